This is an optimization exercise on Yosys and OpenROAD, whose aim is small area, a short achievable clock period and few clock cycles per item, not a production implementation.
At most, simulation tests tie the RTL to the original design; equivalence was not proved.
The runs stand in the order in which they began. Some may have run side by side, so a run need not build on the results above it, and the first need not be the original design.
Not every run is shown, and edits may drop behaviour that the tests do not exercise.
The RTL of runs 3, 4 and 9 was laid out without a check of its function.

==> design/flow/design.v <==
module decoder7seg(Binary, LED);
   input [3:0] Binary;
   output [6:0] LED;
	reg [6:0] LED_L;
	always @(Binary) begin
		case (Binary)
			 8'b0000 : LED_L <= 7'b1000000;    
			 8'b0001 : LED_L <= 7'b1111001;    
			 8'b0010 : LED_L <= 7'b0100100;    
			 8'b0011 : LED_L <= 7'b0110000;    
			 8'b0100 : LED_L <= 7'b0011001;    
			 8'b0101 : LED_L <= 7'b0010010;    
			 8'b0110 : LED_L <= 7'b0000010;    
			 8'b0111 : LED_L <= 7'b1111000;    
			 8'b1000 : LED_L <= 7'b0000000;    
			 8'b1001 : LED_L <= 7'b0010000;    
			 8'b1010 : LED_L <= 7'b0001000;    
			 8'b1011 : LED_L <= 7'b0000011;    
			 8'b1100 : LED_L <= 7'b1000110;    
			 8'b1101 : LED_L <= 7'b0100001;    
			 8'b1110 : LED_L <= 7'b0000110;    
			 8'b1111 : LED_L <= 7'b0001110;    
			 default : 		LED_L <= 7'b1000000;    
		 endcase
	end
	assign LED = ~LED_L;
endmodule
`timescale 1ns / 1ps
module signext(
    input [1:0] in,
    output reg [7:0] out,
    input Clear
    );
	always @(*) begin
		if (Clear) out <= 0;
		else out <= {{6{in[1]}}, in};
	end
endmodule
`timescale 1ns / 1ps
module mux(
    input Control,
    input [7:0] in0,
    input [7:0] in1,
    output reg [7:0] out,
    input Clear
    );
	always @(*) begin
		if (Clear) out <= 0;
		else begin
			if (Control) out <= in1;
			else out <= in0;
		end
	end
endmodule
`timescale 1ns / 1ps
module jump(
    input [7:0] PC_Added,
    input [7:0] Sign_Extended_Instruction,
    output reg [7:0] Jump_Address,
    input Clear
    );
	always @(*) begin
		if (Clear) Jump_Address <= 0;
		else Jump_Address <= PC_Added + Sign_Extended_Instruction;
	end
endmodule
`timescale 1ns / 1ps
module dest(
    input RegDst,
    input [3:0] Instruction30,
    output reg [1:0] Write_Register,
    input Clear
    );
	always @(*) begin
		if (Clear) Write_Register <= 0;
		else begin
			if (RegDst) Write_Register <= Instruction30[1:0];
			else Write_Register <= Instruction30[3:2];
		end
	end
endmodule
`timescale 1ns / 1ps
module control(
    input [1:0] in,
    output reg RegDst,
    output reg RegWrite,
    output reg ALUSrc,
    output reg Branch,
    output reg MemRead,
    output reg MemWrite,
    output reg MemtoReg,
    output reg ALUOp,
    input Clear
    );
	always @(*) begin
		if (Clear) begin RegDst <= 0; RegWrite <= 0; ALUSrc <= 0; Branch <= 0; MemRead <= 0; MemWrite <= 0; MemtoReg <= 0; ALUOp <= 0; end
		else begin
			case (in)
				2'b00: begin RegDst <= 1; RegWrite <= 1; ALUSrc <= 0; Branch <= 0; MemRead <= 0; MemWrite <= 0; MemtoReg <= 0; ALUOp <= 1; end
				2'b01: begin RegDst <= 0; RegWrite <= 1; ALUSrc <= 1; Branch <= 0; MemRead <= 1; MemWrite <= 0; MemtoReg <= 1; ALUOp <= 1 ; end
				2'b10: begin RegDst <= 0; RegWrite <= 0; ALUSrc <= 1; Branch <= 0; MemRead <= 0; MemWrite <= 1; MemtoReg <= 0; ALUOp <= 1 ; end
				2'b11: begin RegDst <= 0; RegWrite <= 0; ALUSrc <= 0; Branch <= 1; MemRead <= 0; MemWrite <= 0; MemtoReg <= 0; ALUOp <= 0; end
				default: begin RegDst <= 0; RegWrite <= 0; ALUSrc <= 0; Branch <= 0; MemRead <= 0; MemWrite <= 0; MemtoReg <= 0; ALUOp <= 0; end
			endcase
		end
	end
endmodule
`timescale 1ns / 1ps
module alu(
    input Clk,
    input [2:0] state,
    input ALUOp,
    input [7:0] Data1,
    input [7:0] Data2,
    output reg [7:0] ALU_Result,
    input Clear
    );
	always @(posedge Clk or posedge Clear) begin
		if (Clear) ALU_Result <= 0;
		else if (state == 3'd2) begin
			if (!ALUOp) ALU_Result <= 0;
			else ALU_Result <= Data1 + Data2;
		end
	end
endmodule
`timescale 1ns / 1ps
module register(
    input [2:0] state,
    input RegWrite,
    input [3:0] Instruction52,
    output reg [7:0] Read_Data1,
    output reg [7:0] Read_Data2,
    input [7:0] Reg_Write_Data,
    input [1:0] Write_Register,
    input Clear,
    input Clk
    );
	reg[7:0] s0;
	reg[7:0] s1;
	reg[7:0] s2;
	reg[7:0] s3;
	always @(posedge Clk or posedge Clear) begin
		if (Clear) begin
			s0 <= 0;
			s1 <= 0;
			s2 <= 0;
			s3 <= 0;
			Read_Data1 <= 0;
			Read_Data2 <= 0;
		end
		else begin
			if (state == 3'd1) begin
				case (Instruction52[3:2])
					2'b00: Read_Data1 <= s0;
					2'b01: Read_Data1 <= s1;
					2'b10: Read_Data1 <= s2;
					2'b11: Read_Data1 <= s3;
					default: Read_Data1 <= 0;
				endcase
				case (Instruction52[1:0])
					2'b00: Read_Data2 <= s0;
					2'b01: Read_Data2 <= s1;
					2'b10: Read_Data2 <= s2;
					2'b11: Read_Data2 <= s3;
					default: Read_Data2 <= 0;
				endcase
			end
			else if (state == 3'd4) begin
				if (RegWrite) begin
					case (Write_Register)
						2'b00: s0 <= Reg_Write_Data;
						2'b01: s1 <= Reg_Write_Data;
						2'b10: s2 <= Reg_Write_Data;
						2'b11: s3 <= Reg_Write_Data;
					endcase
				end
			end
		end
	end
endmodule
`timescale 1ns / 1ps
module programcounter(
    output reg [7:0] PC,
    input [7:0] Next_PC,
    input Clear,
    input Clk,
    input En
    );
	always @(posedge Clk or posedge Clear) begin
		if (Clear) PC <= 0;
		else if (En) PC <= Next_PC;
	end
endmodule
`timescale 1ns / 1ps
module DMEM ( state, Read_Data, Write_Data, Address, MemRead, MemWrite, Clear, Clk );
	input[2:0] state;
	output[7:0]	Read_Data;
	input[7:0]	Write_Data;
	input[7:0]	Address;
	input			MemRead, MemWrite, Clear, Clk;
	reg[7:0] 	MemByte[31:0];
	always @ ( posedge Clk or posedge Clear )
	begin
		if ( Clear )
		begin
			MemByte[0] <= 8'h00;
			MemByte[1] <= 8'h01;
			MemByte[2] <= 8'h02;
			MemByte[3] <= 8'h03;
			MemByte[4] <= 8'h04;
			MemByte[5] <= 8'h05;
			MemByte[6] <= 8'h06;
			MemByte[7] <= 8'h07;
			MemByte[8] <= 8'h08;
			MemByte[9] <= 8'h09;
			MemByte[10] <= 8'h0a;
			MemByte[11] <= 8'h0b;
			MemByte[12] <= 8'h0c;
			MemByte[13] <= 8'h0d;
			MemByte[14] <= 8'h0e;
			MemByte[15] <= 8'h0f;
			MemByte[16] <= 8'h00;
			MemByte[17] <= 8'hff;
			MemByte[18] <= 8'hfe;
			MemByte[19] <= 8'hfd;
			MemByte[20] <= 8'hfc;
			MemByte[21] <= 8'hfb;
			MemByte[22] <= 8'hfa;
			MemByte[23] <= 8'hf9;
			MemByte[24] <= 8'hf8;
			MemByte[25] <= 8'hf7;
			MemByte[26] <= 8'hf6;
			MemByte[27] <= 8'hf5;
			MemByte[28] <= 8'hf4;
			MemByte[29] <= 8'hf3;
			MemByte[30] <= 8'hf2;
			MemByte[31] <= 8'hf1;
		end
		else if ( state == 3'd3 && MemWrite )
		begin
			MemByte[Address[4:0]] <= Write_Data;
		end
	end
	assign Read_Data = ( MemRead ) ? MemByte[Address[4:0]] : 0;
endmodule
`timescale 1ns / 1ps
module MIPS ( Clk_O, Reset, Instruction, PC, Retire, LED, LEDten, LEDPC, LEDPCten, LEDSC, LEDwrr, LEDs);
	input 		Clk_O, Reset;
	output		Retire;
	input [7:0]	Instruction;
	output[7:0] PC;
	output[6:0]	LED, LEDten, LEDPC, LEDPCten, LEDSC, LEDwrr;
	output[3:0] LEDs;
	wire[7:0] 	PC, Next_PC;
	wire[7:0] 	Instruction;
	wire[7:0]	Sign_Extended_Instruction;
	wire[7:0]	Read_Data1, Read_Data2, Reg_Write_Data;
	wire[1:0]	Write_Register;
	wire 			RegWrite, MemtoReg, Branch, MemRead, MemWrite, RegDst, ALUSrc;
	wire			ALUOp;
	wire[7:0]	ALU_SrcB, ALU_Result;
	wire[7:0]	Jump_Address;
	wire[7:0]	Read_Data;
	reg[2:0] current_state;
	reg[2:0] next_state;
	parameter State_None = 3'd0;
	parameter State_Register_Read = 3'd1;
	parameter State_ALU = 3'd2;
	parameter State_Memory = 3'd3;
	parameter State_Register_Write = 3'd4;
	parameter State_Error = 3'd5;
	always @(*) begin
		case (current_state)
			State_None: next_state = State_Register_Read;
			State_Register_Read: next_state = State_ALU;
			State_ALU: next_state = State_Memory;
			State_Memory: next_state = State_Register_Write;
			State_Register_Write: next_state = State_None;
			default: next_state = State_Error;
		endcase
	end
	always @(posedge Clk_O or posedge Reset) begin
		if (Reset) current_state <= State_None;
		else current_state <= next_state;
	end
	assign Retire = (current_state == State_Register_Write);
	mux MUX1(.Control(Branch), .in0(PC + 1'b1), .in1(Jump_Address), .out(Next_PC), .Clear(Reset));
	programcounter Program_Counter(.PC(PC), .Next_PC(Next_PC), .Clear(Reset), .Clk(Clk_O), .En(Retire));
	signext Sign_Extension(.in(Instruction[1:0]), .out(Sign_Extended_Instruction), .Clear(Reset));
	dest Destination(.RegDst(RegDst), .Instruction30(Instruction[3:0]), .Write_Register(Write_Register), .Clear(Reset));
	mux MUX2(.Control(MemtoReg), .in0(ALU_Result), .in1(Read_Data), .out(Reg_Write_Data), .Clear(Reset));
	register Register(.state(current_state), .RegWrite(RegWrite), .Instruction52(Instruction[5:2]), .Read_Data1(Read_Data1), .Read_Data2(Read_Data2), .Reg_Write_Data(Reg_Write_Data), .Write_Register(Write_Register), .Clear(Reset), .Clk(Clk_O));
	control Control(.in(Instruction[7:6]), .RegDst(RegDst), .RegWrite(RegWrite), .ALUSrc(ALUSrc), .Branch(Branch), .MemRead(MemRead), .MemWrite(MemWrite), .MemtoReg(MemtoReg), .ALUOp(ALUOp), .Clear(Reset));
	jump Calc_Jump(.PC_Added(PC + 1'b1), .Sign_Extended_Instruction(Sign_Extended_Instruction), .Jump_Address(Jump_Address), .Clear(Reset));
	mux MUX3(.Control(ALUSrc), .in0(Read_Data2), .in1(Sign_Extended_Instruction), .out(ALU_SrcB), .Clear(Reset));
	alu ALU(.Clk(Clk_O), .state(current_state), .ALUOp(ALUOp), .Data1(Read_Data1), .Data2(ALU_SrcB), .ALU_Result(ALU_Result), .Clear(Reset));
	DMEM Data_Memory (.state(current_state), .Read_Data(Read_Data), .Write_Data(Read_Data2), .Address(ALU_Result), .MemRead(MemRead), .MemWrite(MemWrite), .Clear(Reset), .Clk(Clk_O) );
	decoder7seg LEDoneDecode ( .Binary(Reg_Write_Data[3:0]), .LED(LED) );
	decoder7seg LEDtenDecode ( .Binary(Reg_Write_Data[7:4]), .LED(LEDten) );
	decoder7seg LEDPConeDecode(.Binary(PC[3:0]), .LED(LEDPC));
	decoder7seg LEDPCtenDecode(.Binary(PC[7:4]), .LED(LEDPCten));
	assign LEDSC = 7'b1101101;
	decoder7seg LEDWriteRegister(.Binary({2'b00,Write_Register}), .LED(LEDwrr));
	assign LEDs[0] = ~Instruction[7] & ~Instruction[6];
	assign LEDs[1] = ~Instruction[7] & Instruction[6];
	assign LEDs[2] = Instruction[7] & ~Instruction[6];
	assign LEDs[3] = Instruction[7] & Instruction[6];
endmodule
==> design/flow/run.sh <==
#!/bin/bash
# synth_recipe.tcl (not shown) runs the flow's synth.tcl, then flattens the netlist and writes it again
# the make line also repeats each setting of config.mk as NAME=value (left out here)
make -C /OpenROAD-flow-scripts/flow DESIGN_CONFIG=/design/flow/config.mk WORK_HOME=/design/flow/orfs CLKGATE_MAP_FILE= SYNTH_SCRIPT=/design/flow/synth_recipe.tcl finish
==> design/flow/config.mk <==
export PLATFORM = sky130hd
export DESIGN_NAME = MIPS
export DESIGN_NICKNAME = MIPS
export VERILOG_FILES = /design/flow/design.v
export SDC_FILE = /design/flow/constraint.sdc
export NUM_CORES = 4
export LEC_CHECK = 0
export CAP_MARGIN = 20
export CORE_MARGIN = 2
export CORE_UTILIZATION = 40
export PLACE_DENSITY = 0.6
export SLEW_MARGIN = 20
==> design/flow/constraint.sdc <==
create_clock -name core_clock -period 12.0 [get_ports {Clk_O}]
set_input_delay 2.4000 -clock core_clock [delete_from_list [all_inputs] [get_ports {Clk_O}]]
set_output_delay 2.4000 -clock core_clock [all_outputs]
set_load 0.01 [all_outputs]
==> results of run 1 <==
[through the flow]
stage                     area, sq um  utilization (%)  instances  setup WS (ns)
after global routing            19090            45.62       1993          3.293
after global placement          17910            42.80       1930          3.717
after CTS                       19090            45.62       1993          3.604
after detailed placement        17910            42.80       1930          3.622
final                           19090            45.62       1993          3.602
after floorplan                 16940                -       1396         0.2730
[flip-flops by register name, indices dropped and copies added, names as in the netlist]
name,count
Register.s0,8
Data_Memory.MemByte,256
Register.s3,8
Register.s1,8
ALU.ALU_Result,8
Register.s2,8
Register.Read_Data1,8
current_state,3
Program_Counter.PC,8
Register.Read_Data2,8
[worst paths after layout]
kind                            slack (ns)  cells past startpoint                         end
worst max-delay path                  3.60                     11                      LED[0]
worst min-delay path                  0.50                      1  Data_Memory.MemByte[16][1]
worst max register to register        7.90                      9              Register.s3[6]
worst min register to register        0.50                      1  Data_Memory.MemByte[16][1]
max in group asynchronous             7.23                      5  Data_Memory.MemByte[10][2]
min in group asynchronous             2.56                      3              Register.s1[7]
[layer usage]
| layer | GRT usage [%] | share of wire [%] | vias to the layer above |
|---|---|---|---|
| met5 | 0 | 0 | - |
| met4 | 8.046 | 3.6 | 0 |
| met3 | 3.367 | 4.7 | 72 |
| met2 | 35.39 | 46 | 290 |
| met1 | 31.32 | 45 | 5967 |
| li1 | - | - | 5146 |
[Yosys cell counts (4+ instances only)]
cell type	n
nor2_2	10
mux2i_1	13
clkbuf_1	48
nor4_2	4
nand4_1	16
a2111oi_0	4
nand3b_1	4
o22ai_1	5
nor2_8	7
a221oi_1	6
buf_2	7
buf_6	7
xnor2_1	13
nand3_1	16
nand2b_1	14
a221oi_2	4
a31oi_1	4
mux4_2	17
ha_1	49
or3b_1	4
and3_1	21
nand2_1	118
a22o_1	7
buf_4	16
a21oi_1	30
xor2_1	8
a22oi_1	88
mux2_2	289
a21o_1	6
nor2b_1	10
dfstp_2	124
nor3_1	9
inv_1	30
o21bai_1	4
mux2_1	4
a2bb2oi_1	4
nor2_4	4
dfrtp_1	199
o21ai_0	56
nor2_1	47
[logic make-up (layout without fill, tap and decap cells)]
logic type	Yosys count	after routing	share of synthesized area (%)
AND/OR/NAND/NOR	307	307	9.985
multiplexers	323	323	22.54
XOR/XNOR	21	21	1.087
AO/OA/AOI/OAI	249	249	10.44
flip-flops	323	323	48.70
buffers and inverters	114	172	3.343
adder cells (fa/ha/maj)	51	51	3.861
other	2	8	0.04440
[layout make-up]
type | instances | area, sq um | area share (%)
multi-input combinational | 959 | 8143 | 42.65
tap | 539 | 674.4 | 3.532
clock inverter | 9 | 121.4 | 0.6356
clock buffer | 54 | 1060 | 5.550
inverter | 32 | 123.9 | 0.6488
sequential | 323 | 8240 | 43.16
timing repair buffer | 77 | 730.7 | 3.827
==> results_dict.tcl, run 1 <==
set metrics [dict create \
    die_h_um 209.6 \
    postCtsResizedCells 0 \
    cts_root_buffer "clkbuf_16" \
    max_stage_delay_ns 0.56 \
    crit_slowest_cell "clkdlybuf4s50_1" \
    crit_path_cell_trace "clkdlybuf4s50_1, inv_1, ha_1, nor2b_1, o211ai_1, nor3_1, a211oi_2, ha_1, or3b_1, o211ai_1, clkdlybuf4s50_1" \
    synth.yosys.warnings 12 \
    cts_hold_buf 0 \
    gr-usage-all-layers_pct 22.36 \
    design.portCount 65 \
    ys_dominant_reg_cell "dfrtp_1" \
    grt_antenna_before_repair 0 \
    cts.reportedPaths.clkPinSlew_ns 0.05 \
    h-tree-depth 2 \
    finish.net_count 1489 \
    synth_area_per_cell_sq_um 12.17 \
    post_synth_num_cell_types 80 \
    netlist_top_cells_area "dfrtp_1 (29%), dfstp_2 (19%), mux2_2 (19%)" \
    routed_wire_length_um 48450 \
    most_common_cell_after_layout_fill_and_taps_aside "mux2_2" \
    finalHoldViolations 0 \
    first_global_vias 11680 \
    max-clock-path-buffers 3 \
    worst-path-buf-inv 3 \
    drt_drc_violations_left 0 \
    die_width_um 209.6 \
    placement_rows 75 \
    final-max-slew-violation-count 0 \
    crit_family "buffers and inverters" \
    n_fill_cell 3856 \
    critPathKind "in2out" \
    cts-buffers-inserted 35 \
    final.hold.worst_slack_ns 0.4975 \
    drv.max_cap_violation_count 0 \
    worst_setup_path_end_kind "primary output" \
    arrival_time_of_the_worst_setup_path_ns 6.00 \
    required_ns 9.60 \
    cts_sinks 323 \
    ys_ff_latch 323 \
    globalRouteOverflowTotal 0 \
    postSynthCellCount 1390 \
    final_critical_path_share_of_the_clock_period_pct 69.98 \
    start_util_pct 40.42 \
    vias 11480 \
    unrepaired_setup_endpoints_after_global_routing "false" \
    timing_worst_slew_pin_value_ns 1.045 \
    fmax_mhz 119.1 \
    post_route_cells_drive_above_1_share_pct 38.31 \
    critPathLaunch "Instruction[7]" \
    largest_net_degree_at_the_start_of_global_routing 164 \
    synth-seq-area-share_pct 48.70 \
    drt.antenna.violating_nets 0 \
    hpwlAfterDp_um 33110 \
    flow.area_growth_from_synthesis_pct 12.87 \
    worstHoldStart "Data_Memory.MemByte[16][1]" \
    synth-edff-count 0 \
    detail_route.wl_per_cell_um 24.31 \
    core_sq_um 41850 \
    timing.clock.skew_ns 0.02622 \
    setup.worst_path.start_class "input pin" \
    postCtsSetupBuffers 0 \
    timing.setup.tns_ns 0 \
    synth_area_leader_cell "dfrtp_1" \
    io_buffer_count 56 \
    globalplace.congestion 0.8835 \
    tritoncts "built" \
    clk_latency_ns 0.53 \
    timing.critical_path.fanout_max 10 \
    relSlewSlack_pct 28.52 \
    synth-async-reset-ratio_pct 100.0 \
    avgViaCountPerCell 5.758 \
    post-synth-top-area-fraction_pct 29.44 \
    r2r_start "ALU.ALU_Result[2]" \
    design.die.area_sq_um 43950 \
    global_route_wire_length_before_repair_um 74200 \
    final_cell_mix "mux2_2 (289), dfrtp_1 (197), dfstp_2 (124), nand2_1 (118), a22oi_1 (88)" \
    drt-pass1-iter-count 5 \
    outcome "finished clean" \
    synthesis.area_sq_um 16920 \
    setup_violations 0 \
    drt_iter0_markers 1146 \
    hold_path_class "reg2reg" \
    finalCriticalPeriod_ns 8.398 \
    antenna-diode-count 0 \
]
Testbench counts, summed over its fixed seeds: cycles 96,096, instrs 19,200.
Power of run 1 is not shown: the default activity estimate is doubtful for this run.
==> inputs of run 2 (changes only) <==
==> design/flow/design.v (replaced) <==
module decoder7seg(Binary, LED);
   input [3:0] Binary;
   output [6:0] LED;
	reg [6:0] LED_L;
	always @(Binary) begin
		case (Binary)
			 8'b0000 : LED_L <= 7'b1000000;    
			 8'b0001 : LED_L <= 7'b1111001;    
			 8'b0010 : LED_L <= 7'b0100100;    
			 8'b0011 : LED_L <= 7'b0110000;    
			 8'b0100 : LED_L <= 7'b0011001;    
			 8'b0101 : LED_L <= 7'b0010010;    
			 8'b0110 : LED_L <= 7'b0000010;    
			 8'b0111 : LED_L <= 7'b1111000;    
			 8'b1000 : LED_L <= 7'b0000000;    
			 8'b1001 : LED_L <= 7'b0010000;    
			 8'b1010 : LED_L <= 7'b0001000;    
			 8'b1011 : LED_L <= 7'b0000011;    
			 8'b1100 : LED_L <= 7'b1000110;    
			 8'b1101 : LED_L <= 7'b0100001;    
			 8'b1110 : LED_L <= 7'b0000110;    
			 8'b1111 : LED_L <= 7'b0001110;    
			 default : 		LED_L <= 7'b1000000;    
		 endcase
	end
	assign LED = ~LED_L;
endmodule
`timescale 1ns / 1ps
module signext(
    input [1:0] in,
    output reg [7:0] out,
    input Clear
    );
	always @(*) begin
		if (Clear) out <= 0;
		else out <= {{6{in[1]}}, in};
	end
endmodule
`timescale 1ns / 1ps
module mux(
    input Control,
    input [7:0] in0,
    input [7:0] in1,
    output reg [7:0] out,
    input Clear
    );
	always @(*) begin
		if (Clear) out <= 0;
		else begin
			if (Control) out <= in1;
			else out <= in0;
		end
	end
endmodule
`timescale 1ns / 1ps
module jump(
    input [7:0] PC_Added,
    input [7:0] Sign_Extended_Instruction,
    output reg [7:0] Jump_Address,
    input Clear
    );
	always @(*) begin
		if (Clear) Jump_Address <= 0;
		else Jump_Address <= PC_Added + Sign_Extended_Instruction;
	end
endmodule
`timescale 1ns / 1ps
module dest(
    input RegDst,
    input [3:0] Instruction30,
    output reg [1:0] Write_Register,
    input Clear
    );
	always @(*) begin
		if (Clear) Write_Register <= 0;
		else begin
			if (RegDst) Write_Register <= Instruction30[1:0];
			else Write_Register <= Instruction30[3:2];
		end
	end
endmodule
`timescale 1ns / 1ps
module control(
    input [1:0] in,
    output reg RegDst,
    output reg RegWrite,
    output reg ALUSrc,
    output reg Branch,
    output reg MemRead,
    output reg MemWrite,
    output reg MemtoReg,
    output reg ALUOp,
    input Clear
    );
	always @(*) begin
		if (Clear) begin RegDst <= 0; RegWrite <= 0; ALUSrc <= 0; Branch <= 0; MemRead <= 0; MemWrite <= 0; MemtoReg <= 0; ALUOp <= 0; end
		else begin
			case (in)
				2'b00: begin RegDst <= 1; RegWrite <= 1; ALUSrc <= 0; Branch <= 0; MemRead <= 0; MemWrite <= 0; MemtoReg <= 0; ALUOp <= 1; end
				2'b01: begin RegDst <= 0; RegWrite <= 1; ALUSrc <= 1; Branch <= 0; MemRead <= 1; MemWrite <= 0; MemtoReg <= 1; ALUOp <= 1 ; end
				2'b10: begin RegDst <= 0; RegWrite <= 0; ALUSrc <= 1; Branch <= 0; MemRead <= 0; MemWrite <= 1; MemtoReg <= 0; ALUOp <= 1 ; end
				2'b11: begin RegDst <= 0; RegWrite <= 0; ALUSrc <= 0; Branch <= 1; MemRead <= 0; MemWrite <= 0; MemtoReg <= 0; ALUOp <= 0; end
				default: begin RegDst <= 0; RegWrite <= 0; ALUSrc <= 0; Branch <= 0; MemRead <= 0; MemWrite <= 0; MemtoReg <= 0; ALUOp <= 0; end
			endcase
		end
	end
endmodule
`timescale 1ns / 1ps
module alu(
    input Clk,
    input [2:0] state,
    input ALUOp,
    input [7:0] Data1,
    input [7:0] Data2,
    output reg [7:0] ALU_Result,
    input Clear
    );
	always @(posedge Clk or posedge Clear) begin
		if (Clear) ALU_Result <= 0;
		else if (state == 3'd2) begin
			if (!ALUOp) ALU_Result <= 0;
			else ALU_Result <= Data1 + Data2;
		end
	end
endmodule
`timescale 1ns / 1ps
module register(
    input Clk,
    input Clear,
    input RegWrite,
    input [1:0] Read_Register1,
    input [1:0] Read_Register2,
    output [7:0] Read_Data1,
    output [7:0] Read_Data2,
    input [1:0] Write_Register,
    input [7:0] Reg_Write_Data
    );
	reg [31:0] s;	 
	wire [7:0] wd = Reg_Write_Data & {8{~Clear}};
	genvar k;
	generate
		for (k = 0; k < 4; k = k + 1) begin : regs
			always @(posedge Clk)
				if (Clear | (RegWrite & (Write_Register == k))) s[8*k +: 8] <= wd;
		end
	endgenerate
	assign Read_Data1 = s[8*Read_Register1 +: 8];
	assign Read_Data2 = s[8*Read_Register2 +: 8];
endmodule
`timescale 1ns / 1ps
module programcounter(
    output reg [7:0] PC,
    input [7:0] Next_PC,
    input Clear,
    input Clk,
    input En
    );
	always @(posedge Clk or posedge Clear) begin
		if (Clear) PC <= 0;
		else if (En) PC <= Next_PC;
	end
endmodule
`timescale 1ns / 1ps
module DMEM ( Clk, Clear, MemWrite, Address, Write_Data, Read_Data );
	input			Clk, Clear, MemWrite;
	input[4:0]		Address;
	input[7:0]		Write_Data;
	output[7:0]		Read_Data;
	reg[255:0]	MemByte;	 
	wire[7:0]	wd0 = Write_Data & {8{~Clear}};
	wire[7:0]	wd1 = Write_Data | {8{Clear}};
	genvar i, b;
	generate
		for (i = 0; i < 32; i = i + 1) begin : rows
			localparam [7:0] INIT = (i < 16) ? i : 8'd16 - i;
			wire[7:0] wd;
			for (b = 0; b < 8; b = b + 1) begin : bits
				assign wd[b] = INIT[b] ? wd1[b] : wd0[b];
			end
			always @(posedge Clk)
				if (Clear | (MemWrite & (Address == i))) MemByte[8*i +: 8] <= wd;
		end
	endgenerate
	assign Read_Data = MemByte[8*Address +: 8];
endmodule
`timescale 1ns / 1ps
module MIPS ( Clk_O, Reset, Instruction, PC, Retire, LED, LEDten, LEDPC, LEDPCten, LEDSC, LEDwrr, LEDs);
	input 		Clk_O, Reset;
	output		Retire;
	input [7:0]	Instruction;
	output[7:0] PC;
	output[6:0]	LED, LEDten, LEDPC, LEDPCten, LEDSC, LEDwrr;
	output[3:0] LEDs;
	reg			valid;	 
	reg [7:0]	A;		 
	reg [7:0]	IR;
	wire		is_j = valid & IR[7] & IR[6];
	wire [7:0]	delta = is_j ? {{6{IR[1]}}, IR[1:0]} + 8'd1 : 8'd1;
	assign PC = A + delta;
	always @(posedge Clk_O or posedge Reset) begin
		if (Reset) begin
			valid <= 1'b0;
			A <= 8'hff;
		end else begin
			valid <= 1'b1;
			A <= PC;
		end
	end
	always @(posedge Clk_O) IR <= Instruction;
	assign Retire = valid;
	wire [7:0]	R1, R2, Mem_Data;
	wire [1:0]	Write_Register = IR[6] ? IR[3:2] : IR[1:0];
	wire [4:0]	Mem_Address = R1[4:0] + {{3{IR[1]}}, IR[1:0]};
	wire [7:0]	Reg_Write_Data = IR[6] ? Mem_Data : R1 + R2;
	register Register(.Clk(Clk_O), .Clear(Reset), .RegWrite(valid & ~IR[7]),
		.Read_Register1(IR[5:4]), .Read_Register2(IR[3:2]), .Read_Data1(R1), .Read_Data2(R2),
		.Write_Register(Write_Register), .Reg_Write_Data(Reg_Write_Data));
	DMEM Data_Memory(.Clk(Clk_O), .Clear(Reset), .MemWrite(valid & IR[7] & ~IR[6]),
		.Address(Mem_Address), .Write_Data(R2), .Read_Data(Mem_Data));
	decoder7seg LEDoneDecode ( .Binary(Reg_Write_Data[3:0]), .LED(LED) );
	decoder7seg LEDtenDecode ( .Binary(Reg_Write_Data[7:4]), .LED(LEDten) );
	decoder7seg LEDPConeDecode(.Binary(A[3:0]), .LED(LEDPC));
	decoder7seg LEDPCtenDecode(.Binary(A[7:4]), .LED(LEDPCten));
	decoder7seg LEDWriteRegister(.Binary({2'b00, Write_Register}), .LED(LEDwrr));
	assign LEDSC = 7'b1101101;
	assign LEDs[0] = ~Instruction[7] & ~Instruction[6];
	assign LEDs[1] = ~Instruction[7] & Instruction[6];
	assign LEDs[2] = Instruction[7] & ~Instruction[6];
	assign LEDs[3] = Instruction[7] & Instruction[6];
endmodule
==> run 2 against run 1 <==
Effect of this change:
- design area is 16% lower
- register-to-register slack worse by 1.0 ns
- via count decreased by 36%
- count of clock-buffer cells in the layout down 20
- first-iteration DRC count decreased by 44%
- routed wire length decreased by 38%
- non-clock buffer count decreased by 16
- worst setup slack got worse by 0.35 ns
- still clean
- largest cell class unchanged
- sequential cell count is 18 lower
- critical path type is now reg2out
- synthesized cell count is 41% lower
- critical endpoint is now LED[5]
- clock skew shrank 0.0069 ns
==> results_dict.tcl, run 2 <==
set metrics [dict create \
    global_route_wire_length_before_repair_um 45460 \
    hpwlAfterDp_um 19830 \
    finalHoldViolations 0 \
    die_width_um 191.7 \
    synthesis.area_sq_um 14090 \
    h-tree-depth 1 \
    final-max-slew-violation-count 0 \
    final_cell_mix "edfxtp_1 (288), mux4_2 (88), nand2_1 (82), clkdlybuf4s50_1 (56), ha_1 (42)" \
    r2r_start "IR[4]" \
    rr_worst_depth 7 \
    postCtsResizedCells 0 \
    flow.area_growth_from_synthesis_pct 14.19 \
    synth.yosys.warnings 4 \
    post_synth_num_cell_types 66 \
    worstHoldStart "IR[0]" \
    post_route_cells_drive_above_1_share_pct 20.20 \
    drt-pass1-iter-count 5 \
    globalRouteOverflowTotal 0 \
    clk_latency_ns 0.56 \
    biggestRegsByFlops "Data_Memory.MemByte: 256 flops, Register.s: 32 flops" \
    setup_violations 0 \
    drt.antenna.violating_nets 0 \
    antenna-diode-count 0 \
    die_h_um 191.7 \
    design.portCount 65 \
    vias 7371 \
    gr-usage-all-layers_pct 16.69 \
    routed_wire_length_um 30120 \
    avgViaCountPerCell 5.456 \
    most_common_cell_after_layout_fill_and_taps_aside "edfxtp_1" \
    hold_path_class "reg2reg" \
    timing.setup.tns_ns 0 \
    synth_area_leader_cell "edfxtp_1" \
    drv.max_cap_violation_count 0 \
    io_buffer_count 56 \
    postCtsSetupBuffers 0 \
    timing.critical_path.fanout_max 52 \
    cts-buffers-inserted 31 \
    drt_drc_violations_left 0 \
    cts_sinks 305 \
    ys_ff_latch 305 \
    core_sq_um 34630 \
    detail_route.wl_per_cell_um 22.29 \
    ys_dominant_reg_cell "edfxtp_1" \
    globalplace.congestion 0.7979 \
    post-synth-top-area-fraction_pct 61.36 \
    synth-seq-area-share_pct 64.16 \
    final_critical_path_share_of_the_clock_period_pct 72.89 \
    most_frequent_cell_after_synthesis "edfxtp_1" \
    cts_root_buffer "clkbuf_16" \
    synth_area_per_cell_sq_um 17.11 \
    setup.worst_path.start_class "register" \
    relSlewSlack_pct 24.28 \
    outcome "finished clean" \
    setup.reg_to_reg.worst_slack_ns 6.86 \
    fmax_mhz 114.3 \
    postSynthCellCount 824 \
    design.die.area_sq_um 36750 \
    max-clock-path-buffers 3 \
    drt_iter0_markers 638 \
    cts.reportedPaths.clkPinSlew_ns 0.06 \
    placement_rows 68 \
    largest_register "Data_Memory.MemByte" \
    worst_setup_path_end_kind "primary output" \
    critPathLaunch "IR[4]" \
    synth-edff-count 288 \
    cts_hold_buf 0 \
    start_util_pct 40.70 \
    timing_worst_slew_pin_value_ns 1.120 \
    unrepaired_setup_endpoints_after_global_routing "false" \
    post_synth_most_frequent_cells "edfxtp_1 (288), mux4_2 (88), nand2_1 (82)" \
    first_global_vias 7244 \
    required_ns 9.60 \
    finish.net_count 928 \
    netlist_top_cells_area "edfxtp_1 (61%), mux4_2 (14%), ha_1 (3.8%)" \
    timing.hold.worst_path_depth 2 \
    tritoncts "built" \
    critPathKind "reg2out" \
    timing.clock.skew_ns 0.01930 \
    max_reg_flops 256 \
    largest_net_degree_at_the_start_of_global_routing 70 \
    grt_antenna_before_repair 0 \
    synth-async-reset-ratio_pct 2.951 \
    min_delay_worst_endpoint "A[0]" \
    arrival_time_of_the_worst_setup_path_ns 6.35 \
    timing.rr.end "Register.s[3]" \
    finalCriticalPeriod_ns 8.747 \
]
-- run 2: per-layer routing --
metal	track usage [%]	share of wire (%)
met1	23.23	44
met3	2.997	6.4
met2	26.42	46
met5	0	0
met4	5.976	3.6
-- run 2: how the worst max path moves through the flow --
stage | endpoint | cells past startpoint
floorplan | LED[5] | 16
finish | LED[5] | 11
detailed placement | LED[5] | 11
CTS | LED[5] | 11
global placement | LED[5] | 12
global route | LED[5] | 12
-- run 2: area by class of cell --
class	count	area [sq um]
clock inverter	23	300.3
clock buffer	34	787.0
timing repair buffer	61	598.1
multi-input combinational	439	4668
sequential	305	9044
fill	2936	18530
inverter	34	127.6
tap	455	569.3
-- run 2: critical path, stage by stage (launching register included) --
cell             delay, ns
dfxtp_1               0.67
mux4_2                0.64
ha_4                  0.54
buf_4                 0.85
mux4_1                0.64
mux4_2                0.51
a221oi_4              0.49
inv_2                 0.11
ha_1                  0.26
mux2_1                0.30
a22oi_1               0.21
clkdlybuf4s50_1       0.57
-- run 2: kinds of logic (layout without fill, tap and decap cells) --
family | after synthesis | count (layout) | share of synthesized area (%)
AO/OA/AOI/OAI | 76 | 76 | 4.013
other | 2 | 9 | 0.05328
AND/OR/NAND/NOR | 178 | 178 | 6.036
adder cells (fa/ha/maj) | 46 | 46 | 4.243
XOR/XNOR | 19 | 19 | 1.287
buffers and inverters | 87 | 152 | 3.231
flip-flops | 305 | 305 | 64.16
multiplexers | 111 | 111 | 16.97
-- run 2: metrics by stage --
| stage | worst slack, ns | hold slack [ns] | instance area [sq um] | utilization [%] | std cells |
|---|---|---|---|---|---|
| finish | 3.253 | 0.7079 | 16090 | 46.48 | 1351 |
| global route | 2.798 | 0.7513 | 16090 | 46.48 | 1351 |
| CTS | 3.087 | 0.7317 | 16090 | 46.48 | 1351 |
| detailed placement | 3.675 | 0.7119 | 15010 | 43.34 | 1294 |
| floorplan | 5.175 | 0.5835 | 14120 | - | 831 |
| global placement | 3.729 | 0.7142 | 15010 | 43.34 | 1294 |
Testbench counts for the RTL of run 2, summed over its fixed seeds: cycles 19,344, instrs 19,200.
Power of run 2 is not shown: the default activity estimate is doubtful for this run.
==> inputs of run 3 (changes only) <==
--- a/design/flow/design.v
+++ b/design/flow/design.v
@@ -207,7 +207,6 @@
 		end
 	end
 	always @(posedge Clk_O) IR <= Instruction;
-	assign Retire = valid;
 	wire [7:0]	R1, R2, Mem_Data;
 	wire [1:0]	Write_Register = IR[6] ? IR[3:2] : IR[1:0];
 	wire [4:0]	Mem_Address = R1[4:0] + {{3{IR[1]}}, IR[1:0]};
@@ -217,11 +216,21 @@
 		.Write_Register(Write_Register), .Reg_Write_Data(Reg_Write_Data));
 	DMEM Data_Memory(.Clk(Clk_O), .Clear(Reset), .MemWrite(valid & IR[7] & ~IR[6]),
 		.Address(Mem_Address), .Write_Data(R2), .Read_Data(Mem_Data));
-	decoder7seg LEDoneDecode ( .Binary(Reg_Write_Data[3:0]), .LED(LED) );
-	decoder7seg LEDtenDecode ( .Binary(Reg_Write_Data[7:4]), .LED(LEDten) );
-	decoder7seg LEDPConeDecode(.Binary(A[3:0]), .LED(LEDPC));
-	decoder7seg LEDPCtenDecode(.Binary(A[7:4]), .LED(LEDPCten));
-	decoder7seg LEDWriteRegister(.Binary({2'b00, Write_Register}), .LED(LEDwrr));
+	reg			Retire_Valid;
+	reg [7:0]	Retire_Address, Retire_Data;
+	reg [1:0]	Retire_Register;
+	always @(posedge Clk_O) begin
+		Retire_Valid <= valid;
+		Retire_Address <= A;
+		Retire_Data <= Reg_Write_Data;
+		Retire_Register <= Write_Register;
+	end
+	assign Retire = Retire_Valid;
+	decoder7seg LEDoneDecode ( .Binary(Retire_Data[3:0]), .LED(LED) );
+	decoder7seg LEDtenDecode ( .Binary(Retire_Data[7:4]), .LED(LEDten) );
+	decoder7seg LEDPConeDecode(.Binary(Retire_Address[3:0]), .LED(LEDPC));
+	decoder7seg LEDPCtenDecode(.Binary(Retire_Address[7:4]), .LED(LEDPCten));
+	decoder7seg LEDWriteRegister(.Binary({2'b00, Retire_Register}), .LED(LEDwrr));
 	assign LEDSC = 7'b1101101;
 	assign LEDs[0] = ~Instruction[7] & ~Instruction[6];
 	assign LEDs[1] = ~Instruction[7] & Instruction[6];
--- a/design/flow/config.mk
+++ b/design/flow/config.mk
@@ -8,5 +8,7 @@
 export CAP_MARGIN = 20
 export CORE_MARGIN = 2
 export CORE_UTILIZATION = 40
+export CTS_BUF_LIST = sky130_fd_sc_hd__clkbuf_4 sky130_fd_sc_hd__clkbuf_8
 export PLACE_DENSITY = 0.6
+export SETUP_SLACK_MARGIN = 5
 export SLEW_MARGIN = 20
==> run 3 against run 2 <==
Effect of this change:
- still clean
- non-clock buffer count grew 12
- hold slack lost 0.28 ns
- synthesized area grew 5.6%
- sequential share of layout area grew 1.4 points
- global-route usage grew 0.58 points
- worst setup slack gained 2.4 ns
- first-iteration DRC count grew 5.2%
- critical path depth grew 2
- largest cell class unchanged
- highest routed layer unchanged
==> results_dict.tcl, run 3 <==
set metrics [dict create \
    outcome "finished clean" \
    most_common_cell_after_layout_fill_and_taps_aside "edfxtp_1" \
    synthesis.area_sq_um 14890 \
    globalplace.congestion 0.8024 \
    core_sq_um 36610 \
    flow.area_growth_from_synthesis_pct 13.49 \
    synth-seq-area-share_pct 65.32 \
    antenna-diode-count 0 \
    worst_setup_path_end_kind "primary output" \
    io_buffer_count 56 \
    ys_ff_latch 339 \
    post_route_cells_drive_above_1_share_pct 20.00 \
    largest_net_degree_at_the_start_of_global_routing 65 \
    hpwlAfterDp_um 21160 \
    postCtsResizedCells 0 \
    first_global_vias 8223 \
    fmax_mhz 156.5 \
    unrepaired_setup_endpoints_after_global_routing "false" \
    drt_iter0_markers 671 \
    routed_wire_length_um 32840 \
    critPathLaunch "IR[6]" \
    worst-path-buf-inv 3 \
    setup_violations 0 \
    arrival_time_of_the_worst_setup_path_ns 3.99 \
    gr-usage-all-layers_pct 17.27 \
    post-synth-top-area-fraction_pct 58.09 \
    synth-edff-count 288 \
    timing_worst_slew_pin_value_ns 1.089 \
    synth_area_per_cell_sq_um 15.77 \
    final_cell_mix "edfxtp_1 (288), nand2_1 (94), mux4_2 (74), inv_1 (62), clkdlybuf4s50_1 (56)" \
    finish.net_count 1075 \
    drv.max_cap_violation_count 0 \
    crit_slowest_cell "clkdlybuf4s50_1" \
    timing.setup.tns_ns 0 \
    finalCriticalPeriod_ns 6.389 \
    clk_latency_ns 0.59 \
    timing.clock.skew_ns 0.01167 \
    start_util_pct 40.67 \
    setup.worst_path.start_class "register" \
    critPathKind "reg2out" \
    final-max-slew-violation-count 0 \
    cts.reportedPaths.clkPinSlew_ns 0.06 \
    design.die.area_sq_um 38780 \
    postSynthCellCount 944 \
    drt-pass1-iter-count 6 \
    largest_register "Data_Memory.MemByte" \
    global_route_wire_length_before_repair_um 49840 \
    grt_antenna_before_repair 0 \
    ys_dominant_reg_cell "edfxtp_1" \
    netlist_top_cells_area "edfxtp_1 (58%), mux4_2 (11%), dfxtp_1 (5.6%)" \
    synth_area_leader_cell "edfxtp_1" \
    die_h_um 196.9 \
    die_width_um 196.9 \
    h-tree-depth 2 \
    synth.yosys.warnings 4 \
    r2r_start "IR[4]" \
    final_critical_path_share_of_the_clock_period_pct 53.25 \
    cts_hold_buf 0 \
    post_synth_num_cell_types 76 \
    relSlewSlack_pct 26.94 \
    required_ns 9.60 \
    synth-async-reset-ratio_pct 2.655 \
    vias 8155 \
    max_reg_flops 256 \
    placement_rows 70 \
    postLayoutCoreUtil_pct 46.15 \
    tritoncts "built" \
    finalHoldViolations 0 \
    hold_path_class "reg2reg" \
    design.portCount 65 \
    cts_root_buffer "clkbuf_8" \
    postCtsSetupBuffers 0 \
    post_synth_most_frequent_cells "edfxtp_1 (288), nand2_1 (94), mux4_2 (74)" \
    avgViaCountPerCell 5.320 \
    detail_route.wl_per_cell_um 21.42 \
    globalRouteOverflowTotal 0 \
    crit_path_cell_trace "inv_1, or3_1, inv_1, ha_1, a21o_1, a21oi_1, o21bai_1, a21oi_1, nor2b_1, o21ai_0, nand2b_1, xnor2_1, clkdlybuf4s50_1" \
    most_frequent_cell_after_synthesis "edfxtp_1" \
    crit_family "compound AO/OA/AOI/OAI gates" \
    biggestRegsByFlops "Data_Memory.MemByte: 256 flops, Register.s: 32 flops" \
    cts-buffers-inserted 54 \
    max-clock-path-buffers 3 \
    final.hold.worst_slack_ns 0.4238 \
    drt_drc_violations_left 0 \
    timing.critical_path.fanout_max 18 \
    cts_sinks 339 \
    drt.antenna.violating_nets 0 \
    worstHoldStart "valid" \
    max_stage_delay_ns 0.58 \
]
## run 3: changes by cell type after synthesis, moves of 4 or more
| cell | before | now |
|---|---|---|
| buf_4 | 10 | 17 |
| nand2_1 | 82 | 94 |
| mux2i_1 | 8 | 31 |
| or3_1 | 1 | 5 |
| clkbuf_1 | 22 | 17 |
| ha_1 | 43 | 37 |
| mux4_2 | 88 | 74 |
| a22oi_1 | 8 | 1 |
| dfxtp_1 | 8 | 42 |
| nand3_1 | 2 | 21 |
| inv_1 | 31 | 62 |
| a21oi_1 | 18 | 22 |
| o21ai_0 | 18 | 28 |
## run 3: cell type report
class,instances,area [sq um]
clock inverter,22,92.59
sequential,339,9726
multi-input combinational,494,4668
clock buffer,74,899.6
tap,468,585.6
timing repair buffer,73,688.2
inverter,63,236.5
fill,3198,19710
## run 3: logic make-up after synthesis
kind of cell / share of synthesized area [%]
other: 0.05044
muxes: 14.77
buffers and inverters: 3.841
AOI/OAI and AO/OA: 4.547
and+or+nand+nor: 6.597
xor gates and xnor gates: 1.370
DFF: 65.32
adders and majority gates: 3.513
## run 3: path summary, 6_finish.rpt
kind,to,slack [ns],cells after the start
worst max-delay path,PC[7],5.61,13
worst min-delay path,Retire_Valid,0.42,0
worst max register to register,LEDoneDecode.LED_L[5],6.42,12
worst min register to register,Retire_Valid,0.42,0
max in group asynchronous,valid,9.19,3
min in group asynchronous,valid,2.43,3
## run 3: metal layers
metal	GRT usage (%)	vias up	wire length [um]
met4	5.486	0	861
met1	24.04	4115	14570
met5	0	-	0
li1	-	3730	-
met3	2.960	64	1714
met2	27.84	246	15690
## run 3: through the flow
stage | std cells | cell area, sq um | setup WS (ns)
after floorplan | 951 | 14910 | 7.003
after global placement | 1436 | 15890 | 5.967
after detailed placement | 1436 | 15890 | 5.927
after CTS | 1532 | 16880 | 5.249
after global routing | 1533 | 16900 | 5.161
final | 1533 | 16900 | 5.611
Power of run 3 is not shown: the default activity estimate is doubtful for this run.
==> inputs of run 4 (changes only) <==
--- a/design/flow/config.mk
+++ b/design/flow/config.mk
@@ -8,7 +8,5 @@
 export CAP_MARGIN = 20
 export CORE_MARGIN = 2
 export CORE_UTILIZATION = 40
-export CTS_BUF_LIST = sky130_fd_sc_hd__clkbuf_4 sky130_fd_sc_hd__clkbuf_8
 export PLACE_DENSITY = 0.6
-export SETUP_SLACK_MARGIN = 5
 export SLEW_MARGIN = 20
==> run 4 against run 3 <==
Effect of this change:
- count of clock-buffer cells in the layout is 25 lower
- highest routed layer unchanged
- largest cell class unchanged
- critical path type unchanged
- synthesized cell count unchanged
- critical path depth unchanged
- non-clock buffer count down 1
- die area unchanged
- hold slack worse by 0.0045 ns
- worst setup slack lost 0.25 ns
- still clean
==> results_dict.tcl, run 4 <==
set metrics [dict create \
    ys_dominant_reg_cell "edfxtp_1" \
    first_global_vias 8084 \
    post_synth_num_cell_types 76 \
    synth-simple-area-share_pct 6.597 \
    clk_latency_ns 0.52 \
    design.portCount 65 \
    io_buffer_count 56 \
    max-clock-path-buffers 3 \
    largest_register "Data_Memory.MemByte" \
    arrival_time_of_the_worst_setup_path_ns 4.24 \
    drv.max_cap_violation_count 0 \
    final_critical_path_share_of_the_clock_period_pct 55.32 \
    placement_rows 70 \
    post_route_cells_drive_above_1_share_pct 17.68 \
    synth.yosys.warnings 4 \
    timing.rr.end "LEDoneDecode.LED_L[5]" \
    drt.antenna.violating_nets 0 \
    synth-async-reset-ratio_pct 2.655 \
    global_route_wire_length_before_repair_um 49670 \
    die_h_um 196.9 \
    post-synth-top-area-fraction_pct 58.09 \
    synth_xor_area_share_pct 1.370 \
    biggestRegsByFlops "Data_Memory.MemByte: 256 flops, Register.s: 32 flops" \
    worst_setup_path_end_kind "primary output" \
    ys_ff_latch 339 \
    hold_path_class "reg2reg" \
    most_common_cell_after_layout_fill_and_taps_aside "edfxtp_1" \
    timing_worst_slew_pin_value_ns 1.095 \
    flow.area_growth_from_synthesis_pct 14.78 \
    synth_area_per_cell_sq_um 15.77 \
    drt_iter0_markers 713 \
    relSlewSlack_pct 26.49 \
    timing.hold.worst_path_depth 0 \
    detailedPlace.worstSlack_ns 5.927 \
    tritoncts "built" \
    cts-buffers-inserted 37 \
    fmax_mhz 150.6 \
    largest_net_degree_at_the_start_of_global_routing 65 \
    gr-usage-all-layers_pct 17.26 \
    setup.reg_to_reg.worst_slack_ns 6.44 \
    largest_family_of_logic_cells_by_synthesized_area "multiplexers" \
    muxShareOfSynthArea_pct 14.77 \
    netlist_top_cells_area "edfxtp_1 (58%), mux4_2 (11%), dfxtp_1 (5.6%)" \
    worstHoldStart "valid" \
    synth-edff-count 288 \
    finalHoldViolations 0 \
    critPathKind "reg2out" \
    rr_worst_depth 12 \
    final_cell_mix "edfxtp_1 (288), nand2_1 (94), mux4_2 (74), inv_1 (62), clkdlybuf4s50_1 (56)" \
    start_util_pct 40.67 \
    synth-seq-area-share_pct 65.32 \
    antenna-diode-count 0 \
    routed_wire_length_um 32620 \
    detail_route.wl_per_cell_um 21.70 \
    max_reg_flops 256 \
    final-max-slew-violation-count 0 \
    die_width_um 196.9 \
    setup.worst_path.start_class "register" \
    postCtsResizedCells 0 \
    synth_area_leader_cell "edfxtp_1" \
    synth-adder-area-share_pct 3.513 \
    timing.clock.skew_ns 0.01469 \
    avgViaCountPerCell 5.405 \
    most_frequent_cell_after_synthesis "edfxtp_1" \
    grt_antenna_before_repair 0 \
    synth_compound_area_share_pct 4.547 \
    timing.setup.tns_ns 0 \
    cts_sinks 339 \
    worst_slack_ns 5.361 \
    design.die.area_sq_um 38780 \
    setup_violations 0 \
    postCtsSetupBuffers 0 \
    hpwlAfterDp_um 21160 \
    cts_hold_buf 0 \
    outcome "finished clean" \
    globalRouteOverflowTotal 0 \
    synthesis.area_sq_um 14890 \
    post_synth_most_frequent_cells "edfxtp_1 (288), nand2_1 (94), mux4_2 (74)" \
    cts_root_buffer "clkbuf_16" \
    min_delay_worst_endpoint "Retire_Valid" \
    finalNonFillerCells 1503 \
    finalCriticalPeriod_ns 6.639 \
    timing.critical_path.fanout_max 18 \
    required_ns 9.60 \
    postSynthCellCount 944 \
    n_fill_cell 3144 \
    core_sq_um 36610 \
    unrepaired_setup_endpoints_after_global_routing "false" \
    drt-pass1-iter-count 4 \
    globalplace.congestion 0.8024 \
    h-tree-depth 2 \
    place.detailed.instances 1436 \
    drt_drc_violations_left 0 \
    finish.net_count 1057 \
    vias 8124 \
    r2r_start "IR[4]" \
    cts.reportedPaths.clkPinSlew_ns 0.06 \
]
-- run 4: worst max path at each step --
stage	from	slack [ns]	depth (start not counted)	end
global placement	IR[6]	5.97	13	PC[7]
finish	IR[6]	5.36	13	PC[7]
CTS	IR[6]	5.33	13	PC[7]
global route	IR[6]	4.88	13	PC[7]
floorplan	Instruction[6]	7.00	1	LEDs[1]
detailed placement	IR[6]	5.93	13	PC[7]
-- run 4: critical path, cell delays in order (launching register included) --
cell and delay [ns]:
dfxtp_1 0.78, inv_1 0.31, or3_1 0.48, inv_1 0.08, ha_1 0.21, a21o_1 0.18, a21oi_1 0.23, o21bai_1 0.09
a21oi_1 0.23, nor2b_1 0.07, o21ai_0 0.17, nand2b_1 0.09, xnor2_1 0.23, clkdlybuf4s50_1 0.58
-- run 4: routing by layer --
layer	global-route usage (%)	share of wire, %	vias to the layer above
li1	-	-	3691
met1	24.17	44	4144
met2	27.63	48	240
met3	3.149	5.6	49
met4	5.207	2.6	0
met5	0	0	-
-- run 4: kinds of logic (layout without fill, tap and decap cells) --
group                      count (synthesis)  after routing
other                                      2              9
and+or+nand+nor                          212            212
adders and majority gates                 40             40
buffers and inverters                    118            202
AOI/OAI and AO/OA                         99             99
xor gates and xnor gates                  19             19
muxes                                    115            115
DFF                                      339            339
-- run 4: final cells by class --
class,instances,area (sq um),area share (%)
Clock buffer,49,1023,5.989
Clock inverter,18,166.4,0.9738
Inverter,63,236.5,1.384
Multi-Input combinational cell,494,4672,27.34
Sequential cell,339,9724,56.90
Tap cell,468,585.6,3.427
Timing Repair Buffer,72,680.7,3.983
-- run 4: per-stage QoR --
stage               utilization (%)  hold slack, ns  instance area, sq um
floorplan                         -          0.3605                 14910
global placement              43.41          0.3916                 15890
detailed placement            43.41          0.4103                 15890
CTS                           46.66          0.4201                 17080
global route                  46.68          0.4290                 17090
finish                        46.68          0.4193                 17090
Power of run 4 is not shown: the default activity estimate is doubtful for this run.
==> inputs of run 5 (changes only) <==
--- a/design/flow/design.v
+++ b/design/flow/design.v
@@ -1,29 +1,13 @@
 module decoder7seg(Binary, LED);
    input [3:0] Binary;
    output [6:0] LED;
-	reg [6:0] LED_L;
-	always @(Binary) begin
-		case (Binary)
-			 8'b0000 : LED_L <= 7'b1000000;    
-			 8'b0001 : LED_L <= 7'b1111001;    
-			 8'b0010 : LED_L <= 7'b0100100;    
-			 8'b0011 : LED_L <= 7'b0110000;    
-			 8'b0100 : LED_L <= 7'b0011001;    
-			 8'b0101 : LED_L <= 7'b0010010;    
-			 8'b0110 : LED_L <= 7'b0000010;    
-			 8'b0111 : LED_L <= 7'b1111000;    
-			 8'b1000 : LED_L <= 7'b0000000;    
-			 8'b1001 : LED_L <= 7'b0010000;    
-			 8'b1010 : LED_L <= 7'b0001000;    
-			 8'b1011 : LED_L <= 7'b0000011;    
-			 8'b1100 : LED_L <= 7'b1000110;    
-			 8'b1101 : LED_L <= 7'b0100001;    
-			 8'b1110 : LED_L <= 7'b0000110;    
-			 8'b1111 : LED_L <= 7'b0001110;    
-			 default : 		LED_L <= 7'b1000000;    
-		 endcase
-	end
-	assign LED = ~LED_L;
+	localparam [127:0] SEG = {
+		8'b01110001, 8'b01111001, 8'b01011110, 8'b00111001,	 
+		8'b01111100, 8'b01110111, 8'b01101111, 8'b01111111,	 
+		8'b00000111, 8'b01111101, 8'b01101101, 8'b01100110,	 
+		8'b01001111, 8'b01011011, 8'b00000110, 8'b00111111	 
+	};
+	assign LED = SEG[8*Binary +: 7];
 endmodule
 `timescale 1ns / 1ps
 module signext(
@@ -195,8 +179,20 @@
 	reg [7:0]	A;		 
 	reg [7:0]	IR;
 	wire		is_j = valid & IR[7] & IR[6];
-	wire [7:0]	delta = is_j ? {{6{IR[1]}}, IR[1:0]} + 8'd1 : 8'd1;
-	assign PC = A + delta;
+	wire [7:0]	A_plus1 = A + 8'd1;
+	wire [7:0]	A_plus2 = A + 8'd2;
+	wire [7:0]	A_minus1 = A - 8'd1;
+	reg [7:0]	Next_PC;
+	always @(*) begin
+		if (!is_j) Next_PC = A_plus1;
+		else case (IR[1:0])
+			2'b00: Next_PC = A_plus1;
+			2'b01: Next_PC = A_plus2;
+			2'b10: Next_PC = A_minus1;
+			2'b11: Next_PC = A;
+		endcase
+	end
+	assign PC = Next_PC;
 	always @(posedge Clk_O or posedge Reset) begin
 		if (Reset) begin
 			valid <= 1'b0;
==> design/flow/flow/run.sh (new file) <==
#!/bin/bash
# The standard layout with small port buffers (buf_2 instead of the slow
# clkdlybuf4s50_1) and larger clock-tree sink clusters.
set -o pipefail
bash standard.sh \
  BUFFER_PORTS_ARGS="-buffer_cell sky130_fd_sc_hd__buf_2" \
  CTS_ARGS="-sink_clustering_enable -repair_clock_nets -sink_clustering_size 25 -sink_clustering_max_diameter 120" \
  finish > standard.log 2>&1
==> design/flow/standard.sh (new file) <==
#!/bin/bash
# synth_recipe.tcl (not shown) runs the flow's synth.tcl, then flattens the netlist and writes it again
# the make line also repeats each setting of config.mk as NAME=value (left out here)
make -C /OpenROAD-flow-scripts/flow DESIGN_CONFIG=/design/flow/config.mk WORK_HOME=/design/flow/orfs CLKGATE_MAP_FILE= SYNTH_SCRIPT=/design/flow/synth_recipe.tcl "${@:-finish}"
removed: design/flow/run.sh
==> run 5 against run 4 <==
Effect of this change:
- hold slack worse by 0.0037 ns
- critical endpoint is now LEDs[3]
- via count is 2.7% lower
- register-to-register slack better by 0.65 ns
- cell count is 4.0% lower
- global-route usage is 0.68 points lower
- sequential share of layout area is 2.0 points higher
- clock skew hardly changed
- first-iteration DRC count is 4.8% higher
- die area is 1.4% lower
- non-clock buffer count is 15 higher
- synthesized area is 1.4% lower
- design area is 6.4% lower
==> results_dict.tcl, run 5 <==
set metrics [dict create \
    synth-adder-area-share_pct 4.025 \
    synth_area_per_cell_sq_um 16.02 \
    worst_setup_path_end_kind "primary output" \
    timing.clock.skew_ns 0.01428 \
    synth-simple-area-share_pct 5.082 \
    n_fill_cell 3156 \
    h-tree-depth 1 \
    drv.max_cap_violation_count 0 \
    setup_violations 0 \
    timing.setup.tns_ns 0 \
    post-synth-top-area-fraction_pct 58.94 \
    hold_path_class "reg2reg" \
    routed_wire_length_um 31560 \
    drt.antenna.violating_nets 0 \
    drt_iter0_markers 747 \
    grt_antenna_before_repair 1 \
    synth-seq-area-share_pct 64.22 \
    crit_family "buffers and inverters" \
    relSlewSlack_pct 41.17 \
    design.die.area_sq_um 38230 \
    first_global_vias 7808 \
    io_buffer_count 56 \
    hpwlAfterDp_um 20800 \
    final_critical_path_share_of_the_clock_period_pct 43.31 \
    final_cell_mix "edfxtp_1 (288), mux4_2 (76), nand2_1 (59), buf_2 (57), mux2i_1 (47)" \
    max_reg_flops 256 \
    r2r_start "IR[4]" \
    timing.rr.end "Register.s[3]" \
    synthesis.area_sq_um 14670 \
    setup.worst_path.start_class "input pin" \
    post_synth_num_cell_types 53 \
    core_sq_um 36350 \
    clk_latency_ns 0.51 \
    synth-edff-count 288 \
    unrepaired_setup_endpoints_after_global_routing "false" \
    fmax_mhz 192.4 \
    flow.area_growth_from_synthesis_pct 8.953 \
    drt_drc_violations_left 0 \
    critPathMostFrequentCell "buf_2" \
    antenna-diode-count 0 \
    max_stage_delay_ns 0.15 \
    most_common_cell_after_layout_fill_and_taps_aside "edfxtp_1" \
    rr_worst_depth 9 \
    muxShareOfSynthArea_pct 16.20 \
    largest_register "Data_Memory.MemByte" \
    die_width_um 195.5 \
    drt-pass1-iter-count 5 \
    most_frequent_cell_after_synthesis "edfxtp_1" \
    vias 7905 \
    critPathKind "in2out" \
    crit_slowest_cell "and2_1" \
    required_ns 9.60 \
    globalplace.congestion 0.8435 \
    start_util_pct 40.37 \
    multi_input_area_sq_um 4872 \
    finish.net_count 1027 \
    globalRouteOverflowTotal 0 \
    timing_worst_slew_pin_value_ns 0.8825 \
    tritoncts "built" \
    die_h_um 195.5 \
    outcome "finished clean" \
    gr-usage-all-layers_pct 16.58 \
    synth_compound_area_share_pct 5.440 \
    max-clock-path-buffers 3 \
    finalHoldViolations 0 \
    post_route_cells_drive_above_1_share_pct 21.23 \
    timing.hold.worst_path_depth 0 \
    cts_sinks 324 \
    arrival_time_of_the_worst_setup_path_ns 2.80 \
    synth-async-reset-ratio_pct 2.778 \
    detailedPlace.worstSlack_ns 6.801 \
    postSynthCellCount 916 \
    postCtsResizedCells 0 \
    final-max-slew-violation-count 0 \
    cts_hold_buf 0 \
    timing.critical_path.fanout_max 5 \
    largest_net_degree_at_the_start_of_global_routing 53 \
    min_delay_worst_endpoint "Retire_Valid" \
    post_synth_most_frequent_cells "edfxtp_1 (288), mux4_2 (76), nand2_1 (59)" \
    avgViaCountPerCell 5.478 \
    detail_route.wl_per_cell_um 21.87 \
    cts.reportedPaths.clkPinSlew_ns 0.10 \
    cts-buffers-inserted 16 \
    postCtsSetupBuffers 0 \
    worst-path-buf-inv 2 \
    synth_area_leader_cell "edfxtp_1" \
    ys_dominant_reg_cell "edfxtp_1" \
    critPathLaunch "Instruction[6]" \
    design.portCount 65 \
    ys_ff_latch 324 \
    synth.yosys.warnings 3 \
    biggestRegsByFlops "Data_Memory.MemByte: 256 flops, Register.s: 32 flops" \
    netlist_top_cells_area "edfxtp_1 (59%), mux4_2 (12%), ha_1 (3.8%)" \
    cts_root_buffer "clkbuf_16" \
    placement_rows 70 \
    worst_slack_ns 6.803 \
    largest_family_of_logic_cells_by_synthesized_area "multiplexers" \
    crit_path_cell_trace "buf_2, and2_1, buf_2" \
    global_route_wire_length_before_repair_um 48180 \
    setup.reg_to_reg.worst_slack_ns 7.09 \
    finalCriticalPeriod_ns 5.197 \
    worstHoldStart "valid" \
    synth_xor_area_share_pct 1.927 \
    seq_area_sq_um 9424 \
]
run 5: cell types whose count changed after synthesis, sizes merged, moves of 14 or more:
cell,delta
inv,-23
dfxtp,-15
nand2,-36
mux2i,+16
o21ai,+14
run 5: stage by stage:
stage               hold slack, ns  std cells  utilization, %  area, sq um
floorplan                   0.3813        923               -        14700
global placement            0.4074       1420           42.75        15540
detailed placement          0.4068       1421           42.76        15540
CTS                         0.4214       1443           43.99        15990
global route                0.4468       1443           43.99        15990
finish                      0.4156       1443           43.99        15990
run 5: layer usage:
metal	wire length (um)	GRT usage [%]
met2	15550	27.98
met1	14220	23.67
met4	411	2.827
met5	0	0
met3	1378	1.779
run 5: area by class of cell:
type,count,area share (%)
sequential,324,58.95
clock buffer,22,2.786
inverter,40,0.9391
multi-input combinational,502,30.47
tap,468,3.663
timing repair buffer,87,3.193
run 5: how the worst max path moves through the flow:
stage / endpoint / slack (ns) / cells past startpoint
2_1_floorplan: LEDs[1] / 7.00 / 1
3_3_place_gp: LEDs[3] / 6.81 / 3
3_5_place_dp: LEDs[3] / 6.80 / 3
4_1_cts: LEDs[3] / 6.80 / 3
5_1_grt: PC[5] / 6.56 / 8
6_report: LEDs[3] / 6.80 / 3
run 5: logic make-up after synthesis:
group                      after synthesis
muxes                                  131
and+or+nand+nor                        161
adders and majority gates               46
other                                    2
xor gates and xnor gates                28
buffers and inverters                   97
DFF                                    324
AOI/OAI and AO/OA                      127
Testbench counts for the RTL of run 5, summed over its fixed seeds: cycles 19,392, instrs 19,200.
Power of run 5 is not shown: the default activity estimate is doubtful for this run.
==> inputs of run 6 (changes only) <==
==> design/flow/flow/run.sh (replaced) <==
#!/bin/bash
# The standard layout, changed in how it is made:
#  - synthesis: abc maps with flow/abc.script (area-oriented, with deepsyn)
#    and Yosys does not pre-extract half/full adders; registers are mapped
#    exactly as in the standard synthesis (same dfflibmap step);
#  - port buffers are buf_2 instead of the slow clkdlybuf4s50_1;
#  - clock-tree sinks are clustered in larger groups, without dummy loads.
set -o pipefail
HERE=$(pwd)
rm -rf "$HERE/scripts"
cp -r "$FLOW_HOME/scripts" "$HERE/scripts"
cp "$HERE/flow/abc.script" "$HERE/scripts/abc_speed.script"
bash standard.sh \
  SCRIPTS_DIR="$HERE/scripts" \
  ADDER_MAP_FILE= \
  BUFFER_PORTS_ARGS="-buffer_cell sky130_fd_sc_hd__buf_2" \
  CTS_ARGS="-sink_clustering_enable -repair_clock_nets -sink_clustering_size 30 -sink_clustering_max_diameter 120 -dont_use_dummy_load" \
  finish > standard.log 2>&1
==> design/flow/flow/abc.script (new file) <==
strash
&get -n
&fraig -x
&put
scorr
dc2
strash
&get -n
&deepsyn -T 20
&put
strash
&get -n
&dch -f
&nf
&put
==> run 6 against run 5 <==
Effect of this change:
- sequential cell count did not move
- register-to-register slack better by 0.28 ns
- clock skew grew 0.025 ns
- critical path depth is 7 higher
- hold slack improved by 0.0034 ns
- routed wire length about the same
- non-clock buffer count is 1 higher
- global-route usage increased by 2.2 points
- synthesized area is 13% lower
- via count grew 2.7%
- core utilization grew 0.76 points
- cell count down 2.9%
==> results_dict.tcl, run 6 <==
set metrics [dict create \
    globalplace.congestion 0.8045 \
    post_synth_num_cell_types 54 \
    synth-seq-area-share_pct 73.67 \
    detail_route.wl_per_cell_um 22.51 \
    unrepaired_setup_endpoints_after_global_routing "false" \
    design.die.area_sq_um 33430 \
    antenna-diode-count 0 \
    avgViaCountPerCell 5.796 \
    n_fill_cell 2789 \
    timing.critical_path.fanout_max 11 \
    synth_area_per_cell_sq_um 14.21 \
    io_buffer_count 56 \
    finalCriticalPeriod_ns 5.421 \
    post-synth-top-area-fraction_pct 67.61 \
    drt.antenna.violating_nets 0 \
    drt-pass1-iter-count 5 \
    seq_area_sq_um 9424 \
    design.portCount 65 \
    cts-buffers-inserted 14 \
    h-tree-depth 1 \
    finalHoldViolations 0 \
    synth-edff-count 288 \
    critPathKind "reg2out" \
    multi_input_area_sq_um 3276 \
    synth_area_leader_cell "edfxtp_1" \
    timing_worst_slew_pin_value_ns 1.104 \
    largest_register "Data_Memory.MemByte" \
    cts.reportedPaths.clkPinSlew_ns 0.11 \
    post_synth_most_frequent_cells "edfxtp_1 (288), nor2_1 (101), o22ai_1 (90)" \
    required_ns 9.60 \
    final-max-slew-violation-count 0 \
    relSlewSlack_pct 26.23 \
    core_sq_um 31560 \
    cts_hold_buf 0 \
    timing.setup.tns_ns 0 \
    placement_rows 65 \
    cts_root_buffer "clkbuf_16" \
    ys_dominant_reg_cell "edfxtp_1" \
    fmax_mhz 184.5 \
    largest_net_degree_at_the_start_of_global_routing 62 \
    post_route_cells_drive_above_1_share_pct 11.81 \
    finish.net_count 1011 \
    max-clock-path-buffers 3 \
    grt_antenna_before_repair 0 \
    postCtsResizedCells 0 \
    drt_drc_violations_left 0 \
    globalRouteOverflowTotal 0 \
    gr-usage-all-layers_pct 18.80 \
    arrival_time_of_the_worst_setup_path_ns 3.02 \
    setup.worst_path.start_class "register" \
    die_h_um 182.8 \
    final_cell_mix "edfxtp_1 (288), nor2_1 (99), o22ai_1 (90), nand2_1 (58), buf_2 (57)" \
    cts_sinks 324 \
    ys_ff_latch 324 \
    synth-async-reset-ratio_pct 2.778 \
    drt_iter0_markers 890 \
    worst_slack_ns 6.579 \
    die_width_um 182.8 \
    postCtsSetupBuffers 0 \
    start_util_pct 40.54 \
    hpwlAfterDp_um 20890 \
    synthesis.area_sq_um 12790 \
    clk_latency_ns 0.50 \
    global_route_wire_length_before_repair_um 47730 \
    first_global_vias 7736 \
    hold_path_class "reg2reg" \
    worst_setup_path_end_kind "primary output" \
    timing.clock.skew_ns 0.03909 \
    most_frequent_cell_after_synthesis "edfxtp_1" \
    postSynthCellCount 900 \
    flow.area_growth_from_synthesis_pct 10.38 \
    setup_violations 0 \
    tritoncts "built" \
    vias 8120 \
    outcome "finished clean" \
    drv.max_cap_violation_count 0 \
    biggestRegsByFlops "Data_Memory.MemByte: 256 flops, Register.s: 32 flops" \
    most_common_cell_after_layout_fill_and_taps_aside "edfxtp_1" \
    routed_wire_length_um 31540 \
    netlist_top_cells_area "edfxtp_1 (68%), o22ai_1 (4.4%), dfxtp_1 (4.2%)" \
    synth.yosys.warnings 3 \
    detailedPlace.worstSlack_ns 6.806 \
    final_critical_path_share_of_the_clock_period_pct 45.18 \
    max_reg_flops 256 \
]
-- run 6: changes by cell type after synthesis, sizes merged, moves of 28 or more --
cell and delta:
clkbuf -28, ha -44, inv -40, mux2i -45, mux4 -77, nor2 +64, nor3 +30, o22ai +80
-- run 6: worst max-delay path, stage by stage (launching register included) --
cell and delay, ns:
dfxtp_1 0.61, and3_1 0.31, a21oi_1 0.12, a21oi_1 0.22, nand3_1 0.12, nand2_1 0.07, o21ai_0 0.12, or2_0 0.29
a211oi_1 0.27, xor2_1 0.22, buf_2 0.17
-- run 6: final cells by class --
type                       instances  area share [%]
timing repair buffer              88           3.669
inverter                          13          0.3456
tap                              402           3.562
clock buffer                      14           2.481
multi-input combinational        560           23.20
sequential                       324           66.74
-- run 6: cells by family after synthesis --
logic type               share of synthesized area (%)
buffers and inverters                           0.9683
other                                          0.05871
AO/OA/AOI/OAI                                    11.28
flip-flops                                       73.67
AND/OR/NAND/NOR                                  11.05
adder cells (fa/ha/maj)                         0.2348
multiplexers                                     1.301
XOR/XNOR                                         1.438
-- run 6: worst paths after layout --
path,start,to,slack [ns],cells past startpoint
min in group asynchronous,Reset,valid,2.17,3
worst min register to register,valid,Retire_Valid,0.42,0
worst min-delay path,valid,Retire_Valid,0.42,0
worst max-delay path,IR[6],PC[7],6.58,10
max in group asynchronous,Reset,valid,9.40,3
worst max register to register,IR[4],Register.s[8],7.37,10
-- run 6: through the flow --
step / hold WS (ns) / area [sq um] / std cells / utilization, %
after floorplan: 0.3674 / 12820 / 907 / -
after global placement: 0.3762 / 13760 / 1386 / 43.62
after detailed placement: 0.3974 / 13770 / 1387 / 43.64
after CTS: 0.4234 / 14120 / 1401 / 44.75
after global routing: 0.4370 / 14120 / 1401 / 44.75
final: 0.4190 / 14120 / 1401 / 44.75
-- run 6: routing by layer --
layer	share of wire (%)	global-route usage, %	wire (um)	vias to the layer above
li1	-	-	-	3719
met4	1.6	3.616	507	0
met1	46	28.04	14520	4056
met5	0	0	0	-
met3	6.5	2.542	2049	34
met2	46	29.84	14470	311
Power of run 6 is not shown: the default activity estimate is doubtful for this run.
==> inputs of run 7 (changes only) <==
==> design/flow/flow/run.sh (replaced) <==
#!/bin/bash
# The standard layout with small port buffers (buf_2 instead of the slow
# clkdlybuf4s50_1), larger clock-tree sink clusters without dummy loads, and
# timing repair aimed at a 5.5 ns period.
set -o pipefail
bash standard.sh \
  BUFFER_PORTS_ARGS="-buffer_cell sky130_fd_sc_hd__buf_2" \
  CTS_ARGS="-sink_clustering_enable -repair_clock_nets -sink_clustering_size 30 -sink_clustering_max_diameter 120 -dont_use_dummy_load" \
  SETUP_SLACK_MARGIN=6.5 \
  finish > standard.log 2>&1
removed: design/flow/flow/abc.script
==> run 7 against run 6 <==
Effect of this change:
- die area is 14% higher
- routed wire length is 0.25% lower
- critical path type is now in2out
- synthesized cell count is 1.8% higher
- first-iteration DRC count is 10% lower
- design area is 13% higher
- synthesized area is 15% higher
- via count is 2.7% lower
- cell count is 2.4% higher
- register-to-register slack worse by 0.29 ns
- non-clock buffer count is 1 lower
==> results_dict.tcl, run 7 <==
set metrics [dict create \
    outcome "finished clean" \
    clk_latency_ns 0.51 \
    design.die.area_sq_um 38230 \
    timing.critical_path.fanout_max 5 \
    synth.yosys.warnings 3 \
    max_reg_flops 256 \
    avgViaCountPerCell 5.505 \
    timing_worst_slew_pin_value_ns 0.9272 \
    drt-pass1-iter-count 5 \
    synth_xor_area_share_pct 1.927 \
    core_sq_um 36350 \
    placement_rows 70 \
    cts_sinks 324 \
    cts_hold_buf 0 \
    ys_ff_latch 324 \
    tritoncts "built" \
    synth-adder-area-share_pct 4.025 \
    critPathKind "in2out" \
    required_ns 9.60 \
    postCtsResizedCells 0 \
    crit_family "buffers and inverters" \
    synth-edff-count 288 \
    post_synth_num_cell_types 53 \
    finish.net_count 1025 \
    fmax_mhz 192.4 \
    vias 7900 \
    ys_dominant_reg_cell "edfxtp_1" \
    cts-buffers-inserted 14 \
    antenna-diode-count 0 \
    hpwlAfterDp_um 20800 \
    timing.setup.tns_ns 0 \
    biggestRegsByFlops "Data_Memory.MemByte: 256 flops, Register.s: 32 flops" \
    synth_area_per_cell_sq_um 16.02 \
    global_route_wire_length_before_repair_um 48130 \
    postCtsSetupBuffers 0 \
    h-tree-depth 1 \
    post-synth-top-area-fraction_pct 58.94 \
    routed_wire_length_um 31460 \
    final_critical_path_share_of_the_clock_period_pct 43.31 \
    synthesis.area_sq_um 14670 \
    finalNonFillerCells 1435 \
    largest_family_of_logic_cells_by_synthesized_area "multiplexers" \
    drt.antenna.violating_nets 0 \
    synth-simple-area-share_pct 5.082 \
    synth_area_leader_cell "edfxtp_1" \
    design.portCount 65 \
    hold_path_class "reg2reg" \
    setup_violations 0 \
    finalCriticalPeriod_ns 5.197 \
    most_frequent_cell_after_synthesis "edfxtp_1" \
    synth-seq-area-share_pct 64.22 \
    cts_root_buffer "clkbuf_16" \
    drv.max_cap_violation_count 0 \
    muxShareOfSynthArea_pct 16.20 \
    flow.area_growth_from_synthesis_pct 8.305 \
    grt_antenna_before_repair 0 \
    place.detailed.instances 1421 \
    arrival_time_of_the_worst_setup_path_ns 2.80 \
    netlist_top_cells_area "edfxtp_1 (59%), mux4_2 (12%), ha_1 (3.8%)" \
    cts.reportedPaths.clkPinSlew_ns 0.11 \
    drt_iter0_markers 797 \
    synth-async-reset-ratio_pct 2.778 \
    globalplace.congestion 0.8435 \
    worst-path-buf-inv 2 \
    timing.clock.skew_ns 0.04345 \
    drt_drc_violations_left 0 \
    crit_slowest_cell "and2_1" \
    max-clock-path-buffers 3 \
    largest_net_degree_at_the_start_of_global_routing 53 \
    post_synth_most_frequent_cells "edfxtp_1 (288), mux4_2 (76), nand2_1 (59)" \
    globalRouteOverflowTotal 0 \
    detail_route.wl_per_cell_um 21.92 \
    io_buffer_count 56 \
    post_route_cells_drive_above_1_share_pct 20.99 \
    finalHoldViolations 0 \
    relSlewSlack_pct 37.81 \
    synth_compound_area_share_pct 5.440 \
    crit_path_cell_trace "buf_2, and2_1, buf_2" \
    gr-usage-all-layers_pct 16.59 \
    die_width_um 195.5 \
    n_fill_cell 3164 \
    die_h_um 195.5 \
    final-max-slew-violation-count 0 \
    max_stage_delay_ns 0.15 \
    unrepaired_setup_endpoints_after_global_routing "false" \
    critPathMostFrequentCell "buf_2" \
    first_global_vias 7819 \
    most_common_cell_after_layout_fill_and_taps_aside "edfxtp_1" \
    setup.worst_path.start_class "input pin" \
    largest_register "Data_Memory.MemByte" \
    start_util_pct 40.37 \
    final_cell_mix "edfxtp_1 (288), mux4_2 (76), nand2_1 (59), buf_2 (57), mux2i_1 (47)" \
    postSynthCellCount 916 \
    worst_setup_path_end_kind "primary output" \
]
[run 7: cell types whose count changed after synthesis, moves of 30 or more]
cell / change
inv_1: +40
mux2i_1: +45
ha_1: +44
nor2_1: -66
nor3_1: -30
mux4_2: +70
o22ai_1: -80
[run 7: per-layer routing]
| metal | wire (um) | track usage (%) | part of all wire (%) | up-vias |
|---|---|---|---|---|
| met3 | 1254 | 1.520 | 4.0 | 28 |
| met5 | 0 | 0 | 0 | - |
| met2 | 15430 | 28.04 | 49 | 183 |
| li1 | - | - | - | 3605 |
| met1 | 14300 | 23.67 | 45 | 4084 |
| met4 | 477 | 3.223 | 1.5 | 0 |
[run 7: per-stage QoR]
stage / cell area [sq um] / worst slack, ns / hold slack, ns / util, %
3_3_place_gp: 15540 / 6.807 / 0.4074 / 42.75
2_1_floorplan: 14700 / 7.003 / 0.3813 / -
5_1_grt: 15890 / 6.571 / 0.4572 / 43.72
6_report: 15890 / 6.803 / 0.4285 / 43.72
4_1_cts: 15890 / 6.801 / 0.4262 / 43.72
3_5_place_dp: 15540 / 6.801 / 0.4068 / 42.76
[run 7: final cells by class]
type | count | area (sq um) | area share (%)
Tap cell | 468 | 585.6 | 3.684
Inverter | 40 | 150.1 | 0.9447
Multi-Input combinational cell | 502 | 4872 | 30.66
Clock buffer | 14 | 350.3 | 2.204
Timing Repair Buffer | 87 | 510.5 | 3.212
Sequential cell | 324 | 9424 | 59.30
[run 7: logic make-up (layout without fill, tap and decap cells)]
group	after synthesis	after routing
other cells	2	9
buf+inv	97	141
flops	324	324
simple gates	161	161
xor+xnor	28	28
compound gates	127	127
mux	131	131
fa+ha+maj	46	46
[run 7: worst register-to-register path, stage by stage (launching register included)]
cell	delay (ns)
dfxtp_1	0.65
mux4_1	0.70
ha_4	0.21
fa_4	0.98
buf_4	0.68
mux4_2	0.44
mux2i_1	0.26
mux2i_1	0.16
a221o_1	0.38
and2_1	0.21
[run 7: worst paths after layout]
check,from,end,slack (ns),cells after the start
worst max-delay path,Instruction[6],LEDs[3],6.80,3
worst min-delay path,valid,Retire_Valid,0.43,0
worst max register to register,IR[4],Register.s[19],7.08,9
worst min register to register,valid,Retire_Valid,0.43,0
max in group asynchronous,Reset,valid,9.32,2
min in group asynchronous,Reset,valid,2.23,2
Power of run 7 is not shown: the default activity estimate is doubtful for this run.
==> inputs of run 8 (changes only) <==
==> design/flow/flow/run.sh (replaced) <==
#!/bin/bash
# The standard layout, changed in how it is made:
#  - synthesis: abc maps with flow/abc.script (area-oriented, with deepsyn)
#    and Yosys does not pre-extract half/full adders; registers are mapped
#    exactly as in the standard synthesis (same dfflibmap step);
#  - port buffers are buf_2 instead of the slow clkdlybuf4s50_1;
#  - clock-tree sinks are clustered in larger groups, without dummy loads.
#  - timing repair aims at a 5.1 ns period (setup margin 6.9 ns at 12 ns).
set -o pipefail
HERE=$(pwd)
rm -rf "$HERE/scripts"
cp -r "$FLOW_HOME/scripts" "$HERE/scripts"
cp "$HERE/flow/abc.script" "$HERE/scripts/abc_speed.script"
bash standard.sh \
  SCRIPTS_DIR="$HERE/scripts" \
  ADDER_MAP_FILE= \
  BUFFER_PORTS_ARGS="-buffer_cell sky130_fd_sc_hd__buf_2" \
  CTS_ARGS="-sink_clustering_enable -repair_clock_nets -sink_clustering_size 30 -sink_clustering_max_diameter 120 -dont_use_dummy_load" \
  SETUP_SLACK_MARGIN=6.9 \
  finish > standard.log 2>&1
==> design/flow/flow/abc.script (new file) <==
strash
&get -n
&fraig -x
&put
scorr
dc2
strash
&get -n
&deepsyn -T 20
&put
strash
&get -n
&dch -f
&nf
&put
==> run 8 against run 7 <==
Effect of this change:
- sequential cell count stayed put
- cell count is 2.2% lower
- critical endpoint unchanged
- synthesized area is 13% lower
- still clean
- routed wire length is 0.87% higher
- synthesized cell count is 1.7% lower
- worst setup slack better by 0.032 ns
- first-iteration DRC count is 1.9% higher
- fmax is 0.61% higher
==> results_dict.tcl, run 8 <==
set metrics [dict create \
    outcome "finished clean" \
    final_critical_path_share_of_the_clock_period_pct 43.05 \
    synthesis.area_sq_um 12790 \
    final_cell_mix "edfxtp_1 (288), nor2_1 (98), o22ai_1 (90), nand2_1 (58), buf_2 (52)" \
    final-max-slew-violation-count 0 \
    max_reg_flops 256 \
    detail_route.wl_per_cell_um 22.62 \
    max-clock-path-buffers 3 \
    tritoncts "built" \
    synth-async-reset-ratio_pct 2.778 \
    avgViaCountPerCell 5.794 \
    globalRouteOverflowTotal 0 \
    worst_setup_path_end_kind "primary output" \
    placement_rows 65 \
    io_buffer_count 56 \
    cts-buffers-inserted 14 \
    globalplace.congestion 0.8045 \
    start_util_pct 40.54 \
    post_dp_cell_area_sq_um 13770 \
    hpwlAfterDp_um 20890 \
    synth-seq-area-share_pct 73.67 \
    critPathKind "in2out" \
    flow.area_growth_from_synthesis_pct 11.21 \
    routed_wire_length_um 31730 \
    largest_net_degree_at_the_start_of_global_routing 62 \
    synth.yosys.warnings 3 \
    drv.max_cap_violation_count 0 \
    drt_iter0_markers 812 \
    seq_area_sq_um 9428 \
    postSynthCellCount 900 \
    grt_antenna_before_repair 0 \
    required_ns 9.60 \
    hold_path_class "reg2reg" \
    drt_drc_violations_left 0 \
    cts_hold_buf 0 \
    cts_root_buffer "clkbuf_16" \
    design.die.area_sq_um 33430 \
    synth_area_per_cell_sq_um 14.21 \
    most_frequent_cell_after_synthesis "edfxtp_1" \
    cts_sinks 324 \
    ys_dominant_reg_cell "edfxtp_1" \
    design.portCount 65 \
    cts.reportedPaths.clkPinSlew_ns 0.11 \
    most_common_cell_after_layout_fill_and_taps_aside "edfxtp_1" \
    timing.setup.tns_ns 0 \
    post_route_cells_drive_above_1_share_pct 12.99 \
    first_global_vias 7762 \
    setup.worst_path.start_class "input pin" \
    drt-pass1-iter-count 5 \
    relSlewSlack_pct 30.17 \
    antenna-diode-count 0 \
    biggestRegsByFlops "Data_Memory.MemByte: 256 flops, Register.s: 32 flops" \
    detailedPlace.worstSlack_ns 6.806 \
    finalHoldViolations 0 \
    post_synth_num_cell_types 54 \
    fmax_mhz 193.6 \
    largest_register "Data_Memory.MemByte" \
    timing_worst_slew_pin_value_ns 1.044 \
    timing.clock.skew_ns 0.03993 \
    n_fill_cell 2777 \
    synth_area_leader_cell "edfxtp_1" \
    die_h_um 182.8 \
    arrival_time_of_the_worst_setup_path_ns 2.77 \
    final_area_sq_um 14230 \
    clk_latency_ns 0.50 \
    synth-edff-count 288 \
    finalCriticalPeriod_ns 5.166 \
    gr-usage-all-layers_pct 18.86 \
    worst_slack_ns 6.834 \
    setup_violations 0 \
    drt.antenna.violating_nets 0 \
    global_route_wire_length_before_repair_um 47870 \
    die_width_um 182.8 \
    post_synth_most_frequent_cells "edfxtp_1 (288), nor2_1 (101), o22ai_1 (90)" \
    netlist_top_cells_area "edfxtp_1 (68%), o22ai_1 (4.4%), dfxtp_1 (4.2%)" \
    ys_ff_latch 324 \
    vias 8129 \
    unrepaired_setup_endpoints_after_global_routing "true" \
    h-tree-depth 1 \
    core_sq_um 31560 \
    timing.critical_path.fanout_max 5 \
    multi_input_area_sq_um 3324 \
    finish.net_count 1013 \
    post-synth-top-area-fraction_pct 67.61 \
]
-- run 8: area by class of cell --
| cell class | count | share of cell area [%] |
|---|---|---|
| clock buffers | 14 | 2.463 |
| inverters | 13 | 0.3430 |
| well taps | 402 | 3.536 |
| flip-flops and latches | 324 | 66.27 |
| multi-input cells | 560 | 23.37 |
| repair buffers | 90 | 4.019 |
-- run 8: worst paths after layout --
kind                                 from                 to  slack [ns]  cells past startpoint
min                                  A[7]  Retire_Address[7]        0.42                      0
min reg2reg                          A[7]  Retire_Address[7]        0.42                      0
max reg2reg                         IR[4]      Register.s[8]        7.42                     10
max                        Instruction[6]            LEDs[3]        6.83                      3
min in group asynchronous           Reset              valid        2.17                      3
max in group asynchronous           Reset              valid        9.41                      3
-- run 8: cell families (layout without fill, tap and decap cells) --
| group | count (synthesis) | after routing | synth area share [%] |
|---|---|---|---|
| flops | 324 | 324 | 73.67 |
| other cells | 2 | 9 | 0.05871 |
| mux | 9 | 9 | 1.301 |
| buf+inv | 23 | 117 | 0.9683 |
| xor+xnor | 21 | 21 | 1.438 |
| compound gates | 221 | 221 | 11.28 |
| simple gates | 297 | 297 | 11.05 |
| fa+ha+maj | 3 | 3 | 0.2348 |
-- run 8: critical path, stage by stage --
cell,delay (ns)
buf_8,0.11
and2_4,0.15
buf_6,0.11
-- run 8: through the flow --
step	hold slack, ns	util (%)	cells
floorplan	0.3674	-	907
global placement	0.3762	43.62	1386
detailed placement	0.3974	43.64	1387
CTS	0.4232	44.83	1401
global route	0.4374	45.08	1403
finish	0.4243	45.08	1403
-- run 8: repair_timing --
| item | 4_1_cts | 5_1_grt |
|---|---|---|
| cloned | 0 | 0 |
| buffers inserted | 0 | 2 |
| pin swaps | 3 | 6 |
| endpoints found under the setup margin | 7 | 6 |
| resized for setup | 9 | 14 |
-- run 8: routing by layer --
metal / GRT usage [%] / vias to the layer above / share of wire (%)
met5: 0 / - / 0
met1: 28.07 / 4074 / 46
met3: 2.542 / 34 / 6.6
li1: - / 3725 / -
met2: 30.01 / 296 / 46
met4: 3.616 / 0 / 1.6
Power of run 8 is not shown: the default activity estimate is doubtful for this run.
==> inputs of run 9 (changes only) <==
--- a/design/flow/design.v
+++ b/design/flow/design.v
@@ -176,30 +176,18 @@
 	output[6:0]	LED, LEDten, LEDPC, LEDPCten, LEDSC, LEDwrr;
 	output[3:0] LEDs;
 	reg			valid;	 
-	reg [7:0]	A;		 
+	reg [7:0]	PC;
 	reg [7:0]	IR;
-	wire		is_j = valid & IR[7] & IR[6];
-	wire [7:0]	A_plus1 = A + 8'd1;
-	wire [7:0]	A_plus2 = A + 8'd2;
-	wire [7:0]	A_minus1 = A - 8'd1;
-	reg [7:0]	Next_PC;
-	always @(*) begin
-		if (!is_j) Next_PC = A_plus1;
-		else case (IR[1:0])
-			2'b00: Next_PC = A_plus1;
-			2'b01: Next_PC = A_plus2;
-			2'b10: Next_PC = A_minus1;
-			2'b11: Next_PC = A;
-		endcase
-	end
-	assign PC = Next_PC;
+	function [7:0] step(input [7:0] ins);
+		step = (ins[7] & ins[6]) ? {{6{ins[1]}}, ins[1:0]} + 8'd1 : 8'd1;
+	endfunction
 	always @(posedge Clk_O or posedge Reset) begin
 		if (Reset) begin
 			valid <= 1'b0;
-			A <= 8'hff;
+			PC <= 8'h00;
 		end else begin
 			valid <= 1'b1;
-			A <= PC;
+			PC <= PC + step(Instruction);
 		end
 	end
 	always @(posedge Clk_O) IR <= Instruction;
@@ -217,7 +205,7 @@
 	reg [1:0]	Retire_Register;
 	always @(posedge Clk_O) begin
 		Retire_Valid <= valid;
-		Retire_Address <= A;
+		Retire_Address <= PC - step(IR);	 
 		Retire_Data <= Reg_Write_Data;
 		Retire_Register <= Write_Register;
 	end
--- a/design/flow/flow/run.sh
+++ b/design/flow/flow/run.sh
@@ -5,7 +5,6 @@
 #    exactly as in the standard synthesis (same dfflibmap step);
 #  - port buffers are buf_2 instead of the slow clkdlybuf4s50_1;
 #  - clock-tree sinks are clustered in larger groups, without dummy loads.
-#  - timing repair aims at a 5.1 ns period (setup margin 6.9 ns at 12 ns).
 set -o pipefail
 HERE=$(pwd)
 rm -rf "$HERE/scripts"
@@ -16,5 +15,4 @@
   ADDER_MAP_FILE= \
   BUFFER_PORTS_ARGS="-buffer_cell sky130_fd_sc_hd__buf_2" \
   CTS_ARGS="-sink_clustering_enable -repair_clock_nets -sink_clustering_size 30 -sink_clustering_max_diameter 120 -dont_use_dummy_load" \
-  SETUP_SLACK_MARGIN=6.9 \
   finish > standard.log 2>&1
==> run 9 against run 8 <==
Effect of this change:
- first-iteration DRC count increased by 4.7%
- hold slack got worse by 0.0063 ns
- critical path type unchanged
- die area increased by 2.2%
- largest cell class unchanged
==> results_dict.tcl, run 9 <==
set metrics [dict create \
    outcome "finished clean" \
    synth.yosys.warnings 3 \
    cts_hold_buf 0 \
    globalplace.congestion 0.8932 \
    final_cell_mix "edfxtp_1 (288), o22ai_1 (128), nor2_1 (87), buf_2 (56), nand2_1 (36)" \
    synth_compound_area_share_pct 12.35 \
    design.die.area_sq_um 34170 \
    most_frequent_cell_after_synthesis "edfxtp_1" \
    synth-async-reset-ratio_pct 2.778 \
    post_synth_most_frequent_cells "edfxtp_1 (288), o22ai_1 (128), nor2_1 (88)" \
    post_route_cells_drive_above_1_share_pct 10.67 \
    drt_iter0_markers 850 \
    unrepaired_setup_endpoints_after_global_routing "false" \
    die_width_um 184.9 \
    io_buffer_count 56 \
    max_stage_delay_ns 0.21 \
    ys_dominant_reg_cell "edfxtp_1" \
    antenna-diode-count 0 \
    globalRouteOverflowTotal 0 \
    seq_area_sq_um 9414 \
    drt.antenna.violating_nets 0 \
    synth_xor_area_share_pct 2.008 \
    synth_area_per_cell_sq_um 14.01 \
    detailedPlace.worstSlack_ns 6.709 \
    ys_ff_latch 324 \
    hpwlAfterDp_um 22300 \
    most_common_cell_after_layout_fill_and_taps_aside "edfxtp_1" \
    synth-edff-count 288 \
    max-clock-path-buffers 3 \
    worst_slack_ns 6.716 \
    fmax_mhz 189.2 \
    finalCriticalPeriod_ns 5.284 \
    n_fill_cell 2932 \
    worst-path-buf-inv 2 \
    finish.net_count 1043 \
    synthesis.area_sq_um 13080 \
    gr-usage-all-layers_pct 19.33 \
    final.hold.worst_slack_ns 0.4180 \
    critPathCapture "LEDs[3]" \
    netlist_top_cells_area "edfxtp_1 (66%), o22ai_1 (6.1%), dfxtp_1 (4.1%)" \
    hold_path_class "reg2reg" \
    design.portCount 65 \
    core_sq_um 32370 \
    cts_root_buffer "clkbuf_16" \
    cts-buffers-inserted 14 \
    required_ns 9.60 \
    crit_family "buffers and inverters" \
    timing.clock.skew_ns 0.03588 \
    flow.area_growth_from_synthesis_pct 10.47 \
    muxShareOfSynthArea_pct 1.932 \
    routed_wire_length_um 33000 \
    drt_drc_violations_left 0 \
    final_critical_path_share_of_the_clock_period_pct 44.03 \
    crit_path_cell_trace "buf_2, and2_0, buf_2" \
    arrival_time_of_the_worst_setup_path_ns 2.88 \
    relSlewSlack_pct 22.75 \
    timing.rr.end "Data_Memory.MemByte[113]" \
    post_dp_cell_area_sq_um 14100 \
    synth_area_leader_cell "edfxtp_1" \
    start_util_pct 40.42 \
    grt_antenna_before_repair 0 \
    drv.max_cap_violation_count 0 \
    max_reg_flops 256 \
    synth-adder-area-share_pct 0 \
    h-tree-depth 1 \
    clk_latency_ns 0.51 \
    avgViaCountPerCell 5.737 \
    crit_slowest_cell "and2_0" \
    cts_sinks 324 \
    rr_worst_depth 8 \
    largest_register "Data_Memory.MemByte" \
    tritoncts "built" \
    synth-simple-area-share_pct 10.36 \
    r2r_start "IR[4]" \
    die_h_um 184.9 \
    biggestRegsByFlops "Data_Memory.MemByte: 256 flops, Register.s: 32 flops" \
    drt-pass1-iter-count 6 \
    critPathMostFrequentCell "buf_2" \
    setup_violations 0 \
    cts.reportedPaths.clkPinSlew_ns 0.10 \
    critPathLaunch "Instruction[6]" \
    placement_rows 66 \
    postSynthCellCount 934 \
    post_synth_num_cell_types 54 \
    synth-seq-area-share_pct 71.95 \
    post-synth-top-area-fraction_pct 66.10 \
    vias 8451 \
    worst_setup_path_end_kind "primary output" \
    setup.reg_to_reg.worst_slack_ns 6.78 \
    stages_on_the_worst_setup_path 3 \
    postCtsResizedCells 0 \
    final-max-slew-violation-count 0 \
    setup.worst_path.start_class "input pin" \
    multi_input_area_sq_um 3530 \
    postCtsSetupBuffers 0 \
    detail_route.wl_per_cell_um 22.40 \
    timing.setup.tns_ns 0 \
    timing.critical_path.fanout_max 5 \
    finalHoldViolations 0 \
    global_route_wire_length_before_repair_um 49110 \
    final_area_sq_um 14450 \
    timing_worst_slew_pin_value_ns 1.147 \
    largest_family_of_logic_cells_by_synthesized_area "compound AO/OA/AOI/OAI gates" \
    first_global_vias 7960 \
    largest_net_degree_at_the_start_of_global_routing 57 \
    critPathKind "in2out" \
]
==> run 9: changes by cell type in the layout (fill, tap and decap cells not counted), moves of 11 or more <==
cell / delta
nor2_1: -11
clkinv_1: +14
o2111ai_1: -15
o22ai_1: +38
nand3_1: +13
nand2_1: -22
==> run 9: metrics by stage <==
stage               util, %  cells
global placement      43.55   1459
global route          44.65   1473
detailed placement    43.55   1459
finish                44.65   1473
CTS                   44.63   1473
floorplan                 -    941
==> run 9: cell families (layout without fill, tap and decap cells) <==
group                     count (synthesis)  count (layout)
muxes                                    15              15
xor gates and xnor gates                 30              30
other                                     2               9
AOI/OAI and AO/OA                       253             253
and+or+nand+nor                         273             273
buffers and inverters                    37             127
DFF                                     324             324
==> run 9: worst register-to-register path, cell delays in order, from the launching register on <==
cell and delay, ns:
dfxtp_1 0.68, mux4_2 0.69, xnor2_1 0.52, mux2_1 0.45, nor2_1 0.37, a31o_1 0.23, a21o_1 0.18, nand3_1 0.56
o21ai_0 1.15
==> run 9: cell type report <==
| cell class | count | area share, % |
|---|---|---|
| Clock buffer | 14 | 2.424 |
| Multi-Input combinational cell | 580 | 24.42 |
| Timing Repair Buffer | 86 | 3.497 |
| Inverter | 27 | 0.7012 |
| Sequential cell | 324 | 65.13 |
| Tap cell | 442 | 3.826 |
==> run 9: per-layer routing <==
layer | vias to the layer above | track usage [%] | wire (um)
met1 | 4156 | 27.78 | 14460
li1 | 3881 | - | -
met4 | 0 | 4.698 | 720
met3 | 48 | 2.890 | 2494
met5 | - | 0 | 0
met2 | 366 | 31.07 | 15320
==> run 9: worst min-delay path by stage <==
stage | from | to | slack (ns) | cells past startpoint
global placement | valid | Retire_Valid | 0.40 | 0
global route | valid | Retire_Valid | 0.44 | 0
CTS | valid | Retire_Valid | 0.42 | 0
floorplan | valid | Retire_Valid | 0.35 | 0
detailed placement | valid | Retire_Valid | 0.39 | 0
finish | valid | Retire_Valid | 0.42 | 0
Power of run 9 is not shown: the default activity estimate is doubtful for this run.
==> inputs of run 10 (changes only) <==
--- a/design/flow/design.v
+++ b/design/flow/design.v
@@ -176,18 +176,30 @@
 	output[6:0]	LED, LEDten, LEDPC, LEDPCten, LEDSC, LEDwrr;
 	output[3:0] LEDs;
 	reg			valid;	 
-	reg [7:0]	PC;
+	reg [7:0]	A;		 
 	reg [7:0]	IR;
-	function [7:0] step(input [7:0] ins);
-		step = (ins[7] & ins[6]) ? {{6{ins[1]}}, ins[1:0]} + 8'd1 : 8'd1;
-	endfunction
+	wire		is_j = valid & IR[7] & IR[6];
+	wire [7:0]	A_plus1 = A + 8'd1;
+	wire [7:0]	A_plus2 = A + 8'd2;
+	wire [7:0]	A_minus1 = A - 8'd1;
+	reg [7:0]	Next_PC;
+	always @(*) begin
+		if (!is_j) Next_PC = A_plus1;
+		else case (IR[1:0])
+			2'b00: Next_PC = A_plus1;
+			2'b01: Next_PC = A_plus2;
+			2'b10: Next_PC = A_minus1;
+			2'b11: Next_PC = A;
+		endcase
+	end
+	assign PC = Next_PC;
 	always @(posedge Clk_O or posedge Reset) begin
 		if (Reset) begin
 			valid <= 1'b0;
-			PC <= 8'h00;
+			A <= 8'hff;
 		end else begin
 			valid <= 1'b1;
-			PC <= PC + step(Instruction);
+			A <= PC;
 		end
 	end
 	always @(posedge Clk_O) IR <= Instruction;
@@ -205,7 +217,7 @@
 	reg [1:0]	Retire_Register;
 	always @(posedge Clk_O) begin
 		Retire_Valid <= valid;
-		Retire_Address <= PC - step(IR);	 
+		Retire_Address <= A;
 		Retire_Data <= Reg_Write_Data;
 		Retire_Register <= Write_Register;
 	end
--- a/design/flow/flow/run.sh
+++ b/design/flow/flow/run.sh
@@ -5,6 +5,7 @@
 #    exactly as in the standard synthesis (same dfflibmap step);
 #  - port buffers are buf_2 instead of the slow clkdlybuf4s50_1;
 #  - clock-tree sinks are clustered in larger groups, without dummy loads.
+#  - timing repair aims at a 5.1 ns period (setup margin 6.9 ns at 12 ns).
 set -o pipefail
 HERE=$(pwd)
 rm -rf "$HERE/scripts"
@@ -15,4 +16,5 @@
   ADDER_MAP_FILE= \
   BUFFER_PORTS_ARGS="-buffer_cell sky130_fd_sc_hd__buf_2" \
   CTS_ARGS="-sink_clustering_enable -repair_clock_nets -sink_clustering_size 30 -sink_clustering_max_diameter 120 -dont_use_dummy_load" \
+  SETUP_SLACK_MARGIN=6.9 CORE_UTILIZATION=60 PLACE_DENSITY=0.75 CAP_MARGIN=0 SLEW_MARGIN=0 \
   finish > standard.log 2>&1
==> run 10 against run 9 <==
Effect of this change:
- cell count fell by 14%
- first-iteration DRC count rose by 24%
- sequential share of layout area rose by 2.4 points
- die area fell by 34%
- count of clock-buffer cells in the layout did not move
- design area fell by 3.4%
- hold slack got worse by 0.0016 ns
- critical endpoint unchanged
- global-route usage rose by 8.9 points
- core utilization rose by 22 points
- synthesized cell count fell by 3.6%
- fmax rose by 2.4%
==> results_dict.tcl, run 10 <==
set metrics [dict create \
    outcome "finished clean" \
    setup_violations 0 \
    timing_worst_slew_pin_value_ns 1.318 \
    max_reg_flops 256 \
    relSlewSlack_pct 11.22 \
    netlist_top_cells_area "edfxtp_1 (68%), o22ai_1 (4.4%), dfxtp_1 (4.2%)" \
    timing.critical_path.fanout_max 5 \
    drt_iter0_markers 1053 \
    die_h_um 150.0 \
    finish.net_count 1005 \
    postSynthCellCount 900 \
    critPathKind "in2out" \
    drt-pass1-iter-count 7 \
    required_ns 9.60 \
    final-max-slew-violation-count 0 \
    synth-async-reset-ratio_pct 2.778 \
    globalRouteOverflowTotal 0 \
    synth.yosys.warnings 3 \
    drv.max_cap_violation_count 0 \
    hpwlAfterDp_um 20540 \
    worst_setup_path_end_kind "primary output" \
    synth_area_per_cell_sq_um 14.21 \
    arrival_time_of_the_worst_setup_path_ns 2.76 \
    design.portCount 65 \
    biggestRegsByFlops "Data_Memory.MemByte: 256 flops, Register.s: 32 flops" \
    antenna-diode-count 0 \
    synthesis.area_sq_um 12790 \
    r2r_start "IR[4]" \
    tritoncts "built" \
    synth-seq-area-share_pct 73.67 \
    cts.reportedPaths.clkPinSlew_ns 0.11 \
    vias 8376 \
    final_critical_path_share_of_the_clock_period_pct 42.99 \
    rr_worst_depth 9 \
    die_width_um 150.0 \
    start_util_pct 61.05 \
    io_buffer_count 56 \
    ys_ff_latch 324 \
    timing.rr.end "Data_Memory.MemByte[93]" \
    unrepaired_setup_endpoints_after_global_routing "true" \
    most_frequent_cell_after_synthesis "edfxtp_1" \
    hold_path_class "reg2reg" \
    synth-edff-count 288 \
    core_sq_um 20960 \
    synth_area_leader_cell "edfxtp_1" \
    flow.area_growth_from_synthesis_pct 9.125 \
    final_cell_mix "edfxtp_1 (288), nor2_1 (98), o22ai_1 (90), nand2_1 (58), buf_2 (53)" \
    setup.reg_to_reg.worst_slack_ns 7.21 \
    max-clock-path-buffers 3 \
    grt_antenna_before_repair 0 \
    cts_root_buffer "clkbuf_16" \
    globalplace.congestion 0.9036 \
    min_delay_worst_endpoint "Retire_Valid" \
    timing.clock.skew_ns 0.01672 \
    finalCriticalPeriod_ns 5.159 \
    first_global_vias 7881 \
    h-tree-depth 1 \
    post_synth_most_frequent_cells "edfxtp_1 (288), nor2_1 (101), o22ai_1 (90)" \
    gr-usage-all-layers_pct 28.25 \
    routed_wire_length_um 31410 \
    most_common_cell_after_layout_fill_and_taps_aside "edfxtp_1" \
    post_route_cells_drive_above_1_share_pct 11.88 \
    timing.setup.tns_ns 0 \
    ys_dominant_reg_cell "edfxtp_1" \
    cts_sinks 324 \
    detail_route.wl_per_cell_um 24.77 \
    drt.antenna.violating_nets 0 \
    post_synth_num_cell_types 54 \
    largest_net_degree_at_the_start_of_global_routing 46 \
    design.die.area_sq_um 22500 \
    avgViaCountPerCell 6.606 \
    fmax_mhz 193.8 \
    timing.hold.worst_path_depth 0 \
    global_route_wire_length_before_repair_um 47000 \
    placement_rows 53 \
    clk_latency_ns 0.50 \
    finalHoldViolations 0 \
    post-synth-top-area-fraction_pct 67.61 \
    worstHoldStart "valid" \
    cts-buffers-inserted 14 \
    drt_drc_violations_left 0 \
    setup.worst_path.start_class "input pin" \
    largest_register "Data_Memory.MemByte" \
]
[run 10: layer usage]
| layer | track usage, % | vias up | share of wire [%] |
|---|---|---|---|
| met3 | 4.634 | 63 | 10 |
| met2 | 44.50 | 491 | 47 |
| met4 | 8.821 | 0 | 2.9 |
| li1 | - | 3713 | - |
| met5 | 0 | - | 0 |
| met1 | 41.09 | 4109 | 40 |
[run 10: area by class of cell]
class	instances	area, sq um
Sequential cell	324	9428
Fill cell	1485	6995
Multi-Input combinational cell	560	3293
Timing Repair Buffer	82	495.5
Clock buffer	14	350.3
Tap cell	275	344.1
Inverter	13	48.80
[run 10: cells by family after synthesis]
logic type                 share of synthesized area, %
DFF                                               73.67
and+or+nand+nor                                   11.05
AOI/OAI and AO/OA                                 11.28
buffers and inverters                            0.9683
xor gates and xnor gates                          1.438
muxes                                             1.301
adders and majority gates                        0.2348
other                                           0.05871
[run 10: worst max path at each step]
| stage | cells after the start | slack [ns] | to | startpoint |
|---|---|---|---|---|
| 2_1_floorplan | 1 | 7.00 | LEDs[1] | Instruction[6] |
| 3_3_place_gp | 3 | 6.81 | LEDs[3] | Instruction[6] |
| 3_5_place_dp | 3 | 6.81 | LEDs[3] | Instruction[6] |
| 4_1_cts | 3 | 6.84 | LEDs[3] | Instruction[7] |
| 5_1_grt | 3 | 6.83 | LEDs[3] | Instruction[7] |
| 6_report | 3 | 6.84 | LEDs[3] | Instruction[7] |
[run 10: metrics by stage]
| step | area, sq um | hold slack, ns | cells | setup slack (ns) | util [%] |
|---|---|---|---|---|---|
| after floorplan | 12820 | 0.3674 | 907 | 7.003 | - |
| after global placement | 13540 | 0.3770 | 1250 | 6.810 | 64.62 |
| after CTS | 13920 | 0.4114 | 1264 | 6.838 | 66.43 |
| after detailed placement | 13540 | 0.3855 | 1250 | 6.811 | 64.62 |
| final | 13960 | 0.4165 | 1268 | 6.841 | 66.62 |
| after global routing | 13960 | 0.4275 | 1268 | 6.832 | 66.62 |
[run 10: worst max-delay path, stage by stage]
cell and delay, ns:
buf_8 0.10, and2_4 0.15, buf_6 0.11
[run 10: what timing repair did]
item,CTS,global route
setup endpoints to repair,7,22
setup buffers,0,3
pin swaps,2,5
resized for setup,10,6
hold buffers,0,0
Testbench counts for the RTL of run 10, summed over its fixed seeds: cycles 19,392, instrs 19,200.
Power of run 10 is not shown: the default activity estimate is doubtful for this run.
==> inputs of run 11 (changes only) <==
--- a/design/flow/flow/run.sh
+++ b/design/flow/flow/run.sh
@@ -16,5 +16,5 @@
   ADDER_MAP_FILE= \
   BUFFER_PORTS_ARGS="-buffer_cell sky130_fd_sc_hd__buf_2" \
   CTS_ARGS="-sink_clustering_enable -repair_clock_nets -sink_clustering_size 30 -sink_clustering_max_diameter 120 -dont_use_dummy_load" \
-  SETUP_SLACK_MARGIN=6.9 CORE_UTILIZATION=60 PLACE_DENSITY=0.75 CAP_MARGIN=0 SLEW_MARGIN=0 \
+  SETUP_SLACK_MARGIN=6.9 CORE_UTILIZATION=60 PLACE_DENSITY=0.75 \
   finish > standard.log 2>&1
==> run 11 against run 10 <==
Effect of this change:
- first-iteration DRC count is 18% higher
- cell count stayed put
- via count is 0.26% lower
- critical path depth stayed put
- worst setup slack worse by 0.0082 ns
- clock skew is 0.0091 ns higher
- hold slack better by 0.017 ns
- critical endpoint unchanged
- largest cell class unchanged
==> results_dict.tcl, run 11 <==
set metrics [dict create \
    antenna-diode-count 0 \
    finalCriticalPeriod_ns 5.167 \
    globalRouteOverflowTotal 0 \
    synth.yosys.warnings 3 \
    global_route_wire_length_before_repair_um 46970 \
    ys_dominant_reg_cell "edfxtp_1" \
    finish.net_count 1005 \
    rr_worst_depth 10 \
    unrepaired_setup_endpoints_after_global_routing "true" \
    detail_route.wl_per_cell_um 24.47 \
    h-tree-depth 1 \
    cts_sinks 324 \
    max_stage_delay_ns 0.13 \
    crit_family "buffers and inverters" \
    tritoncts "built" \
    routed_wire_length_um 31030 \
    synth_area_per_cell_sq_um 14.21 \
    design.portCount 65 \
    final-max-slew-violation-count 0 \
    biggestRegsByFlops "Data_Memory.MemByte: 256 flops, Register.s: 32 flops" \
    max_reg_flops 256 \
    postSynthCellCount 900 \
    design.die.area_sq_um 22500 \
    avgViaCountPerCell 6.588 \
    vias 8354 \
    clk_latency_ns 0.51 \
    setup_violations 0 \
    synthesis.area_sq_um 12790 \
    required_ns 9.60 \
    grt_antenna_before_repair 0 \
    arrival_time_of_the_worst_setup_path_ns 2.77 \
    cts_root_buffer "clkbuf_16" \
    crit_path_cell_trace "buf_8, and2_0, buf_2" \
    cts.reportedPaths.clkPinSlew_ns 0.11 \
    io_buffer_count 56 \
    post_synth_most_frequent_cells "edfxtp_1 (288), nor2_1 (101), o22ai_1 (90)" \
    critPathLaunch "Instruction[6]" \
    die_h_um 150.0 \
    drt_iter0_markers 1243 \
    hold_path_class "reg2reg" \
    most_common_cell_after_layout_fill_and_taps_aside "edfxtp_1" \
    die_width_um 150.0 \
    core_sq_um 20960 \
    netlist_top_cells_area "edfxtp_1 (68%), o22ai_1 (4.4%), dfxtp_1 (4.2%)" \
    setup.reg_to_reg.worst_slack_ns 7.20 \
    first_global_vias 7934 \
    synth-async-reset-ratio_pct 2.778 \
    cts-buffers-inserted 14 \
    crit_slowest_cell "and2_0" \
    timing.clock.skew_ns 0.02582 \
    timing.rr.end "Data_Memory.MemByte[50]" \
    final_cell_mix "edfxtp_1 (288), nor2_1 (97), o22ai_1 (90), nand2_1 (58), buf_2 (55)" \
    fmax_mhz 193.5 \
    min_delay_worst_endpoint "Retire_Address[7]" \
    synth-edff-count 288 \
    post_route_cells_drive_above_1_share_pct 11.98 \
    timing.critical_path.fanout_max 5 \
    max-clock-path-buffers 3 \
    relSlewSlack_pct 27.28 \
    r2r_start "IR[4]" \
    setup.worst_path.start_class "input pin" \
    drv.max_cap_violation_count 0 \
    n_fill_cell 1481 \
    worst-path-buf-inv 2 \
    worstHoldStart "A[7]" \
    critPathKind "in2out" \
    outcome "finished clean" \
    drt.antenna.violating_nets 0 \
    finalHoldViolations 0 \
    synth-seq-area-share_pct 73.67 \
    synth_area_leader_cell "edfxtp_1" \
    hpwlAfterDp_um 20520 \
    post-synth-top-area-fraction_pct 67.61 \
    most_frequent_cell_after_synthesis "edfxtp_1" \
    drt-pass1-iter-count 7 \
    flow.area_growth_from_synthesis_pct 9.203 \
    timing_worst_slew_pin_value_ns 1.079 \
    largest_register "Data_Memory.MemByte" \
    placement_rows 53 \
    final_critical_path_share_of_the_clock_period_pct 43.06 \
    gr-usage-all-layers_pct 28.19 \
    ys_ff_latch 324 \
    largest_net_degree_at_the_start_of_global_routing 46 \
    timing.hold.worst_path_depth 0 \
    post_synth_num_cell_types 54 \
    timing.setup.tns_ns 0 \
    worst_setup_path_end_kind "primary output" \
    start_util_pct 61.05 \
    globalplace.congestion 0.9036 \
    drt_drc_violations_left 0 \
]
## run 11: logic make-up after synthesis
logic type      after synthesis  synth area share, %
simple gates                297                11.05
other cells                   2              0.05871
mux                           9                1.301
fa+ha+maj                     3               0.2348
flops                       324                73.67
compound gates              221                11.28
xor+xnor                     21                1.438
buf+inv                      23               0.9683
## run 11: repair_timing
| action | in CTS | in global routing |
|---|---|---|
| hold buffers | 0 | 0 |
| gates resized for setup | 11 | 5 |
| pin swaps | 2 | 6 |
| setup buffers | 0 | 2 |
| setup endpoints to repair | 7 | 6 |
## run 11: layer usage
layer,track usage [%],wire (um),up-vias
met5,0,0,-
met1,40.61,12440,4088
met2,45.00,14740,490
met3,4.238,2857,67
met4,8.962,993,0
li1,-,-,3709
## run 11: worst register-to-register path, cell delays in order (launching register included)
cell and delay (ns):
dfxtp_1 0.61, mux4_2 0.73, or4_1 0.59, nand2_1 0.14, a22oi_1 0.09, buf_4 0.25, mux2i_1 0.21, xnor2_1 0.13
nand2b_1 0.49, o21ai_0 1.00, buf_4 0.27
## run 11: worst max-delay path by stage
stage | endpoint | slack [ns] | cells past startpoint
after floorplan | LEDs[1] | 7.00 | 1
after global placement | LEDs[3] | 6.81 | 3
after detailed placement | LEDs[3] | 6.80 | 3
after CTS | LEDs[3] | 6.84 | 3
after global routing | LEDs[0] | 6.81 | 3
final | LEDs[3] | 6.83 | 3
## run 11: area by class of cell
type                       instances  area, sq um  share of cell area (%)
clock buffer                      14        350.3                   2.508
timing repair buffer              82        493.0                   3.529
tap                              275        344.1                   2.463
multi-input combinational        560         3306                   23.66
inverter                          13        48.80                  0.3493
sequential                       324         9428                   67.49
## run 11: per-stage QoR
step / utilization (%) / instances / hold slack (ns) / instance area, sq um / setup WS (ns)
6_report: 66.66 / 1268 / 0.4337 / 13970 / 6.833
3_3_place_gp: 64.62 / 1250 / 0.3770 / 13540 / 6.810
4_1_cts: 66.48 / 1265 / 0.4231 / 13930 / 6.838
3_5_place_dp: 64.65 / 1251 / 0.3984 / 13550 / 6.804
5_1_grt: 66.66 / 1268 / 0.4336 / 13970 / 6.814
2_1_floorplan: - / 907 / 0.3674 / 12820 / 7.003
Power of run 11 is not shown: the default activity estimate is doubtful for this run.
==> inputs of run 12 (changes only) <==
==> design/flow/flow/run.sh (replaced) <==
#!/bin/bash
# The standard layout, changed in how it is made:
#  - synthesis: abc maps with flow/abc.script (area-oriented, with deepsyn)
#    and Yosys does not pre-extract half/full adders; registers are mapped
#    exactly as in the standard synthesis (same dfflibmap step);
#  - port buffers are buf_1 instead of the slow clkdlybuf4s50_1;
#  - clock-tree sinks are clustered in larger groups, without dummy loads.
#  - timing repair aims at a 5.1 ns period (setup margin 6.9 ns at 12 ns).
set -o pipefail
HERE=$(pwd)
rm -rf "$HERE/scripts"
cp -r "$FLOW_HOME/scripts" "$HERE/scripts"
cp "$HERE/flow/abc.script" "$HERE/scripts/abc_speed.script"
bash standard.sh \
  SCRIPTS_DIR="$HERE/scripts" \
  ADDER_MAP_FILE= \
  BUFFER_PORTS_ARGS="-buffer_cell sky130_fd_sc_hd__buf_1" \
  CTS_ARGS="-sink_clustering_enable -repair_clock_nets -sink_clustering_size 30 -sink_clustering_max_diameter 120 -dont_use_dummy_load" \
  SETUP_SLACK_MARGIN=6.9 CORE_UTILIZATION=75 PLACE_DENSITY=0.85 CAP_MARGIN=0 SLEW_MARGIN=0 \
  finish > standard.log 2>&1
==> design/flow/flow/abc.script (replaced) <==
strash
&get -n
&fraig -x
&put
scorr
dc2
strash
&get -n
&deepsyn -T 20
&put
strash
&get -n
&dch -f
&nf -R 1000
&put
==> run 12 against run 11 <==
Effect of this change:
- still clean on timing, DRC and antenna
- synthesized cell count grew 2.0%
- count of clock-buffer cells in the layout is the same
- clock skew shrank 0.0070 ns
- largest cell class unchanged
==> results_dict.tcl, run 12 <==
set metrics [dict create \
    detail_route.wl_per_cell_um 24.93 \
    design.die.area_sq_um 18020 \
    synth_area_leader_cell "edfxtp_1" \
    tritoncts "built" \
    ys_dominant_reg_cell "edfxtp_1" \
    arrival_time_of_the_worst_setup_path_ns 2.78 \
    n_fill_cell 854 \
    critPathKind "in2out" \
    detailedPlace.worstSlack_ns 6.706 \
    final_area_sq_um 13840 \
    avgViaCountPerCell 7.027 \
    die_width_um 134.2 \
    setup.reg_to_reg.worst_slack_ns 6.96 \
    rr_worst_depth 12 \
    io_buffer_count 56 \
    die_h_um 134.2 \
    vias 8685 \
    routed_wire_length_um 30810 \
    relSlewSlack_pct 10.69 \
    cts_sinks 324 \
    cts_hold_buf 0 \
    seq_area_sq_um 9428 \
    netlist_top_cells_area "edfxtp_1 (68%), o22ai_1 (4.5%), dfxtp_1 (4.2%)" \
    gr-usage-all-layers_pct 34.35 \
    setup.worst_path.start_class "input pin" \
    final_cell_mix "edfxtp_1 (288), nor2_1 (110), o22ai_1 (92), nand2_1 (69), buf_1 (49)" \
    unrepaired_setup_endpoints_after_global_routing "true" \
    cts.reportedPaths.clkPinSlew_ns 0.10 \
    multi_input_area_sq_um 3256 \
    finalCriticalPeriod_ns 5.177 \
    biggestRegsByFlops "Data_Memory.MemByte: 256 flops, Register.s: 32 flops" \
    start_util_pct 76.70 \
    largest_net_degree_at_the_start_of_global_routing 42 \
    final-max-slew-violation-count 0 \
    worst_setup_path_end_kind "primary output" \
    worst_slack_ns 6.823 \
    timing.clock.skew_ns 0.01878 \
    synth.yosys.warnings 3 \
    critPathCapture "LEDs[2]" \
    synth-async-reset-ratio_pct 2.778 \
    hold_path_class "reg2reg" \
    post_route_cells_drive_above_1_share_pct 7.185 \
    core_sq_um 16580 \
    flow.area_growth_from_synthesis_pct 8.814 \
    drv.max_cap_violation_count 0 \
    largest_register "Data_Memory.MemByte" \
    max-clock-path-buffers 3 \
    clk_latency_ns 0.50 \
    cts_root_buffer "clkbuf_16" \
    timing_worst_slew_pin_value_ns 1.335 \
    drt_drc_violations_left 0 \
    grt_antenna_before_repair 0 \
    place.detailed.instances 1220 \
    final_critical_path_share_of_the_clock_period_pct 43.14 \
    post_synth_num_cell_types 47 \
    timing.critical_path.fanout_max 5 \
    synth-seq-area-share_pct 74.09 \
    global_route_wire_length_before_repair_um 46240 \
    first_global_vias 8272 \
    fmax_mhz 193.1 \
    synth_area_per_cell_sq_um 13.86 \
    cts-buffers-inserted 14 \
    post-synth-top-area-fraction_pct 67.99 \
    outcome "finished clean" \
    globalplace.congestion 0.8689 \
    design.portCount 65 \
    max_reg_flops 256 \
    globalRouteOverflowTotal 0 \
    setup_violations 0 \
    drt_iter0_markers 1181 \
    ys_ff_latch 324 \
    post_dp_cell_area_sq_um 13370 \
    drt-pass1-iter-count 6 \
    postSynthCellCount 918 \
    synth-edff-count 288 \
    critPathLaunch "Instruction[7]" \
    finish.net_count 1028 \
    timing.rr.end "Data_Memory.MemByte[231]" \
    antenna-diode-count 0 \
    synthesis.area_sq_um 12720 \
    finalNonFillerCells 1236 \
    timing.setup.tns_ns 0 \
    hpwlAfterDp_um 20210 \
    most_common_cell_after_layout_fill_and_taps_aside "edfxtp_1" \
    most_frequent_cell_after_synthesis "edfxtp_1" \
    post_synth_most_frequent_cells "edfxtp_1 (288), nor2_1 (111), o22ai_1 (92)" \
    drt.antenna.violating_nets 0 \
    finalHoldViolations 0 \
    required_ns 9.60 \
    r2r_start "IR[4]" \
    h-tree-depth 1 \
    placement_rows 47 \
]
-- run 12: changes by cell type after synthesis, sizes merged, moves of 3 or more --
cell	previous run	this run
o22a	9	13
nor4	8	11
nor3	39	33
o21ai	49	59
nand3b	3	0
o221ai	0	3
nand2	58	73
or4	7	4
a21oi	15	18
o2111ai	16	13
nor2	101	111
mux4	6	0
-- run 12: repair_timing --
action | CTS | global route
setup buffers | 0 | 2
setup endpoints to repair | 7 | 167
gates cloned | 0 | 0
resized for setup | 18 | 26
endpoints found under the hold margin | 0 | 0
pin swaps | 2 | 4
-- run 12: worst min path at each step --
stage / from / cells after the start / end
after CTS: A[7] / 0 / Retire_Address[7]
after global placement: A[7] / 0 / Retire_Address[7]
final: A[7] / 0 / Retire_Address[7]
after global routing: A[7] / 0 / Retire_Address[7]
after detailed placement: A[7] / 0 / Retire_Address[7]
after floorplan: valid / 0 / Retire_Valid
-- run 12: per-layer routing --
| layer | routed length [um] | global-route usage [%] | share of wire [%] | vias up |
|---|---|---|---|---|
| met3 | 4036 | 6.122 | 13 | 96 |
| met1 | 10830 | 47.88 | 35 | 4129 |
| met2 | 14670 | 54.62 | 48 | 704 |
| met5 | 0 | 0 | 0 | - |
| li1 | - | - | - | 3756 |
| met4 | 1275 | 14.85 | 4.1 | 0 |
-- run 12: cell families after synthesis --
logic type | Yosys count | share of synthesized area [%]
flip-flops | 324 | 74.09
AND/OR/NAND/NOR | 308 | 11.14
AO/OA/AOI/OAI | 239 | 12.11
XOR/XNOR | 21 | 1.446
buffers and inverters | 21 | 0.9148
other | 2 | 0.05904
multiplexers | 2 | 0.1574
adder cells (fa/ha/maj) | 1 | 0.07870
-- run 12: area by class of cell --
type / count / area share, %
flip-flops and latches: 324 / 68.12
multi-input cells: 580 / 23.52
repair buffers: 87 / 3.544
clock buffers: 14 / 2.531
well taps: 220 / 1.989
inverters: 11 / 0.2983
-- run 12: metrics by stage --
| step | utilization, % | hold slack, ns |
|---|---|---|
| after floorplan | - | 0.3674 |
| after global placement | 80.65 | 0.4085 |
| after detailed placement | 80.65 | 0.4057 |
| after CTS | 83.03 | 0.4254 |
| after global routing | 83.46 | 0.4308 |
| final | 83.46 | 0.4247 |
-- run 12: critical path, cell delays in order --
cell,delay [ns]
buf_8,0.10
nor2b_1,0.14
buf_2,0.14
Power of run 12 is not shown: the default activity estimate is doubtful for this run.
==> inputs of run 13 (changes only) <==
--- a/design/flow/flow/run.sh
+++ b/design/flow/flow/run.sh
@@ -16,5 +16,5 @@
   ADDER_MAP_FILE= \
   BUFFER_PORTS_ARGS="-buffer_cell sky130_fd_sc_hd__buf_1" \
   CTS_ARGS="-sink_clustering_enable -repair_clock_nets -sink_clustering_size 30 -sink_clustering_max_diameter 120 -dont_use_dummy_load" \
-  SETUP_SLACK_MARGIN=6.9 CORE_UTILIZATION=75 PLACE_DENSITY=0.85 CAP_MARGIN=0 SLEW_MARGIN=0 \
+  SETUP_SLACK_MARGIN=6.9 CORE_UTILIZATION=60 PLACE_DENSITY=0.75 CAP_MARGIN=0 SLEW_MARGIN=0 \
   finish > standard.log 2>&1
==> run 13 against run 12 <==
Effect of this change:
- design area fell by 0.23%
- non-clock buffer count down 14
- die area up 24%
- routed wire length up 1.0%
- synthesized cell count unchanged
- fmax grew 0.37%
- still clean
- core utilization fell by 17 points
- critical path depth stayed put
- first-iteration DRC count is 14% lower
- clock skew decreased by 0.0015 ns
- count of clock-buffer cells in the layout stayed put
- cell count increased by 3.3%
==> results_dict.tcl, run 13 <==
set metrics [dict create \
    timing.setup.tns_ns 0 \
    max_stage_delay_ns 0.15 \
    cts-buffers-inserted 14 \
    synth-seq-area-share_pct 74.09 \
    max_reg_flops 256 \
    timing_worst_slew_pin_value_ns 1.330 \
    crit_family "buffers and inverters" \
    routed_wire_length_um 31130 \
    antenna-diode-count 0 \
    most_common_cell_after_layout_fill_and_taps_aside "edfxtp_1" \
    post-synth-top-area-fraction_pct 67.99 \
    synthesis.area_sq_um 12720 \
    cts_sinks 324 \
    die_h_um 149.6 \
    placement_rows 53 \
    globalRouteOverflowTotal 0 \
    postSynthCellCount 918 \
    fmax_mhz 193.9 \
    synth_area_per_cell_sq_um 13.86 \
    timing.clock.skew_ns 0.01725 \
    synth_area_leader_cell "edfxtp_1" \
    post_synth_num_cell_types 47 \
    final_cell_mix "edfxtp_1 (288), nor2_1 (106), o22ai_1 (92), nand2_1 (73), buf_1 (49)" \
    start_util_pct 60.89 \
    drt.antenna.violating_nets 0 \
    avgViaCountPerCell 6.665 \
    critPathKind "in2out" \
    drv.max_cap_violation_count 0 \
    timing.hold.worst_path_depth 0 \
    hpwlAfterDp_um 20560 \
    drt_drc_violations_left 0 \
    tritoncts "built" \
    globalplace.congestion 0.9398 \
    global_route_wire_length_before_repair_um 46190 \
    max-clock-path-buffers 3 \
    detail_route.wl_per_cell_um 24.38 \
    vias 8511 \
    flow.area_growth_from_synthesis_pct 8.568 \
    setup.worst_path.start_class "input pin" \
    unrepaired_setup_endpoints_after_global_routing "true" \
    arrival_time_of_the_worst_setup_path_ns 2.76 \
    r2r_start "IR[5]" \
    synth.yosys.warnings 3 \
    largest_net_degree_at_the_start_of_global_routing 42 \
    die_width_um 149.6 \
    relSlewSlack_pct 10.39 \
    synth-edff-count 288 \
    post_synth_most_frequent_cells "edfxtp_1 (288), nor2_1 (111), o22ai_1 (92)" \
    worstHoldStart "A[7]" \
    worst-path-buf-inv 2 \
    largest_register "Data_Memory.MemByte" \
    rr_worst_depth 13 \
    most_frequent_cell_after_synthesis "edfxtp_1" \
    hold_path_class "reg2reg" \
    gr-usage-all-layers_pct 28.09 \
    finalCriticalPeriod_ns 5.159 \
    final_critical_path_share_of_the_clock_period_pct 42.99 \
    drt-pass1-iter-count 6 \
    core_sq_um 20890 \
    h-tree-depth 1 \
    first_global_vias 7913 \
    synth-async-reset-ratio_pct 2.778 \
    setup_violations 0 \
    stages_on_the_worst_setup_path 3 \
    design.portCount 65 \
    setup.reg_to_reg.worst_slack_ns 6.99 \
    post_route_cells_drive_above_1_share_pct 6.188 \
    outcome "finished clean" \
    required_ns 9.60 \
    clk_latency_ns 0.50 \
    grt_antenna_before_repair 1 \
    drt_iter0_markers 1011 \
    biggestRegsByFlops "Data_Memory.MemByte: 256 flops, Register.s: 32 flops" \
    ys_ff_latch 324 \
    ys_dominant_reg_cell "edfxtp_1" \
    cts_root_buffer "clkbuf_16" \
    worst_setup_path_end_kind "primary output" \
    cts.reportedPaths.clkPinSlew_ns 0.11 \
    final-max-slew-violation-count 0 \
    critPathLaunch "Instruction[6]" \
    design.die.area_sq_um 22380 \
    min_delay_worst_endpoint "Retire_Address[7]" \
    finish.net_count 1014 \
    netlist_top_cells_area "edfxtp_1 (68%), o22ai_1 (4.5%), dfxtp_1 (4.2%)" \
    finalHoldViolations 0 \
    crit_slowest_cell "and2_4" \
    timing.critical_path.fanout_max 5 \
    io_buffer_count 56 \
    crit_path_cell_trace "buf_8, and2_4, buf_6" \
    timing.rr.end "Data_Memory.MemByte[39]" \
]
## run 13: cell counts after synthesis
Identical to the previous run, type by type.
## run 13: logic make-up (layout without fill, tap and decap cells)
logic type	count (synthesis)	count (layout)	share of synthesized area, %
buffers and inverters	21	98	0.9148
other	2	9	0.05904
muxes	2	2	0.1574
xor gates and xnor gates	21	21	1.446
adders and majority gates	1	1	0.07870
and+or+nand+nor	308	308	11.14
DFF	324	324	74.09
AOI/OAI and AO/OA	239	239	12.11
## run 13: cell type report
cell class | instances | area (sq um)
timing repair buffer | 73 | 379.1
fill | 1487 | 7079
multi-input combinational | 580 | 3267
sequential | 324 | 9428
tap | 275 | 344.1
clock buffer | 14 | 350.3
inverter | 11 | 41.29
## run 13: worst reg2reg max path, cell delays in order, from the launching register on
cell and delay, ns:
dfxtp_1 0.47, nor2b_1 0.47, clkinv_1 0.24, o22ai_1 0.17, nor2_1 0.05, o21ai_0 0.25, clkinv_1 0.20, nor2_1 0.32
a32oi_1 0.16, buf_4 0.25, a21oi_1 0.27, xor2_1 0.22, nand2_1 0.41, o21ai_0 1.16
## run 13: what timing repair did
item	CTS	global route
pin swaps	2	4
setup buffers	3	0
endpoints found under the setup margin	7	251
hold buffers	0	0
gates resized for setup	15	25
## run 13: per-layer routing
layer  GRT usage, %  share of wire [%]  routed length (um)
met1          38.66                 37               11540
met2          45.73                 48               14950
met3          4.634                 11                3533
met4          10.57                3.5                1097
met5              0              0.035                  11
## run 13: how the worst max path moves through the flow
stage and endpoint:
3_3_place_gp LEDs[2], 4_1_cts LEDs[3], 5_1_grt Data_Memory.MemByte[62], 2_1_floorplan LEDs[1], 6_report LEDs[3], 3_5_place_dp LEDs[2]
## run 13: per-stage QoR
stage               cell area, sq um  utilization, %  hold slack (ns)  worst slack, ns  instances
CTS                            13750           65.85           0.4225            6.835       1276
global route                   13810           66.11           0.4231            6.678       1277
floorplan                      12750               -           0.3674            7.003        925
finish                         13810           66.11           0.4194            6.841       1277
detailed placement             13350           63.89           0.4099            6.720       1259
global placement               13350           63.89           0.4026            6.754       1259
Power of run 13 is not shown: the default activity estimate is doubtful for this run.
==> inputs of run 14 (changes only) <==
--- a/design/flow/flow/run.sh
+++ b/design/flow/flow/run.sh
@@ -15,6 +15,6 @@
   SCRIPTS_DIR="$HERE/scripts" \
   ADDER_MAP_FILE= \
   BUFFER_PORTS_ARGS="-buffer_cell sky130_fd_sc_hd__buf_1" \
-  CTS_ARGS="-sink_clustering_enable -repair_clock_nets -sink_clustering_size 30 -sink_clustering_max_diameter 120 -dont_use_dummy_load" \
+  CTS_ARGS="-sink_clustering_enable -repair_clock_nets -sink_clustering_size 20 -sink_clustering_max_diameter 100 -dont_use_dummy_load -buf_list sky130_fd_sc_hd__clkbuf_8 -root_buf sky130_fd_sc_hd__clkbuf_16" \
   SETUP_SLACK_MARGIN=6.9 CORE_UTILIZATION=60 PLACE_DENSITY=0.75 CAP_MARGIN=0 SLEW_MARGIN=0 \
   finish > standard.log 2>&1
==> run 14 against run 13 <==
Effect of this change:
- count of clock-buffer cells in the layout grew 6
- worst setup slack stayed put
- global-route usage about the same
- hold slack better by 0.0032 ns
- synthesized area unchanged
- synthesized cell count did not move
- non-clock buffer count down 1
- via count is 0.66% lower
- fmax stayed put
- sequential share of layout area increased by 0.23 points
- routed wire length rose by 0.18%
- first-iteration DRC count rose by 15%
- critical endpoint unchanged
- highest routed layer is now met4
==> results_dict.tcl, run 14 <==
set metrics [dict create \
    outcome "finished clean" \
    hpwlAfterDp_um 20560 \
    die_width_um 149.6 \
    avgViaCountPerCell 6.590 \
    finish.net_count 1019 \
    drt_drc_violations_left 0 \
    cts.reportedPaths.clkPinSlew_ns 0.12 \
    post_synth_most_frequent_cells "edfxtp_1 (288), nor2_1 (111), o22ai_1 (92)" \
    drt.antenna.violating_nets 0 \
    drv.max_cap_violation_count 0 \
    synth_area_per_cell_sq_um 13.86 \
    post_route_cells_drive_above_1_share_pct 6.653 \
    synth-seq-area-share_pct 74.09 \
    vias 8455 \
    placement_rows 53 \
    cts_root_buffer "clkbuf_16" \
    globalplace.congestion 0.9398 \
    largest_net_degree_at_the_start_of_global_routing 42 \
    flow.area_growth_from_synthesis_pct 8.204 \
    gr-usage-all-layers_pct 28.07 \
    arrival_time_of_the_worst_setup_path_ns 2.76 \
    netlist_top_cells_area "edfxtp_1 (68%), o22ai_1 (4.5%), dfxtp_1 (4.2%)" \
    topRoutingLayerUsed "met4" \
    timing_worst_slew_pin_value_ns 1.349 \
    timing.hold.worst_path_depth 0 \
    io_buffer_count 56 \
    start_util_pct 60.89 \
    final.hold.worst_slack_ns 0.4226 \
    timing.rr.end "Data_Memory.MemByte[101]" \
    largest_register "Data_Memory.MemByte" \
    clk_latency_ns 0.49 \
    timing.critical_path.fanout_max 5 \
    critPathKind "in2out" \
    drt-pass1-iter-count 6 \
    h-tree-depth 1 \
    met1_length_um 11700 \
    hold_path_class "reg2reg" \
    final_critical_path_share_of_the_clock_period_pct 42.99 \
    post-synth-top-area-fraction_pct 67.99 \
    max_reg_flops 256 \
    core_sq_um 20890 \
    post_synth_num_cell_types 47 \
    route.met3.wl_um 3622 \
    required_ns 9.60 \
    tritoncts "built" \
    worst_setup_path_end_kind "primary output" \
    rr_worst_depth 13 \
    synthesis.area_sq_um 12720 \
    cts_sinks 324 \
    min_delay_worst_endpoint "Retire_Address[7]" \
    max-clock-path-buffers 3 \
    worstHoldStart "A[7]" \
    drt_iter0_markers 1160 \
    die_h_um 149.6 \
    ys_dominant_reg_cell "edfxtp_1" \
    synth-edff-count 288 \
    synth.yosys.warnings 3 \
    timing.clock.skew_ns 0.05003 \
    setup.reg_to_reg.worst_slack_ns 6.96 \
    detail_route.wl_per_cell_um 24.31 \
    routed_wire_length_um 31190 \
    unrepaired_setup_endpoints_after_global_routing "true" \
    setup.worst_path.start_class "input pin" \
    design.portCount 65 \
    globalRouteOverflowTotal 0 \
    synth-async-reset-ratio_pct 2.778 \
    relSlewSlack_pct 9.120 \
    first_global_vias 7974 \
    most_frequent_cell_after_synthesis "edfxtp_1" \
    final-max-slew-violation-count 0 \
    r2r_start "IR[4]" \
    synth_area_leader_cell "edfxtp_1" \
    final_cell_mix "edfxtp_1 (288), nor2_1 (106), o22ai_1 (92), nand2_1 (73), buf_1 (49)" \
    design.die.area_sq_um 22380 \
    postSynthCellCount 918 \
    finalHoldViolations 0 \
    global_route_wire_length_before_repair_um 46270 \
    timing.setup.tns_ns 0 \
    fmax_mhz 193.9 \
    grt_antenna_before_repair 1 \
    most_common_cell_after_layout_fill_and_taps_aside "edfxtp_1" \
    finalCriticalPeriod_ns 5.159 \
    ys_ff_latch 324 \
    cts-buffers-inserted 20 \
    setup_violations 0 \
    met2RoutedLength_um 14790 \
    biggestRegsByFlops "Data_Memory.MemByte: 256 flops, Register.s: 32 flops" \
]
run 14: cell counts after synthesis:
No cell type changed its count.
run 14: timing repair:
action	in CTS	in global routing
setup endpoints to repair	7	256
resized for setup	15	28
hold buffers	0	0
setup buffers	3	0
pin swaps	2	4
run 14: per-layer routing:
metal  vias up  global-route usage, %
met5         -                      0
met4         0                  9.857
met3        77                  5.671
met2       526                  45.41
met1      4106                  38.50
li1       3746                      -
run 14: cell families (layout without fill, tap and decap cells):
group / after synthesis / after routing / share of synthesized area, %
mux: 2 / 2 / 0.1574
simple gates: 308 / 308 / 11.14
other cells: 2 / 10 / 0.05904
compound gates: 239 / 239 / 12.11
xor+xnor: 21 / 21 / 1.446
flops: 324 / 324 / 74.09
fa+ha+maj: 1 / 1 / 0.07870
buf+inv: 21 / 103 / 0.9148
run 14: per-stage QoR:
step	area (sq um)	instances	setup WS, ns	utilization [%]
after floorplan	12750	925	7.003	-
after global routing	13760	1282	6.617	65.88
after detailed placement	13350	1259	6.720	63.89
final	13760	1283	6.841	65.89
after global placement	13350	1259	6.754	63.89
after CTS	13710	1282	6.835	65.65
run 14: cell type report:
cell class / count / area [sq um]
diodes: 1 / 2.502
clock buffers: 20 / 309.0
fillers: 1481 / 7126
inverters: 11 / 41.29
multi-input cells: 580 / 3267
flip-flops and latches: 324 / 9428
well taps: 275 / 344.1
repair buffers: 72 / 371.6
run 14: worst max path at each step:
stage,cells after the start,from,to,slack [ns]
3_5_place_dp,3,Instruction[7],LEDs[2],6.72
4_1_cts,3,Instruction[7],LEDs[3],6.83
3_3_place_gp,3,Instruction[7],LEDs[2],6.75
6_report,3,Instruction[6],LEDs[3],6.84
5_1_grt,13,IR[4],Data_Memory.MemByte[99],6.62
2_1_floorplan,1,Instruction[6],LEDs[1],7.00
run 14: worst max-delay path, cell delays in order:
cell    delay, ns
buf_8        0.10
and2_4       0.15
buf_6        0.11
Power of run 14 is not shown: the default activity estimate is doubtful for this run.
==> inputs of run 15 (changes only) <==
==> design/flow/flow/run.sh (replaced) <==
#!/bin/bash
# The standard layout, changed in how it is made:
#  - synthesis: abc maps with flow/abc.script (area-oriented, with deepsyn)
#    and Yosys does not pre-extract half/full adders; registers are mapped
#    exactly as in the standard synthesis (same dfflibmap step);
#  - port buffers are buf_1 instead of the slow clkdlybuf4s50_1;
#  - clock-tree sinks are clustered in larger groups, without dummy loads.
#  - timing repair aims at a 4.8 ns period (setup margin 7.2 ns at 12 ns).
set -o pipefail
HERE=$(pwd)
rm -rf "$HERE/scripts"
cp -r "$FLOW_HOME/scripts" "$HERE/scripts"
cp "$HERE/flow/abc.script" "$HERE/scripts/abc_speed.script"
bash standard.sh \
  SCRIPTS_DIR="$HERE/scripts" \
  ADDER_MAP_FILE= \
  BUFFER_PORTS_ARGS="-buffer_cell sky130_fd_sc_hd__buf_1" \
  CTS_ARGS="-sink_clustering_enable -repair_clock_nets -sink_clustering_size 30 -sink_clustering_max_diameter 120 -dont_use_dummy_load" \
  SETUP_SLACK_MARGIN=7.2 CORE_UTILIZATION=60 PLACE_DENSITY=0.75 CAP_MARGIN=0 SLEW_MARGIN=0 \
  finish > standard.log 2>&1
==> run 15 against run 14 <==
Effect of this change:
- still clean
- first-iteration DRC count rose by 1.4%
- clock skew fell by 0.030 ns
- hold slack improved by 0.0019 ns
- highest routed layer unchanged
==> results_dict.tcl, run 15 <==
set metrics [dict create \
    outcome "finished clean" \
    synth.yosys.warnings 3 \
    synth_area_per_cell_sq_um 13.86 \
    largest_register "Data_Memory.MemByte" \
    critPathLaunch "Instruction[6]" \
    final.hold.worst_slack_ns 0.4245 \
    ys_dominant_reg_cell "edfxtp_1" \
    ys_ff_latch 324 \
    h-tree-depth 1 \
    setup.worst_path.start_class "input pin" \
    post_synth_num_cell_types 47 \
    synth-seq-area-share_pct 74.09 \
    largest_net_degree_at_the_start_of_global_routing 41 \
    final_area_sq_um 14170 \
    finalHoldViolations 0 \
    r2r_start "IR[5]" \
    detail_route.wl_per_cell_um 24.18 \
    post_dp_cell_area_sq_um 13450 \
    crit_path_cell_trace "buf_12, and2_4, buf_6" \
    timing.setup.tns_ns 0 \
    final_critical_path_share_of_the_clock_period_pct 43.08 \
    globalplace.congestion 0.8797 \
    max_stage_delay_ns 0.15 \
    required_ns 9.60 \
    final-max-slew-violation-count 0 \
    crit_slowest_cell "and2_4" \
    critPathKind "in2out" \
    grt_antenna_before_repair 0 \
    globalRouteOverflowTotal 0 \
    placement_rows 53 \
    worst_setup_path_end_kind "primary output" \
    final_cell_mix "edfxtp_1 (288), nor2_1 (107), o22ai_1 (92), nand2_1 (66), buf_1 (47)" \
    cts_root_buffer "clkbuf_16" \
    global_route_wire_length_before_repair_um 46760 \
    die_h_um 149.6 \
    io_buffer_count 56 \
    worstHoldStart "A[7]" \
    antenna-diode-count 0 \
    timing.critical_path.fanout_max 5 \
    finish.net_count 1030 \
    most_common_cell_after_layout_fill_and_taps_aside "edfxtp_1" \
    relSlewSlack_pct 23.26 \
    start_util_pct 60.89 \
    timing_worst_slew_pin_value_ns 1.147 \
    most_frequent_cell_after_synthesis "edfxtp_1" \
    finalCriticalPeriod_ns 5.169 \
    flow.area_growth_from_synthesis_pct 11.39 \
    drv.max_cap_violation_count 0 \
    arrival_time_of_the_worst_setup_path_ns 2.77 \
    drt.antenna.violating_nets 0 \
    netlist_top_cells_area "edfxtp_1 (68%), o22ai_1 (4.5%), dfxtp_1 (4.2%)" \
    drt_iter0_markers 1176 \
    routed_wire_length_um 31260 \
    biggestRegsByFlops "Data_Memory.MemByte: 256 flops, Register.s: 32 flops" \
    hpwlAfterDp_um 20580 \
    worst-path-buf-inv 2 \
    design.die.area_sq_um 22380 \
    max_reg_flops 256 \
    post_route_cells_drive_above_1_share_pct 12.28 \
    core_sq_um 20890 \
    first_global_vias 7861 \
    synthesis.area_sq_um 12720 \
    synth-async-reset-ratio_pct 2.778 \
    gr-usage-all-layers_pct 28.08 \
    setup_violations 0 \
    design.portCount 65 \
    unrepaired_setup_endpoints_after_global_routing "true" \
    post-synth-top-area-fraction_pct 67.99 \
    tritoncts "built" \
    postLayoutCoreUtil_pct 67.83 \
    cts_hold_buf 0 \
    max-clock-path-buffers 3 \
    die_width_um 149.6 \
    post_synth_most_frequent_cells "edfxtp_1 (288), nor2_1 (111), o22ai_1 (92)" \
    postSynthCellCount 918 \
    timing.clock.skew_ns 0.02001 \
    crit_family "buffers and inverters" \
    avgViaCountPerCell 6.523 \
    fmax_mhz 193.5 \
    cts-buffers-inserted 14 \
    drt-pass1-iter-count 8 \
    vias 8434 \
    drt_drc_violations_left 0 \
    synth_area_leader_cell "edfxtp_1" \
    cts_sinks 324 \
    cts.reportedPaths.clkPinSlew_ns 0.10 \
    clk_latency_ns 0.50 \
    hold_path_class "reg2reg" \
    synth-edff-count 288 \
]
[run 15: cell count changes in the layout (fill, tap and decap cells not counted), sizes merged]
cell | previous run | this run
buf | 72 | 89
diode | 1 | 0
clkbuf | 20 | 14
[run 15: kinds of logic after synthesis]
group	Yosys count	synth area share [%]
other cells	2	0.05904
xor+xnor	21	1.446
flops	324	74.09
simple gates	308	11.14
compound gates	239	12.11
mux	2	0.1574
buf+inv	21	0.9148
fa+ha+maj	1	0.07870
[run 15: final cells by class]
cell class                 count  area [sq um]
sequential                   324          9429
fill                        1457          6720
multi-input combinational    580          3480
timing repair buffer          89         524.3
clock buffer                  14         350.3
tap                          275         344.1
inverter                      11         41.29
[run 15: final timing paths]
check	slack [ns]	endpoint	cells past startpoint
worst max-delay path	6.83	LEDs[3]	3
worst min-delay path	0.42	Retire_Address[7]	0
worst max register to register	7.41	Register.s[21]	15
worst min register to register	0.42	Retire_Address[7]	0
max in group asynchronous	9.49	A[3]	2
min in group asynchronous	2.15	valid	2
[run 15: worst reg2reg max path, cell delays in order (launching register included)]
cell,delay (ns)
dfxtp_1,0.49
nor2b_4,0.30
clkinv_1,0.15
o22ai_1,0.28
nor3_4,0.12
nor2b_2,0.22
mux2i_1,0.24
o21ai_0,0.19
nand2_1,0.68
nor2_1,0.11
nor3_1,0.37
o2111ai_1,0.34
nor3_1,0.25
o22a_1,0.17
o31a_1,0.22
and2_0,0.29
[run 15: metal layers]
metal	vias to the layer above	global-route usage, %	share of wire [%]
met5	-	0	0
met4	0	7.905	2.7
met3	66	4.817	11
met2	492	44.72	48
met1	4101	40.60	39
li1	3775	-	-
[run 15: metrics by stage]
stage | setup WS, ns | cells
3_3_place_gp | 6.595 | 1271
4_1_cts | 6.828 | 1287
2_1_floorplan | 7.057 | 925
6_report | 6.831 | 1293
5_1_grt | 6.822 | 1293
3_5_place_dp | 6.557 | 1271
[run 15: what timing repair did]
item | CTS | global route
endpoints found under the setup margin | 233 | 299
pin swaps | 4 | 9
setup buffers | 2 | 6
hold endpoints to repair | 0 | 0
gates resized for setup | 61 | 53
Power of run 15 is not shown: the default activity estimate is doubtful for this run.
==> inputs of run 16 (changes only) <==
--- a/design/flow/flow/run.sh
+++ b/design/flow/flow/run.sh
@@ -5,7 +5,7 @@
 #    exactly as in the standard synthesis (same dfflibmap step);
 #  - port buffers are buf_1 instead of the slow clkdlybuf4s50_1;
 #  - clock-tree sinks are clustered in larger groups, without dummy loads.
-#  - timing repair aims at a 4.8 ns period (setup margin 7.2 ns at 12 ns).
+#  - timing repair aims at a 5.2 ns period (setup margin 6.8 ns at 12 ns).
 set -o pipefail
 HERE=$(pwd)
 rm -rf "$HERE/scripts"
@@ -16,5 +16,5 @@
   ADDER_MAP_FILE= \
   BUFFER_PORTS_ARGS="-buffer_cell sky130_fd_sc_hd__buf_1" \
   CTS_ARGS="-sink_clustering_enable -repair_clock_nets -sink_clustering_size 30 -sink_clustering_max_diameter 120 -dont_use_dummy_load" \
-  SETUP_SLACK_MARGIN=7.2 CORE_UTILIZATION=60 PLACE_DENSITY=0.75 CAP_MARGIN=0 SLEW_MARGIN=0 \
+  SETUP_SLACK_MARGIN=6.8 CORE_UTILIZATION=60 PLACE_DENSITY=0.75 CAP_MARGIN=0 SLEW_MARGIN=0 \
   finish > standard.log 2>&1
==> run 16 against run 15 <==
Effect of this change:
- still clean on timing, DRC and antenna
- hold slack worse by 0.0034 ns
- worst setup slack got worse by 0.030 ns
- via count increased by 0.66%
- critical path type unchanged
- largest cell class unchanged
==> results_dict.tcl, run 16 <==
set metrics [dict create \
    gr-usage-all-layers_pct 28.04 \
    globalplace.congestion 0.9398 \
    drt_iter0_markers 1082 \
    global_route_wire_length_before_repair_um 46110 \
    worstHoldStart "A[7]" \
    post_dp_cell_area_sq_um 13350 \
    arrival_time_of_the_worst_setup_path_ns 2.80 \
    vias 8490 \
    final_area_sq_um 13770 \
    tritoncts "built" \
    worst_setup_path_end_kind "primary output" \
    outcome "finished clean" \
    drt_drc_violations_left 0 \
    required_ns 9.60 \
    synth-async-reset-ratio_pct 2.778 \
    drv.max_cap_violation_count 0 \
    final-max-slew-violation-count 0 \
    synth_area_leader_cell "edfxtp_1" \
    final_critical_path_share_of_the_clock_period_pct 43.32 \
    start_util_pct 60.89 \
    hold_path_class "reg2reg" \
    flow.area_growth_from_synthesis_pct 8.234 \
    rr_worst_depth 13 \
    critPathCapture "LEDs[3]" \
    timing_worst_slew_pin_value_ns 1.337 \
    routed_wire_length_um 30980 \
    place.detailed.instances 1259 \
    relSlewSlack_pct 9.941 \
    setup.reg_to_reg.worst_slack_ns 6.96 \
    finalCriticalPeriod_ns 5.199 \
    placement_rows 53 \
    final.hold.worst_slack_ns 0.4211 \
    largest_register "Data_Memory.MemByte" \
    synth-edff-count 288 \
    finalHoldViolations 0 \
    synth_xor_area_share_pct 1.446 \
    die_h_um 149.6 \
    timing.rr.end "Data_Memory.MemByte[39]" \
    cts.reportedPaths.clkPinSlew_ns 0.11 \
    r2r_start "IR[5]" \
    most_common_cell_after_layout_fill_and_taps_aside "edfxtp_1" \
    avgViaCountPerCell 6.659 \
    synth_compound_area_share_pct 12.11 \
    synthesis.area_sq_um 12720 \
    clk_latency_ns 0.50 \
    grt_antenna_before_repair 1 \
    antenna-diode-count 0 \
    max_reg_flops 256 \
    ys_ff_latch 324 \
    seq_area_sq_um 9428 \
    cts_root_buffer "clkbuf_16" \
    setup_violations 0 \
    design.die.area_sq_um 22380 \
    synth-simple-area-share_pct 11.14 \
    most_frequent_cell_after_synthesis "edfxtp_1" \
    fmax_mhz 192.3 \
    hpwlAfterDp_um 20560 \
    timing.clock.skew_ns 0.02240 \
    post_synth_most_frequent_cells "edfxtp_1 (288), nor2_1 (111), o22ai_1 (92)" \
    synth.yosys.warnings 3 \
    cts_hold_buf 0 \
    post_synth_num_cell_types 47 \
    die_width_um 149.6 \
    finish.net_count 1012 \
    final_cell_mix "edfxtp_1 (288), nor2_1 (107), o22ai_1 (92), nand2_1 (73), buf_1 (50)" \
    drt-pass1-iter-count 5 \
    timing.critical_path.fanout_max 5 \
    finalNonFillerCells 1275 \
    muxShareOfSynthArea_pct 0.1574 \
    synth-seq-area-share_pct 74.09 \
    synth-adder-area-share_pct 0.07869 \
    synth_area_per_cell_sq_um 13.86 \
    unrepaired_setup_endpoints_after_global_routing "true" \
    largest_family_of_logic_cells_by_synthesized_area "compound AO/OA/AOI/OAI gates" \
    h-tree-depth 1 \
    first_global_vias 7906 \
    largest_net_degree_at_the_start_of_global_routing 42 \
    critPathLaunch "Instruction[7]" \
    detail_route.wl_per_cell_um 24.30 \
    ys_dominant_reg_cell "edfxtp_1" \
    setup.worst_path.start_class "input pin" \
    timing.setup.tns_ns 0 \
    design.portCount 65 \
    io_buffer_count 56 \
    biggestRegsByFlops "Data_Memory.MemByte: 256 flops, Register.s: 32 flops" \
    cts_sinks 324 \
    post-synth-top-area-fraction_pct 67.99 \
    post_route_cells_drive_above_1_share_pct 5.600 \
    cts-buffers-inserted 14 \
    postSynthCellCount 918 \
    multi_input_area_sq_um 3262 \
    drt.antenna.violating_nets 0 \
    globalRouteOverflowTotal 0 \
    critPathKind "in2out" \
    netlist_top_cells_area "edfxtp_1 (68%), o22ai_1 (4.5%), dfxtp_1 (4.2%)" \
    core_sq_um 20890 \
    max-clock-path-buffers 3 \
    n_fill_cell 1495 \
]
-- run 16: worst min-delay path by stage --
stage / cells after the start / slack, ns / endpoint
final: 0 / 0.42 / Retire_Address[7]
after global routing: 0 / 0.42 / Retire_Address[7]
after CTS: 0 / 0.42 / Retire_Address[7]
after detailed placement: 0 / 0.41 / Retire_Valid
after global placement: 0 / 0.40 / Retire_Valid
after floorplan: 0 / 0.37 / Retire_Valid
-- run 16: what timing repair did --
item,4_1_cts,5_1_grt
endpoints found under the hold margin,0,0
setup buffers,0,1
endpoints found under the setup margin,5,221
pin swaps,0,2
gates resized for setup,5,25
-- run 16: metal layers --
layer	track usage [%]	vias up	share of wire (%)
met5	0	-	0.036
met4	10.57	2	3.9
met3	4.634	85	11
met2	45.57	544	47
met1	38.65	4131	38
li1	-	3728	-
-- run 16: cell type report --
cell class                      instances  share of cell area [%]
Clock buffer                           14                   2.545
Inverter                               11                  0.2999
Multi-Input combinational cell        580                   23.69
Tap cell                              275                   2.499
Timing Repair Buffer                   71                   2.481
Sequential cell                       324                   68.48
-- run 16: stage by stage --
| step | utilization [%] | setup WS (ns) |
|---|---|---|
| finish | 65.91 | 6.801 |
| global placement | 63.89 | 6.754 |
| floorplan | - | 7.003 |
| global route | 65.91 | 6.678 |
| detailed placement | 63.89 | 6.720 |
| CTS | 65.59 | 6.758 |
-- run 16: kinds of logic after synthesis --
family	count (synthesis)
simple gates	308
buf+inv	21
flops	324
xor+xnor	21
compound gates	239
mux	2
other cells	2
fa+ha+maj	1
-- run 16: worst max-delay path: stages --
cell,delay [ns]
buf_4,0.14
and2_4,0.15
buf_6,0.11
Power of run 16 is not shown: the default activity estimate is doubtful for this run.
==> inputs of run 17 (changes only) <==
--- a/design/flow/flow/run.sh
+++ b/design/flow/flow/run.sh
@@ -5,7 +5,7 @@
 #    exactly as in the standard synthesis (same dfflibmap step);
 #  - port buffers are buf_1 instead of the slow clkdlybuf4s50_1;
 #  - clock-tree sinks are clustered in larger groups, without dummy loads.
-#  - timing repair aims at a 5.2 ns period (setup margin 6.8 ns at 12 ns).
+#  - timing repair aims at a 5.1 ns period (setup margin 6.9 ns at 12 ns).
 set -o pipefail
 HERE=$(pwd)
 rm -rf "$HERE/scripts"
@@ -16,5 +16,5 @@
   ADDER_MAP_FILE= \
   BUFFER_PORTS_ARGS="-buffer_cell sky130_fd_sc_hd__buf_1" \
   CTS_ARGS="-sink_clustering_enable -repair_clock_nets -sink_clustering_size 30 -sink_clustering_max_diameter 120 -dont_use_dummy_load" \
-  SETUP_SLACK_MARGIN=6.8 CORE_UTILIZATION=60 PLACE_DENSITY=0.75 CAP_MARGIN=0 SLEW_MARGIN=0 \
+  SETUP_SLACK_MARGIN=6.9 CORE_UTILIZATION=50 PLACE_DENSITY=0.65 CAP_MARGIN=0 SLEW_MARGIN=0 \
   finish > standard.log 2>&1
==> run 17 against run 16 <==
Effect of this change:
- core utilization shrank 10 points
- still clean on timing, DRC and antenna
- sequential cell count is the same
- clock skew grew 0.0053 ns
- critical path type unchanged
- global-route usage decreased by 4.0 points
- fmax rose by 0.73%
- first-iteration DRC count fell by 16%
- non-clock buffer count increased by 16
- sequential share of layout area down 1.1 points
- register-to-register slack improved by 0.32 ns
- hold slack improved by 0.0018 ns
==> results_dict.tcl, run 17 <==
set metrics [dict create \
    outcome "finished clean" \
    global_route_wire_length_before_repair_um 47360 \
    tritoncts "built" \
    drt_drc_violations_left 0 \
    first_global_vias 7727 \
    timing.hold.worst_path_depth 0 \
    final_area_sq_um 13980 \
    core_sq_um 25110 \
    top_usage_layer "met2" \
    timing_worst_slew_pin_value_ns 1.132 \
    post_synth_most_frequent_cells "edfxtp_1 (288), nor2_1 (111), o22ai_1 (92)" \
    die_h_um 163.5 \
    drt_iter0_markers 907 \
    detailedPlace.worstSlack_ns 6.716 \
    gr-usage-all-layers_pct 24.05 \
    antenna-diode-count 0 \
    rr_worst_depth 14 \
    design.portCount 65 \
    setup_violations 0 \
    critPathKind "in2out" \
    max-clock-path-buffers 3 \
    relSlewSlack_pct 24.49 \
    synth_area_leader_cell "edfxtp_1" \
    finalCriticalPeriod_ns 5.162 \
    routed_wire_length_um 32510 \
    postSynthCellCount 918 \
    h-tree-depth 1 \
    ys_ff_latch 324 \
    post_dp_cell_area_sq_um 13520 \
    most_common_cell_after_layout_fill_and_taps_aside "edfxtp_1" \
    unrepaired_setup_endpoints_after_global_routing "true" \
    cts-buffers-inserted 14 \
    met1_usage_pct 33.55 \
    grt_util_met2_pct 38.53 \
    postLayoutCoreUtil_pct 55.69 \
    most_frequent_cell_after_synthesis "edfxtp_1" \
    largest_register "Data_Memory.MemByte" \
    finish.net_count 1028 \
    worst_slack_ns 6.839 \
    detail_route.wl_per_cell_um 24.16 \
    ys_dominant_reg_cell "edfxtp_1" \
    drt.antenna.violating_nets 0 \
    fmax_mhz 193.7 \
    final-max-slew-violation-count 0 \
    drt-pass1-iter-count 5 \
    synth_area_per_cell_sq_um 13.86 \
    vias 8392 \
    timing.setup.tns_ns 0 \
    io_buffer_count 56 \
    timing.critical_path.fanout_max 5 \
    globalplace.congestion 0.9314 \
    largest_net_degree_at_the_start_of_global_routing 62 \
    max_reg_flops 256 \
    finalHoldViolations 0 \
    post_route_cells_drive_above_1_share_pct 7.776 \
    final_critical_path_share_of_the_clock_period_pct 43.01 \
    post-synth-top-area-fraction_pct 67.99 \
    synth-seq-area-share_pct 74.09 \
    grtUsageMet3_pct 4.393 \
    netlist_top_cells_area "edfxtp_1 (68%), o22ai_1 (4.5%), dfxtp_1 (4.2%)" \
    timing.clock.skew_ns 0.02774 \
    cts_hold_buf 0 \
    grt_antenna_before_repair 0 \
    cts_sinks 324 \
    final_cell_mix "edfxtp_1 (288), nor2_1 (108), o22ai_1 (92), nand2_1 (68), buf_1 (49)" \
    worst_setup_path_end_kind "primary output" \
    clk_latency_ns 0.51 \
    post_synth_num_cell_types 47 \
    setup.worst_path.start_class "input pin" \
    placement_rows 58 \
    design.die.area_sq_um 26730 \
    die_width_um 163.5 \
    biggestRegsByFlops "Data_Memory.MemByte: 256 flops, Register.s: 32 flops" \
    synthesis.area_sq_um 12720 \
    synth-edff-count 288 \
    globalRouteOverflowTotal 0 \
    flow.area_growth_from_synthesis_pct 9.926 \
    synth-async-reset-ratio_pct 2.778 \
    start_util_pct 50.66 \
    hold_path_class "reg2reg" \
    drv.max_cap_violation_count 0 \
    synth.yosys.warnings 3 \
    hpwlAfterDp_um 21240 \
    arrival_time_of_the_worst_setup_path_ns 2.76 \
    avgViaCountPerCell 6.235 \
    cts.reportedPaths.clkPinSlew_ns 0.11 \
    cts_root_buffer "clkbuf_16" \
    required_ns 9.60 \
]
==> run 17: cell counts after synthesis <==
Identical to the previous run, type by type.
==> run 17: cell families (layout without fill, tap and decap cells) <==
| group | count (synthesis) | in the layout | share of synthesized area (%) |
|---|---|---|---|
| muxes | 2 | 2 | 0.1574 |
| AOI/OAI and AO/OA | 239 | 239 | 12.11 |
| DFF | 324 | 324 | 74.09 |
| xor gates and xnor gates | 21 | 21 | 1.446 |
| and+or+nand+nor | 308 | 308 | 11.14 |
| adders and majority gates | 1 | 1 | 0.07870 |
| buffers and inverters | 21 | 112 | 0.9148 |
| other | 2 | 9 | 0.05904 |
==> run 17: path summary, 6_finish.rpt <==
check                                    start                      end  slack, ns
worst max-delay path            Instruction[7]                  LEDs[3]       6.84
worst min-delay path                      A[7]        Retire_Address[7]       0.42
max in group asynchronous                Reset                    valid       9.23
worst max register to register           IR[5]  Data_Memory.MemByte[15]       7.28
worst min register to register            A[7]        Retire_Address[7]       0.42
min in group asynchronous                Reset                    valid       2.35
==> run 17: area by class of cell <==
class	count	area, sq um
Tap cell	330	412.9
Inverter	11	41.29
Timing Repair Buffer	87	471.7
Clock buffer	14	350.3
Multi-Input combinational cell	580	3278
Sequential cell	324	9428
Fill cell	2079	11130
==> run 17: worst max-delay path, stage by stage <==
cell,delay [ns]
buf_8,0.10
and2_0,0.13
buf_2,0.13
==> run 17: metrics by stage <==
step / cells / hold WS, ns
6_report: 1346 / 0.4229
5_1_grt: 1346 / 0.4283
4_1_cts: 1343 / 0.4235
3_5_place_dp: 1328 / 0.4089
3_3_place_gp: 1328 / 0.4066
2_1_floorplan: 925 / 0.3674
==> run 17: routing by layer <==
layer | up-vias | routed length [um]
li1 | 3769 | -
met1 | 4152 | 13330
met2 | 406 | 15190
met3 | 65 | 2967
met4 | 0 | 1033
met5 | - | 0
==> run 17: repair_timing <==
item,in CTS,in global routing
setup endpoints to repair,7,200
setup buffers,1,3
endpoints found under the hold margin,0,0
pin swaps,2,3
resized for setup,15,36
Power of run 17 is not shown: the default activity estimate is doubtful for this run.
==> inputs of run 18 (changes only) <==
--- a/design/flow/flow/run.sh
+++ b/design/flow/flow/run.sh
@@ -16,5 +16,5 @@
   ADDER_MAP_FILE= \
   BUFFER_PORTS_ARGS="-buffer_cell sky130_fd_sc_hd__buf_1" \
   CTS_ARGS="-sink_clustering_enable -repair_clock_nets -sink_clustering_size 30 -sink_clustering_max_diameter 120 -dont_use_dummy_load" \
-  SETUP_SLACK_MARGIN=6.9 CORE_UTILIZATION=50 PLACE_DENSITY=0.65 CAP_MARGIN=0 SLEW_MARGIN=0 \
+  SETUP_SLACK_MARGIN=6.9 CORE_UTILIZATION=60 PLACE_DENSITY=0.75 CAP_MARGIN=0 SLEW_MARGIN=0 GPL_TIMING_DRIVEN=0 \
   finish > standard.log 2>&1
==> run 18 against run 17 <==
Effect of this change:
- still clean on timing, DRC and antenna
- via count down 0.26%
- hold slack worse by 0.00086 ns
- global-route usage up 3.2 points
- clock skew about the same
- critical path depth unchanged
- sequential cell count unchanged
- register-to-register slack worse by 0.20 ns
- largest cell class unchanged
- first-iteration DRC count up 2.4%
- synthesized cell count unchanged
- fmax up 0.11%
- worst setup slack better by 0.0055 ns
- cell count down 4.8%
- highest routed layer unchanged
==> results_dict.tcl, run 18 <==
set metrics [dict create \
    setup.worst_path.start_class "input pin" \
    ys_dominant_reg_cell "edfxtp_1" \
    drv.max_cap_violation_count 0 \
    timing.rr.end "Register.s[11]" \
    synth_area_per_cell_sq_um 13.86 \
    synthesis.area_sq_um 12720 \
    postSynthCellCount 918 \
    avgViaCountPerCell 6.534 \
    unrepaired_setup_endpoints_after_global_routing "true" \
    detailedPlace.worstSlack_ns 6.618 \
    first_global_vias 7987 \
    placement_rows 53 \
    netlist_top_cells_area "edfxtp_1 (68%), o22ai_1 (4.5%), dfxtp_1 (4.2%)" \
    final_cell_mix "edfxtp_1 (288), nor2_1 (109), o22ai_1 (92), nand2_1 (67), buf_1 (48)" \
    crit_path_cell_trace "buf_6, and2_0, clkbuf_2" \
    final_area_sq_um 13960 \
    n_fill_cell 1463 \
    setup.reg_to_reg.worst_slack_ns 7.08 \
    detail_route.wl_per_cell_um 24.13 \
    die_h_um 149.6 \
    cts.reportedPaths.clkPinSlew_ns 0.11 \
    required_ns 9.60 \
    most_common_cell_after_layout_fill_and_taps_aside "edfxtp_1" \
    drt_iter0_markers 929 \
    h-tree-depth 1 \
    tritoncts "built" \
    crit_family "buffers and inverters" \
    largest_net_degree_at_the_start_of_global_routing 62 \
    flow.area_growth_from_synthesis_pct 9.748 \
    critPathCapture "LEDs[3]" \
    start_util_pct 60.89 \
    grt_antenna_before_repair 0 \
    cts_hold_buf 0 \
    cts_root_buffer "clkbuf_16" \
    arrival_time_of_the_worst_setup_path_ns 2.76 \
    multi_input_area_sq_um 3388 \
    largest_register "Data_Memory.MemByte" \
    synth-seq-area-share_pct 74.09 \
    cts_sinks 324 \
    max-clock-path-buffers 3 \
    post_route_cells_drive_above_1_share_pct 9.344 \
    crit_slowest_cell "and2_0" \
    worst_setup_path_end_kind "primary output" \
    global_route_wire_length_before_repair_um 45080 \
    synth-edff-count 288 \
    max_reg_flops 256 \
    core_sq_um 20890 \
    critPathKind "in2out" \
    ys_ff_latch 324 \
    finalHoldViolations 0 \
    cts-buffers-inserted 14 \
    synth.yosys.warnings 3 \
    final_critical_path_share_of_the_clock_period_pct 42.97 \
    synth-async-reset-ratio_pct 2.778 \
    biggestRegsByFlops "Data_Memory.MemByte: 256 flops, Register.s: 32 flops" \
    gr-usage-all-layers_pct 27.28 \
    relSlewSlack_pct 9.541 \
    r2r_start "IR[4]" \
    finalCriticalPeriod_ns 5.156 \
    timing.critical_path.fanout_max 5 \
    place.detailed.instances 1262 \
    outcome "finished clean" \
    vias 8370 \
    timing_worst_slew_pin_value_ns 1.352 \
    worst_slack_ns 6.844 \
    post-synth-top-area-fraction_pct 67.99 \
    most_frequent_cell_after_synthesis "edfxtp_1" \
    antenna-diode-count 0 \
    post_synth_most_frequent_cells "edfxtp_1 (288), nor2_1 (111), o22ai_1 (92)" \
    finish.net_count 1018 \
    seq_area_sq_um 9428 \
    clk_latency_ns 0.52 \
    post_dp_cell_area_sq_um 13390 \
    post_synth_num_cell_types 47 \
    worst-path-buf-inv 2 \
    fmax_mhz 193.9 \
    design.portCount 65 \
    finalNonFillerCells 1281 \
    drt.antenna.violating_nets 0 \
    routed_wire_length_um 30910 \
    design.die.area_sq_um 22380 \
    globalplace.congestion 0.8801 \
    timing.clock.skew_ns 0.02804 \
    max_stage_delay_ns 0.14 \
    timing.setup.tns_ns 0 \
    synth_area_leader_cell "edfxtp_1" \
    die_width_um 149.6 \
    critPathLaunch "Instruction[6]" \
    hpwlAfterDp_um 19740 \
    hold_path_class "reg2reg" \
    drt-pass1-iter-count 5 \
    drt_drc_violations_left 0 \
    stages_on_the_worst_setup_path 3 \
    rr_worst_depth 14 \
    io_buffer_count 56 \
    setup_violations 0 \
    globalRouteOverflowTotal 0 \
    final-max-slew-violation-count 0 \
]
## run 18: cell types whose count changed in the layout (fill, tap and decap cells not counted), sizes merged
cell / before / now
clkbuf: 14 / 15
buf: 87 / 76
## run 18: cells by family (layout without fill, tap and decap cells)
| family | count (synthesis) | after routing | share of synthesized area (%) |
|---|---|---|---|
| AO/OA/AOI/OAI | 239 | 239 | 12.11 |
| XOR/XNOR | 21 | 21 | 1.446 |
| buffers and inverters | 21 | 102 | 0.9148 |
| other | 2 | 9 | 0.05904 |
| multiplexers | 2 | 2 | 0.1574 |
| AND/OR/NAND/NOR | 308 | 308 | 11.14 |
| flip-flops | 324 | 324 | 74.09 |
| adder cells (fa/ha/maj) | 1 | 1 | 0.07870 |
## run 18: layer usage
layer	track usage, %	share of wire, %
met1	35.93	39
met2	45.78	48
met3	5.030	9.7
met4	10.14	3.4
met5	0	0
## run 18: how the worst min path moves through the flow
stage	start	to	cells after the start
after floorplan	valid	Retire_Valid	0
after global placement	A[7]	Retire_Address[7]	0
after detailed placement	A[7]	Retire_Address[7]	0
after CTS	valid	Retire_Valid	0
after global routing	A[7]	Retire_Address[7]	0
final	A[7]	Retire_Address[7]	0
## run 18: timing repair
action                                  4_1_cts  5_1_grt
hold endpoints to repair                      0        0
endpoints found under the setup margin      227      296
setup buffers                                 0        5
gates resized for setup                      27       54
pin swaps                                     0        4
## run 18: cell type report
| cell class | instances | area share, % |
|---|---|---|
| clock buffer | 14 | 2.510 |
| sequential | 324 | 67.54 |
| tap | 275 | 2.465 |
| multi-input combinational | 580 | 24.27 |
| timing repair buffer | 67 | 2.375 |
| inverter | 11 | 0.3047 |
| buffer | 10 | 0.5378 |
## run 18: stage by stage
stage               hold slack [ns]  util (%)
floorplan                    0.3674         -
global placement             0.4030     63.67
detailed placement           0.4061     64.10
CTS                          0.4155     65.89
global route                 0.4328     66.83
finish                       0.4220     66.83
Power of run 18 is not shown: the default activity estimate is doubtful for this run.

what the ideal ports hide:
The results above use ideal ports. As a check the final layouts listed here were re-extracted and re-timed, cells and wires unchanged.
Step 1 (the two cells are an assumption about what drives the block):
set clk [get_ports {Clk_O}]
set_driving_cell -lib_cell sky130_fd_sc_hd__clkbuf_16 $clk
set_driving_cell -lib_cell sky130_fd_sc_hd__buf_2 [delete_from_list [all_inputs] $clk]
Step 2 also shifts input and output timing later by t, the mid clock arrival at the registers, as if the neighbouring blocks saw the same clock.
Three values: ideal, step 1, step 2; two values: the first two.
run	t (ns)	setup WS [ns]	clock arrival spread, ns
run 1	0.574	3.602 / 3.574 / 3.574	0.026 / 0.026
run 2	0.604	3.253 / 3.198 / 3.802	0.019 / 0.020
run 3	0.625	5.611 / 5.565 / 5.951	0.012 / 0.012
run 4	0.568	5.361 / 5.310 / 5.877	0.016 / 0.015
run 5	0.548	6.803 / 6.783 / 6.783	0.016 / 0.016
run 6	0.537	6.579 / 6.528 / 6.787	0.042 / 0.042
run 7	0.537	6.803 / 6.783 / 6.783	0.047 / 0.046
run 8	0.535	6.834 / 6.792 / 6.792	0.042 / 0.042
run 9	0.539	6.716 / 6.685 / 6.685	0.036 / 0.036
run 10	0.534	6.841 / 6.799 / 6.799	0.022 / 0.022
run 11	0.540	6.833 / 6.794 / 6.794	0.029 / 0.029
run 12	0.536	6.823 / 6.769 / 6.769	0.019 / 0.019
run 13	0.528	6.841 / 6.801 / 6.801	0.022 / 0.022
run 14	0.522	6.841 / 6.801 / 6.801	0.068 / 0.069
run 15	0.534	6.831 / 6.784 / 6.782	0.024 / 0.024
run 16	0.532	6.801 / 6.778 / 6.778	0.024 / 0.024
run 17	0.540	6.838 / 6.799 / 6.799	0.028 / 0.028
run 18	0.550	6.844 / 6.810 / 6.810	0.028 / 0.028
After both steps every run listed still meets setup and hold. The setup slack of run 12, which loses most, moves by -0.054 ns with the drivers and by -0.054 ns with both steps.
